This design comes from an exercise in tuning for small area and a short achievable clock period on the open sky130 flow, not from production work. At most, simulation tests tie the RTL to the original design; equivalence was not proved. Order is by start time. A run may have started before the one above it ended, and the first run may already hold edits. Some runs may be left out. An edit can pass the tests and still lose a function that they never use. Only the layout flow was run in runs 10, 14 and 16 to 20; the RTL was not checked for function there. No driver is modelled on the clock port, so clocking that relies on it looks cheaper here than on a real chip.

--- design/flow/constraint.sdc ---
create_clock -name core_clock -period 13.0 [get_ports {clk}]
set_input_delay 2.6000 -clock core_clock [delete_from_list [all_inputs] [get_ports {clk}]]
set_output_delay 2.6000 -clock core_clock [all_outputs]
set_load 0.01 [all_outputs]
--- design/flow/run.sh ---
#!/bin/bash
# synth_recipe.tcl (not shown) runs the flow's synth.tcl, then flattens the netlist and writes it again
# the make line also repeats each setting of config.mk as NAME=value (left out here)
make -C /OpenROAD-flow-scripts/flow DESIGN_CONFIG=/design/flow/config.mk WORK_HOME=/design/flow/orfs CLKGATE_MAP_FILE= SYNTH_SCRIPT=/design/flow/synth_recipe.tcl finish
--- design/flow/design.v ---
module cic_dec_filter #(
    parameter R     = 32,            
    parameter M     = 1 ,            
    parameter N     = 3 ,            
    parameter BIN   = 12,            
    parameter BOUT  = 24             
) (
    input   wire                clk         ,
    input   wire                rst         ,
    input   wire    [BIN-1:0]   din         ,
    input   wire                din_valid   ,
    output  wire    [BOUT-1:0]  dout        ,
    output  wire                dout_valid  
);
    generate    
        genvar i;
        for ( i=0 ; i<N ; i=i+1 ) begin :LOOP
            reg  [BOUT-1:0]acc;
            wire [BOUT-1:0]sum;
            if ( i == 0 ) begin
                assign sum = acc + {{(BOUT-BIN){din[BIN-1]}},din};
            end else begin
                assign sum = acc + ( LOOP[i-1].sum );
            end
            always@(posedge clk)begin
                if (rst==1'b1)begin
                    acc <= {(BOUT){1'd0}};
                end else if (din_valid == 1'b1) begin
                    acc <= sum;
                end   
            end    
        end
    endgenerate
    wire [BOUT-1:0]acc_out;
    assign acc_out=LOOP[N-1].sum;
    reg [$clog2(R)-1:0]cnt0;
    reg [BOUT-1:0]dec_out;
    wire dval;
    assign dval = (cnt0==(R-1)) && (din_valid == 1'b1);
    always@(posedge clk)begin
        if (rst==1'b1) begin
            cnt0    <=  'd0;
            dec_out <=  'd0;
        end else if(din_valid == 1'b1)begin
            cnt0    <=  dval?'d0        :cnt0 + 1'd1;
            dec_out <=  dval?acc_out   :dec_out;
        end
    end
    generate
        genvar j;
        for ( j=0 ; j<N ; j=j+1 ) begin :LOOP2
            reg  [BOUT-1:0]comb[0:M-1];
            wire [BOUT-1:0]sub;   
            integer k;
            if ( j == 0 ) begin
                if (M==1) begin
                    assign sub = dec_out - comb[0];
                    always@(posedge clk )begin
                        if (rst==1'b1)begin
                            comb[0] <= {(BOUT){1'd0}};
                        end else begin
                            comb[0] <= (dval) ? dec_out : comb[0];
                        end
                    end  
                end else begin
                    assign sub = dec_out - comb[M-1];
                    always@(posedge clk )begin
                        if (rst==1'b1)begin
                            for (k = 0; k<M; k=k+1) begin
                                comb[k] <= {(BOUT){1'd0}};
                            end
                        end else if (dval) begin
                            comb[0] <= dec_out;
                            for (k = 1; k<M; k=k+1) begin
                                comb[k] <= comb[k-1];
                            end
                        end 
                    end  
                end
            end else begin
                if (M==1) begin
                    assign sub = LOOP2[j-1].sub - comb[0];
                    always@(posedge clk )begin
                        if (rst==1'b1)begin
                            comb[0] <= {(BOUT){1'd0}};
                        end else begin
                            comb[0] <= (dval) ? LOOP2[j-1].sub : comb[0];
                        end
                    end  
                end else begin
                    assign sub = LOOP2[j-1].sub - comb[M-1];
                    always@(posedge clk )begin
                        if (rst==1'b1)begin
                            for (k = 0; k<M; k=k+1) begin
                                comb[k] <= {(BOUT){1'd0}};
                            end
                        end else if(dval)begin
                            comb[0] <=  LOOP2[j-1].sub;
                            for (k = 1; k<M; k=k+1) begin
                                comb[k] <= comb[k-1];
                            end
                        end
                    end 
                end
            end
        end
        endgenerate
        assign dout = LOOP2[N-1].sub;
        reg comb_valid;
        always @(posedge clk ) begin
            if (rst==1'b1) begin
                comb_valid <= 1'b0;
            end else begin
                comb_valid <= dval;
            end
        end
        assign dout_valid = comb_valid;
endmodule
module cic_decimator (
    input   wire            clk         ,
    input   wire            rst         ,
    input   wire    [11:0]  din         ,
    input   wire            din_valid   ,
    output  wire    [36:0]  dout        ,
    output  wire            dout_valid
);
    cic_dec_filter #(
        .R    ( 16 ),
        .M    ( 2  ),
        .N    ( 5  ),
        .BIN  ( 12 ),
        .BOUT ( 37 )
    ) u_cic_dec_filter (
        .clk        ( clk        ),
        .rst        ( rst        ),
        .din        ( din        ),
        .din_valid  ( din_valid  ),
        .dout       ( dout       ),
        .dout_valid ( dout_valid )
    );
endmodule
--- design/flow/config.mk ---
export PLATFORM = sky130hd
export DESIGN_NAME = cic_decimator
export DESIGN_NICKNAME = cic_decimator
export VERILOG_FILES = /design/flow/design.v
export SDC_FILE = /design/flow/constraint.sdc
export NUM_CORES = 4
export LEC_CHECK = 0
export CAP_MARGIN = 20
export CORE_MARGIN = 2
export CORE_UTILIZATION = 40
export SLEW_MARGIN = 20
==> reports/metrics.cfg, run 1 <==
[min_path]
worst_hold_path_type = register to register
hold-path-cell-count = 2
worstHoldEndpoint = u_cic_dec_filter.LOOP2[2].comb[0][1]
min_from = u_cic_dec_filter.LOOP2[2].comb[0][1]

[clocking]
cts_num_sinks = 597
clock_tree.root_cell = clkbuf_16
insertion_delay_to_the_later_sink_of_the_worst_skew_pair_ns = 0.61
cts-root-to-sink-buffers = 3
cts_tree = done
cts_inserted_buffers = 68
ctsHoldBuffers = 0
clkTransAtPathRegs_ns = 0.06
h_tree_level_count = 3

[timing]
fin_worst_hold_slack_ns = 0.4522
fmaxAchievable_mhz = 79.75
min_period_over_period_pct = 96.46
transition_time_at_the_pin_with_the_least_slew_margin_ns = 1.077
finalHoldViolCount = 0
slew_headroom_pct = 28.20
clock-skew-final_ns = 0.01962
setup-violations-final = 0
drv_slew = 0
timing.setup.tns_ns = 0
finalCriticalPeriod_ns = 12.54
rsz0062_at_grt = true

[finish]
final_cell_count_no_fill = 5394
area.sequential_um2 = 11950
fillerInstances = 8862
final_net_count = 4549
combined_area_of_the_multi_input_logic_cells_um2 = 23700
fin_util_pct = 45.41
drive_gt1_share_pct = 7.414
antenna-diode-count = 0
area_delta_synth_final_pct = 12.80

[yosys]
synth_warnings = 6
asyncSetResetFlopFracSynth_pct = 0
synthesis.area_per_instance_um2 = 8.933
ys_seq_area_share_pct = 32.44
post_synth_edffs = 0
syn_inst = 4125
synth-seq-cells = 597
postSynthNetCount = 4515
netlist_area_um2 = 36850
synthFlopType = dfxtp_1
synthDistinctLibCells = 95

[placed_design]
gp_congestion = 0.8367
dp.final_hpwl_um = 61770
port_buffers = 52
dp.cells = 5253

[die]
core_region_area_um2 = 91520
fp.dieH_um = 307.5
pin_count = 53
design.die.area_um2 = 94560
placement_rows = 111
floorplan.die.width_um = 307.5
starting_density_of_the_core_pct = 40.26

[routing]
post-route-drc-count = 0
wl_per_cell_um = 15.99
detailed_routing_iteration_count_for_the_pre_antenna_repair_pass = 5
detail_route.vias_per_cell = 5.433
antenna_left = 0
postRouteWirelength_um = 86260
detail_route.iter0.violations = 1585
detailroute.via_count = 29304

[grt]
grt_start_max_net_pins = 230
first_global_vias = 27865
grt_util_met1_pct = 23.73
track_usage_pct = 18.00
grt_antenna_before_repair = 0
global_route_wire_length_before_repair_um = 142100
grt-busiest-layer = met2
grt_remaining_overflow = 0
grt.met2_usage_pct = 30.62
gr-usage-met3_pct = 2.182

[worst_setup_path]
path_class = register to primary output
worst_setup_path_start_kind = register
critical-path-max-stage-delay_ns = 0.56
rr_worst_depth = 46
cp_max_fo = 6
r2r_start = u_cic_dec_filter.LOOP[0].acc[0]
crit_path_top_delay_cell = clkdlybuf4s50_1
worst_setup_path_end_kind = primary output
cp_data_arrival_time_ns = 9.94
rr_endpoint = u_cic_dec_filter.dec_out[36]
critical_path_required_ns = 10.40
ff2ff_setup_slack_ns = 2.98

[status]
status = complete, no violations

[job]
max_cap_viols = 0

==> timing repair <==
item,CTS,global route
pin swaps,9,40
setup endpoints to repair,5,12
buffers inserted,6,16
gates resized for setup,19,90
==> layout by cell type, fill, tap and decap left out, drive strengths merged, types with 11 or more instances in the layout <==
cell type / n
nand3: 55
a31oi: 30
o21bai: 53
mux2i: 148
or3: 18
xnor2: 217
inv: 282
nor3: 40
a211oi: 27
clkdlybuf4s50: 47
nor2b: 36
a21boi: 21
clkbuf: 97
nand4: 31
o211ai: 18
clkinv: 12
buf: 65
o21a: 49
xor2: 110
a22o: 410
a21oi: 304
and3: 37
and2: 15
a21o: 180
nor2: 331
ha: 365
o21ai: 174
nand2: 179
a31o: 11
dfxtp: 597
nand2b: 52
o31ai: 18
or2: 15
==> final cells by class <==
type / count / area share (%)
clock buffer: 95 / 4.708
tap: 1186 / 3.570
sequential: 597 / 28.76
timing repair buffer: 116 / 2.472
clock inverter: 24 / 0.9152
multi-input combinational: 3095 / 57.02
inverter: 281 / 2.556
==> synthesized netlist by cell type, drive strengths merged (7+ instances only) <==
library cell	n	share of area, %
a21oi	304	4.2
a31oi	30	0.51
o211ai	18	0.42
xor2	110	2.6
ha	365	12
o31a	9	0.22
nand2b	52	0.88
buf	17	0.22
a2111oi	8	0.22
or3	18	0.31
a22o	410	9.7
fa	10	0.54
and4	10	0.24
a221oi	7	0.18
dfxtp	597	32
nand4	31	0.53
o21ai	174	2.4
mux2i	148	4.0
and3	37	0.63
nor3	40	0.54
or2	15	0.25
nand2	179	1.8
a211oi	27	0.58
nand3	55	0.75
a221o	8	0.22
clkbuf	134	1.4
nor4	9	0.15
inv	281	2.9
and2	15	0.25
a21boi	21	0.43
a31o	11	0.26
nor2b	36	0.61
nor3b	9	0.18
o21a	49	1.0
a21o	180	3.7
o21bai	53	1.1
o31ai	18	0.38
xnor2	217	5.2
nor2	331	3.4
==> worst max path at each step <==
stage	to	cells after the start	slack [ns]	start
floorplan	dout[36]	50	1.56	u_cic_dec_filter.dec_out[0]
global placement	dout[36]	49	0.08	u_cic_dec_filter.dec_out[0]
detailed placement	dout[36]	49	-0.02	u_cic_dec_filter.dec_out[0]
CTS	dout[35]	43	0.09	u_cic_dec_filter.dec_out[0]
global route	dout[36]	47	-0.19	u_cic_dec_filter.LOOP2[0].comb[1][1]
finish	dout[32]	47	0.46	u_cic_dec_filter.dec_out[0]
==> stage by stage <==
step / instance area, um^2 / worst slack [ns]
floorplan: 36850 / 1.559
global placement: 38600 / 0.08198
detailed placement: 38600 / -0.02395
CTS: 41060 / 0.09186
global route: 41560 / -0.1911
finish: 41560 / 0.4601
==> layer usage <==
layer  wire [um]  up-vias
li1            -    15111
met1       41880    13722
met2       39730      352
met3        2209      119
met4        2440        0
met5           0        -
==> kinds of logic after synthesis <==
kind of cell | after synthesis | share of synthesized area [%]
XOR/XNOR | 330 | 8.034
adder cells (fa/ha/maj) | 375 | 12.94
multiplexers | 149 | 4.051
AND/OR/NAND/NOR | 853 | 10.89
flip-flops | 597 | 32.44
buffers and inverters | 433 | 4.557
AO/OA/AOI/OAI | 1388 | 27.09
==> worst max-delay path, delay by kind of cell, from the launching register on <==
kind / cells / cell delay [ns]
and+or+nand+nor: 9 / 1.62
DFF: 1 / 0.31
xor gates and xnor gates: 5 / 0.83
buffers and inverters: 3 / 0.69
AOI/OAI and AO/OA: 24 / 4.10
adders and majority gates: 6 / 1.76
==> sequential cells by signal, indices dropped and copies added (netlist names) <==
register,count
u_cic_dec_filter.cnt0,4
u_cic_dec_filter.LOOP.acc,185
u_cic_dec_filter.dec_out,37
u_cic_dec_filter.comb_valid,1
u_cic_dec_filter.LOOP2.comb,370
Power of run 1 is not shown: the default activity estimate is doubtful for this run.
==> run 2: changes to the inputs <==
==> design/flow/design.v (replaced) <==
module cic_rca #(
    parameter W = 8
) (
    input  wire [W-1:0] a,
    input  wire [W-1:0] b,
    input  wire         ci,
    output wire [W-1:0] s,
    output wire         co
);
    wire [W:0] c;
    assign c[0] = ci;
    genvar i;
    generate
        for (i = 0; i < W; i = i + 1) begin : B
            assign s[i]   = a[i] ^ b[i] ^ c[i];
            assign c[i+1] = (a[i] & b[i]) | (c[i] & (a[i] ^ b[i]));
        end
    endgenerate
    assign co = c[W];
endmodule
module cic_decimator (
    input   wire            clk         ,
    input   wire            rst         ,
    input   wire    [11:0]  din         ,
    input   wire            din_valid   ,
    output  wire    [36:0]  dout        ,
    output  wire            dout_valid
);
    localparam W  = 37;
    localparam N  = 5;
    localparam K  = 3;                        
    function integer LO(input integer k);
        LO = (k == 0) ? 0 : (k == 1) ? 12 : (k == 2) ? 25 : 37;
    endfunction
    function integer WD(input integer k);
        WD = LO(k + 1) - LO(k);
    endfunction
    wire acc_in = din_valid & ~rst;
    reg  [11:0] xr;
    reg  [3:0]  cnt;
    reg  [N+K:0] vd;                  
    reg  [N+K:0] dd;                  
    reg  [K-1:0] sg;                  
    always @(posedge clk) begin
        if (rst) begin
            xr  <= 12'd0;
            cnt <= 4'd0;
            vd  <= {(N+K+1){1'b0}};
            dd  <= {(N+K+1){1'b0}};
            sg  <= {K{1'b0}};
        end else begin
            xr  <= din_valid ? din : 12'd0;
            if (din_valid) cnt <= cnt + 4'd1;
            vd  <= {vd[N+K-1:0], din_valid};
            dd  <= {dd[N+K-1:0], din_valid & (cnt == 4'd15)};
            sg  <= {sg[K-2:0], xr[11]};
        end
    end
    wire [W-1:0] acc [1:N];
    genvar i, k;
    generate
        for (i = 1; i <= N; i = i + 1) begin : INT
            for (k = 0; k < K; k = k + 1) begin : S
                reg  [WD(k)-1:0] a;
                wire [WD(k)-1:0] b;
                wire [WD(k)-1:0] s;
                wire             ci, co;
                if (i == 1) begin : IN
                    if (k == 0) assign b = xr;
                    else        assign b = {WD(k){sg[k-1]}};
                end else begin : IN
                    assign b = acc[i-1][LO(k) +: WD(k)] & {WD(k){vd[i+k-1]}};
                end
                if (k == 0) begin : C
                    assign ci = 1'b0;
                end else begin : C
                    reg c;
                    always @(posedge clk) c <= rst ? 1'b0 : INT[i].S[k-1].co;
                    assign ci = c;
                end
                cic_rca #(.W(WD(k))) u_add (.a(a), .b(b), .ci(ci), .s(s), .co(co));
                always @(posedge clk) a <= rst ? {WD(k){1'b0}} : s;
                assign acc[i][LO(k) +: WD(k)] = a;
            end
        end
    endgenerate
    reg  [2:0] ph;                    
    reg        pend, run;
    reg  [1:0] grp;                   
    reg  [K-1:1] act_d, byp_d, last_d;
    reg        vout;
    wire cap0  = dd[N];
    wire go    = (cap0 | pend) & (ph == 3'd0);
    wire act0  = go | (run & (ph != 3'd0));
    wire byp0  = go & cap0;
    wire last0 = act0 & (ph == 3'd4);
    wire [K-1:0] act  = {act_d,  act0};
    wire [K-1:0] byp  = {byp_d,  byp0};
    wire [K-1:0] last = {last_d, last0};
    wire         mask = grp[1];
    always @(posedge clk) begin
        if (rst) begin
            ph     <= 3'd0;
            pend   <= 1'b0;
            run    <= 1'b0;
            grp    <= 2'd0;
            act_d  <= {(K-1){1'b0}};
            byp_d  <= {(K-1){1'b0}};
            last_d <= {(K-1){1'b0}};
            vout   <= 1'b0;
        end else begin
            ph     <= (ph == 3'd4) ? 3'd0 : ph + 3'd1;
            pend   <= (cap0 | pend) & ~go;
            run    <= act0 & ~last0;
            act_d  <= act[K-2:0];
            byp_d  <= byp[K-2:0];
            last_d <= last[K-2:0];
            vout   <= last[K-1];
            if (last[K-1] && !grp[1]) grp <= grp + 2'd1;
        end
    end
    generate
        for (k = 0; k < K; k = k + 1) begin : CB
            reg  [WD(k)-1:0] cur;
            reg  [N*WD(k)-1:0] rn;            
            reg  [N*WD(k)-1:0] ro;            
            wire [WD(k)-1:0] d5 = acc[N][LO(k) +: WD(k)];
            wire [WD(k)-1:0] opnd = byp[k] ? d5 : cur;
            wire [WD(k)-1:0] rn0  = rn[WD(k)-1:0];
            wire [WD(k)-1:0] ro0  = ro[WD(k)-1:0];
            wire [WD(k)-1:0] old  = ro0 & {WD(k){mask}};
            wire [WD(k)-1:0] diff;
            wire             ci, co;
            if (k == 0) begin : C
                assign ci = 1'b1;
            end else begin : C
                reg c;
                always @(posedge clk) c <= CB[k-1].co;
                assign ci = c;
            end
            cic_rca #(.W(WD(k))) u_sub (.a(opnd), .b(~old), .ci(ci), .s(diff), .co(co));
            always @(posedge clk) begin
                rn <= {act[k] ? opnd : rn0, rn[N*WD(k)-1:WD(k)]};
                ro <= {act[k] ? rn0  : ro0, ro[N*WD(k)-1:WD(k)]};
                if (act[k])
                    cur <= diff;
                else if (dd[N+k])
                    cur <= d5;
            end
            assign dout[LO(k) +: WD(k)] = cur;
        end
    endgenerate
    assign dout_valid = vout;
endmodule
==> reports/metrics.cfg, run 2 <==
[yosys]
synthMostInstantiatedCell = dfxtp_1
syn_inst = 1740
synth_warnings = 1
netlist_area_um2 = 22820
synthesis.area_per_instance_um2 = 13.12
most_frequent_cells_after_synthesis = dfxtp_1 (614), fa_1 (210), nor2b_1 (182), and2_1 (172), inv_1 (85)
post_synth_edffs = 37
ys_seq_area_share_pct = 58.73
asyncSetResetFlopFracSynth_pct = 0
synth-seq-cells = 651
synthDistinctLibCells = 37
synth_area_leader_cell = dfxtp_1
synthFlopType = dfxtp_1
yosysTopAreaCellShare_pct = 53.86
postSynthNetCount = 1974
ys_top_cells_by_area = dfxtp_1 (54%), fa_1 (18%), nor2b_1 (5.0%), edfxtp_1 (4.9%), and2_1 (4.7%)

[routing]
detailed_routing_iteration_count_for_the_pre_antenna_repair_pass = 4
detail_route.iter0.violations = 439
wl_per_cell_um = 13.21
post-route-drc-count = 0
detailroute.via_count = 11056
detail_route.vias_per_cell = 4.249
postRouteWirelength_um = 34360
antenna_left = 0

[die]
fp.dieH_um = 242.9
floorplan.die.width_um = 242.9
pin_count = 53
design.die.area_um2 = 58980
placement_rows = 87
core_region_area_um2 = 56390
starting_density_of_the_core_pct = 40.47

[worst_setup_path]
worst_setup_path_start_kind = register
critical_path_required_ns = 13.31
cp_data_arrival_time_ns = 7.60
crit_path_top_delay_cell = dfxtp_1
critPathMostFrequentCell = fa_1
worst_setup_path_end_kind = register
critPathTopFamily = adder cells
path_cells = mux2i_1 > fa_1 > fa_1 > fa_1 > fa_1 > fa_1 > fa_1 > fa_1 > fa_1 > fa_1 > inv_1 > fa_1 > inv_1 > fa_1 > fa_1 > inv_1 > fa_1 > nand2_1 > o21ai_0
cp_max_fo = 14
critical-path-max-stage-delay_ns = 0.82
timing.critical_path.buf_inv = 3
path_class = register to register

[grt]
first_global_vias = 11841
grt_start_max_net_pins = 132
grt_antenna_before_repair = 0
global_route_wire_length_before_repair_um = 60210
track_usage_pct = 12.57
grt_remaining_overflow = 0

[finish]
combined_area_of_the_multi_input_logic_cells_um2 = 8797
fillerInstances = 5060
area_delta_synth_final_pct = 15.29
layout_common_cells = dfxtp_1 (611), fa_1 (210), nor2b_1 (182)
antenna-diode-count = 0
area.sequential_um2 = 13410
reg_top3 = CB.rn (185), CB.ro (185), INT.S.a (185)
drive_gt1_share_pct = 8.722
mostFrequentLayoutCell = dfxtp_1
final_net_count = 2028

[clocking]
cts_tree = done
cts_num_sinks = 651
cts_inserted_buffers = 67
h_tree_level_count = 3
cts_repair_resize_count = 0
clock_tree.root_cell = clkbuf_16
ctsHoldBuffers = 0
clkTransAtPathRegs_ns = 0.06
insertion_delay_to_the_later_sink_of_the_worst_skew_pair_ns = 0.59
cts-root-to-sink-buffers = 3
cts_setup_buffers = 0

[timing]
finalCriticalPeriod_ns = 7.291
fin_worst_hold_slack_ns = 0.3115
timing.setup.tns_ns = 0
drv_slew = 0
rsz0062_at_grt = false
transition_time_at_the_pin_with_the_least_slew_margin_ns = 0.9689
clock-skew-final_ns = 0.01783
finalHoldViolCount = 0
fmaxAchievable_mhz = 137.2
slew_headroom_pct = 35.41
setup-violations-final = 0
min_period_over_period_pct = 56.08

[placed_design]
dp.final_hpwl_um = 23340
port_buffers = 52
gp_congestion = 0.7395

[min_path]
worst_hold_path_type = register to register

[job]
max_cap_viols = 0

[status]
status = complete, no violations

==> run 2: changes by cell type in the layout (fill, tap and decap cells not counted), moves of 193 or more <==
cell,before,now
a21oi_1,282,36
xnor2_1,206,13
fa_1,9,210
a22o_1,410,0
inv_1,279,85
nor2_1,326,81
ha_1,353,9
==> run 2: worst paths after layout <==
check,startpoint,to,slack [ns],depth (start not counted)
worst max-delay path,byp_d[1],CB[1].cur[12],5.71,19
worst min register to register,CB[0].ro[14],CB[0].ro[2],0.31,0
worst max register to register,byp_d[1],CB[1].cur[12],5.71,19
worst min-delay path,CB[0].ro[14],CB[0].ro[2],0.31,0
==> run 2: routing by layer <==
layer  global-route usage, %  part of all wire (%)  vias to the layer above
li1                        -                     -                     5545
met1                   17.29                    49                     5277
met2                   19.31                    44                      172
met3                   2.985                   4.2                       62
met4                   4.728                   2.6                        0
met5                       0                     0                        -
==> run 2: cell type report <==
cell class | instances | share of cell area (%)
Inverter | 85 | 1.213
Clock buffer | 94 | 7.261
Timing Repair Buffer | 58 | 2.230
Tap cell | 756 | 3.595
Sequential cell | 651 | 50.95
Clock inverter | 27 | 1.312
Multi-Input combinational cell | 931 | 33.43
==> run 2: cells by family (layout without fill, tap and decap cells) <==
kind of cell | Yosys count | after routing | share of synthesized area (%)
AOI/OAI and AO/OA | 73 | 73 | 2.017
xor gates and xnor gates | 17 | 17 | 0.6524
adders and majority gates | 219 | 219 | 18.91
buffers and inverters | 158 | 264 | 2.725
DFF | 651 | 651 | 58.73
muxes | 80 | 80 | 3.777
and+or+nand+nor | 542 | 542 | 13.19
==> run 2: worst reg2reg max path: cells and delay by family, from the launching register on <==
family / cells / cell delay (ns)
compound gates: 1 / 0.08
fa+ha+maj: 13 / 5.58
buf+inv: 3 / 0.22
flops: 1 / 0.82
mux: 1 / 0.24
simple gates: 1 / 0.07
==> run 2: per-stage QoR <==
step / instance area (um^2) / setup WS [ns] / std cells / util, %
final: 26310 / 5.709 / 2602 / 46.66
after global routing: 26310 / 5.358 / 2602 / 46.66
after CTS: 26280 / 5.662 / 2601 / 46.61
after detailed placement: 24030 / 5.664 / 2480 / 42.61
after global placement: 24030 / 5.744 / 2480 / 42.61
after floorplan: 22820 / 6.242 / 1740 / -
Power of run 2 is not shown: the default activity estimate is doubtful for this run.
==> run 3: changes to the inputs <==
==> design/flow/design.v (replaced) <==
module cic_add #(
    parameter W = 8
) (
    input  wire [W-1:0] a,
    input  wire [W-1:0] b,
    input  wire         ci,
    output wire [W-1:0] s,
    output wire         co
);
    assign {co, s} = a + b + ci;
endmodule
module cic_decimator (
    input   wire            clk         ,
    input   wire            rst         ,
    input   wire    [11:0]  din         ,
    input   wire            din_valid   ,
    output  wire    [36:0]  dout        ,
    output  wire            dout_valid
);
    localparam W  = 37;
    localparam N  = 5;
    localparam K  = 3;                        
    localparam D  = N + K;                    
    function integer LO(input integer k);
        LO = (k * W + K - 1) / K;
    endfunction
    function integer WD(input integer k);
        WD = LO(k + 1) - LO(k);
    endfunction
    reg  [11:0]  xr;
    reg  [3:0]   cnt;
    reg  [D-1:0] vd;                  
    reg  [D-1:0] rd;                  
    reg  [D-1:0] dd;                  
    always @(posedge clk) begin
        xr <= din;
        vd <= {vd[D-2:0], din_valid & ~rst};
        rd <= {rd[D-2:0], rst};
        if (rst) begin
            cnt <= 4'd0;
            dd  <= {D{1'b0}};
        end else begin
            if (din_valid) cnt <= cnt + 4'd1;
            dd  <= {dd[D-2:0], din_valid & (cnt == 4'd15)};
        end
    end
    wire [W-1:0] xs [0:K-1];
    assign xs[0] = {{(W-12){xr[11]}}, xr};
    genvar i, k;
    generate
        for (k = 1; k < K; k = k + 1) begin : XD
            reg [W-1:0] x;
            always @(posedge clk) x <= xs[k-1];
            assign xs[k] = x;
        end
    endgenerate
    wire [W-1:0] acc [0:N];
    assign acc[0] = 0;
    generate
        for (i = 1; i <= N; i = i + 1) begin : INT
            for (k = 0; k < K; k = k + 1) begin : S
                reg  [WD(k)-1:0] a;
                wire [WD(k)-1:0] src = (i == 1) ? xs[k][LO(k) +: WD(k)]
                                                : acc[i-1][LO(k) +: WD(k)];
                wire [WD(k)-1:0] b   = src & {WD(k){vd[i+k-1]}};
                wire [WD(k)-1:0] fb  = a & {WD(k){~rd[i+k-1]}};
                wire [WD(k)-1:0] s;
                wire             ci, co;
                if (k == 0) begin : C
                    assign ci = 1'b0;
                end else begin : C
                    reg c;
                    always @(posedge clk) c <= INT[i].S[k-1].co;
                    assign ci = c;
                end
                cic_add #(.W(WD(k))) u_add (.a(fb), .b(b), .ci(ci), .s(s), .co(co));
                always @(posedge clk) a <= s;
                assign acc[i][LO(k) +: WD(k)] = a;
            end
        end
    endgenerate
    reg  [2:0] ph;                    
    reg        pend, run;
    reg  [1:0] grp;                   
    reg  [K-1:1] act_d, byp_d, last_d;
    reg        vout;
    wire cap0  = dd[N];               
    wire go    = (cap0 | pend) & (ph == 3'd0);
    wire act0  = go | (run & (ph != 3'd0));
    wire byp0  = go & cap0;
    wire last0 = act0 & (ph == 3'd4);
    wire [K-1:0] act  = {act_d,  act0};
    wire [K-1:0] byp  = {byp_d,  byp0};
    wire [K-1:0] last = {last_d, last0};
    wire         mask = grp[1];
    always @(posedge clk) begin
        if (rst) begin
            ph     <= 3'd0;
            pend   <= 1'b0;
            run    <= 1'b0;
            grp    <= 2'd0;
            act_d  <= {(K-1){1'b0}};
            byp_d  <= {(K-1){1'b0}};
            last_d <= {(K-1){1'b0}};
            vout   <= 1'b0;
        end else begin
            ph     <= (ph == 3'd4) ? 3'd0 : ph + 3'd1;
            pend   <= (cap0 | pend) & ~go;
            run    <= act0 & ~last0;
            act_d  <= act[K-2:0];
            byp_d  <= byp[K-2:0];
            last_d <= last[K-2:0];
            vout   <= last[K-1];
            if (last[K-1] && !grp[1]) grp <= grp + 2'd1;
        end
    end
    generate
        for (k = 0; k < K; k = k + 1) begin : CB
            reg  [WD(k)-1:0]   cur;
            reg  [N*WD(k)-1:0] rn;            
            reg  [N*WD(k)-1:0] ro;            
            wire [WD(k)-1:0] rn0  = rn[WD(k)-1:0];
            wire [WD(k)-1:0] ro0  = ro[WD(k)-1:0];
            wire [WD(k)-1:0] d5   = acc[N][LO(k) +: WD(k)];
            wire [WD(k)-1:0] opnd = byp[k] ? d5 : cur;
            wire [WD(k)-1:0] old  = ro0 & {WD(k){mask}};
            wire [WD(k)-1:0] diff;
            wire             ci, co;
            if (k == 0) begin : C
                assign ci = 1'b1;
            end else begin : C
                reg c;
                always @(posedge clk) c <= CB[k-1].co;
                assign ci = c;
            end
            cic_add #(.W(WD(k))) u_sub (.a(opnd), .b(~old), .ci(ci), .s(diff), .co(co));
            always @(posedge clk) begin
                rn <= {act[k] ? opnd : rn0, rn[N*WD(k)-1:WD(k)]};
                ro <= {act[k] ? rn0  : ro0, ro[N*WD(k)-1:WD(k)]};
                if (act[k])
                    cur <= diff;
                else if (dd[N+k])
                    cur <= d5;
            end
            assign dout[LO(k) +: WD(k)] = cur;
        end
    endgenerate
    assign dout_valid = vout;
endmodule
==> reports/metrics.cfg, run 3 <==
[timing]
fmaxAchievable_mhz = 234.1
fin_worst_hold_slack_ns = 0.3078
timing.setup.tns_ns = 0
min_period_over_period_pct = 32.86
drv_slew = 0
rsz0062_at_grt = false
slew_headroom_pct = 28.36
clock-skew-final_ns = 0.02260
finalCriticalPeriod_ns = 4.272
finalHoldViolCount = 0
transition_time_at_the_pin_with_the_least_slew_margin_ns = 1.075
setup-violations-final = 0

[finish]
mostFrequentLayoutCell = dfxtp_1
final_net_count = 2844
reg_top3 = CB.rn (185), CB.ro (185), INT.S.a (185)
drive_gt1_share_pct = 10.38
antenna-diode-count = 0
layout_common_cells = dfxtp_1 (618), nor2b_1 (215), ha_1 (206)
finalInstanceArea_um2 = 31110
area_delta_synth_final_pct = 14.59

[grt]
track_usage_pct = 14.22
gr-usage-met3_pct = 2.610
grt_antenna_before_repair = 1
grt_remaining_overflow = 0
first_global_vias = 17355
grt.met2_usage_pct = 23.79
grt_util_met1_pct = 18.23
grt_start_max_net_pins = 63
global_route_wire_length_before_repair_um = 83470
grt-busiest-layer = met2

[worst_setup_path]
path_class = register to primary output
crit_path_top_delay_cell = clkdlybuf4s50_1
critPathTopFamily = buffers and inverters
cp_max_fo = 5
cp_data_arrival_time_ns = 1.67
timing.critical_path.buf_inv = 1
worst_setup_path_end_kind = primary output
critical_path_required_ns = 10.40
critical-path-max-stage-delay_ns = 0.59
path_cells = clkdlybuf4s50_1
worst_setup_path_start_kind = register

[clocking]
insertion_delay_to_the_later_sink_of_the_worst_skew_pair_ns = 0.61
clkTransAtPathRegs_ns = 0.06
cts_tree = done
cts_inserted_buffers = 73
cts-root-to-sink-buffers = 3
cts_setup_buffers = 0
h_tree_level_count = 3
cts_num_sinks = 658
ctsHoldBuffers = 0
cts_repair_resize_count = 0
clock_tree.root_cell = clkbuf_16

[yosys]
synth-xor-area-share_pct = 5.291
synthesis.area_per_instance_um2 = 10.77
post_synth_edffs = 37
synthFlopType = dfxtp_1
multiplexer_share_of_the_synthesized_area_pct = 5.084
ys_top_cells_by_area = dfxtp_1 (46%), ha_1 (9.5%), nor2b_1 (5.0%), mux2_2 (4.5%), edfxtp_1 (4.1%)
synthMostInstantiatedCell = dfxtp_1
synth_warnings = 1
yosysTopAreaCellShare_pct = 45.79
compound_gate_portion_of_the_synthesized_area_pct = 10.13
netlist_area_um2 = 27150
postSynthNetCount = 2771
most_frequent_cells_after_synthesis = dfxtp_1 (621), nor2b_1 (215), ha_1 (206), and2_1 (159), nand2_1 (125)
ys_seq_area_share_pct = 49.89
synthDistinctLibCells = 69
synth_simple_gate_area_share_pct = 15.78
syn_inst = 2520
largest_family_of_logic_cells_by_synthesized_area = simple AND/OR/NAND/NOR gates
yosys.area_share.adder_pct = 11.78
asyncSetResetFlopFracSynth_pct = 0
synth-seq-cells = 658
synth_area_leader_cell = dfxtp_1

[routing]
postRouteWirelength_um = 49240
detailroute.via_count = 17105
wl_per_cell_um = 13.98
detail_route.iter0.violations = 668
detail_route.vias_per_cell = 4.855
detailed_routing_iteration_count_for_the_pre_antenna_repair_pass = 5
antenna_left = 0
post-route-drc-count = 0

[die]
floorplan.die.width_um = 264.5
pin_count = 53
starting_density_of_the_core_pct = 40.42
core_region_area_um2 = 67160
design.die.area_um2 = 69970
placement_rows = 95
fp.dieH_um = 264.5

[placed_design]
dp.final_hpwl_um = 35380
gp_congestion = 0.8454
postPlaceCellArea_um2 = 28600
port_buffers = 52

[status]
status = complete, no violations

[min_path]
worst_hold_path_type = register to register

[job]
max_cap_viols = 0

## run 3: metal layers
layer	routed length, um	share of wire [%]
met1	23530	48
met2	22610	46
met4	1337	2.7
met5	0	0
met3	1756	3.6
## run 3: metrics by stage
stage	utilization, %	setup WS, ns	instances
after global routing	46.32	8.639	3523
final	46.32	8.728	3523
after global placement	42.58	8.798	3391
after CTS	46.33	8.673	3523
after floorplan	-	9.558	2520
after detailed placement	42.58	8.756	3391
## run 3: final cells by class
cell class / instances / area [um^2]
Clock buffer: 99 / 2161
Clock inverter: 33 / 355.3
Fill cell: 6118 / 36050
Inverter: 83 / 311.5
Multi-Input combinational cell: 1716 / 13060
Sequential cell: 658 / 13550
Tap cell: 873 / 1092
Timing Repair Buffer: 61 / 583.1
## run 3: cells by family (layout without fill, tap and decap cells)
family	after synthesis	count (layout)
AO/OA/AOI/OAI	402	402
AND/OR/NAND/NOR	789	789
XOR/XNOR	164	164
multiplexers	123	123
adder cells (fa/ha/maj)	238	238
flip-flops	658	658
buffers and inverters	146	276
## run 3: path summary, 6_finish.rpt
path                            slack (ns)       endpoint         start  cells after the start
worst min register to register        0.31   CB[1].ro[15]  CB[1].ro[27]                      0
worst max-delay path                  8.73        dout[5]  CB[0].cur[5]                      1
worst max register to register        8.91  CB[0].cur[12]         ph[0]                     13
worst min-delay path                  0.31   CB[1].ro[15]  CB[1].ro[27]                      0
Power of run 3 is not shown: the default activity estimate is doubtful for this run.
==> run 4: changes to the inputs <==
--- a/design/flow/config.mk
+++ b/design/flow/config.mk
@@ -6,4 +6,5 @@
 export NUM_CORES = 4
 export LEC_CHECK = 0
+export ABC_CLOCK_PERIOD_IN_PS = 3000
 export CAP_MARGIN = 20
 export CORE_MARGIN = 2
==> reports/metrics.cfg, run 4 <==
[placed_design]
dp.final_hpwl_um = 35380
port_buffers = 52
gp_congestion = 0.8454

[timing]
slew_headroom_pct = 28.36
setup-violations-final = 0
transition_time_at_the_pin_with_the_least_slew_margin_ns = 1.075
fmaxAchievable_mhz = 234.1
min_period_over_period_pct = 32.86
rsz0062_at_grt = false
finalHoldViolCount = 0
timing.setup.tns_ns = 0
drv_slew = 0
finalCriticalPeriod_ns = 4.272
clock-skew-final_ns = 0.02260

[worst_setup_path]
cp_data_arrival_time_ns = 1.67
crit_path_top_delay_cell = clkdlybuf4s50_1
worst_setup_path_start_kind = register
critPathTopFamily = buffers and inverters
path_cells = clkdlybuf4s50_1
ff2ff_setup_slack_ns = 8.91
critical_path_required_ns = 10.40
path_class = register to primary output
cp_max_fo = 5
worst_setup_path_end_kind = primary output
timing.critical_path.buf_inv = 1
critical-path-max-stage-delay_ns = 0.59

[die]
fp.dieH_um = 264.5
pin_count = 53
placement_rows = 95
floorplan.die.width_um = 264.5
core_region_area_um2 = 67160
design.die.area_um2 = 69970
starting_density_of_the_core_pct = 40.42

[finish]
reg_top3 = CB.rn (185), CB.ro (185), INT.S.a (185)
fin_util_pct = 46.32
mostFrequentLayoutCell = dfxtp_1
layout_common_cells = dfxtp_1 (618), nor2b_1 (215), ha_1 (206)
antenna-diode-count = 0
final_net_count = 2844
drive_gt1_share_pct = 10.38
area_delta_synth_final_pct = 14.59

[yosys]
ys_seq_area_share_pct = 49.89
ys_top_cells_by_area = dfxtp_1 (46%), ha_1 (9.5%), nor2b_1 (5.0%), mux2_2 (4.5%), edfxtp_1 (4.1%)
netlist_area_um2 = 27150
asyncSetResetFlopFracSynth_pct = 0
synth_area_leader_cell = dfxtp_1
syn_inst = 2520
synth-seq-cells = 658
synth_warnings = 1
synthDistinctLibCells = 69
synthesis.area_per_instance_um2 = 10.77
yosysTopAreaCellShare_pct = 45.79
synthFlopType = dfxtp_1
postSynthNetCount = 2771
most_frequent_cells_after_synthesis = dfxtp_1 (621), nor2b_1 (215), ha_1 (206), and2_1 (159), nand2_1 (125)
post_synth_edffs = 37
synthMostInstantiatedCell = dfxtp_1

[grt]
track_usage_pct = 14.22
grt_remaining_overflow = 0
global_route_wire_length_before_repair_um = 83470
first_global_vias = 17355
grt_start_max_net_pins = 63
grt_antenna_before_repair = 1

[routing]
detail_route.iter0.violations = 668
detailroute.via_count = 17105
post-route-drc-count = 0
detail_route.vias_per_cell = 4.855
antenna_left = 0
postRouteWirelength_um = 49240
wl_per_cell_um = 13.98
detailed_routing_iteration_count_for_the_pre_antenna_repair_pass = 5

[clocking]
h_tree_level_count = 3
clock_tree.root_cell = clkbuf_16
clkTransAtPathRegs_ns = 0.06
cts_repair_resize_count = 0
cts_inserted_buffers = 73
cts_num_sinks = 658
ctsHoldBuffers = 0
cts-root-to-sink-buffers = 3
cts_tree = done
cts_setup_buffers = 0
insertion_delay_to_the_later_sink_of_the_worst_skew_pair_ns = 0.61

[job]
max_cap_viols = 0

[min_path]
worst_hold_path_type = register to register

[status]
status = complete, no violations

## run 4: cell counts in the layout (fill, tap and decap cells not counted)
No cell type changed its count.
## run 4: worst paths after layout
kind | start | cells after the start | to
worst max-delay path | CB[0].cur[5] | 1 | dout[5]
worst min register to register | CB[1].ro[27] | 0 | CB[1].ro[15]
worst min-delay path | CB[1].ro[27] | 0 | CB[1].ro[15]
worst max register to register | ph[0] | 13 | CB[0].cur[12]
## run 4: stage by stage
stage	area, um^2	setup WS (ns)	instances	hold slack [ns]
after floorplan	27150	9.558	2520	0.3096
after global placement	28600	8.798	3391	0.3096
after detailed placement	28600	8.756	3391	0.3121
after CTS	31110	8.673	3523	0.3060
after global routing	31110	8.639	3523	0.3173
final	31110	8.728	3523	0.3078
## run 4: kinds of logic after synthesis
kind of cell    synth area share (%)
xor+xnor                       5.291
simple gates                   15.78
flops                          49.89
buf+inv                        2.056
compound gates                 10.13
fa+ha+maj                      11.78
mux                            5.084
## run 4: area by class of cell
class                      instances  area (um^2)
clock buffer                      99         2161
clock inverter                    33        355.3
fill                            6118        36050
inverter                          83        311.5
multi-input combinational       1716        13060
sequential                       658        13550
tap                              873         1092
timing repair buffer              61        583.1
## run 4: per-layer routing
| metal | wire length (um) | vias to the layer above | share of wire [%] | global-route usage [%] |
|---|---|---|---|---|
| met5 | 0 | - | 0 | 0 |
| met4 | 1337 | 0 | 2.7 | 5.482 |
| met3 | 1756 | 74 | 3.6 | 2.610 |
| met2 | 22610 | 250 | 46 | 23.79 |
| met1 | 23530 | 7938 | 48 | 18.23 |
| li1 | - | 8843 | - | - |
Power of run 4 is not shown: the default activity estimate is doubtful for this run.
==> run 5: changes to the inputs <==
--- a/design/flow/config.mk
+++ b/design/flow/config.mk
@@ -6,7 +6,8 @@
 export NUM_CORES = 4
 export LEC_CHECK = 0
-export ABC_CLOCK_PERIOD_IN_PS = 3000
 export CAP_MARGIN = 20
 export CORE_MARGIN = 2
 export CORE_UTILIZATION = 40
+export CTS_BUF_LIST = sky130_fd_sc_hd__clkbuf_4
+export CTS_CLUSTER_SIZE = 20
 export SLEW_MARGIN = 20
==> reports/metrics.cfg, run 5 <==
[grt]
grt_start_max_net_pins = 63
global_route_wire_length_before_repair_um = 85490
grt_antenna_before_repair = 3
first_global_vias = 18386
track_usage_pct = 14.69
grt_remaining_overflow = 0

[timing]
clock-skew-final_ns = 0.06398
fmaxAchievable_mhz = 217.3
slew_headroom_pct = 29.26
timing.setup.tns_ns = 0
setup-violations-final = 0
min_period_over_period_pct = 35.39
drv_slew = 0
rsz0062_at_grt = false
finalHoldViolCount = 0
transition_time_at_the_pin_with_the_least_slew_margin_ns = 1.061
finalCriticalPeriod_ns = 4.601

[routing]
detail_route.iter0.violations = 605
detail_route.vias_per_cell = 4.808
wl_per_cell_um = 13.65
detailroute.via_count = 17702
postRouteWirelength_um = 50270
post-route-drc-count = 0
antenna_left = 0
detailed_routing_iteration_count_for_the_pre_antenna_repair_pass = 5

[finish]
final_net_count = 2943
mostFrequentLayoutCell = dfxtp_1
final_cell_count_no_fill = 3682
layout_common_cells = dfxtp_1 (618), clkbuf_4 (230), nor2b_1 (215)
fillerInstances = 6232
reg_top3 = CB.rn (185), CB.ro (185), INT.S.a (185)
drive_gt1_share_pct = 14.32
area_delta_synth_final_pct = 13.20

[die]
core_region_area_um2 = 67160
placement_rows = 95
pin_count = 53
starting_density_of_the_core_pct = 40.42
design.die.area_um2 = 69970
floorplan.die.width_um = 264.5
fp.dieH_um = 264.5

[yosys]
synthDistinctLibCells = 69
synth_area_leader_cell = dfxtp_1
synthesis.area_per_instance_um2 = 10.77
ys_seq_area_share_pct = 49.89
syn_inst = 2520
synthFlopType = dfxtp_1
postSynthNetCount = 2771
synth-seq-cells = 658
netlist_area_um2 = 27150
ys_top_cells_by_area = dfxtp_1 (46%), ha_1 (9.5%), nor2b_1 (5.0%), mux2_2 (4.5%), edfxtp_1 (4.1%)
synthMostInstantiatedCell = dfxtp_1
yosysTopAreaCellShare_pct = 45.79
synth_warnings = 1
most_frequent_cells_after_synthesis = dfxtp_1 (621), nor2b_1 (215), ha_1 (206), and2_1 (159), nand2_1 (125)
post_synth_edffs = 37
asyncSetResetFlopFracSynth_pct = 0

[status]
status = complete, no violations

[worst_setup_path]
path_cells = clkdlybuf4s50_1
critical-path-max-stage-delay_ns = 0.59
path_class = register to primary output
cp_max_fo = 5
critical_path_required_ns = 10.40
critPathTopFamily = buffers and inverters
cp_data_arrival_time_ns = 2.00
worst_setup_path_end_kind = primary output
worst_setup_path_start_kind = register
timing.critical_path.buf_inv = 1
crit_path_top_delay_cell = clkdlybuf4s50_1

[clocking]
insertion_delay_to_the_later_sink_of_the_worst_skew_pair_ns = 0.98
cts_inserted_buffers = 172
cts_repair_resize_count = 0
ctsHoldBuffers = 0
cts-root-to-sink-buffers = 3
cts_num_sinks = 658
cts_tree = done
clkTransAtPathRegs_ns = 0.07
h_tree_level_count = 4
clock_tree.root_cell = clkbuf_4
cts_setup_buffers = 0

[min_path]
worst_hold_path_type = register to register

[placed_design]
dp.final_hpwl_um = 35380
dp.cells = 3391
port_buffers = 52
gp_congestion = 0.8454

[job]
max_cap_viols = 0

==> run 5: cell counts after synthesis <==
Identical to the previous run, type by type.
==> run 5: cells by family after synthesis <==
logic type	Yosys count	share of synthesized area [%]
adder cells (fa/ha/maj)	238	11.78
flip-flops	658	49.89
XOR/XNOR	164	5.291
AO/OA/AOI/OAI	402	10.13
buffers and inverters	146	2.056
AND/OR/NAND/NOR	789	15.78
multiplexers	123	5.084
==> run 5: final cells by class <==
type                            count  area (um^2)  area share, %
Inverter                           83        311.5          1.014
Clock buffer                      230         1727          5.619
Clock inverter                     59        406.6          1.323
Multi-Input combinational cell   1716        13060          42.49
Timing Repair Buffer               61        583.1          1.897
Tap cell                          873         1092          3.555
Antenna cell                        2        5.005        0.01629
Sequential cell                   658        13550          44.08
==> run 5: path summary, 6_finish.rpt <==
kind	from	end	slack, ns	depth (start not counted)
setup / recovery	CB[0].cur[5]	dout[5]	8.40	1
hold / removal	CB[2].rn[39]	CB[2].rn[27]	0.29	0
setup reg to reg	ph[0]	CB[0].cur[12]	8.88	13
hold reg to reg	CB[2].rn[39]	CB[2].rn[27]	0.29	0
==> run 5: through the flow <==
| stage | hold WS [ns] | setup WS [ns] | utilization [%] | area, um^2 |
|---|---|---|---|---|
| global placement | 0.3096 | 8.798 | 42.58 | 28600 |
| floorplan | 0.3096 | 9.558 | - | 27150 |
| detailed placement | 0.3121 | 8.756 | 42.58 | 28600 |
| finish | 0.2850 | 8.399 | 45.76 | 30730 |
| CTS | 0.2607 | 8.219 | 45.76 | 30730 |
| global route | 0.2717 | 8.217 | 45.76 | 30730 |
==> run 5: per-layer routing <==
| metal | GRT usage [%] | wire, um | vias up |
|---|---|---|---|
| met5 | 0 | 0 | - |
| met3 | 4.143 | 2024 | 100 |
| met4 | 6.496 | 1323 | 0 |
| met2 | 24.35 | 23540 | 293 |
| met1 | 17.76 | 23380 | 8194 |
| li1 | - | - | 9115 |
Power of run 5 is not shown: the default activity estimate is doubtful for this run.
==> run 6: changes to the inputs <==
--- a/design/flow/config.mk
+++ b/design/flow/config.mk
@@ -9,5 +9,5 @@
 export CORE_MARGIN = 2
 export CORE_UTILIZATION = 40
-export CTS_BUF_LIST = sky130_fd_sc_hd__clkbuf_4
-export CTS_CLUSTER_SIZE = 20
+export CTS_BUF_LIST = sky130_fd_sc_hd__clkbuf_8
+export CTS_CLUSTER_SIZE = 30
 export SLEW_MARGIN = 20
==> reports/metrics.cfg, run 6 <==
[worst_setup_path]
path_cells = clkdlybuf4s50_1
crit_path_top_delay_cell = clkdlybuf4s50_1
timing.critical_path.buf_inv = 1
worst_setup_path_end_kind = primary output
cp_data_arrival_time_ns = 1.75
worst_setup_path_start_kind = register
critical-path-max-stage-delay_ns = 0.59
critPathTopFamily = buffers and inverters
cp_max_fo = 5
path_class = register to primary output
critical_path_required_ns = 10.40

[grt]
grt_remaining_overflow = 0
grt_antenna_before_repair = 2
grt_start_max_net_pins = 63
track_usage_pct = 14.36
first_global_vias = 17754
global_route_wire_length_before_repair_um = 84470

[timing]
finalCriticalPeriod_ns = 4.349
setup-violations-final = 0
setup_ws_ns = 8.651
finalHoldViolCount = 0
min_period_over_period_pct = 33.46
timing.setup.tns_ns = 0
fin_worst_hold_slack_ns = 0.2956
fmaxAchievable_mhz = 229.9
clock-skew-final_ns = 0.03839
rsz0062_at_grt = false
transition_time_at_the_pin_with_the_least_slew_margin_ns = 1.069
slew_headroom_pct = 28.71
drv_slew = 0

[finish]
mostFrequentLayoutCell = dfxtp_1
drive_gt1_share_pct = 11.22
reg_top3 = CB.rn (185), CB.ro (185), INT.S.a (185)
combined_area_of_the_multi_input_logic_cells_um2 = 13060
final_net_count = 2878
area_delta_synth_final_pct = 13.28
area.sequential_um2 = 13550
layout_common_cells = dfxtp_1 (618), nor2b_1 (215), ha_1 (206)
fin_util_pct = 45.79
fillerInstances = 6192

[routing]
wl_per_cell_um = 13.88
detailroute.via_count = 17315
detail_route.vias_per_cell = 4.843
detail_route.iter0.violations = 656
post-route-drc-count = 0
detailed_routing_iteration_count_for_the_pre_antenna_repair_pass = 5
antenna_left = 0
postRouteWirelength_um = 49640

[job]
max_cap_viols = 0

[yosys]
syn_inst = 2520
yosysTopAreaCellShare_pct = 45.79
ys_top_cells_by_area = dfxtp_1 (46%), ha_1 (9.5%), nor2b_1 (5.0%), mux2_2 (4.5%), edfxtp_1 (4.1%)
synthesis.area_per_instance_um2 = 10.77
synth_area_leader_cell = dfxtp_1
postSynthNetCount = 2771
synth-seq-cells = 658
most_frequent_cells_after_synthesis = dfxtp_1 (621), nor2b_1 (215), ha_1 (206), and2_1 (159), nand2_1 (125)
asyncSetResetFlopFracSynth_pct = 0
netlist_area_um2 = 27150
synth_warnings = 1
post_synth_edffs = 37
synthFlopType = dfxtp_1
ys_seq_area_share_pct = 49.89
synthMostInstantiatedCell = dfxtp_1
synthDistinctLibCells = 69

[placed_design]
port_buffers = 52
dp.final_hpwl_um = 35380
preCtsSetupSlack_ns = 8.756
gp_congestion = 0.8454

[die]
pin_count = 53
design.die.area_um2 = 69970
fp.dieH_um = 264.5
floorplan.die.width_um = 264.5
placement_rows = 95
core_region_area_um2 = 67160
starting_density_of_the_core_pct = 40.42

[min_path]
worst_hold_path_type = register to register

[clocking]
cts-root-to-sink-buffers = 3
clkTransAtPathRegs_ns = 0.06
cts_inserted_buffers = 107
h_tree_level_count = 3
ctsHoldBuffers = 0
cts_num_sinks = 658
insertion_delay_to_the_later_sink_of_the_worst_skew_pair_ns = 0.71
cts_setup_buffers = 0
clock_tree.root_cell = clkbuf_8
cts_tree = done
cts_repair_resize_count = 0

[status]
status = complete, no violations

[run 6: cells by family after synthesis]
| group | Yosys count | synth area share (%) |
|---|---|---|
| buf+inv | 146 | 2.056 |
| mux | 123 | 5.084 |
| simple gates | 789 | 15.78 |
| xor+xnor | 164 | 5.291 |
| flops | 658 | 49.89 |
| fa+ha+maj | 238 | 11.78 |
| compound gates | 402 | 10.13 |
[run 6: worst paths after layout]
path	start	end	slack [ns]	cells past startpoint
max	CB[0].cur[5]	dout[5]	8.65	1
min	CB[2].rn[49]	CB[2].rn[37]	0.30	0
max reg2reg	ph[0]	CB[0].cur[12]	8.91	13
min reg2reg	CB[2].rn[49]	CB[2].rn[37]	0.30	0
[run 6: stage by stage]
stage / cell area (um^2) / cells
final: 30750 / 3575
after global routing: 30750 / 3575
after CTS: 30750 / 3574
after detailed placement: 28600 / 3391
after global placement: 28600 / 3391
after floorplan: 27150 / 2520
[run 6: cell type report]
type	count	area share [%]
inverter	83	1.013
multi-input combinational	1716	42.46
sequential	658	44.05
clock buffer	123	5.505
antenna	1	0.008137
tap	873	3.552
timing repair buffer	61	1.896
clock inverter	60	1.514
[run 6: per-layer routing]
metal | GRT usage [%] | part of all wire, % | wire length (um) | up-vias
met5 | 0 | 0 | 0 | -
li1 | - | - | - | 8895
met1 | 18.05 | 47 | 23350 | 8062
met4 | 5.037 | 2.6 | 1287 | 0
met3 | 3.158 | 3.7 | 1854 | 93
met2 | 24.27 | 47 | 23150 | 265
Power of run 6 is not shown: the default activity estimate is doubtful for this run.
==> run 7: changes to the inputs <==
--- a/design/flow/config.mk
+++ b/design/flow/config.mk
@@ -8,6 +8,7 @@
 export CAP_MARGIN = 20
 export CORE_MARGIN = 2
-export CORE_UTILIZATION = 40
-export CTS_BUF_LIST = sky130_fd_sc_hd__clkbuf_8
+export CORE_UTILIZATION = 60
+export CTS_BUF_LIST = sky130_fd_sc_hd__clkbuf_16
+export CTS_CLUSTER_DIAMETER = 100
 export CTS_CLUSTER_SIZE = 30
 export SLEW_MARGIN = 20
==> reports/metrics.cfg, run 7 <==
[grt]
gr-usage-met3_pct = 2.274
grt_util_met1_pct = 28.31
grt_remaining_overflow = 0
grt.met2_usage_pct = 34.31
track_usage_pct = 20.37
grt-busiest-layer = met2
global_route_wire_length_before_repair_um = 80130
grt_antenna_before_repair = 0
first_global_vias = 16670
grt_start_max_net_pins = 50

[die]
core_region_area_um2 = 44410
placement_rows = 77
floorplan.die.width_um = 216.7
pin_count = 53
design.die.area_um2 = 46960
fp.dieH_um = 216.7
starting_density_of_the_core_pct = 61.12

[yosys]
asyncSetResetFlopFracSynth_pct = 0
ys_seq_area_share_pct = 49.89
yosysTopAreaCellShare_pct = 45.79
synth_warnings = 1
synthDistinctLibCells = 69
post_synth_edffs = 37
most_frequent_cells_after_synthesis = dfxtp_1 (621), nor2b_1 (215), ha_1 (206), and2_1 (159), nand2_1 (125)
syn_inst = 2520
synthMostInstantiatedCell = dfxtp_1
ys_top_cells_by_area = dfxtp_1 (46%), ha_1 (9.5%), nor2b_1 (5.0%), mux2_2 (4.5%), edfxtp_1 (4.1%)
synth_area_leader_cell = dfxtp_1
synthFlopType = dfxtp_1
synthesis.area_per_instance_um2 = 10.77
postSynthNetCount = 2771
netlist_area_um2 = 27150
synth-seq-cells = 658

[timing]
timing.setup.tns_ns = 0
drv_slew = 0
slew_headroom_pct = 31.98
finalHoldViolCount = 0
fmaxAchievable_mhz = 233.9
clock-skew-final_ns = 0.02126
rsz0062_at_grt = false
transition_time_at_the_pin_with_the_least_slew_margin_ns = 1.020
min_period_over_period_pct = 32.89
setup-violations-final = 0
finalCriticalPeriod_ns = 4.275

[finish]
area_delta_synth_final_pct = 6.558
fillerInstances = 3529
final_net_count = 2796
antenna-diode-count = 0
reg_top3 = CB.rn (185), CB.ro (185), INT.S.a (185)
fin_util_pct = 65.13
layout_common_cells = dfxtp_1 (618), nor2b_1 (215), ha_1 (206)
drive_gt1_share_pct = 6.891
mostFrequentLayoutCell = dfxtp_1
finalInstanceArea_um2 = 28930

[worst_setup_path]
critPathTopFamily = buffers and inverters
critical_path_required_ns = 10.40
r2r_start = byp_d[2]
setup.worst_path.end = dout[5]
rr_worst_depth = 9
path_class = register to primary output
cp_data_arrival_time_ns = 1.68
crit_path_top_delay_cell = clkdlybuf4s50_1
timing.critical_path.buf_inv = 1
critical-path-max-stage-delay_ns = 0.58
path_cells = clkdlybuf4s50_1
cell_depth_of_the_worst_setup_path = 1
worst_setup_path_end_kind = primary output
startpoint = CB[0].cur[5]
rr_endpoint = CB[2].cur[11]
cp_max_fo = 5
ff2ff_setup_slack_ns = 9.15
worst_setup_path_start_kind = register

[routing]
post-route-drc-count = 0
postRouteWirelength_um = 47100
antenna_left = 0
wl_per_cell_um = 14.97
detailroute.via_count = 16701
detailed_routing_iteration_count_for_the_pre_antenna_repair_pass = 7
detail_route.iter0.violations = 781
detail_route.vias_per_cell = 5.309

[clocking]
h_tree_level_count = 1
cts_setup_buffers = 0
cts_repair_resize_count = 0
ctsHoldBuffers = 0
cts_num_sinks = 658
cts_tree = done
cts-root-to-sink-buffers = 3
insertion_delay_to_the_later_sink_of_the_worst_skew_pair_ns = 0.60
cts_inserted_buffers = 25
clkTransAtPathRegs_ns = 0.12
clock_tree.root_cell = clkbuf_16

[job]
max_cap_viols = 0

[placed_design]
gp_congestion = 0.8198
port_buffers = 52
postPlaceCellArea_um2 = 28240
dp.final_hpwl_um = 35040

[min_path]
worst_hold_path_type = register to register
hold-path-cell-count = 0

[status]
status = complete, no violations

==> run 7: how the worst min path moves through the flow <==
stage / startpoint / end / slack, ns
detailed placement: CB[1].rn[50] / CB[1].rn[38] / 0.31
global placement: CB[1].ro[39] / CB[1].ro[27] / 0.31
global route: CB[2].rn[30] / CB[2].rn[18] / 0.33
CTS: CB[2].ro[19] / CB[2].ro[7] / 0.33
finish: CB[2].rn[40] / CB[2].rn[28] / 0.33
floorplan: CB[0].rn[13] / CB[0].rn[0] / 0.31
==> run 7: layout make-up <==
class / instances / area, um^2 / area share [%]
multi-input combinational: 1716 / 13060 / 45.14
sequential: 658 / 13550 / 46.83
clock inverter: 11 / 57.56 / 0.1990
clock buffer: 25 / 625.6 / 2.163
inverter: 83 / 311.5 / 1.077
timing repair buffer: 61 / 588.1 / 2.033
tap: 592 / 740.7 / 2.561
==> run 7: logic make-up (layout without fill, tap and decap cells) <==
group,Yosys count,in the layout,share of synthesized area [%]
xor+xnor,164,164,5.291
simple gates,789,789,15.78
flops,658,658,49.89
mux,123,123,5.084
compound gates,402,402,10.13
buf+inv,146,180,2.056
fa+ha+maj,238,238,11.78
==> run 7: stage by stage <==
stage | setup slack, ns | hold slack, ns | instances
final | 8.725 | 0.3267 | 3146
after detailed placement | 8.843 | 0.3121 | 3110
after global routing | 8.640 | 0.3343 | 3146
after floorplan | 9.558 | 0.3096 | 2520
after global placement | 8.949 | 0.3099 | 3110
after CTS | 8.687 | 0.3276 | 3146
==> run 7: per-layer routing <==
layer,part of all wire (%),vias up
met5,0,-
met1,49,7789
li1,-,8683
met3,2.5,57
met4,2.1,0
met2,46,172
Power of run 7 is not shown: the default activity estimate is doubtful for this run.
==> run 8: changes to the inputs <==
==> design/flow/flow/run.sh (new file) <==
#!/bin/bash
# Standard synthesis and layout; only the port buffers use a faster cell
# than the one buffer_ports picks by default.
set -euo pipefail
bash standard.sh synth > synth.log 2>&1
bash standard.sh "BUFFER_PORTS_ARGS=-buffer_cell sky130_fd_sc_hd__buf_4" finish > layout.log 2>&1
==> design/flow/standard.sh (new file) <==
#!/bin/bash
# synth_recipe.tcl (not shown) runs the flow's synth.tcl, then flattens the netlist and writes it again
# the make line also repeats each setting of config.mk as NAME=value (left out here)
make -C /OpenROAD-flow-scripts/flow DESIGN_CONFIG=/design/flow/config.mk WORK_HOME=/design/flow/orfs CLKGATE_MAP_FILE= SYNTH_SCRIPT=/design/flow/synth_recipe.tcl "${@:-finish}"
removed: design/flow/run.sh
==> reports/metrics.cfg, run 8 <==
[status]
status = complete, no violations

[yosys]
most_frequent_cells_after_synthesis = dfxtp_1 (621), nor2b_1 (215), ha_1 (206), and2_1 (159), nand2_1 (125)
synthMostInstantiatedCell = dfxtp_1
post_synth_edffs = 37
ys_seq_area_share_pct = 49.89
ys_top_cells_by_area = dfxtp_1 (46%), ha_1 (9.5%), nor2b_1 (5.0%), mux2_2 (4.5%), edfxtp_1 (4.1%)
postSynthNetCount = 2771
synthDistinctLibCells = 69
yosysTopAreaCellShare_pct = 45.79
synth-seq-cells = 658
asyncSetResetFlopFracSynth_pct = 0
synth_area_leader_cell = dfxtp_1
synth_warnings = 1
syn_inst = 2520
synthesis.area_per_instance_um2 = 10.77
synthFlopType = dfxtp_1
netlist_area_um2 = 27150

[worst_setup_path]
critical_path_required_ns = 13.35
setup.worst_path.end = CB[0].cur[12]
critPathTopFamily = simple AND/OR/NAND/NOR gates
path_cells = inv_1 > ha_1 > nand3b_1 > mux2i_1 > ha_1 > fa_1 > nor2b_1 > o21ai_0 > nand2b_1 > a221oi_4 > o41ai_4 > a21oi_1 > or3_1
rr_worst_depth = 13
cp_max_fo = 19
cp_data_arrival_time_ns = 4.50
r2r_start = ph[0]
rr_endpoint = CB[0].cur[12]
worst_setup_path_end_kind = register
path_class = register to register
critical-path-max-stage-delay_ns = 0.72
timing.critical_path.buf_inv = 1
cell_depth_of_the_worst_setup_path = 13
crit_path_top_delay_cell = nand3b_1
worst_setup_path_start_kind = register
startpoint = ph[0]
critPathMostFrequentCell = ha_1
ff2ff_setup_slack_ns = 8.85

[timing]
setup_ws_ns = 8.845
clock-skew-final_ns = 0.02364
drv_slew = 0
slew_headroom_pct = 31.86
rsz0062_at_grt = false
transition_time_at_the_pin_with_the_least_slew_margin_ns = 1.022
finalHoldViolCount = 0
fmaxAchievable_mhz = 240.7
min_period_over_period_pct = 31.96
finalCriticalPeriod_ns = 4.155
setup-violations-final = 0
timing.setup.tns_ns = 0

[clocking]
clock_tree.root_cell = clkbuf_16
cts_tree = done
cts-root-to-sink-buffers = 3
insertion_delay_to_the_later_sink_of_the_worst_skew_pair_ns = 0.61
ctsHoldBuffers = 0
cts_num_sinks = 658
clkTransAtPathRegs_ns = 0.12
cts_repair_resize_count = 0
h_tree_level_count = 1
cts_inserted_buffers = 26
cts_setup_buffers = 0

[routing]
detailroute.via_count = 16728
wl_per_cell_um = 15.02
detailed_routing_iteration_count_for_the_pre_antenna_repair_pass = 5
post-route-drc-count = 0
detail_route.vias_per_cell = 5.310
detail_route.iter0.violations = 802
antenna_left = 0
postRouteWirelength_um = 47310

[grt]
grt_start_max_net_pins = 50
gr-usage-met3_pct = 2.204
global_route_wire_length_before_repair_um = 79210
first_global_vias = 16422
grt_util_met1_pct = 28.00
grt_remaining_overflow = 0
grt-busiest-layer = met2
track_usage_pct = 20.13
grt.met2_usage_pct = 34.22
grt_antenna_before_repair = 0

[job]
max_cap_viols = 0

[die]
placement_rows = 77
floorplan.die.width_um = 216.7
fp.dieH_um = 216.7
design.die.area_um2 = 46960
core_region_area_um2 = 44410
starting_density_of_the_core_pct = 61.12
pin_count = 53

[finish]
drive_gt1_share_pct = 9.070
fillerInstances = 3552
area_delta_synth_final_pct = 6.365
final_cell_count_no_fill = 3150
mostFrequentLayoutCell = dfxtp_1
final_net_count = 2796
antenna-diode-count = 0
layout_common_cells = dfxtp_1 (618), nor2b_1 (215), ha_1 (206)
reg_top3 = CB.rn (185), CB.ro (185), INT.S.a (185)

[placed_design]
dp.final_hpwl_um = 35010
port_buffers = 52
dp.cells = 3109
preCtsSetupSlack_ns = 8.881
gp_congestion = 0.8552

[min_path]
worst_hold_path_type = register to register

run 8: cell counts after synthesis:
No cell type changed its count.
run 8: cell type report:
class                   instances  area, um^2  area share [%]
flip-flops and latches        658       13550           46.91
multi-input cells            1716       13060           45.22
well taps                     592       740.7           2.565
clock buffers                  26       650.6           2.253
repair buffers                 60       450.4           1.560
inverters                      83       311.5           1.079
clock inverters                15       117.6          0.4073
run 8: cells by family after synthesis:
family                     count (synthesis)  synth area share, %
buffers and inverters                    146                2.056
muxes                                    123                5.084
and+or+nand+nor                          789                15.78
adders and majority gates                238                11.78
xor gates and xnor gates                 164                5.291
AOI/OAI and AO/OA                        402                10.13
DFF                                      658                49.89
run 8: worst register-to-register path: stages, from the launching register on:
cell and delay (ns):
dfxtp_1 0.33, inv_1 0.06, ha_1 0.26, nand3b_1 0.72
mux2i_1 0.33, ha_1 0.28, fa_1 0.40, nor2b_1 0.12
o21ai_0 0.08, nand2b_1 0.17, a221oi_4 0.10, o41ai_4 0.55
a21oi_1 0.11, or3_1 0.39
run 8: layer usage:
metal | routed length [um] | vias up
met5 | 0 | -
met4 | 804 | 0
met3 | 1161 | 52
met2 | 21870 | 176
met1 | 23480 | 7813
li1 | - | 8687
run 8: how the worst min path moves through the flow:
stage,start,endpoint,slack [ns],depth (start not counted)
2_1_floorplan,CB[0].rn[13],CB[0].rn[0],0.31,0
3_3_place_gp,CB[0].rn[32],CB[0].rn[19],0.31,0
3_5_place_dp,CB[1].rn[17],CB[1].rn[5],0.31,0
4_1_cts,CB[0].ro[36],CB[0].ro[23],0.33,0
5_1_grt,CB[0].ro[36],CB[0].ro[23],0.33,0
6_report,CB[2].ro[31],CB[2].ro[19],0.33,0
run 8: stage by stage:
stage / util, % / hold slack (ns) / cell area (um^2)
2_1_floorplan: - / 0.3096 / 27150
3_3_place_gp: 63.28 / 0.3098 / 28110
3_5_place_dp: 63.28 / 0.3121 / 28110
4_1_cts: 65.01 / 0.3261 / 28880
5_1_grt: 65.01 / 0.3264 / 28880
6_report: 65.01 / 0.3262 / 28880
Power of run 8 is not shown: the default activity estimate is doubtful for this run.
==> run 9: changes to the inputs <==
--- a/design/flow/design.v
+++ b/design/flow/design.v
@@ -30,7 +30,7 @@
     reg  [11:0]  xr;
     reg  [3:0]   cnt;
-    reg  [D-1:0] vd;                  
-    reg  [D-1:0] rd;                  
-    reg  [D-1:0] dd;                  
+    reg  [D-1:0] vd;
+    reg  [D-1:0] rd;
+    reg  [D-1:0] dd;
     always @(posedge clk) begin
         xr <= din;
@@ -82,12 +82,15 @@
     reg  [2:0] ph;                    
     reg        pend, run;
+    reg        go, act0, byp0, last0;
     reg  [1:0] grp;                   
     reg  [K-1:1] act_d, byp_d, last_d;
     reg        vout;
-    wire cap0  = dd[N];               
-    wire go    = (cap0 | pend) & (ph == 3'd0);
-    wire act0  = go | (run & (ph != 3'd0));
-    wire byp0  = go & cap0;
-    wire last0 = act0 & (ph == 3'd4);
+    wire cap0   = dd[N];              
+    wire cap_n  = dd[N-1];            
+    wire [2:0] ph_n = (ph == 3'd4) ? 3'd0 : ph + 3'd1;
+    wire pend_n = (cap0 | pend) & ~go;
+    wire run_n  = act0 & ~last0;
+    wire go_n   = (cap_n | pend_n) & (ph_n == 3'd0);
+    wire act_n  = go_n | (run_n & (ph_n != 3'd0));
     wire [K-1:0] act  = {act_d,  act0};
     wire [K-1:0] byp  = {byp_d,  byp0};
@@ -99,4 +102,8 @@
             pend   <= 1'b0;
             run    <= 1'b0;
+            go     <= 1'b0;
+            act0   <= 1'b0;
+            byp0   <= 1'b0;
+            last0  <= 1'b0;
             grp    <= 2'd0;
             act_d  <= {(K-1){1'b0}};
@@ -105,7 +112,11 @@
             vout   <= 1'b0;
         end else begin
-            ph     <= (ph == 3'd4) ? 3'd0 : ph + 3'd1;
-            pend   <= (cap0 | pend) & ~go;
-            run    <= act0 & ~last0;
+            ph     <= ph_n;
+            pend   <= pend_n;
+            run    <= run_n;
+            go     <= go_n;
+            act0   <= act_n;
+            byp0   <= go_n & cap_n;
+            last0  <= act_n & (ph_n == 3'd4);
             act_d  <= act[K-2:0];
             byp_d  <= byp[K-2:0];
==> design/flow/run.sh (new file) <==
#!/bin/bash
# synth_recipe.tcl (not shown) runs the flow's synth.tcl, then flattens the netlist and writes it again
# the make line also repeats each setting of config.mk as NAME=value (left out here)
make -C /OpenROAD-flow-scripts/flow DESIGN_CONFIG=/design/flow/config.mk WORK_HOME=/design/flow/orfs CLKGATE_MAP_FILE= SYNTH_SCRIPT=/design/flow/synth_recipe.tcl finish
removed: design/flow/flow/run.sh
removed: design/flow/standard.sh
==> reports/metrics.cfg, run 9 <==
[status]
status = complete, no violations

[yosys]
synthMostInstantiatedCell = dfxtp_1
synthesis.area_per_instance_um2 = 10.51
ys_seq_area_share_pct = 49.44
postSynthNetCount = 2870
asyncSetResetFlopFracSynth_pct = 0
synthDistinctLibCells = 66
synth-seq-cells = 661
post_synth_edffs = 37
synthFlopType = dfxtp_1
netlist_area_um2 = 27520
yosysTopAreaCellShare_pct = 45.40
ys_top_cells_by_area = dfxtp_1 (45%), ha_1 (9.4%), nor2b_1 (4.9%), mux2_2 (4.6%), edfxtp_1 (4.0%)
syn_inst = 2618
synth_area_leader_cell = dfxtp_1
most_frequent_cells_after_synthesis = dfxtp_1 (624), nor2b_1 (215), ha_1 (207), and2_1 (164), nor2_1 (159)
synth_warnings = 1

[grt]
grt_antenna_before_repair = 0
global_route_wire_length_before_repair_um = 81680
grt_remaining_overflow = 0
first_global_vias = 16999
grt_start_max_net_pins = 47
track_usage_pct = 20.56

[worst_setup_path]
cp_max_fo = 2
ff2ff_setup_slack_ns = 9.46
critPathTopFamily = buffers and inverters
worst_setup_path_start_kind = register
critical-path-max-stage-delay_ns = 0.57
startpoint = CB[0].cur[9]
path_class = register to primary output
timing.critical_path.buf_inv = 1
critical_path_required_ns = 10.40
r2r_start = byp0
cp_data_arrival_time_ns = 1.57
path_cells = clkdlybuf4s50_1
worst_setup_path_end_kind = primary output
crit_path_top_delay_cell = clkdlybuf4s50_1

[min_path]
min_from = CB[1].rn[23]
worst_hold_path_type = register to register

[routing]
detail_route.vias_per_cell = 5.313
detailroute.via_count = 17266
detailed_routing_iteration_count_for_the_pre_antenna_repair_pass = 5
antenna_left = 0
detail_route.iter0.violations = 874
post-route-drc-count = 0
postRouteWirelength_um = 48090
wl_per_cell_um = 14.80

[die]
placement_rows = 78
design.die.area_um2 = 47590
pin_count = 53
fp.dieH_um = 218.1
core_region_area_um2 = 45280
starting_density_of_the_core_pct = 60.76
floorplan.die.width_um = 218.1

[timing]
clock-skew-final_ns = 0.03190
transition_time_at_the_pin_with_the_least_slew_margin_ns = 1.050
min_period_over_period_pct = 32.06
setup_ws_ns = 8.832
setup-violations-final = 0
rsz0062_at_grt = false
drv_slew = 0
finalHoldViolCount = 0
timing.setup.tns_ns = 0
slew_headroom_pct = 29.98
finalCriticalPeriod_ns = 4.168
fmaxAchievable_mhz = 239.9

[clocking]
cts_tree = done
cts_inserted_buffers = 26
clkTransAtPathRegs_ns = 0.12
clock_tree.root_cell = clkbuf_16
cts_num_sinks = 661
cts_setup_buffers = 0
cts-root-to-sink-buffers = 3
h_tree_level_count = 1
cts_repair_resize_count = 0
ctsHoldBuffers = 0
insertion_delay_to_the_later_sink_of_the_worst_skew_pair_ns = 0.61

[placed_design]
dp.cells = 3210
port_buffers = 52
preCtsSetupSlack_ns = 8.751
dp.final_hpwl_um = 35770
gp_congestion = 0.8377

[finish]
antenna-diode-count = 0
fin_util_pct = 64.75
drive_gt1_share_pct = 6.415
final_cell_count_no_fill = 3250
layout_common_cells = dfxtp_1 (622), nor2b_1 (215), ha_1 (207)
area_delta_synth_final_pct = 6.566
final_net_count = 2890
reg_top3 = CB.rn (185), CB.ro (185), INT.S.a (185)
mostFrequentLayoutCell = dfxtp_1

[job]
max_cap_viols = 0

## run 9: changes by cell type in the layout (fill, tap and decap cells not counted), moves of 17 or more
cell             change
buf_4               -55
clkdlybuf4s50_1     +52
nor2_1              +41
a21oi_1             +34
nor3_1              -31
nand3_1             +20
o21a_1              -20
o21ai_1             +17
xnor2_1             -17
## run 9: final cells by class
| cell class | count | area (um^2) |
|---|---|---|
| Fill cell | 3656 | 15960 |
| Sequential cell | 661 | 13610 |
| Multi-Input combinational cell | 1793 | 13300 |
| Tap cell | 600 | 750.7 |
| Clock buffer | 26 | 650.6 |
| Timing Repair Buffer | 57 | 558.0 |
| Inverter | 99 | 371.6 |
| Clock inverter | 14 | 88.84 |
## run 9: metal layers
metal / up-vias / global-route usage (%) / part of all wire, %
met5: - / 0 / 0
met4: 0 / 3.628 / 1.3
met3: 41 / 2.227 / 2.8
met2: 182 / 34.24 / 45
met1: 8044 / 29.29 / 51
li1: 8999 / - / -
## run 9: kinds of logic after synthesis
| group | count (synthesis) | share of synthesized area [%] |
|---|---|---|
| and+or+nand+nor | 812 | 15.76 |
| buffers and inverters | 164 | 2.237 |
| AOI/OAI and AO/OA | 459 | 10.80 |
| muxes | 126 | 5.111 |
| DFF | 661 | 49.44 |
| adders and majority gates | 237 | 11.60 |
| xor gates and xnor gates | 159 | 5.061 |
## run 9: metrics by stage
step | area (um^2) | hold WS (ns)
6_report | 29320 | 0.3071
5_1_grt | 29320 | 0.3276
4_1_cts | 29320 | 0.3205
3_5_place_dp | 28580 | 0.3121
3_3_place_gp | 28580 | 0.3098
2_1_floorplan | 27520 | 0.3096
## run 9: final timing paths
check | endpoint | cells after the start
worst max-delay path | dout[9] | 1
worst max register to register | CB[0].cur[10] | 10
worst min-delay path | CB[1].rn[11] | 0
worst min register to register | CB[1].rn[11] | 0
Power of run 9 is not shown: the default activity estimate is doubtful for this run.
==> run 10: changes to the inputs <==
--- a/design/flow/design.v
+++ b/design/flow/design.v
@@ -1,4 +1,5 @@
 module cic_add #(
-    parameter W = 8
+    parameter W    = 8,
+    parameter FAST = 1
 ) (
     input  wire [W-1:0] a,
@@ -8,5 +9,31 @@
     output wire         co
 );
-    assign {co, s} = a + b + ci;
+    generate
+        if (FAST) begin : KS
+            assign {co, s} = a + b + ci;
+        end else begin : BK
+            localparam L = 1 << ($clog2(W) - 1);
+            wire [W-1:0] p = a ^ b;
+            reg  [W-1:0] g, q;            
+            integer i, d;
+            always @* begin
+                g = a & b;
+                q = p;
+                g[0] = g[0] | (q[0] & ci);
+                for (d = 1; d < W; d = d * 2)
+                    for (i = 2 * d - 1; i < W; i = i + 2 * d) begin
+                        g[i] = g[i] | (q[i] & g[i-d]);
+                        q[i] = q[i] & q[i-d];
+                    end
+                for (d = L / 2; d >= 1; d = d / 2)
+                    for (i = 3 * d - 1; i < W; i = i + 2 * d) begin
+                        g[i] = g[i] | (q[i] & g[i-d]);
+                        q[i] = q[i] & q[i-d];
+                    end
+            end
+            assign s  = p ^ {g[W-2:0], ci};
+            assign co = g[W-1];
+        end
+    endgenerate
 endmodule
 module cic_decimator (
@@ -74,5 +101,5 @@
                     assign ci = c;
                 end
-                cic_add #(.W(WD(k))) u_add (.a(fb), .b(b), .ci(ci), .s(s), .co(co));
+                cic_add #(.W(WD(k)), .FAST(0)) u_add (.a(fb), .b(b), .ci(ci), .s(s), .co(co));
                 always @(posedge clk) a <= s;
                 assign acc[i][LO(k) +: WD(k)] = a;
@@ -145,5 +172,5 @@
                 assign ci = c;
             end
-            cic_add #(.W(WD(k))) u_sub (.a(opnd), .b(~old), .ci(ci), .s(diff), .co(co));
+            cic_add #(.W(WD(k)), .FAST(1)) u_sub (.a(opnd), .b(~old), .ci(ci), .s(diff), .co(co));
             always @(posedge clk) begin
                 rn <= {act[k] ? opnd : rn0, rn[N*WD(k)-1:WD(k)]};
==> design/flow/flow/run.sh (new file) <==
#!/bin/bash
# Standard synthesis and layout; only the port buffers use a faster cell
# than the one buffer_ports picks by default.
set -euo pipefail
bash standard.sh synth > synth.log 2>&1
bash standard.sh "BUFFER_PORTS_ARGS=-buffer_cell sky130_fd_sc_hd__buf_4" finish > layout.log 2>&1
==> design/flow/standard.sh (new file) <==
#!/bin/bash
# synth_recipe.tcl (not shown) runs the flow's synth.tcl, then flattens the netlist and writes it again
# the make line also repeats each setting of config.mk as NAME=value (left out here)
make -C /OpenROAD-flow-scripts/flow DESIGN_CONFIG=/design/flow/config.mk WORK_HOME=/design/flow/orfs CLKGATE_MAP_FILE= SYNTH_SCRIPT=/design/flow/synth_recipe.tcl "${@:-finish}"
removed: design/flow/run.sh
==> reports/metrics.cfg, run 10 <==
[routing]
postRouteWirelength_um = 42230
antenna_left = 0
detailroute.via_count = 14506
detail_route.vias_per_cell = 5.093
post-route-drc-count = 0
wl_per_cell_um = 14.83
detailed_routing_iteration_count_for_the_pre_antenna_repair_pass = 5
detail_route.iter0.violations = 585

[clocking]
cts_num_sinks = 661
cts_tree = done
cts_setup_buffers = 0
insertion_delay_to_the_later_sink_of_the_worst_skew_pair_ns = 0.62
cts-root-to-sink-buffers = 3
clock_tree.root_cell = clkbuf_16
clkTransAtPathRegs_ns = 0.12
cts_repair_resize_count = 0
ctsHoldBuffers = 0
h_tree_level_count = 1
cts_inserted_buffers = 26

[min_path]
min_from = CB[0].ro[27]
worst_hold_path_type = register to register
worstHoldEndpoint = CB[0].ro[14]
hold-path-cell-count = 0

[die]
core_region_area_um2 = 42980
design.die.area_um2 = 45150
pin_count = 53
placement_rows = 76
floorplan.die.width_um = 212.5
fp.dieH_um = 212.5
starting_density_of_the_core_pct = 60.67

[yosys]
ys_seq_area_share_pct = 52.16
netlist_area_um2 = 26080
synthMostInstantiatedCell = dfxtp_1
synthDistinctLibCells = 66
postSynthNetCount = 2519
syn_inst = 2224
most_frequent_cells_after_synthesis = dfxtp_1 (624), nor2b_1 (194), ha_1 (182), and2_1 (133), mux2_2 (121)
post_synth_edffs = 37
synth-seq-cells = 661
asyncSetResetFlopFracSynth_pct = 0
synth_warnings = 3
ys_top_cells_by_area = dfxtp_1 (48%), ha_1 (8.7%), fa_1 (7.5%), mux2_2 (5.2%), nor2b_1 (4.7%)
yosysTopAreaCellShare_pct = 47.90
synthesis.area_per_instance_um2 = 11.73
synthFlopType = dfxtp_1
synth_area_leader_cell = dfxtp_1

[timing]
transition_time_at_the_pin_with_the_least_slew_margin_ns = 1.037
timing.setup.tns_ns = 0
slew_headroom_pct = 30.89
min_period_over_period_pct = 30.60
clock-skew-final_ns = 0.06000
drv_slew = 0
finalCriticalPeriod_ns = 3.978
finalHoldViolCount = 0
setup_ws_ns = 9.022
setup-violations-final = 0
fmaxAchievable_mhz = 251.4
rsz0062_at_grt = false

[worst_setup_path]
ff2ff_setup_slack_ns = 9.02
r2r_start = vd[2]
cp_max_fo = 28
path_class = register to register
critical-path-max-stage-delay_ns = 0.79
startpoint = vd[2]
path_cells = nand2_2 > xnor2_1 > ha_1 > a21o_1 > fa_1 > maj3_2 > a21o_1 > a21oi_2 > nor2_1 > a31o_2 > ha_1 > nor3_1 > a21oi_1 > nand3_1 > nand2_1
worst_setup_path_end_kind = register
critical_path_required_ns = 13.49
crit_path_top_delay_cell = dfxtp_1
rr_worst_depth = 15
worst_setup_path_start_kind = register
cp_data_arrival_time_ns = 4.47
rr_endpoint = INT[1].S[2].a[11]

[placed_design]
port_buffers = 52
gp_congestion = 0.8334
preCtsSetupSlack_ns = 9.036
dp.final_hpwl_um = 30740

[finish]
antenna-diode-count = 0
final_net_count = 2544
area_delta_synth_final_pct = 6.491
layout_common_cells = dfxtp_1 (622), nor2b_1 (194), ha_1 (182)
mostFrequentLayoutCell = dfxtp_1
reg_top3 = CB.rn (185), CB.ro (185), INT.S.a (185)
drive_gt1_share_pct = 10.83
fin_util_pct = 64.61

[grt]
grt_remaining_overflow = 0
global_route_wire_length_before_repair_um = 72590
grt_antenna_before_repair = 0
track_usage_pct = 19.37
grt_start_max_net_pins = 46
first_global_vias = 14996

[job]
max_cap_viols = 0

[status]
status = complete, no violations

[run 10: worst max-delay path by stage]
stage	slack (ns)	cells past startpoint	endpoint
4_1_cts	9.02	15	INT[1].S[2].a[11]
3_3_place_gp	9.13	15	INT[1].S[2].a[11]
5_1_grt	8.68	15	INT[1].S[2].a[11]
3_5_place_dp	9.04	15	INT[1].S[2].a[11]
2_1_floorplan	9.51	13	INT[2].S[2].a[11]
6_report	9.02	15	INT[1].S[2].a[11]
[run 10: logic make-up (layout without fill, tap and decap cells)]
kind of cell | count (synthesis) | count (layout) | synth area share (%)
AO/OA/AOI/OAI | 279 | 279 | 7.504
XOR/XNOR | 118 | 118 | 3.963
flip-flops | 661 | 661 | 52.16
adder cells (fa/ha/maj) | 283 | 283 | 16.38
multiplexers | 125 | 125 | 5.378
buffers and inverters | 182 | 221 | 2.653
AND/OR/NAND/NOR | 576 | 576 | 11.96
[run 10: worst max-delay path, delay by kind of cell (launching register included)]
family                     cells  cell delay [ns]
AOI/OAI and AO/OA              5             0.85
and+or+nand+nor                5             0.79
xor gates and xnor gates       1             0.26
adders and majority gates      4             1.20
DFF                            1             0.79
[run 10: stage by stage]
| stage | cells | cell area (um^2) | hold slack (ns) |
|---|---|---|---|
| 5_1_grt | 2848 | 27770 | 0.3257 |
| 3_3_place_gp | 2806 | 27020 | 0.3098 |
| 6_report | 2848 | 27770 | 0.3191 |
| 2_1_floorplan | 2224 | 26080 | 0.3096 |
| 3_5_place_dp | 2806 | 27020 | 0.3121 |
| 4_1_cts | 2848 | 27770 | 0.3163 |
[run 10: area by class of cell]
cell class              instances  area (um^2)
fillers                      3426        15210
flip-flops and latches        661        13610
multi-input cells            1381        11780
well taps                     585        732.0
clock buffers                  26        650.6
repair buffers                 61        457.9
inverters                     118        442.9
clock inverters                16        98.84
[run 10: layer usage]
metal / routed length, um / GRT usage (%) / part of all wire [%] / vias to the layer above
met1: 21090 / 26.91 / 50 / 6925
met2: 19210 / 32.68 / 45 / 145
met4: 799 / 4.630 / 1.9 / 0
met5: 0 / 0 / 0 / -
li1: - / - / - / 7387
met3: 1126 / 2.009 / 2.7 / 49
Power of run 10 is not shown: the default activity estimate is doubtful for this run.
==> run 11: changes to the inputs <==
--- a/design/flow/design.v
+++ b/design/flow/design.v
@@ -1,5 +1,4 @@
 module cic_add #(
-    parameter W    = 8,
-    parameter FAST = 1
+    parameter W = 8
 ) (
     input  wire [W-1:0] a,
@@ -9,31 +8,5 @@
     output wire         co
 );
-    generate
-        if (FAST) begin : KS
-            assign {co, s} = a + b + ci;
-        end else begin : BK
-            localparam L = 1 << ($clog2(W) - 1);
-            wire [W-1:0] p = a ^ b;
-            reg  [W-1:0] g, q;            
-            integer i, d;
-            always @* begin
-                g = a & b;
-                q = p;
-                g[0] = g[0] | (q[0] & ci);
-                for (d = 1; d < W; d = d * 2)
-                    for (i = 2 * d - 1; i < W; i = i + 2 * d) begin
-                        g[i] = g[i] | (q[i] & g[i-d]);
-                        q[i] = q[i] & q[i-d];
-                    end
-                for (d = L / 2; d >= 1; d = d / 2)
-                    for (i = 3 * d - 1; i < W; i = i + 2 * d) begin
-                        g[i] = g[i] | (q[i] & g[i-d]);
-                        q[i] = q[i] & q[i-d];
-                    end
-            end
-            assign s  = p ^ {g[W-2:0], ci};
-            assign co = g[W-1];
-        end
-    endgenerate
+    assign {co, s} = a + b + ci;
 endmodule
 module cic_decimator (
@@ -101,5 +74,5 @@
                     assign ci = c;
                 end
-                cic_add #(.W(WD(k)), .FAST(0)) u_add (.a(fb), .b(b), .ci(ci), .s(s), .co(co));
+                cic_add #(.W(WD(k))) u_add (.a(fb), .b(b), .ci(ci), .s(s), .co(co));
                 always @(posedge clk) a <= s;
                 assign acc[i][LO(k) +: WD(k)] = a;
@@ -172,5 +145,5 @@
                 assign ci = c;
             end
-            cic_add #(.W(WD(k)), .FAST(1)) u_sub (.a(opnd), .b(~old), .ci(ci), .s(diff), .co(co));
+            cic_add #(.W(WD(k))) u_sub (.a(opnd), .b(~old), .ci(ci), .s(diff), .co(co));
             always @(posedge clk) begin
                 rn <= {act[k] ? opnd : rn0, rn[N*WD(k)-1:WD(k)]};
==> design/flow/flow/run.sh (replaced) <==
#!/bin/bash
# Standard synthesis and layout; the port buffers use a faster cell than
# the one buffer_ports picks by default, and timing repair aims for a
# slack margin so the design closes well under the clock period.
set -euo pipefail
bash standard.sh synth > synth.log 2>&1
bash standard.sh "BUFFER_PORTS_ARGS=-buffer_cell sky130_fd_sc_hd__buf_4" SETUP_SLACK_MARGIN=9.6 finish > layout.log 2>&1
==> reports/metrics.cfg, run 11 <==
[finish]
antenna-diode-count = 0
area_delta_synth_final_pct = 7.353
final_net_count = 2912
finalInstanceArea_um2 = 29540
drive_gt1_share_pct = 9.476
reg_top3 = CB.rn (185), CB.ro (185), INT.S.a (185)
layout_common_cells = dfxtp_1 (614), nor2b_1 (215), ha_1 (207)
fin_util_pct = 65.23
mostFrequentLayoutCell = dfxtp_1

[clocking]
clock_tree.root_cell = clkbuf_16
cts_inserted_buffers = 26
cts_tree = done
clkTransAtPathRegs_ns = 0.11
h_tree_level_count = 1
ctsHoldBuffers = 0
cts-root-to-sink-buffers = 3
cts_num_sinks = 661
insertion_delay_to_the_later_sink_of_the_worst_skew_pair_ns = 0.61

[timing]
finalHoldViolCount = 0
clock-skew-final_ns = 0.02549
rsz0062_at_grt = true
finalCriticalPeriod_ns = 3.806
timing.setup.tns_ns = 0
min_period_over_period_pct = 29.28
transition_time_at_the_pin_with_the_least_slew_margin_ns = 0.9865
fmaxAchievable_mhz = 262.8
slew_headroom_pct = 34.23
drv_slew = 0
setup-violations-final = 0

[worst_setup_path]
path_class = register to primary output
critical-path-max-stage-delay_ns = 0.45
r2r_start = grp[1]
path_cells = buf_6
cp_max_fo = 2
worst_setup_path_end_kind = primary output
startpoint = CB[2].cur[10]
crit_path_top_delay_cell = edfxtp_1
critical_path_required_ns = 10.40
worst_setup_path_start_kind = register
critPathTopFamily = flip-flops
cp_data_arrival_time_ns = 1.21
timing.critical_path.buf_inv = 1

[min_path]
min_from = CB[2].ro[25]
worst_hold_path_type = register to register

[yosys]
netlist_area_um2 = 27520
asyncSetResetFlopFracSynth_pct = 0
synthDistinctLibCells = 66
ys_top_cells_by_area = dfxtp_1 (45%), ha_1 (9.4%), nor2b_1 (4.9%), mux2_2 (4.6%), edfxtp_1 (4.0%)
synthFlopType = dfxtp_1
post_synth_edffs = 37
synthMostInstantiatedCell = dfxtp_1
most_frequent_cells_after_synthesis = dfxtp_1 (624), nor2b_1 (215), ha_1 (207), and2_1 (164), nor2_1 (159)
yosysTopAreaCellShare_pct = 45.40
synthesis.area_per_instance_um2 = 10.51
synth_warnings = 1
synth_area_leader_cell = dfxtp_1
syn_inst = 2618
synth-seq-cells = 661
ys_seq_area_share_pct = 49.44
postSynthNetCount = 2870

[status]
status = complete, no violations

[die]
placement_rows = 78
core_region_area_um2 = 45280
starting_density_of_the_core_pct = 60.76
design.die.area_um2 = 47590
fp.dieH_um = 218.1
pin_count = 53
floorplan.die.width_um = 218.1

[grt]
grt.met2_usage_pct = 34.97
first_global_vias = 17128
gr-usage-met3_pct = 2.185
grt_antenna_before_repair = 0
track_usage_pct = 20.89
grt_start_max_net_pins = 47
global_route_wire_length_before_repair_um = 83080
grt_remaining_overflow = 0
grt-busiest-layer = met2
grt_util_met1_pct = 29.46

[placed_design]
postPlaceCellArea_um2 = 28450
gp_congestion = 0.8495
port_buffers = 52
dp.final_hpwl_um = 36130

[routing]
detail_route.vias_per_cell = 5.330
detailed_routing_iteration_count_for_the_pre_antenna_repair_pass = 5
detail_route.iter0.violations = 841
postRouteWirelength_um = 49260
post-route-drc-count = 0
detailroute.via_count = 17430
wl_per_cell_um = 15.06
antenna_left = 0

[job]
max_cap_viols = 0

[run 11: cell types whose count changed after synthesis, moves of 33 or more]
cell,before,now
xnor2_1,72,105
fa_1,98,30
a21o_1,85,46
nor2_1,96,159
a21oi_1,65,149
o21ai_0,33,70
[run 11: final cells by class]
cell class                      instances  area (um^2)
Fill cell                            3615        15750
Clock inverter                         12        111.4
Multi-Input combinational cell       1793        13300
Sequential cell                       661        13620
Inverter                               99        371.6
Timing Repair Buffer                   79        732.0
Tap cell                              600        750.7
Clock buffer                           26        650.6
[run 11: what timing repair did]
action,4_1_cts,5_1_grt
gates resized for setup,33,14
endpoints found under the setup margin,40,55
buffers inserted,14,8
cloned,0,0
[run 11: layer usage]
layer  wire length [um]  share of wire, %
met3               1341               2.7
met4                669               1.4
met2              22480                46
met5                  0                 0
met1              24760                50
[run 11: kinds of logic (layout without fill, tap and decap cells)]
logic type,count (synthesis),in the layout,synth area share [%]
muxes,126,126,5.111
AOI/OAI and AO/OA,459,459,10.80
adders and majority gates,237,237,11.60
DFF,661,661,49.44
and+or+nand+nor,812,812,15.76
buffers and inverters,164,216,2.237
xor gates and xnor gates,159,159,5.061
[run 11: path summary, 6_finish.rpt]
check	to	slack, ns	cells after the start
max	dout[35]	9.19	1
min	CB[2].ro[13]	0.33	0
max reg2reg	CB[2].cur[10]	9.77	10
min reg2reg	CB[2].ro[13]	0.33	0
[run 11: stage by stage]
step	hold WS (ns)	worst slack [ns]	std cells
2_1_floorplan	0.3096	9.660	2618
3_3_place_gp	0.3095	9.673	3210
3_5_place_dp	0.3121	9.579	3210
4_1_cts	0.3280	9.153	3262
5_1_grt	0.3344	9.138	3270
6_report	0.3255	9.194	3270
Power of run 11 is not shown: the default activity estimate is doubtful for this run.
==> run 12: changes to the inputs <==
==> design/flow/flow/run.sh (replaced) <==
#!/bin/bash
# Standard synthesis and layout; only the port buffers use a faster cell
# than the one buffer_ports picks by default.
set -euo pipefail
bash standard.sh synth > synth.log 2>&1
bash standard.sh "BUFFER_PORTS_ARGS=-buffer_cell sky130_fd_sc_hd__buf_4" finish > layout.log 2>&1
--- a/design/flow/config.mk
+++ b/design/flow/config.mk
@@ -9,6 +9,6 @@
 export CORE_MARGIN = 2
 export CORE_UTILIZATION = 60
-export CTS_BUF_LIST = sky130_fd_sc_hd__clkbuf_16
-export CTS_CLUSTER_DIAMETER = 100
+export CTS_BUF_LIST = sky130_fd_sc_hd__clkbuf_16 sky130_fd_sc_hd__clkbuf_8
+export CTS_CLUSTER_DIAMETER = 60
 export CTS_CLUSTER_SIZE = 30
 export SLEW_MARGIN = 20
==> reports/metrics.cfg, run 12 <==
[status]
status = complete, no violations

[finish]
layout_common_cells = dfxtp_1 (622), nor2b_1 (215), ha_1 (207)
mostFrequentLayoutCell = dfxtp_1
final_cell_count_no_fill = 3285
drive_gt1_share_pct = 9.832
area_delta_synth_final_pct = 9.027
fin_util_pct = 66.25
antenna-diode-count = 0
final_net_count = 2906
reg_top3 = CB.rn (185), CB.ro (185), INT.S.a (185)

[die]
starting_density_of_the_core_pct = 60.76
design.die.area_um2 = 47590
floorplan.die.width_um = 218.1
fp.dieH_um = 218.1
placement_rows = 78
core_region_area_um2 = 45280
pin_count = 53

[grt]
first_global_vias = 17170
grt_antenna_before_repair = 0
grt_remaining_overflow = 0
track_usage_pct = 21.04
global_route_wire_length_before_repair_um = 82920
grt_start_max_net_pins = 47

[routing]
detail_route.vias_per_cell = 5.310
postRouteWirelength_um = 49070
detailroute.via_count = 17442
detailed_routing_iteration_count_for_the_pre_antenna_repair_pass = 5
detail_route.iter0.violations = 879
post-route-drc-count = 0
antenna_left = 0
wl_per_cell_um = 14.94

[clocking]
h_tree_level_count = 2
clkTransAtPathRegs_ns = 0.11
cts_inserted_buffers = 42
cts-root-to-sink-buffers = 3
ctsHoldBuffers = 0
cts_num_sinks = 661
cts_repair_resize_count = 0
insertion_delay_to_the_later_sink_of_the_worst_skew_pair_ns = 0.60
cts_setup_buffers = 0
cts_tree = done
clock_tree.root_cell = clkbuf_16

[timing]
timing.setup.tns_ns = 0
slew_headroom_pct = 33.05
setup-violations-final = 0
finalHoldViolCount = 0
transition_time_at_the_pin_with_the_least_slew_margin_ns = 1.003
clock-skew-final_ns = 0.02969
rsz0062_at_grt = false
fmaxAchievable_mhz = 260.8
fin_worst_hold_slack_ns = 0.3136
drv_slew = 0
finalCriticalPeriod_ns = 3.835
min_period_over_period_pct = 29.50

[worst_setup_path]
critPathTopFamily = flip-flops
path_class = register to primary output
critical-path-max-stage-delay_ns = 0.45
worst_setup_path_end_kind = primary output
cp_max_fo = 2
critical_path_required_ns = 10.40
crit_path_top_delay_cell = edfxtp_1
worst_setup_path_start_kind = register
cp_data_arrival_time_ns = 1.23
path_cells = buf_4
timing.critical_path.buf_inv = 1

[yosys]
most_frequent_cells_after_synthesis = dfxtp_1 (624), nor2b_1 (215), ha_1 (207), and2_1 (164), nor2_1 (159)
ys_seq_area_share_pct = 49.44
synthDistinctLibCells = 66
syn_inst = 2618
netlist_area_um2 = 27520
synthFlopType = dfxtp_1
synth-seq-cells = 661
synth_area_leader_cell = dfxtp_1
post_synth_edffs = 37
ys_top_cells_by_area = dfxtp_1 (45%), ha_1 (9.4%), nor2b_1 (4.9%), mux2_2 (4.6%), edfxtp_1 (4.0%)
asyncSetResetFlopFracSynth_pct = 0
yosysTopAreaCellShare_pct = 45.40
synth_warnings = 1
synthMostInstantiatedCell = dfxtp_1
postSynthNetCount = 2870
synthesis.area_per_instance_um2 = 10.51

[placed_design]
port_buffers = 52
gp_congestion = 0.8495
dp.cells = 3210
dp.final_hpwl_um = 36130

[job]
max_cap_viols = 0

[min_path]
worst_hold_path_type = register to register

[run 12: cell counts after synthesis]
No cell type changed its count.
[run 12: area by class of cell]
class	instances	area [um^2]
multi-input cells	1793	13300
clock buffers	44	1079
well taps	600	750.7
inverters	99	371.6
fillers	3567	15280
clock inverters	31	465.4
repair buffers	57	427.9
flip-flops and latches	661	13610
[run 12: through the flow]
| stage | cell area [um^2] | worst slack (ns) |
|---|---|---|
| floorplan | 27520 | 9.660 |
| global placement | 28450 | 9.673 |
| detailed placement | 28450 | 9.579 |
| CTS | 30000 | 9.139 |
| global route | 30000 | 9.120 |
| finish | 30000 | 9.165 |
[run 12: cells by family (layout without fill, tap and decap cells)]
| kind of cell | count (synthesis) | in the layout | share of synthesized area [%] |
|---|---|---|---|
| flops | 661 | 661 | 49.44 |
| compound gates | 459 | 459 | 10.80 |
| simple gates | 812 | 812 | 15.76 |
| fa+ha+maj | 237 | 237 | 11.60 |
| buf+inv | 164 | 231 | 2.237 |
| mux | 126 | 126 | 5.111 |
| xor+xnor | 159 | 159 | 5.061 |
[run 12: routing by layer]
layer / vias up / part of all wire [%] / track usage, %
met4: 0 / 2.0 / 5.147
met3: 71 / 2.9 / 3.215
met1: 8102 / 50 / 29.19
met2: 200 / 45 / 34.54
li1: 9069 / - / -
met5: - / 0 / 0
[run 12: worst reg2reg max path, delay by kind of cell (launching register included)]
| family | cells | cell delay (ns) |
|---|---|---|
| mux | 2 | 0.57 |
| fa+ha+maj | 2 | 0.71 |
| compound gates | 4 | 1.02 |
| xor+xnor | 1 | 0.10 |
| flops | 1 | 0.73 |
| buf+inv | 1 | 0.07 |
[run 12: worst paths after layout]
check,start,slack [ns],depth (start not counted),end
max reg2reg,byp0,9.56,10,CB[0].cur[10]
min reg2reg,CB[2].rn[31],0.31,0,CB[2].rn[19]
min,CB[2].rn[31],0.31,0,CB[2].rn[19]
max,CB[1].cur[0],9.17,1,dout[13]
Power of run 12 is not shown: the default activity estimate is doubtful for this run.
==> run 13: changes to the inputs <==
--- a/design/flow/config.mk
+++ b/design/flow/config.mk
@@ -9,6 +9,6 @@
 export CORE_MARGIN = 2
 export CORE_UTILIZATION = 60
-export CTS_BUF_LIST = sky130_fd_sc_hd__clkbuf_16 sky130_fd_sc_hd__clkbuf_8
-export CTS_CLUSTER_DIAMETER = 60
+export CTS_BUF_LIST = sky130_fd_sc_hd__clkbuf_16
+export CTS_CLUSTER_DIAMETER = 100
 export CTS_CLUSTER_SIZE = 30
 export SLEW_MARGIN = 20
==> reports/metrics.cfg, run 13 <==
[clocking]
ctsHoldBuffers = 0
cts_tree = done
cts_repair_resize_count = 0
h_tree_level_count = 1
cts_inserted_buffers = 26
cts_setup_buffers = 0
insertion_delay_to_the_later_sink_of_the_worst_skew_pair_ns = 0.61
cts-root-to-sink-buffers = 3
cts_num_sinks = 661
clock_tree.root_cell = clkbuf_16
clkTransAtPathRegs_ns = 0.12

[grt]
global_route_wire_length_before_repair_um = 82560
first_global_vias = 17022
grt_antenna_before_repair = 0
grt_start_max_net_pins = 47
grt_remaining_overflow = 0
track_usage_pct = 20.75

[timing]
finalHoldViolCount = 0
rsz0062_at_grt = false
setup-violations-final = 0
drv_slew = 0
finalCriticalPeriod_ns = 3.815
clock-skew-final_ns = 0.02603
min_period_over_period_pct = 29.35
fmaxAchievable_mhz = 262.1
slew_headroom_pct = 33.19
timing.setup.tns_ns = 0
transition_time_at_the_pin_with_the_least_slew_margin_ns = 1.002

[worst_setup_path]
path_cells = buf_4
critPathTopFamily = flip-flops
timing.critical_path.buf_inv = 1
critical_path_required_ns = 10.40
startpoint = CB[1].cur[0]
critical-path-max-stage-delay_ns = 0.45
r2r_start = byp0
path_class = register to primary output
crit_path_top_delay_cell = edfxtp_1
worst_setup_path_end_kind = primary output
cp_max_fo = 2
cp_data_arrival_time_ns = 1.22
worst_setup_path_start_kind = register

[routing]
met3WireLength_um = 1448
route.layer.met1.wl_um = 24570
detailroute.via_count = 17388
dr.max_layer_used = met4
detailed_routing_iteration_count_for_the_pre_antenna_repair_pass = 5
wl_per_cell_um = 15.04
detail_route.vias_per_cell = 5.353
detail_route.iter0.violations = 940
postRouteWirelength_um = 48850
antenna_left = 0
post-route-drc-count = 0
met2WireLength_um = 22100

[finish]
final_net_count = 2890
layout_common_cells = dfxtp_1 (622), nor2b_1 (215), ha_1 (207)
antenna-diode-count = 0
mostFrequentLayoutCell = dfxtp_1
drive_gt1_share_pct = 8.346
area_delta_synth_final_pct = 6.184
reg_top3 = CB.rn (185), CB.ro (185), INT.S.a (185)

[yosys]
syn_inst = 2618
synth_area_leader_cell = dfxtp_1
synthDistinctLibCells = 66
postSynthNetCount = 2870
synthesis.area_per_instance_um2 = 10.51
yosysTopAreaCellShare_pct = 45.40
most_frequent_cells_after_synthesis = dfxtp_1 (624), nor2b_1 (215), ha_1 (207), and2_1 (164), nor2_1 (159)
post_synth_edffs = 37
asyncSetResetFlopFracSynth_pct = 0
netlist_area_um2 = 27520
ys_seq_area_share_pct = 49.44
synthMostInstantiatedCell = dfxtp_1
synthFlopType = dfxtp_1
synth_warnings = 1
synth-seq-cells = 661
ys_top_cells_by_area = dfxtp_1 (45%), ha_1 (9.4%), nor2b_1 (4.9%), mux2_2 (4.6%), edfxtp_1 (4.0%)

[status]
status = complete, no violations

[placed_design]
gp_congestion = 0.8495
port_buffers = 52
dp.final_hpwl_um = 36130

[die]
placement_rows = 78
fp.dieH_um = 218.1
design.die.area_um2 = 47590
starting_density_of_the_core_pct = 60.76
floorplan.die.width_um = 218.1
core_region_area_um2 = 45280
pin_count = 53

[job]
max_cap_viols = 0

[min_path]
min_from = CB[2].rn[21]
worst_hold_path_type = register to register

-- run 13: cell families after synthesis --
| group | count (synthesis) | synth area share, % |
|---|---|---|
| AOI/OAI and AO/OA | 459 | 10.80 |
| muxes | 126 | 5.111 |
| buffers and inverters | 164 | 2.237 |
| and+or+nand+nor | 812 | 15.76 |
| xor gates and xnor gates | 159 | 5.061 |
| adders and majority gates | 237 | 11.60 |
| DFF | 661 | 49.44 |
-- run 13: stage by stage --
step | util [%] | worst slack (ns) | hold WS (ns) | area, um^2 | instances
after floorplan | - | 9.660 | 0.3096 | 27520 | 2618
after global placement | 62.83 | 9.673 | 0.3095 | 28450 | 3210
after detailed placement | 62.83 | 9.579 | 0.3121 | 28450 | 3210
after CTS | 64.51 | 9.146 | 0.3280 | 29210 | 3248
after global routing | 64.52 | 9.120 | 0.3353 | 29220 | 3248
final | 64.52 | 9.185 | 0.3242 | 29220 | 3248
-- run 13: path summary, 6_finish.rpt --
check        cells after the start       endpoint  slack (ns)
max                              1       dout[13]        9.18
min                              0    CB[2].rn[9]        0.32
max reg2reg                     10  CB[0].cur[10]        9.57
min reg2reg                      0    CB[2].rn[9]        0.32
-- run 13: routing by layer --
metal | up-vias | GRT usage (%)
li1 | 9010 | -
met1 | 8122 | 29.33
met2 | 206 | 34.55
met3 | 50 | 2.269
met4 | 0 | 4.172
met5 | - | 0
-- run 13: layout make-up --
class | instances | area, um^2
Fill cell | 3652 | 16070
Sequential cell | 661 | 13610
Multi-Input combinational cell | 1793 | 13300
Tap cell | 600 | 750.7
Clock buffer | 26 | 650.6
Timing Repair Buffer | 57 | 427.9
Inverter | 99 | 371.6
Clock inverter | 12 | 111.4
Power of run 13 is not shown: the default activity estimate is doubtful for this run.
==> run 14: changes to the inputs <==
--- a/design/flow/design.v
+++ b/design/flow/design.v
@@ -1,4 +1,5 @@
 module cic_add #(
-    parameter W = 8
+    parameter W    = 8,
+    parameter FAST = 1
 ) (
     input  wire [W-1:0] a,
@@ -8,5 +9,31 @@
     output wire         co
 );
-    assign {co, s} = a + b + ci;
+    generate
+        if (FAST) begin : KS
+            assign {co, s} = a + b + ci;
+        end else begin : BK
+            localparam L = 1 << ($clog2(W) - 1);
+            wire [W-1:0] p = a ^ b;
+            reg  [W-1:0] g, q;            
+            integer i, d;
+            always @* begin
+                g = a & b;
+                q = p;
+                g[0] = g[0] | (q[0] & ci);
+                for (d = 1; d < W; d = d * 2)
+                    for (i = 2 * d - 1; i < W; i = i + 2 * d) begin
+                        g[i] = g[i] | (q[i] & g[i-d]);
+                        q[i] = q[i] & q[i-d];
+                    end
+                for (d = L / 2; d >= 1; d = d / 2)
+                    for (i = 3 * d - 1; i < W; i = i + 2 * d) begin
+                        g[i] = g[i] | (q[i] & g[i-d]);
+                        q[i] = q[i] & q[i-d];
+                    end
+            end
+            assign s  = p ^ {g[W-2:0], ci};
+            assign co = g[W-1];
+        end
+    endgenerate
 endmodule
 module cic_decimator (
@@ -74,5 +101,5 @@
                     assign ci = c;
                 end
-                cic_add #(.W(WD(k))) u_add (.a(fb), .b(b), .ci(ci), .s(s), .co(co));
+                cic_add #(.W(WD(k)), .FAST(0)) u_add (.a(fb), .b(b), .ci(ci), .s(s), .co(co));
                 always @(posedge clk) a <= s;
                 assign acc[i][LO(k) +: WD(k)] = a;
@@ -145,12 +172,11 @@
                 assign ci = c;
             end
-            cic_add #(.W(WD(k))) u_sub (.a(opnd), .b(~old), .ci(ci), .s(diff), .co(co));
+            cic_add #(.W(WD(k)), .FAST(1)) u_sub (.a(opnd), .b(~old), .ci(ci), .s(diff), .co(co));
             always @(posedge clk) begin
                 rn <= {act[k] ? opnd : rn0, rn[N*WD(k)-1:WD(k)]};
                 ro <= {act[k] ? rn0  : ro0, ro[N*WD(k)-1:WD(k)]};
-                if (act[k])
-                    cur <= diff;
-                else if (dd[N+k])
-                    cur <= d5;
+                cur <= ({WD(k){act[k]}} & diff)
+                     | ({WD(k){~act[k] & dd[N+k]}} & d5)
+                     | ({WD(k){~act[k] & ~dd[N+k]}} & cur);
             end
             assign dout[LO(k) +: WD(k)] = cur;
==> design/flow/flow/run.sh (replaced) <==
#!/bin/bash
# Standard synthesis and layout; the port buffers use a faster cell than
# the one buffer_ports picks by default, and timing repair aims for a
# slack margin so the design closes well under the clock period.
set -euo pipefail
bash standard.sh synth > synth.log 2>&1
bash standard.sh "BUFFER_PORTS_ARGS=-buffer_cell sky130_fd_sc_hd__buf_4" SETUP_SLACK_MARGIN=9.6 finish > layout.log 2>&1
==> reports/metrics.cfg, run 14 <==
[status]
status = complete, no violations

[routing]
detail_route.vias_per_cell = 5.074
detailroute.via_count = 15050
post-route-drc-count = 0
detail_route.iter0.violations = 519
detailed_routing_iteration_count_for_the_pre_antenna_repair_pass = 5
wl_per_cell_um = 14.59
postRouteWirelength_um = 43270
antenna_left = 0

[clocking]
cts_inserted_buffers = 26
clock_tree.root_cell = clkbuf_16
h_tree_level_count = 1
cts-root-to-sink-buffers = 3
cts_num_sinks = 661
clkTransAtPathRegs_ns = 0.11
insertion_delay_to_the_later_sink_of_the_worst_skew_pair_ns = 0.61
cts_tree = done

[die]
placement_rows = 76
floorplan.die.width_um = 211.8
core_region_area_um2 = 42890
starting_density_of_the_core_pct = 60.39
pin_count = 53
design.die.area_um2 = 44840
fp.dieH_um = 211.8

[yosys]
post_synth_edffs = 0
synthDistinctLibCells = 53
synth_warnings = 3
syn_inst = 2307
asyncSetResetFlopFracSynth_pct = 0
ys_top_cells_by_area = dfxtp_1 (51%), ha_1 (8.8%), fa_1 (7.6%), nor2b_1 (5.5%), mux2_2 (4.1%)
synthMostInstantiatedCell = dfxtp_1
synthFlopType = dfxtp_1
ys_seq_area_share_pct = 51.09
synthesis.area_per_instance_um2 = 11.23
yosysTopAreaCellShare_pct = 51.09
synth_area_leader_cell = dfxtp_1
netlist_area_um2 = 25900
synth-seq-cells = 661
postSynthNetCount = 2602
most_frequent_cells_after_synthesis = dfxtp_1 (661), nor2b_1 (226), ha_1 (182), and2_1 (135), nand2_1 (114)

[placed_design]
port_buffers = 52
gp_congestion = 0.7973
dp.final_hpwl_um = 31110

[worst_setup_path]
cp_data_arrival_time_ns = 1.08
critPathTopFamily = flip-flops
cp_max_fo = 3
worst_setup_path_start_kind = register
crit_path_top_delay_cell = dfxtp_2
path_class = register to primary output
critical-path-max-stage-delay_ns = 0.37
ff2ff_setup_slack_ns = 9.74
worst_setup_path_end_kind = primary output
path_cells = buf_6
critical_path_required_ns = 10.40
timing.critical_path.buf_inv = 1

[min_path]
worst_hold_path_type = register to register

[finish]
fillerInstances = 3356
antenna-diode-count = 0
mostFrequentLayoutCell = dfxtp_1
reg_top3 = CB.rn (185), CB.ro (185), INT.S.a (185)
final_net_count = 2674
drive_gt1_share_pct = 14.45
layout_common_cells = dfxtp_1 (610), nor2b_1 (225), ha_1 (182)
area_delta_synth_final_pct = 9.715

[timing]
rsz0062_at_grt = true
clock-skew-final_ns = 0.02714
finalCriticalPeriod_ns = 3.683
drv_slew = 0
finalHoldViolCount = 0
min_period_over_period_pct = 28.33
transition_time_at_the_pin_with_the_least_slew_margin_ns = 0.9211
setup-violations-final = 0
fmaxAchievable_mhz = 271.5
timing.setup.tns_ns = 0
fin_worst_hold_slack_ns = 0.3223
slew_headroom_pct = 38.51

[grt]
grt_remaining_overflow = 0
grt_start_max_net_pins = 58
track_usage_pct = 19.63
global_route_wire_length_before_repair_um = 73080
first_global_vias = 15352
grt_antenna_before_repair = 0

[job]
max_cap_viols = 0

[run 14: cell types whose count changed after synthesis, sizes merged, moves of 18 or more]
cell | previous run | this run
a2111oi | 20 | 0
a21oi | 149 | 104
and2 | 164 | 135
dfxtp | 624 | 661
edfxtp | 37 | 0
fa | 30 | 98
ha | 207 | 182
mux2 | 113 | 95
nand3 | 38 | 15
nor2 | 159 | 89
xnor2 | 105 | 64
[run 14: worst paths after layout]
| kind | start | to | cells past startpoint |
|---|---|---|---|
| setup reg to reg | vd[4] | INT[4].S[1].a[11] | 12 |
| hold reg to reg | CB[0].ro[63] | CB[0].ro[50] | 0 |
| hold / removal | CB[0].ro[63] | CB[0].ro[50] | 0 |
| setup / recovery | CB[0].cur[12] | dout[12] | 1 |
[run 14: cells by family (layout without fill, tap and decap cells)]
family                   Yosys count  after routing  synth area share, %
buffers and inverters            176            250                2.560
multiplexers                     123            123                5.213
AND/OR/NAND/NOR                  654            654                13.84
XOR/XNOR                         116            116                3.923
AO/OA/AOI/OAI                    295            295                6.928
adder cells (fa/ha/maj)          282            282                16.44
flip-flops                       661            661                51.09
[run 14: layout make-up]
class | count | area, um^2 | area share (%)
clock buffer | 26 | 650.6 | 2.290
clock inverter | 4 | 50.05 | 0.1761
inverter | 106 | 402.9 | 1.418
multi-input combinational | 1470 | 12180 | 42.85
sequential | 661 | 13310 | 46.85
tap | 585 | 732.0 | 2.576
timing repair buffer | 114 | 1092 | 3.844
[run 14: layer usage]
metal  GRT usage (%)  routed length, um
met5               0                  0
met4           3.497                679
met3           2.329               1025
met2           34.14              20350
met1           26.65              21220
[run 14: timing repair]
item                                    in CTS  in global routing
hold buffers                                 0                  0
setup buffers                               36                 12
resized for setup                          111                 45
pin swaps                                    4                 16
gates cloned                                 0                  2
endpoints found under the setup margin      83                 70
[run 14: per-stage QoR]
stage	cell area (um^2)	instances	setup WS, ns	util (%)
finish	28420	2966	9.317	66.26
global route	28420	2966	9.264	66.26
CTS	28120	2952	9.277	65.56
detailed placement	26860	2886	9.048	62.62
global placement	26860	2886	9.181	62.62
floorplan	25920	2307	9.554	-
Power of run 14 is not shown: the default activity estimate is doubtful for this run.
==> run 15: changes to the inputs <==
--- a/design/flow/design.v
+++ b/design/flow/design.v
@@ -1,5 +1,4 @@
 module cic_add #(
-    parameter W    = 8,
-    parameter FAST = 1
+    parameter W = 8
 ) (
     input  wire [W-1:0] a,
@@ -9,31 +8,5 @@
     output wire         co
 );
-    generate
-        if (FAST) begin : KS
-            assign {co, s} = a + b + ci;
-        end else begin : BK
-            localparam L = 1 << ($clog2(W) - 1);
-            wire [W-1:0] p = a ^ b;
-            reg  [W-1:0] g, q;            
-            integer i, d;
-            always @* begin
-                g = a & b;
-                q = p;
-                g[0] = g[0] | (q[0] & ci);
-                for (d = 1; d < W; d = d * 2)
-                    for (i = 2 * d - 1; i < W; i = i + 2 * d) begin
-                        g[i] = g[i] | (q[i] & g[i-d]);
-                        q[i] = q[i] & q[i-d];
-                    end
-                for (d = L / 2; d >= 1; d = d / 2)
-                    for (i = 3 * d - 1; i < W; i = i + 2 * d) begin
-                        g[i] = g[i] | (q[i] & g[i-d]);
-                        q[i] = q[i] & q[i-d];
-                    end
-            end
-            assign s  = p ^ {g[W-2:0], ci};
-            assign co = g[W-1];
-        end
-    endgenerate
+    assign {co, s} = a + b + ci;
 endmodule
 module cic_decimator (
@@ -101,5 +74,5 @@
                     assign ci = c;
                 end
-                cic_add #(.W(WD(k)), .FAST(0)) u_add (.a(fb), .b(b), .ci(ci), .s(s), .co(co));
+                cic_add #(.W(WD(k))) u_add (.a(fb), .b(b), .ci(ci), .s(s), .co(co));
                 always @(posedge clk) a <= s;
                 assign acc[i][LO(k) +: WD(k)] = a;
@@ -172,5 +145,5 @@
                 assign ci = c;
             end
-            cic_add #(.W(WD(k)), .FAST(1)) u_sub (.a(opnd), .b(~old), .ci(ci), .s(diff), .co(co));
+            cic_add #(.W(WD(k))) u_sub (.a(opnd), .b(~old), .ci(ci), .s(diff), .co(co));
             always @(posedge clk) begin
                 rn <= {act[k] ? opnd : rn0, rn[N*WD(k)-1:WD(k)]};
==> reports/metrics.cfg, run 15 <==
[status]
status = complete, no violations

[routing]
wl_per_cell_um = 15.22
post-route-drc-count = 0
antenna_left = 0
postRouteWirelength_um = 49720
detailed_routing_iteration_count_for_the_pre_antenna_repair_pass = 5
detail_route.vias_per_cell = 5.364
detailroute.via_count = 17524
detail_route.iter0.violations = 809

[min_path]
worst_hold_path_type = register to register

[timing]
min_period_over_period_pct = 28.38
timing.setup.tns_ns = 0
finalHoldViolCount = 0
finalCriticalPeriod_ns = 3.690
transition_time_at_the_pin_with_the_least_slew_margin_ns = 1.070
clock-skew-final_ns = 0.02774
slew_headroom_pct = 28.63
fmaxAchievable_mhz = 271.0
drv_slew = 0
setup-violations-final = 0
rsz0062_at_grt = true

[worst_setup_path]
cp_data_arrival_time_ns = 1.09
critical-path-max-stage-delay_ns = 0.37
crit_path_top_delay_cell = dfxtp_4
path_class = register to primary output
timing.critical_path.buf_inv = 1
path_cells = buf_6
critical_path_required_ns = 10.40
worst_setup_path_end_kind = primary output
worst_setup_path_start_kind = register
critPathTopFamily = flip-flops
cp_max_fo = 3

[yosys]
asyncSetResetFlopFracSynth_pct = 0
synth_warnings = 1
syn_inst = 2604
synthFlopType = dfxtp_1
ys_top_cells_by_area = dfxtp_1 (48%), ha_1 (9.5%), nor2b_1 (5.3%), mux2_2 (4.2%), and2_1 (3.7%)
netlist_area_um2 = 27290
yosysTopAreaCellShare_pct = 48.48
most_frequent_cells_after_synthesis = dfxtp_1 (661), nor2b_1 (230), ha_1 (207), and2_1 (160), a21oi_1 (130)
synth-seq-cells = 661
synthesis.area_per_instance_um2 = 10.48
synth_area_leader_cell = dfxtp_1
postSynthNetCount = 2856
synthMostInstantiatedCell = dfxtp_1
synthDistinctLibCells = 71
ys_seq_area_share_pct = 48.48
post_synth_edffs = 0

[grt]
track_usage_pct = 21.26
global_route_wire_length_before_repair_um = 84250
first_global_vias = 17532
grt_start_max_net_pins = 58
grt_remaining_overflow = 0
grt_antenna_before_repair = 2

[finish]
reg_top3 = CB.rn (185), CB.ro (185), INT.S.a (185)
mostFrequentLayoutCell = dfxtp_1
antenna-diode-count = 0
fillerInstances = 3552
final_net_count = 2916
layout_common_cells = dfxtp_1 (613), nor2b_1 (230), ha_1 (207)
fin_util_pct = 65.18
area_delta_synth_final_pct = 7.898
drive_gt1_share_pct = 10.61

[job]
max_cap_viols = 0

[placed_design]
port_buffers = 52
dp.final_hpwl_um = 35890
gp_congestion = 0.8705

[clocking]
clock_tree.root_cell = clkbuf_16
cts-root-to-sink-buffers = 3
cts_num_sinks = 661
cts_tree = done
ctsHoldBuffers = 0
insertion_delay_to_the_later_sink_of_the_worst_skew_pair_ns = 0.62
cts_inserted_buffers = 26
clkTransAtPathRegs_ns = 0.11
h_tree_level_count = 1

[die]
floorplan.die.width_um = 217.3
fp.dieH_um = 217.3
placement_rows = 78
core_region_area_um2 = 45190
design.die.area_um2 = 47210
starting_density_of_the_core_pct = 60.41
pin_count = 53

-- run 15: logic make-up after synthesis --
family	count (synthesis)	share of synthesized area, %
flip-flops	661	48.48
AND/OR/NAND/NOR	795	16.01
buffers and inverters	157	2.159
adder cells (fa/ha/maj)	237	11.69
multiplexers	140	5.602
AO/OA/AOI/OAI	455	10.96
XOR/XNOR	159	5.102
-- run 15: repair_timing --
item | CTS | global route
endpoints found under the setup margin | 39 | 44
setup buffers | 31 | 3
resized for setup | 78 | 6
-- run 15: cell type report --
class,instances,area (um^2),area share (%)
clock buffer,26,650.6,2.209
multi-input combinational,1786,13470,45.75
clock inverter,5,78.83,0.2677
sequential,661,13300,45.16
inverter,97,364.1,1.236
timing repair buffer,92,833.3,2.829
tap,600,750.7,2.549
-- run 15: worst paths after layout --
kind / startpoint / endpoint / slack [ns] / depth (start not counted)
worst max register to register: rd[3] / INT[2].S[2].a[8] / 9.79 / 11
worst min-delay path: CB[0].rn[34] / CB[0].rn[21] / 0.32 / 0
worst max-delay path: CB[2].cur[11] / dout[36] / 9.31 / 1
worst min register to register: CB[0].rn[34] / CB[0].rn[21] / 0.32 / 0
-- run 15: per-layer routing --
layer  part of all wire, %  vias to the layer above  GRT usage, %
li1                      -                     9015             -
met1                    48                     8253         27.91
met2                    48                      191         37.53
met3                   2.5                       65         2.306
met4                   2.2                        0         5.091
met5                     0                        -             0
-- run 15: metrics by stage --
step	hold WS, ns	worst slack (ns)	instance area [um^2]	instances
after floorplan	0.3096	9.818	27290	2604
after global placement	0.3098	9.471	28260	3202
after detailed placement	0.3121	9.411	28260	3202
after CTS	0.3275	9.267	29420	3264
after global routing	0.3365	9.259	29450	3267
final	0.3232	9.310	29450	3267
Power of run 15 is not shown: the default activity estimate is doubtful for this run.
==> run 16: changes to the inputs <==
--- a/design/flow/design.v
+++ b/design/flow/design.v
@@ -1,4 +1,5 @@
 module cic_add #(
-    parameter W = 8
+    parameter W    = 8,
+    parameter FAST = 1
 ) (
     input  wire [W-1:0] a,
@@ -8,5 +9,31 @@
     output wire         co
 );
-    assign {co, s} = a + b + ci;
+    generate
+        if (FAST) begin : KS
+            assign {co, s} = a + b + ci;
+        end else begin : BK
+            localparam L = 1 << ($clog2(W) - 1);
+            wire [W-1:0] p = a ^ b;
+            reg  [W-1:0] g, q;            
+            integer i, d;
+            always @* begin
+                g = a & b;
+                q = p;
+                g[0] = g[0] | (q[0] & ci);
+                for (d = 1; d < W; d = d * 2)
+                    for (i = 2 * d - 1; i < W; i = i + 2 * d) begin
+                        g[i] = g[i] | (q[i] & g[i-d]);
+                        q[i] = q[i] & q[i-d];
+                    end
+                for (d = L / 2; d >= 1; d = d / 2)
+                    for (i = 3 * d - 1; i < W; i = i + 2 * d) begin
+                        g[i] = g[i] | (q[i] & g[i-d]);
+                        q[i] = q[i] & q[i-d];
+                    end
+            end
+            assign s  = p ^ {g[W-2:0], ci};
+            assign co = g[W-1];
+        end
+    endgenerate
 endmodule
 module cic_decimator (
@@ -74,5 +101,5 @@
                     assign ci = c;
                 end
-                cic_add #(.W(WD(k))) u_add (.a(fb), .b(b), .ci(ci), .s(s), .co(co));
+                cic_add #(.W(WD(k)), .FAST(0)) u_add (.a(fb), .b(b), .ci(ci), .s(s), .co(co));
                 always @(posedge clk) a <= s;
                 assign acc[i][LO(k) +: WD(k)] = a;
@@ -145,5 +172,5 @@
                 assign ci = c;
             end
-            cic_add #(.W(WD(k))) u_sub (.a(opnd), .b(~old), .ci(ci), .s(diff), .co(co));
+            cic_add #(.W(WD(k)), .FAST(0)) u_sub (.a(opnd), .b(~old), .ci(ci), .s(diff), .co(co));
             always @(posedge clk) begin
                 rn <= {act[k] ? opnd : rn0, rn[N*WD(k)-1:WD(k)]};
==> reports/metrics.cfg, run 16 <==
[status]
status = complete, no violations

[clocking]
ctsHoldBuffers = 0
cts_num_sinks = 661
insertion_delay_to_the_later_sink_of_the_worst_skew_pair_ns = 0.60
cts_tree = done
clock_tree.root_cell = clkbuf_16
cts-root-to-sink-buffers = 3
clkTransAtPathRegs_ns = 0.11
h_tree_level_count = 1
cts_inserted_buffers = 26

[placed_design]
port_buffers = 52
gp_congestion = 0.7863
preCtsSetupSlack_ns = 9.218
dp.final_hpwl_um = 29250

[timing]
fmaxAchievable_mhz = 270.2
setup-violations-final = 0
setup_ws_ns = 9.300
min_period_over_period_pct = 28.46
timing.setup.tns_ns = 0
finalHoldViolCount = 0
slew_headroom_pct = 36.02
rsz0062_at_grt = true
transition_time_at_the_pin_with_the_least_slew_margin_ns = 0.9583
drv_slew = 0
finalCriticalPeriod_ns = 3.700
clock-skew-final_ns = 0.01925

[die]
starting_density_of_the_core_pct = 60.85
placement_rows = 75
design.die.area_um2 = 44300
floorplan.die.width_um = 210.5
fp.dieH_um = 210.5
pin_count = 53
core_region_area_um2 = 42040

[worst_setup_path]
critical_path_required_ns = 10.40
timing.critical_path.buf_inv = 1
worst_setup_path_start_kind = register
cp_data_arrival_time_ns = 1.10
path_cells = buf_6
critPathTopFamily = flip-flops
cp_max_fo = 3
path_class = register to primary output
critical-path-max-stage-delay_ns = 0.38
crit_path_top_delay_cell = dfxtp_4
worst_setup_path_end_kind = primary output

[yosys]
postSynthNetCount = 2497
netlist_area_um2 = 25580
synth_warnings = 3
yosysTopAreaCellShare_pct = 51.73
ys_top_cells_by_area = dfxtp_1 (52%), fa_1 (9.9%), ha_1 (8.7%), nor2b_1 (5.1%), and2_1 (3.9%)
post_synth_edffs = 0
ys_seq_area_share_pct = 51.73
synth-seq-cells = 661
synthFlopType = dfxtp_1
most_frequent_cells_after_synthesis = dfxtp_1 (661), nor2b_1 (208), ha_1 (177), and2_1 (159), fa_1 (126)
synthDistinctLibCells = 39
synthesis.area_per_instance_um2 = 11.74
synth_area_leader_cell = dfxtp_1
asyncSetResetFlopFracSynth_pct = 0
syn_inst = 2179
synthMostInstantiatedCell = dfxtp_1

[grt]
grt-busiest-layer = met2
gr-usage-met3_pct = 1.982
first_global_vias = 14420
grt_start_max_net_pins = 62
track_usage_pct = 18.87
global_route_wire_length_before_repair_um = 69570
grt_util_met1_pct = 26.43
grt.met2_usage_pct = 32.07
grt_antenna_before_repair = 0
grt_remaining_overflow = 0

[routing]
detailroute.via_count = 13957
detail_route.vias_per_cell = 5.013
detailed_routing_iteration_count_for_the_pre_antenna_repair_pass = 4
post-route-drc-count = 0
antenna_left = 0
detail_route.iter0.violations = 513
wl_per_cell_um = 14.45
postRouteWirelength_um = 40220

[finish]
drive_gt1_share_pct = 10.20
area_delta_synth_final_pct = 8.266
mostFrequentLayoutCell = dfxtp_1
reg_top3 = CB.rn (185), CB.ro (185), INT.S.a (185)
fin_util_pct = 65.88
layout_common_cells = dfxtp_1 (615), nor2b_1 (208), ha_1 (177)
antenna-diode-count = 0
final_net_count = 2560

[min_path]
worst_hold_path_type = register to register

[job]
max_cap_viols = 0

## run 16: cell count changes after synthesis, sizes merged, moves of 40 or more
cell,previous run,this run
nor2,127,36
o21a,45,4
fa,30,126
o21ai,91,43
xnor2,108,45
a21oi,130,90
## run 16: cell families (layout without fill, tap and decap cells)
kind of cell | Yosys count | after routing | share of synthesized area, %
adders and majority gates | 303 | 303 | 18.52
AOI/OAI and AO/OA | 252 | 252 | 6.104
and+or+nand+nor | 572 | 572 | 12.74
muxes | 108 | 108 | 4.641
buffers and inverters | 183 | 249 | 2.851
xor gates and xnor gates | 100 | 100 | 3.424
DFF | 661 | 661 | 51.73
## run 16: timing repair
item                                    in CTS  in global routing
setup buffers                               33                  2
endpoints found under the setup margin      44                 61
resized for setup                           82                 18
pin swaps                                    1                  2
## run 16: per-stage QoR
step,cell area [um^2],hold slack [ns],instances
after floorplan,25590,0.3096,2179
after global placement,26460,0.3096,2718
after detailed placement,26460,0.3121,2718
after CTS,27620,0.3293,2782
after global routing,27700,0.3343,2784
final,27700,0.3229,2784
## run 16: area by class of cell
type	count	area [um^2]
Clock buffer	26	650.6
Clock inverter	5	56.30
Tap cell	539	674.4
Fill cell	3270	14340
Timing Repair Buffer	99	917.1
Multi-Input combinational cell	1335	11650
Sequential cell	661	13300
Inverter	119	446.7
## run 16: worst paths after layout
kind         cells after the start  slack, ns          from             to
max                              1       9.30  CB[1].cur[1]       dout[14]
min                              0       0.32  CB[0].ro[20]    CB[0].ro[7]
max reg2reg                     14       9.75        grp[1]  CB[2].cur[11]
min reg2reg                      0       0.32  CB[0].ro[20]    CB[0].ro[7]
## run 16: per-layer routing
metal / share of wire, % / vias to the layer above
met2: 46 / 70
met5: 0 / -
met4: 1.9 / 0
met1: 50 / 6667
met3: 1.7 / 48
li1: - / 7172
Power of run 16 is not shown: the default activity estimate is doubtful for this run.
==> run 17: changes to the inputs <==
--- a/design/flow/flow/run.sh
+++ b/design/flow/flow/run.sh
@@ -5,3 +5,3 @@
 set -euo pipefail
 bash standard.sh synth > synth.log 2>&1
-bash standard.sh "BUFFER_PORTS_ARGS=-buffer_cell sky130_fd_sc_hd__buf_4" SETUP_SLACK_MARGIN=9.6 finish > layout.log 2>&1
+bash standard.sh "BUFFER_PORTS_ARGS=-buffer_cell sky130_fd_sc_hd__buf_2" SETUP_SLACK_MARGIN=9.6 finish > layout.log 2>&1
==> reports/metrics.cfg, run 17 <==
[worst_setup_path]
rr_endpoint = CB[2].cur[11]
cp_data_arrival_time_ns = 1.09
path_class = register to primary output
ff2ff_setup_slack_ns = 9.56
critPathTopFamily = flip-flops
r2r_start = byp_d[2]
critical-path-max-stage-delay_ns = 0.38
worst_setup_path_end_kind = primary output
worst_setup_path_start_kind = register
crit_path_top_delay_cell = dfxtp_2
timing.critical_path.buf_inv = 1
path_cells = buf_6
critical_path_required_ns = 10.40
rr_worst_depth = 13
cp_max_fo = 2

[finish]
layout_common_cells = dfxtp_1 (615), nor2b_1 (208), ha_1 (177)
mostFrequentLayoutCell = dfxtp_1
final_net_count = 2564
area.sequential_um2 = 13300
fillerInstances = 3305
reg_top3 = CB.rn (185), CB.ro (185), INT.S.a (185)
area_delta_synth_final_pct = 8.090
combined_area_of_the_multi_input_logic_cells_um2 = 11630
drive_gt1_share_pct = 10.32
antenna-diode-count = 0

[min_path]
worstHoldEndpoint = CB[0].ro[9]
hold-path-cell-count = 0
min_from = CB[0].ro[22]
worst_hold_path_type = register to register

[routing]
post-route-drc-count = 0
detailroute.via_count = 14035
wl_per_cell_um = 14.46
detail_route.iter0.violations = 516
detailed_routing_iteration_count_for_the_pre_antenna_repair_pass = 4
antenna_left = 0
postRouteWirelength_um = 40290
detail_route.vias_per_cell = 5.036

[clocking]
cts_inserted_buffers = 26
cts-root-to-sink-buffers = 3
clock_tree.root_cell = clkbuf_16
ctsHoldBuffers = 0
insertion_delay_to_the_later_sink_of_the_worst_skew_pair_ns = 0.59
h_tree_level_count = 1
clkTransAtPathRegs_ns = 0.11
cts_num_sinks = 661
cts_tree = done

[yosys]
synthMostInstantiatedCell = dfxtp_1
synthDistinctLibCells = 39
synth_warnings = 3
yosysTopAreaCellShare_pct = 51.73
synth_area_leader_cell = dfxtp_1
synth-seq-cells = 661
ys_seq_area_share_pct = 51.73
most_frequent_cells_after_synthesis = dfxtp_1 (661), nor2b_1 (208), ha_1 (177), and2_1 (159), fa_1 (126)
syn_inst = 2179
ys_top_cells_by_area = dfxtp_1 (52%), fa_1 (9.9%), ha_1 (8.7%), nor2b_1 (5.1%), and2_1 (3.9%)
asyncSetResetFlopFracSynth_pct = 0
post_synth_edffs = 0
synthFlopType = dfxtp_1
synthesis.area_per_instance_um2 = 11.74
netlist_area_um2 = 25580
postSynthNetCount = 2497

[die]
pin_count = 53
placement_rows = 75
floorplan.die.width_um = 210.5
fp.dieH_um = 210.5
design.die.area_um2 = 44300
starting_density_of_the_core_pct = 60.85
core_region_area_um2 = 42040

[grt]
global_route_wire_length_before_repair_um = 69660
grt_antenna_before_repair = 1
first_global_vias = 14348
grt_start_max_net_pins = 62
grt_remaining_overflow = 0
track_usage_pct = 18.86

[placed_design]
port_buffers = 52
gp_congestion = 0.7531
dp.final_hpwl_um = 29490

[timing]
clock-skew-final_ns = 0.02625
min_period_over_period_pct = 28.35
rsz0062_at_grt = true
drv_slew = 0
transition_time_at_the_pin_with_the_least_slew_margin_ns = 0.9468
slew_headroom_pct = 36.80
finalHoldViolCount = 0
finalCriticalPeriod_ns = 3.686
fmaxAchievable_mhz = 271.3
setup-violations-final = 0
timing.setup.tns_ns = 0
fin_worst_hold_slack_ns = 0.3281

[status]
status = complete, no violations

[job]
max_cap_viols = 0

[run 17: cell counts after synthesis]
Identical to the previous run, type by type.
[run 17: how the worst max path moves through the flow]
stage / from / endpoint / slack, ns / depth (start not counted)
3_3_place_gp: byp_d[2] / CB[2].cur[11] / 9.22 / 13
5_1_grt: CB[0].cur[10] / dout[10] / 9.27 / 1
6_report: CB[1].cur[1] / dout[14] / 9.31 / 1
3_5_place_dp: byp_d[2] / CB[2].cur[11] / 9.16 / 13
4_1_cts: CB[0].cur[10] / dout[10] / 9.28 / 1
2_1_floorplan: grp[1] / CB[2].cur[11] / 9.65 / 15
[run 17: cells by family after synthesis]
family	Yosys count	share of synthesized area [%]
and+or+nand+nor	572	12.74
buffers and inverters	183	2.851
adders and majority gates	303	18.52
AOI/OAI and AO/OA	252	6.104
DFF	661	51.73
muxes	108	4.641
xor gates and xnor gates	100	3.424
[run 17: per-layer routing]
metal	GRT usage (%)	share of wire [%]
met1	26.55	50
met2	31.51	46
met3	2.712	2.6
met4	3.327	1.7
met5	0	0.032
[run 17: layout make-up]
cell class	count	area share, %
clock buffer	26	2.353
clock inverter	4	0.2036
inverter	119	1.615
multi-input combinational	1335	42.07
sequential	661	48.09
tap	539	2.439
timing repair buffer	103	3.231
[run 17: what timing repair did]
item                                   4_1_cts  5_1_grt
pin swaps                                    0        1
buffers inserted                            34        7
cloned                                       0        0
resized for setup                           84       13
setup endpoints to repair                   49       62
endpoints found under the hold margin        0        0
[run 17: per-stage QoR]
step,utilization [%],cell area [um^2],setup WS (ns),cells
after floorplan,-,25590,9.649,2179
after global placement,62.60,26320,9.221,2716
after detailed placement,62.60,26320,9.158,2716
after CTS,65.57,27570,9.275,2780
after global routing,65.77,27650,9.273,2787
final,65.77,27650,9.314,2787
Power of run 17 is not shown: the default activity estimate is doubtful for this run.
==> run 18: changes to the inputs <==
--- a/design/flow/flow/run.sh
+++ b/design/flow/flow/run.sh
@@ -5,3 +5,3 @@
 set -euo pipefail
 bash standard.sh synth > synth.log 2>&1
-bash standard.sh "BUFFER_PORTS_ARGS=-buffer_cell sky130_fd_sc_hd__buf_2" SETUP_SLACK_MARGIN=9.6 finish > layout.log 2>&1
+bash standard.sh "BUFFER_PORTS_ARGS=-buffer_cell sky130_fd_sc_hd__buf_4" SETUP_SLACK_MARGIN=9.6 finish > layout.log 2>&1
--- a/design/flow/config.mk
+++ b/design/flow/config.mk
@@ -8,5 +8,5 @@
 export CAP_MARGIN = 20
 export CORE_MARGIN = 2
-export CORE_UTILIZATION = 60
+export CORE_UTILIZATION = 70
 export CTS_BUF_LIST = sky130_fd_sc_hd__clkbuf_16
 export CTS_CLUSTER_DIAMETER = 100
==> reports/metrics.cfg, run 18 <==
[status]
status = complete, no violations

[clocking]
clock_tree.root_cell = clkbuf_16
cts_num_sinks = 661
cts_tree = done
cts-root-to-sink-buffers = 3
cts_inserted_buffers = 26
h_tree_level_count = 1
insertion_delay_to_the_later_sink_of_the_worst_skew_pair_ns = 0.59
clkTransAtPathRegs_ns = 0.10

[routing]
wl_per_cell_um = 14.94
post-route-drc-count = 0
detailroute.via_count = 14126
postRouteWirelength_um = 40570
antenna_left = 0
detailed_routing_iteration_count_for_the_pre_antenna_repair_pass = 4
detail_route.iter0.violations = 481
detail_route.vias_per_cell = 5.203

[placed_design]
port_buffers = 52
gp_congestion = 0.7609
dp.final_hpwl_um = 29180

[die]
fp.dieH_um = 195.2
starting_density_of_the_core_pct = 70.55
placement_rows = 70
floorplan.die.width_um = 195.2
core_region_area_um2 = 36260
design.die.area_um2 = 38090
pin_count = 53

[timing]
transition_time_at_the_pin_with_the_least_slew_margin_ns = 0.9925
timing.setup.tns_ns = 0
drv_slew = 0
setup-violations-final = 0
slew_headroom_pct = 33.74
fmaxAchievable_mhz = 271.4
rsz0062_at_grt = true
min_period_over_period_pct = 28.34
clock-skew-final_ns = 0.03746
finalCriticalPeriod_ns = 3.684
finalHoldViolCount = 0

[grt]
first_global_vias = 14635
track_usage_pct = 21.91
grt_start_max_net_pins = 61
grt.met2_usage_pct = 37.94
grt_remaining_overflow = 0
gr-usage-met3_pct = 2.677
grt-busiest-layer = met2
global_route_wire_length_before_repair_um = 69540
grt_antenna_before_repair = 0
grt_util_met1_pct = 30.07

[finish]
final_net_count = 2564
reg_top3 = CB.rn (185), CB.ro (185), INT.S.a (185)
antenna-diode-count = 0
layout_common_cells = dfxtp_1 (615), nor2b_1 (208), ha_1 (177)
area_delta_synth_final_pct = 7.899
drive_gt1_share_pct = 10.19
fillerInstances = 2471
mostFrequentLayoutCell = dfxtp_1

[worst_setup_path]
cp_data_arrival_time_ns = 1.08
critPathTopFamily = flip-flops
timing.critical_path.buf_inv = 1
cp_max_fo = 2
critical-path-max-stage-delay_ns = 0.37
worst_setup_path_end_kind = primary output
crit_path_top_delay_cell = dfxtp_4
worst_setup_path_start_kind = register
path_class = register to primary output
critical_path_required_ns = 10.40
path_cells = buf_6

[yosys]
synthFlopType = dfxtp_1
postSynthNetCount = 2497
post_synth_edffs = 0
most_frequent_cells_after_synthesis = dfxtp_1 (661), nor2b_1 (208), ha_1 (177), and2_1 (159), fa_1 (126)
netlist_area_um2 = 25580
synth_warnings = 3
synth-seq-cells = 661
yosysTopAreaCellShare_pct = 51.73
synthMostInstantiatedCell = dfxtp_1
syn_inst = 2179
ys_seq_area_share_pct = 51.73
synth_area_leader_cell = dfxtp_1
asyncSetResetFlopFracSynth_pct = 0
synthesis.area_per_instance_um2 = 11.74
synthDistinctLibCells = 39
ys_top_cells_by_area = dfxtp_1 (52%), fa_1 (9.9%), ha_1 (8.7%), nor2b_1 (5.1%), and2_1 (3.9%)

[min_path]
worst_hold_path_type = register to register

[job]
max_cap_viols = 0

## run 18: path summary, 6_finish.rpt
kind                 from             to  slack [ns]  cells past startpoint
min reg2reg  CB[2].rn[44]   CB[2].rn[32]        0.33                      0
min          CB[2].rn[44]   CB[2].rn[32]        0.33                      0
max          CB[2].cur[1]       dout[26]        9.32                      1
max reg2reg      byp_d[2]  CB[2].cur[11]        9.59                     13
## run 18: logic make-up (layout without fill, tap and decap cells)
group	Yosys count	in the layout	synth area share, %
AOI/OAI and AO/OA	252	252	6.104
xor gates and xnor gates	100	100	3.424
adders and majority gates	303	303	18.52
buffers and inverters	183	251	2.851
DFF	661	661	51.73
muxes	108	108	4.641
and+or+nand+nor	572	572	12.74
## run 18: final cells by class
class	instances	area [um^2]	area share (%)
well taps	468	585.6	2.121
clock buffers	26	650.6	2.357
inverters	119	450.4	1.632
multi-input cells	1335	11630	42.14
flip-flops and latches	661	13300	48.18
clock inverters	3	50.05	0.1813
repair buffers	103	934.6	3.386
## run 18: routing by layer
metal  routed length [um]  up-vias
li1                     -     7184
met1                19550     6790
met2                19430      110
met3                  964       42
met4                  637        0
met5                    0        -
## run 18: timing repair
item,4_1_cts,5_1_grt
endpoints found under the setup margin,50,53
setup buffers,36,5
resized for setup,81,12
pin swaps,0,1
hold endpoints to repair,0,0
hold buffers,0,0
## run 18: through the flow
| step | cell area, um^2 | utilization (%) | hold slack, ns | setup WS (ns) | std cells |
|---|---|---|---|---|---|
| after global placement | 26360 | 72.70 | 0.3095 | 9.252 | 2645 |
| after detailed placement | 26360 | 72.70 | 0.3121 | 9.214 | 2645 |
| after floorplan | 25590 | - | 0.3096 | 9.649 | 2179 |
| after global routing | 27600 | 76.12 | 0.3327 | 9.277 | 2715 |
| final | 27600 | 76.12 | 0.3277 | 9.316 | 2715 |
| after CTS | 27530 | 75.92 | 0.3279 | 9.291 | 2710 |
Power of run 18 is not shown: the default activity estimate is doubtful for this run.
==> run 19: changes to the inputs <==
--- a/design/flow/design.v
+++ b/design/flow/design.v
@@ -109,7 +109,7 @@
     reg  [2:0] ph;                    
     reg        pend, run;
-    reg        go, act0, byp0, last0;
+    reg        go, act0, last0;
     reg  [1:0] grp;                   
-    reg  [K-1:1] act_d, byp_d, last_d;
+    reg  [K-1:1] act_d, last_d;
     reg        vout;
     wire cap0   = dd[N];              
@@ -121,5 +121,4 @@
     wire act_n  = go_n | (run_n & (ph_n != 3'd0));
     wire [K-1:0] act  = {act_d,  act0};
-    wire [K-1:0] byp  = {byp_d,  byp0};
     wire [K-1:0] last = {last_d, last0};
     wire         mask = grp[1];
@@ -131,9 +130,7 @@
             go     <= 1'b0;
             act0   <= 1'b0;
-            byp0   <= 1'b0;
             last0  <= 1'b0;
             grp    <= 2'd0;
             act_d  <= {(K-1){1'b0}};
-            byp_d  <= {(K-1){1'b0}};
             last_d <= {(K-1){1'b0}};
             vout   <= 1'b0;
@@ -144,8 +141,6 @@
             go     <= go_n;
             act0   <= act_n;
-            byp0   <= go_n & cap_n;
             last0  <= act_n & (ph_n == 3'd4);
             act_d  <= act[K-2:0];
-            byp_d  <= byp[K-2:0];
             last_d <= last[K-2:0];
             vout   <= last[K-1];
@@ -160,6 +155,6 @@
             wire [WD(k)-1:0] rn0  = rn[WD(k)-1:0];
             wire [WD(k)-1:0] ro0  = ro[WD(k)-1:0];
-            wire [WD(k)-1:0] d5   = acc[N][LO(k) +: WD(k)];
-            wire [WD(k)-1:0] opnd = byp[k] ? d5 : cur;
+            wire [WD(k)-1:0] d5   = INT[N].S[k].s;      
+            wire [WD(k)-1:0] opnd = cur;
             wire [WD(k)-1:0] old  = ro0 & {WD(k){mask}};
             wire [WD(k)-1:0] diff;
@@ -177,6 +172,6 @@
                 ro <= {act[k] ? rn0  : ro0, ro[N*WD(k)-1:WD(k)]};
                 cur <= ({WD(k){act[k]}} & diff)
-                     | ({WD(k){~act[k] & dd[N+k]}} & d5)
-                     | ({WD(k){~act[k] & ~dd[N+k]}} & cur);
+                     | ({WD(k){~act[k] & dd[N-1+k]}} & d5)
+                     | ({WD(k){~act[k] & ~dd[N-1+k]}} & cur);
             end
             assign dout[LO(k) +: WD(k)] = cur;
--- a/design/flow/flow/run.sh
+++ b/design/flow/flow/run.sh
@@ -5,3 +5,3 @@
 set -euo pipefail
 bash standard.sh synth > synth.log 2>&1
-bash standard.sh "BUFFER_PORTS_ARGS=-buffer_cell sky130_fd_sc_hd__buf_4" SETUP_SLACK_MARGIN=9.6 finish > layout.log 2>&1
+bash standard.sh "BUFFER_PORTS_ARGS=-buffer_cell sky130_fd_sc_hd__buf_2" SETUP_SLACK_MARGIN=9.6 finish > layout.log 2>&1
--- a/design/flow/config.mk
+++ b/design/flow/config.mk
@@ -8,5 +8,5 @@
 export CAP_MARGIN = 20
 export CORE_MARGIN = 2
-export CORE_UTILIZATION = 70
+export CORE_UTILIZATION = 60
 export CTS_BUF_LIST = sky130_fd_sc_hd__clkbuf_16
 export CTS_CLUSTER_DIAMETER = 100
==> reports/metrics.cfg, run 19 <==
[status]
status = complete, no violations

[worst_setup_path]
critical-path-max-stage-delay_ns = 0.38
r2r_start = vd[4]
cp_max_fo = 2
worst_setup_path_end_kind = primary output
timing.critical_path.buf_inv = 1
path_class = register to primary output
startpoint = CB[1].cur[7]
critPathTopFamily = flip-flops
crit_path_top_delay_cell = dfxtp_4
path_cells = buf_6
critical_path_required_ns = 10.40
cp_data_arrival_time_ns = 1.11
worst_setup_path_start_kind = register

[timing]
fin_worst_hold_slack_ns = 0.3179
finalHoldViolCount = 0
transition_time_at_the_pin_with_the_least_slew_margin_ns = 1.007
timing.setup.tns_ns = 0
fmaxAchievable_mhz = 269.7
slew_headroom_pct = 32.84
setup-violations-final = 0
drv_slew = 0
rsz0062_at_grt = true
min_period_over_period_pct = 28.52
finalCriticalPeriod_ns = 3.707
clock-skew-final_ns = 0.02483

[finish]
drive_gt1_share_pct = 12.87
layout_common_cells = dfxtp_1 (609), nor2b_1 (177), ha_1 (177)
mostFrequentLayoutCell = dfxtp_1
reg_top3 = CB.rn (185), CB.ro (185), INT.S.a (185)
fin_util_pct = 66.34
area_delta_synth_final_pct = 8.739
finalInstanceArea_um2 = 27150
final_net_count = 2470
antenna-diode-count = 0
fillerInstances = 3153

[yosys]
synth_warnings = 3
post_synth_edffs = 0
synth_area_leader_cell = dfxtp_1
synth-seq-cells = 657
ys_seq_area_share_pct = 52.68
postSynthNetCount = 2398
synthesis.area_per_instance_um2 = 12.00
syn_inst = 2080
ys_top_cells_by_area = dfxtp_1 (53%), fa_1 (10%), ha_1 (8.9%), nor2b_1 (4.4%), and2_1 (3.7%)
synthMostInstantiatedCell = dfxtp_1
synthFlopType = dfxtp_1
netlist_area_um2 = 24970
synthDistinctLibCells = 45
most_frequent_cells_after_synthesis = dfxtp_1 (657), ha_1 (177), nor2b_1 (177), and2_1 (147), fa_1 (126)
asyncSetResetFlopFracSynth_pct = 0
yosysTopAreaCellShare_pct = 52.68

[routing]
detail_route.vias_per_cell = 5.034
antenna_left = 0
wl_per_cell_um = 15.05
detailroute.via_count = 13512
postRouteWirelength_um = 40400
post-route-drc-count = 0
detailed_routing_iteration_count_for_the_pre_antenna_repair_pass = 4
detail_route.iter0.violations = 421

[clocking]
cts-root-to-sink-buffers = 3
h_tree_level_count = 1
clkTransAtPathRegs_ns = 0.11
cts_inserted_buffers = 25
cts_tree = done
clock_tree.root_cell = clkbuf_16
ctsHoldBuffers = 0
insertion_delay_to_the_later_sink_of_the_worst_skew_pair_ns = 0.60
cts_num_sinks = 657

[min_path]
min_from = CB[0].ro[34]
worst_hold_path_type = register to register

[grt]
first_global_vias = 14008
grt_remaining_overflow = 0
grt_antenna_before_repair = 0
grt_start_max_net_pins = 54
track_usage_pct = 19.14
global_route_wire_length_before_repair_um = 69080

[placed_design]
postPlaceCellArea_um2 = 25740
port_buffers = 52
dp.final_hpwl_um = 28900
gp_congestion = 0.7956

[die]
fp.dieH_um = 208.0
floorplan.die.width_um = 208.0
design.die.area_um2 = 43260
starting_density_of_the_core_pct = 61.01
pin_count = 53
core_region_area_um2 = 40920
placement_rows = 74

[job]
max_cap_viols = 0

## run 19: changes by cell type in the layout (fill, tap and decap cells not counted), sizes merged, moves of 12 or more
| cell | delta |
|---|---|
| nor2 | -15 |
| nor2b | -31 |
| a211oi | -16 |
| a21oi | -38 |
| nand2 | +16 |
| and2 | -12 |
## run 19: final timing paths
check	to	slack (ns)	depth (start not counted)
worst min register to register	CB[0].ro[21]	0.32	0
worst min-delay path	CB[0].ro[21]	0.32	0
worst max-delay path	dout[20]	9.29	1
worst max register to register	INT[3].S[2].a[11]	9.77	11
## run 19: routing by layer
metal  GRT usage, %  up-vias  share of wire (%)
li1               -     6887                  -
met1          27.11     6498                 50
met2          31.92       84                 46
met3          2.294       43                2.1
met4          3.791        0                1.9
met5              0        -                  0
## run 19: metrics by stage
step	std cells	setup WS (ns)
after global routing	2684	9.248
after global placement	2617	9.372
after detailed placement	2617	9.243
after floorplan	2080	9.640
after CTS	2680	9.240
final	2684	9.293
## run 19: kinds of logic after synthesis
kind of cell	share of synthesized area, %
adder cells (fa/ha/maj)	18.97
AO/OA/AOI/OAI	5.823
AND/OR/NAND/NOR	11.75
flip-flops	52.68
XOR/XNOR	3.508
buffers and inverters	2.631
multiplexers	4.640
## run 19: area by class of cell
class	count	area, um^2	area share (%)
Sequential cell	657	13290	48.94
Multi-Input combinational cell	1250	11210	41.29
Timing Repair Buffer	100	889.6	3.277
Tap cell	532	665.6	2.452
Clock buffer	25	625.6	2.304
Inverter	118	445.4	1.641
Clock inverter	2	25.02	0.09217
## run 19: what timing repair did
action,in CTS,in global routing
endpoints found under the hold margin,0,0
resized for setup,123,31
setup endpoints to repair,62,62
pin swaps,0,2
buffers inserted,36,4
Power of run 19 is not shown: the default activity estimate is doubtful for this run.
==> run 20: changes to the inputs <==
--- a/design/flow/config.mk
+++ b/design/flow/config.mk
@@ -8,5 +8,5 @@
 export CAP_MARGIN = 20
 export CORE_MARGIN = 2
-export CORE_UTILIZATION = 60
+export CORE_UTILIZATION = 70
 export CTS_BUF_LIST = sky130_fd_sc_hd__clkbuf_16
 export CTS_CLUSTER_DIAMETER = 100
==> reports/metrics.cfg, run 20 <==
[timing]
finalCriticalPeriod_ns = 3.698
slew_headroom_pct = 33.47
finalHoldViolCount = 0
fin_worst_hold_slack_ns = 0.3219
timing.setup.tns_ns = 0
transition_time_at_the_pin_with_the_least_slew_margin_ns = 0.9980
drv_slew = 0
setup-violations-final = 0
rsz0062_at_grt = true
min_period_over_period_pct = 28.45
fmaxAchievable_mhz = 270.4
clock-skew-final_ns = 0.01506

[routing]
detailed_routing_iteration_count_for_the_pre_antenna_repair_pass = 4
wl_per_cell_um = 15.39
detailroute.via_count = 13616
postRouteWirelength_um = 40270
antenna_left = 0
post-route-drc-count = 0
detail_route.vias_per_cell = 5.205
detail_route.iter0.violations = 489

[yosys]
synthMostInstantiatedCell = dfxtp_1
synthFlopType = dfxtp_1
yosysTopAreaCellShare_pct = 52.68
synth_area_leader_cell = dfxtp_1
syn_inst = 2080
netlist_area_um2 = 24970
synth-seq-cells = 657
ys_top_cells_by_area = dfxtp_1 (53%), fa_1 (10%), ha_1 (8.9%), nor2b_1 (4.4%), and2_1 (3.7%)
post_synth_edffs = 0
synthDistinctLibCells = 45
postSynthNetCount = 2398
synthesis.area_per_instance_um2 = 12.00
most_frequent_cells_after_synthesis = dfxtp_1 (657), ha_1 (177), nor2b_1 (177), and2_1 (147), fa_1 (126)
synth_warnings = 3
asyncSetResetFlopFracSynth_pct = 0
ys_seq_area_share_pct = 52.68

[finish]
fillerInstances = 2338
area.sequential_um2 = 13290
mostFrequentLayoutCell = dfxtp_1
antenna-diode-count = 0
final_net_count = 2473
area_delta_synth_final_pct = 8.464
reg_top3 = CB.rn (185), CB.ro (185), INT.S.a (185)
layout_common_cells = dfxtp_1 (610), nor2b_1 (177), ha_1 (177)
drive_gt1_share_pct = 13.04
combined_area_of_the_multi_input_logic_cells_um2 = 11220
fin_util_pct = 76.70

[clocking]
cts_inserted_buffers = 25
cts_num_sinks = 657
cts_tree = done
h_tree_level_count = 1
clkTransAtPathRegs_ns = 0.11
insertion_delay_to_the_later_sink_of_the_worst_skew_pair_ns = 0.60
cts-root-to-sink-buffers = 3
clock_tree.root_cell = clkbuf_16

[grt]
grt_antenna_before_repair = 0
global_route_wire_length_before_repair_um = 68100
grt-busiest-layer = met2
grt_start_max_net_pins = 50
track_usage_pct = 22.51
grt_remaining_overflow = 0
gr-usage-met3_pct = 2.346
first_global_vias = 14137
grt_util_met1_pct = 31.71
grt.met2_usage_pct = 38.19

[die]
placement_rows = 69
pin_count = 53
floorplan.die.width_um = 192.9
core_region_area_um2 = 35310
starting_density_of_the_core_pct = 70.71
fp.dieH_um = 192.9
design.die.area_um2 = 37200

[worst_setup_path]
timing.critical_path.buf_inv = 1
critical_path_required_ns = 10.40
cp_max_fo = 2
worst_setup_path_start_kind = register
crit_path_top_delay_cell = dfxtp_4
path_class = register to primary output
path_cells = buf_6
cp_data_arrival_time_ns = 1.10
critPathTopFamily = flip-flops
worst_setup_path_end_kind = primary output
critical-path-max-stage-delay_ns = 0.38

[placed_design]
gp_congestion = 0.8114
port_buffers = 52
dp.final_hpwl_um = 28370

[status]
status = complete, no violations

[job]
max_cap_viols = 0

[min_path]
worst_hold_path_type = register to register

[run 20: area by class of cell]
cell class	count	area share, %
Multi-Input combinational cell	1250	41.43
Inverter	118	1.645
Sequential cell	657	49.06
Tap cell	461	2.130
Clock inverter	2	0.09240
Timing Repair Buffer	103	3.336
Clock buffer	25	2.310
[run 20: cell families (layout without fill, tap and decap cells)]
logic type / count (synthesis) / count (layout) / share of synthesized area, %
muxes: 106 / 106 / 4.640
adders and majority gates: 303 / 303 / 18.97
and+or+nand+nor: 519 / 519 / 11.75
buffers and inverters: 173 / 248 / 2.631
xor gates and xnor gates: 100 / 100 / 3.508
DFF: 657 / 657 / 52.68
AOI/OAI and AO/OA: 222 / 222 / 5.823
[run 20: stage by stage]
step	instance area, um^2	setup WS, ns	instances
after floorplan	24970	9.640	2080
after global placement	25670	9.292	2548
after detailed placement	25670	9.185	2548
after CTS	26960	9.263	2611
after global routing	27080	9.256	2616
final	27080	9.302	2616
[run 20: final timing paths]
check / depth (start not counted) / from / end / slack [ns]
hold / removal: 0 / CB[0].ro[56] / CB[0].ro[43] / 0.32
setup / recovery: 1 / CB[0].cur[2] / dout[2] / 9.30
setup reg to reg: 10 / rd[3] / INT[3].S[1].a[11] / 9.76
hold reg to reg: 0 / CB[0].ro[56] / CB[0].ro[43] / 0.32
[run 20: per-layer routing]
layer,share of wire [%],wire [um]
met5,0,0
met4,1.6,646
met3,2.0,790
met2,47,18940
met1,49,19900
[run 20: what timing repair did]
action | in CTS | in global routing
gates resized for setup | 124 | 27
setup buffers | 36 | 5
setup endpoints to repair | 61 | 57
pin swaps | 0 | 3
endpoints found under the hold margin | 0 | 0
hold buffers | 0 | 0
Power of run 20 is not shown: the default activity estimate is doubtful for this run.
==> run 21: changes to the inputs <==
--- a/design/flow/design.v
+++ b/design/flow/design.v
@@ -1,39 +1,24 @@
-module cic_add #(
+module cic_madd #(
     parameter W    = 8,
-    parameter FAST = 1
+    parameter FILL = 0
 ) (
     input  wire [W-1:0] a,
     input  wire [W-1:0] b,
+    input  wire         v,
     input  wire         ci,
     output wire [W-1:0] s,
     output wire         co
 );
+    wire [W:0] c;
+    assign c[0] = ci;
+    genvar i;
     generate
-        if (FAST) begin : KS
-            assign {co, s} = a + b + ci;
-        end else begin : BK
-            localparam L = 1 << ($clog2(W) - 1);
-            wire [W-1:0] p = a ^ b;
-            reg  [W-1:0] g, q;            
-            integer i, d;
-            always @* begin
-                g = a & b;
-                q = p;
-                g[0] = g[0] | (q[0] & ci);
-                for (d = 1; d < W; d = d * 2)
-                    for (i = 2 * d - 1; i < W; i = i + 2 * d) begin
-                        g[i] = g[i] | (q[i] & g[i-d]);
-                        q[i] = q[i] & q[i-d];
-                    end
-                for (d = L / 2; d >= 1; d = d / 2)
-                    for (i = 3 * d - 1; i < W; i = i + 2 * d) begin
-                        g[i] = g[i] | (q[i] & g[i-d]);
-                        q[i] = q[i] & q[i-d];
-                    end
-            end
-            assign s  = p ^ {g[W-2:0], ci};
-            assign co = g[W-1];
+        for (i = 0; i < W; i = i + 1) begin : B
+            wire p = v ? (a[i] ^ b[i]) : (a[i] ^ FILL[0]);
+            assign c[i+1] = p ? c[i] : a[i];
+            assign s[i]   = p ^ c[i];
         end
     endgenerate
+    assign co = c[W];
 endmodule
 module cic_decimator (
@@ -90,5 +75,4 @@
                 wire [WD(k)-1:0] src = (i == 1) ? xs[k][LO(k) +: WD(k)]
                                                 : acc[i-1][LO(k) +: WD(k)];
-                wire [WD(k)-1:0] b   = src & {WD(k){vd[i+k-1]}};
                 wire [WD(k)-1:0] fb  = a & {WD(k){~rd[i+k-1]}};
                 wire [WD(k)-1:0] s;
@@ -101,5 +85,5 @@
                     assign ci = c;
                 end
-                cic_add #(.W(WD(k)), .FAST(0)) u_add (.a(fb), .b(b), .ci(ci), .s(s), .co(co));
+                cic_madd #(.W(WD(k)), .FILL(0)) u_add (.a(fb), .b(src), .v(vd[i+k-1]), .ci(ci), .s(s), .co(co));
                 always @(posedge clk) a <= s;
                 assign acc[i][LO(k) +: WD(k)] = a;
@@ -157,5 +141,4 @@
             wire [WD(k)-1:0] d5   = INT[N].S[k].s;      
             wire [WD(k)-1:0] opnd = cur;
-            wire [WD(k)-1:0] old  = ro0 & {WD(k){mask}};
             wire [WD(k)-1:0] diff;
             wire             ci, co;
@@ -167,5 +150,5 @@
                 assign ci = c;
             end
-            cic_add #(.W(WD(k)), .FAST(0)) u_sub (.a(opnd), .b(~old), .ci(ci), .s(diff), .co(co));
+            cic_madd #(.W(WD(k)), .FILL(1)) u_sub (.a(opnd), .b(~ro0), .v(mask), .ci(ci), .s(diff), .co(co));
             always @(posedge clk) begin
                 rn <= {act[k] ? opnd : rn0, rn[N*WD(k)-1:WD(k)]};
--- a/design/flow/config.mk
+++ b/design/flow/config.mk
@@ -6,7 +6,8 @@
 export NUM_CORES = 4
 export LEC_CHECK = 0
+export ABC_AREA = 1
 export CAP_MARGIN = 20
 export CORE_MARGIN = 2
-export CORE_UTILIZATION = 70
+export CORE_UTILIZATION = 60
 export CTS_BUF_LIST = sky130_fd_sc_hd__clkbuf_16
 export CTS_CLUSTER_DIAMETER = 100
==> reports/metrics.cfg, run 21 <==
[die]
pin_count = 53
design.die.area_um2 = 40520
core_region_area_um2 = 38560
starting_density_of_the_core_pct = 60.57
placement_rows = 72
fp.dieH_um = 201.3
floorplan.die.width_um = 201.3

[placed_design]
dp.final_hpwl_um = 26270
postPlaceCellArea_um2 = 23970
port_buffers = 52
gp_congestion = 0.7446

[worst_setup_path]
worst_setup_path_start_kind = register
r2r_start = rd[5]
ff2ff_setup_slack_ns = 9.87
critical_path_required_ns = 10.40
crit_path_top_delay_cell = dfxtp_4
critical-path-max-stage-delay_ns = 0.37
worst_setup_path_end_kind = primary output
rr_worst_depth = 26
cp_data_arrival_time_ns = 1.08
timing.critical_path.buf_inv = 1
cp_max_fo = 4
rr_endpoint = CB[1].cur[11]
path_cells = buf_6
path_class = register to primary output
critPathTopFamily = flip-flops

[grt]
grt_antenna_before_repair = 0
grt_start_max_net_pins = 62
track_usage_pct = 19.40
first_global_vias = 14733
global_route_wire_length_before_repair_um = 67010
grt_remaining_overflow = 0

[yosys]
largest_family_of_logic_cells_by_synthesized_area = simple AND/OR/NAND/NOR gates
netlist_area_um2 = 23350
post_synth_edffs = 0
multiplexer_share_of_the_synthesized_area_pct = 0.04822
synth_area_leader_cell = dfxtp_1
yosysTopAreaCellShare_pct = 56.32
asyncSetResetFlopFracSynth_pct = 0
synth-seq-cells = 657
compound_gate_portion_of_the_synthesized_area_pct = 4.586
syn_inst = 2616
synthFlopType = dfxtp_1
ys_top_cells_by_area = dfxtp_1 (56%), nand2_1 (16%), xor2_1 (8.0%), xnor2_1 (5.7%), o21ai_0 (1.6%)
synthDistinctLibCells = 43
synth_simple_gate_area_share_pct = 21.09
synth-xor-area-share_pct = 14.07
synthMostInstantiatedCell = nand2_1
ys_seq_area_share_pct = 56.32
yosys.area_share.adder_pct = 0.7982
postSynthNetCount = 2645
synth_warnings = 1
synthesis.area_per_instance_um2 = 8.928
most_frequent_cells_after_synthesis = nand2_1 (997), dfxtp_1 (657), xor2_1 (214), xnor2_1 (152), inv_1 (90)

[finish]
final_net_count = 2710
finalInstanceArea_um2 = 25380
layout_common_cells = nand2_1 (997), dfxtp_1 (611), xor2_1 (213)
reg_top3 = CB.rn (185), CB.ro (185), INT.S.a (185)
mostFrequentLayoutCell = nand2_1
antenna-diode-count = 0
drive_gt1_share_pct = 10.37
area_delta_synth_final_pct = 8.668

[clocking]
cts_num_sinks = 657
h_tree_level_count = 1
clkTransAtPathRegs_ns = 0.10
cts-root-to-sink-buffers = 3
cts_inserted_buffers = 25
insertion_delay_to_the_later_sink_of_the_worst_skew_pair_ns = 0.60
cts_tree = done
clock_tree.root_cell = clkbuf_16

[status]
status = complete, no violations

[timing]
rsz0062_at_grt = true
transition_time_at_the_pin_with_the_least_slew_margin_ns = 1.069
drv_slew = 0
fmaxAchievable_mhz = 271.9
clock-skew-final_ns = 0.01231
timing.setup.tns_ns = 0
finalHoldViolCount = 0
slew_headroom_pct = 28.44
min_period_over_period_pct = 28.29
setup-violations-final = 0
finalCriticalPeriod_ns = 3.677

[job]
max_cap_viols = 0

[routing]
detailroute.via_count = 15235
postRouteWirelength_um = 38400
antenna_left = 0
detail_route.vias_per_cell = 4.761
post-route-drc-count = 0
detailed_routing_iteration_count_for_the_pre_antenna_repair_pass = 4
wl_per_cell_um = 12.00
detail_route.iter0.violations = 502

[min_path]
hold-path-cell-count = 0
worst_hold_path_type = register to register
min_from = CB[0].ro[42]
worstHoldEndpoint = CB[0].ro[29]

[run 21: worst max path at each step]
stage | endpoint | from | cells after the start | slack [ns]
floorplan | cnt[3] | din_valid | 5 | 9.95
global placement | cnt[1] | rst | 4 | 9.60
detailed placement | CB[1].cur[11] | rd[5] | 25 | 9.49
CTS | dout[16] | CB[1].cur[3] | 1 | 9.28
global route | dout[16] | CB[1].cur[3] | 1 | 9.28
finish | dout[2] | CB[0].cur[2] | 1 | 9.32
[run 21: layout make-up]
| class | instances | area (um^2) |
|---|---|---|
| Clock inverter | 3 | 16.27 |
| Multi-Input combinational cell | 1794 | 9497 |
| Fill cell | 3226 | 13180 |
| Clock buffer | 25 | 625.6 |
| Sequential cell | 657 | 13270 |
| Tap cell | 518 | 648.1 |
| Timing Repair Buffer | 106 | 943.4 |
| Inverter | 95 | 374.1 |
| Timing Repair inverter | 2 | 10.01 |
[run 21: metrics by stage]
step	cells	hold WS (ns)	setup slack, ns	util, %
after floorplan	2616	0.3096	9.946	-
after global placement	3124	0.3099	9.598	62.14
after detailed placement	3125	0.3121	9.494	62.16
after CTS	3187	0.3298	9.276	65.34
after global routing	3200	0.3347	9.280	65.82
final	3200	0.3324	9.323	65.82
[run 21: cell families after synthesis]
family | count (synthesis)
adder cells (fa/ha/maj) | 15
AND/OR/NAND/NOR | 1222
XOR/XNOR | 371
flip-flops | 657
multiplexers | 1
buffers and inverters | 165
AO/OA/AOI/OAI | 185
[run 21: repair_timing]
| item | CTS | global route |
|---|---|---|
| buffers inserted | 33 | 12 |
| hold buffers | 0 | 0 |
| endpoints found under the setup margin | 41 | 58 |
| gates resized for setup | 107 | 31 |
| gates cloned | 1 | 1 |
[run 21: per-layer routing]
metal	global-route usage, %	wire (um)	vias to the layer above
li1	-	-	8184
met1	25.61	18620	6876
met2	34.31	18060	128
met3	2.316	973	47
met4	4.175	750	0
met5	0	0	-
Power of run 21 is not shown: the default activity estimate is doubtful for this run.
==> run 22: changes to the inputs <==
--- a/design/flow/flow/run.sh
+++ b/design/flow/flow/run.sh
@@ -5,3 +5,3 @@
 set -euo pipefail
 bash standard.sh synth > synth.log 2>&1
-bash standard.sh "BUFFER_PORTS_ARGS=-buffer_cell sky130_fd_sc_hd__buf_2" SETUP_SLACK_MARGIN=9.6 finish > layout.log 2>&1
+bash standard.sh "BUFFER_PORTS_ARGS=-buffer_cell sky130_fd_sc_hd__buf_2" SETUP_SLACK_MARGIN=9.0 finish > layout.log 2>&1
==> reports/metrics.cfg, run 22 <==
[status]
status = complete, no violations

[die]
fp.dieH_um = 201.3
floorplan.die.width_um = 201.3
design.die.area_um2 = 40520
core_region_area_um2 = 38560
starting_density_of_the_core_pct = 60.57
pin_count = 53
placement_rows = 72

[timing]
finalCriticalPeriod_ns = 3.840
drv_slew = 0
transition_time_at_the_pin_with_the_least_slew_margin_ns = 1.036
min_period_over_period_pct = 29.53
finalHoldViolCount = 0
setup-violations-final = 0
slew_headroom_pct = 30.65
clock-skew-final_ns = 0.01197
fmaxAchievable_mhz = 260.4
rsz0062_at_grt = false
timing.setup.tns_ns = 0

[worst_setup_path]
worst_setup_path_end_kind = primary output
rr_endpoint = CB[1].cur[11]
critical-path-max-stage-delay_ns = 0.45
critPathTopFamily = flip-flops
path_class = register to primary output
ff2ff_setup_slack_ns = 9.48
rr_worst_depth = 25
path_cells = buf_2
r2r_start = rd[5]
cp_data_arrival_time_ns = 1.24
crit_path_top_delay_cell = dfxtp_1
cp_max_fo = 5
worst_setup_path_start_kind = register
timing.critical_path.buf_inv = 1
critical_path_required_ns = 10.40

[yosys]
synthFlopType = dfxtp_1
syn_inst = 2616
synth-seq-cells = 657
synthMostInstantiatedCell = nand2_1
post_synth_edffs = 0
postSynthNetCount = 2645
yosysTopAreaCellShare_pct = 56.32
synth_area_leader_cell = dfxtp_1
ys_seq_area_share_pct = 56.32
synth_warnings = 1
synthesis.area_per_instance_um2 = 8.928
ys_top_cells_by_area = dfxtp_1 (56%), nand2_1 (16%), xor2_1 (8.0%), xnor2_1 (5.7%), o21ai_0 (1.6%)
asyncSetResetFlopFracSynth_pct = 0
netlist_area_um2 = 23350
most_frequent_cells_after_synthesis = nand2_1 (997), dfxtp_1 (657), xor2_1 (214), xnor2_1 (152), inv_1 (90)
synthDistinctLibCells = 43

[clocking]
h_tree_level_count = 1
cts_inserted_buffers = 25
cts-root-to-sink-buffers = 3
cts_setup_buffers = 0
cts_repair_resize_count = 0
ctsHoldBuffers = 0
cts_num_sinks = 657
insertion_delay_to_the_later_sink_of_the_worst_skew_pair_ns = 0.59
clock_tree.root_cell = clkbuf_16
clkTransAtPathRegs_ns = 0.10
cts_tree = done

[job]
max_cap_viols = 0

[min_path]
worstHoldEndpoint = CB[0].ro[29]
min_from = CB[0].ro[42]
hold-path-cell-count = 0
worst_hold_path_type = register to register

[placed_design]
dp.final_hpwl_um = 26270
gp_congestion = 0.7446
port_buffers = 52

[finish]
area_delta_synth_final_pct = 5.379
mostFrequentLayoutCell = nand2_1
drive_gt1_share_pct = 6.983
layout_common_cells = nand2_1 (997), dfxtp_1 (654), xor2_1 (214)
reg_top3 = CB.rn (185), CB.ro (185), INT.S.a (185)
final_net_count = 2663
antenna-diode-count = 0
fillerInstances = 3305

[grt]
track_usage_pct = 19.06
grt_remaining_overflow = 0
global_route_wire_length_before_repair_um = 65940
grt_start_max_net_pins = 62
grt_antenna_before_repair = 0
first_global_vias = 14470

[routing]
detail_route.iter0.violations = 584
detailroute.via_count = 14942
detail_route.vias_per_cell = 4.739
post-route-drc-count = 0
detailed_routing_iteration_count_for_the_pre_antenna_repair_pass = 4
antenna_left = 0
postRouteWirelength_um = 37440
wl_per_cell_um = 11.88

-- run 22: cell count changes in the layout (fill, tap and decap cells not counted), moves of 2 or more --
| cell | before | now |
|---|---|---|
| dfxtp_1 | 611 | 654 |
| buf_4 | 49 | 9 |
| buf_6 | 40 | 0 |
| buf_2 | 14 | 52 |
| dfxtp_4 | 22 | 0 |
| dfxtp_2 | 24 | 3 |
| buf_12 | 2 | 0 |
| clkinvlp_2 | 2 | 0 |
| clkinvlp_4 | 2 | 0 |
| inv_1 | 89 | 91 |
| inv_2 | 2 | 4 |
| inv_6 | 3 | 1 |
-- run 22: layout make-up --
| class | instances | area [um^2] | share of cell area, % |
|---|---|---|---|
| repair buffers | 61 | 327.8 | 1.332 |
| flip-flops and latches | 657 | 13160 | 53.46 |
| inverters | 95 | 356.6 | 1.449 |
| clock inverters | 3 | 16.27 | 0.06609 |
| clock buffers | 25 | 625.6 | 2.542 |
| multi-input cells | 1794 | 9480 | 38.52 |
| well taps | 518 | 648.1 | 2.633 |
-- run 22: worst max-delay path by stage --
stage / start / to / slack (ns) / depth (start not counted)
floorplan: din_valid / cnt[3] / 9.95 / 5
global placement: rst / cnt[1] / 9.60 / 4
detailed placement: rd[5] / CB[1].cur[11] / 9.49 / 25
CTS: CB[1].cur[0] / dout[13] / 9.12 / 1
global route: rd[5] / CB[1].cur[11] / 9.10 / 25
finish: CB[1].cur[0] / dout[13] / 9.16 / 1
-- run 22: cell families after synthesis --
kind of cell	after synthesis	synth area share [%]
AO/OA/AOI/OAI	185	4.586
XOR/XNOR	371	14.07
adder cells (fa/ha/maj)	15	0.7982
buffers and inverters	165	3.091
flip-flops	657	56.32
multiplexers	1	0.04821
AND/OR/NAND/NOR	1222	21.09
-- run 22: per-stage QoR --
| step | utilization, % | area, um^2 | cells | setup WS, ns | hold WS [ns] |
|---|---|---|---|---|---|
| after floorplan | - | 23350 | 2616 | 9.946 | 0.3096 |
| after CTS | 63.83 | 24610 | 3153 | 9.123 | 0.3298 |
| final | 63.83 | 24610 | 3153 | 9.160 | 0.3298 |
| after detailed placement | 62.16 | 23970 | 3125 | 9.494 | 0.3121 |
| after global routing | 63.83 | 24610 | 3153 | 9.103 | 0.3340 |
| after global placement | 62.14 | 23960 | 3124 | 9.598 | 0.3099 |
-- run 22: per-layer routing --
| layer | share of wire [%] | vias up | GRT usage, % |
|---|---|---|---|
| met4 | 1.8 | 0 | 3.965 |
| met1 | 49 | 6721 | 25.42 |
| met2 | 46 | 97 | 33.42 |
| met3 | 2.4 | 42 | 2.316 |
| li1 | - | 8082 | - |
| met5 | 0 | - | 0 |
Power of run 22 is not shown: the default activity estimate is doubtful for this run.
==> run 23: changes to the inputs <==
==> design/flow/run.sh (new file) <==
#!/bin/bash
# synth_recipe.tcl (not shown) runs the flow's synth.tcl, then flattens the netlist and writes it again
# the make line also repeats each setting of config.mk as NAME=value (left out here)
make -C /OpenROAD-flow-scripts/flow DESIGN_CONFIG=/design/flow/config.mk WORK_HOME=/design/flow/orfs CLKGATE_MAP_FILE= SYNTH_SCRIPT=/design/flow/synth_recipe.tcl finish
removed: design/flow/flow/run.sh
removed: design/flow/standard.sh
==> reports/metrics.cfg, run 23 <==
[clocking]
clkTransAtPathRegs_ns = 0.11
clock_tree.root_cell = clkbuf_16
cts_num_sinks = 657
cts_setup_buffers = 0
insertion_delay_to_the_later_sink_of_the_worst_skew_pair_ns = 0.58
h_tree_level_count = 1
cts_inserted_buffers = 25
cts_tree = done
cts_repair_resize_count = 0
cts-root-to-sink-buffers = 3
ctsHoldBuffers = 0

[timing]
finalCriticalPeriod_ns = 4.233
clock-skew-final_ns = 0.01671
setup-violations-final = 0
finalHoldViolCount = 0
slew_headroom_pct = 32.08
fmaxAchievable_mhz = 236.2
drv_slew = 0
min_period_over_period_pct = 32.56
transition_time_at_the_pin_with_the_least_slew_margin_ns = 1.019
timing.setup.tns_ns = 0
rsz0062_at_grt = false

[worst_setup_path]
worst_setup_path_start_kind = register
crit_path_top_delay_cell = clkdlybuf4s50_1
critical_path_required_ns = 10.40
worst_setup_path_end_kind = primary output
path_class = register to primary output
timing.critical_path.buf_inv = 1
path_cells = clkdlybuf4s50_1
startpoint = CB[1].cur[0]
r2r_start = vd[1]
critical-path-max-stage-delay_ns = 0.62
critPathTopFamily = buffers and inverters
cp_data_arrival_time_ns = 1.63
cp_max_fo = 5

[die]
core_region_area_um2 = 38560
placement_rows = 72
pin_count = 53
floorplan.die.width_um = 201.3
fp.dieH_um = 201.3
design.die.area_um2 = 40520
starting_density_of_the_core_pct = 60.57

[yosys]
ys_seq_area_share_pct = 56.32
yosysTopAreaCellShare_pct = 56.32
netlist_area_um2 = 23350
synth_warnings = 1
synth_area_leader_cell = dfxtp_1
post_synth_edffs = 0
asyncSetResetFlopFracSynth_pct = 0
syn_inst = 2616
ys_top_cells_by_area = dfxtp_1 (56%), nand2_1 (16%), xor2_1 (8.0%), xnor2_1 (5.7%), o21ai_0 (1.6%)
synthMostInstantiatedCell = nand2_1
synthFlopType = dfxtp_1
synth-seq-cells = 657
synthesis.area_per_instance_um2 = 8.928
postSynthNetCount = 2645
most_frequent_cells_after_synthesis = nand2_1 (997), dfxtp_1 (657), xor2_1 (214), xnor2_1 (152), inv_1 (90)
synthDistinctLibCells = 43

[job]
max_cap_viols = 0

[routing]
postRouteWirelength_um = 37540
detailroute.via_count = 15090
antenna_left = 0
detailed_routing_iteration_count_for_the_pre_antenna_repair_pass = 5
post-route-drc-count = 0
wl_per_cell_um = 11.91
detail_route.vias_per_cell = 4.787
detail_route.iter0.violations = 540

[finish]
mostFrequentLayoutCell = nand2_1
antenna-diode-count = 0
drive_gt1_share_pct = 5.125
layout_common_cells = nand2_1 (997), dfxtp_1 (655), xor2_1 (214)
area_delta_synth_final_pct = 6.509
reg_top3 = CB.rn (185), CB.ro (185), INT.S.a (185)
final_net_count = 2663
combined_area_of_the_multi_input_logic_cells_um2 = 9488
area.sequential_um2 = 13160
fillerInstances = 3319

[grt]
grt_antenna_before_repair = 0
grt_start_max_net_pins = 62
global_route_wire_length_before_repair_um = 66020
track_usage_pct = 19.08
grt_remaining_overflow = 0
first_global_vias = 14601

[status]
status = complete, no violations

[min_path]
min_from = CB[0].rn[37]
worst_hold_path_type = register to register

[placed_design]
port_buffers = 52
gp_congestion = 0.7715
dp.final_hpwl_um = 26400

-- run 23: changes by cell type in the layout (fill, tap and decap cells not counted) --
cell | previous run | this run
inv_1 | 91 | 90
clkdlybuf4s50_1 | 0 | 52
buf_2 | 52 | 0
clkinv_1 | 2 | 1
nor2_2 | 0 | 3
dfxtp_1 | 654 | 655
dfxtp_2 | 3 | 2
nor2_1 | 88 | 85
clkinv_2 | 0 | 1
-- run 23: logic make-up after synthesis --
group / Yosys count / share of synthesized area (%)
simple gates: 1222 / 21.09
xor+xnor: 371 / 14.07
compound gates: 185 / 4.586
flops: 657 / 56.32
buf+inv: 165 / 3.091
mux: 1 / 0.04821
fa+ha+maj: 15 / 0.7982
-- run 23: layout make-up --
type	instances	area share, %
sequential	657	52.88
multi-input combinational	1794	38.14
tap	518	2.606
clock buffer	25	2.515
timing repair buffer	61	2.364
inverter	95	1.434
clock inverter	2	0.05533
-- run 23: through the flow --
step	util (%)	worst slack [ns]	area (um^2)	hold WS [ns]	std cells
3_5_place_dp	62.84	8.705	24230	0.3121	3125
6_report	64.52	8.767	24880	0.3283	3152
3_3_place_gp	62.84	8.887	24230	0.3098	3125
5_1_grt	64.52	8.683	24880	0.3393	3152
4_1_cts	64.50	8.726	24870	0.3307	3152
2_1_floorplan	-	9.946	23350	0.3096	2616
-- run 23: final timing paths --
check	slack, ns	cells past startpoint	to
worst max-delay path	8.77	1	dout[13]
worst min-delay path	0.33	0	CB[0].rn[24]
worst max register to register	9.50	23	INT[1].S[2].C.c
worst min register to register	0.33	0	CB[0].rn[24]
-- run 23: layer usage --
layer / track usage, % / share of wire (%) / vias to the layer above / routed length (um)
met5: 0 / 0 / - / 0
met3: 2.187 / 2.5 / 46 / 932
met4: 3.860 / 1.9 / 0 / 700
met2: 34.11 / 47 / 127 / 17480
li1: - / - / 8076 / -
met1: 25.01 / 49 / 6841 / 18440
Power of run 23 is not shown: the default activity estimate is doubtful for this run.
==> run 24: changes to the inputs <==
==> design/flow/flow/run.sh (new file) <==
#!/bin/bash
# Standard synthesis and layout; the port buffers use a faster cell than
# the one buffer_ports picks by default, timing repair aims for a slack
# margin so the design closes well under the clock period, and the clock
# tree puts fewer buffer levels between the clock port and the registers.
set -euo pipefail
bash standard.sh synth > synth.log 2>&1
bash standard.sh "BUFFER_PORTS_ARGS=-buffer_cell sky130_fd_sc_hd__buf_2" SETUP_SLACK_MARGIN=9.3 \
  "CTS_ARGS=-sink_clustering_enable -repair_clock_nets -sink_clustering_size 30 -sink_clustering_max_diameter 100 -buf_list sky130_fd_sc_hd__clkbuf_16 -distance_between_buffers 1000 -branching_point_buffers_distance 1000" \
  finish > layout.log 2>&1
==> design/flow/standard.sh (new file) <==
#!/bin/bash
# synth_recipe.tcl (not shown) runs the flow's synth.tcl, then flattens the netlist and writes it again
# the make line also repeats each setting of config.mk as NAME=value (left out here)
make -C /OpenROAD-flow-scripts/flow DESIGN_CONFIG=/design/flow/config.mk WORK_HOME=/design/flow/orfs CLKGATE_MAP_FILE= SYNTH_SCRIPT=/design/flow/synth_recipe.tcl "${@:-finish}"
removed: design/flow/run.sh
==> reports/metrics.cfg, run 24 <==
[worst_setup_path]
critPathTopFamily = flip-flops
worst_setup_path_end_kind = primary output
critical-path-max-stage-delay_ns = 0.37
cp_max_fo = 4
worst_setup_path_start_kind = register
cp_data_arrival_time_ns = 1.07
path_class = register to primary output
timing.critical_path.buf_inv = 1
critical_path_required_ns = 10.40
crit_path_top_delay_cell = dfxtp_4
path_cells = buf_6

[finish]
final_net_count = 2702
mostFrequentLayoutCell = nand2_1
fillerInstances = 3245
area.sequential_um2 = 13250
drive_gt1_share_pct = 9.835
area_delta_synth_final_pct = 7.902
reg_top3 = CB.rn (185), CB.ro (185), INT.S.a (185)
layout_common_cells = nand2_1 (997), dfxtp_1 (615), xor2_1 (214)
antenna-diode-count = 0
final_cell_count_no_fill = 3192
combined_area_of_the_multi_input_logic_cells_um2 = 9480

[placed_design]
gp_congestion = 0.7446
dp.final_hpwl_um = 26270
dp.cells = 3125
port_buffers = 52

[routing]
detail_route.iter0.violations = 553
post-route-drc-count = 0
wl_per_cell_um = 11.95
detail_route.vias_per_cell = 4.741
detailroute.via_count = 15134
postRouteWirelength_um = 38160
antenna_left = 0
detailed_routing_iteration_count_for_the_pre_antenna_repair_pass = 4

[yosys]
ys_seq_area_share_pct = 56.32
asyncSetResetFlopFracSynth_pct = 0
synthDistinctLibCells = 43
post_synth_edffs = 0
ys_top_cells_by_area = dfxtp_1 (56%), nand2_1 (16%), xor2_1 (8.0%), xnor2_1 (5.7%), o21ai_0 (1.6%)
synth_area_leader_cell = dfxtp_1
postSynthNetCount = 2645
most_frequent_cells_after_synthesis = nand2_1 (997), dfxtp_1 (657), xor2_1 (214), xnor2_1 (152), inv_1 (90)
synthMostInstantiatedCell = nand2_1
yosysTopAreaCellShare_pct = 56.32
netlist_area_um2 = 23350
synth_warnings = 1
synthFlopType = dfxtp_1
synth-seq-cells = 657
syn_inst = 2616
synthesis.area_per_instance_um2 = 8.928

[timing]
timing.setup.tns_ns = 0
min_period_over_period_pct = 28.27
setup-violations-final = 0
rsz0062_at_grt = true
slew_headroom_pct = 31.56
fmaxAchievable_mhz = 272.1
transition_time_at_the_pin_with_the_least_slew_margin_ns = 1.023
finalHoldViolCount = 0
clock-skew-final_ns = 0.009961
drv_slew = 0
finalCriticalPeriod_ns = 3.675

[die]
starting_density_of_the_core_pct = 60.57
fp.dieH_um = 201.3
core_region_area_um2 = 38560
floorplan.die.width_um = 201.3
design.die.area_um2 = 40520
pin_count = 53
placement_rows = 72

[min_path]
worst_hold_path_type = register to register

[clocking]
h_tree_level_count = 1
ctsHoldBuffers = 0
clkTransAtPathRegs_ns = 0.11
insertion_delay_to_the_later_sink_of_the_worst_skew_pair_ns = 0.59
cts_tree = done
cts_inserted_buffers = 25
cts_num_sinks = 657
cts-root-to-sink-buffers = 3
clock_tree.root_cell = clkbuf_16

[grt]
first_global_vias = 14689
grt_antenna_before_repair = 0
global_route_wire_length_before_repair_um = 66870
grt_remaining_overflow = 0
track_usage_pct = 19.35
grt_start_max_net_pins = 62

[job]
max_cap_viols = 0

[status]
status = complete, no violations

-- run 24: per-layer routing --
| layer | track usage, % | routed length (um) | up-vias |
|---|---|---|---|
| met5 | 0 | 0 | - |
| met2 | 34.08 | 17880 | 118 |
| li1 | - | - | 8165 |
| met3 | 2.316 | 981 | 45 |
| met1 | 25.67 | 18580 | 6806 |
| met4 | 4.123 | 714 | 0 |
-- run 24: layout make-up --
cell class / instances / share of cell area, %
timing repair inverter: 1 / 0.01986
clock buffer: 25 / 2.483
multi-input combinational: 1794 / 37.62
timing repair buffer: 99 / 3.222
sequential: 657 / 52.59
clock inverter: 3 / 0.06455
tap: 518 / 2.572
inverter: 95 / 1.430
-- run 24: through the flow --
step	area, um^2	util [%]	hold slack [ns]	setup WS, ns
4_1_cts	25080	65.04	0.3298	9.269
6_report	25200	65.36	0.3314	9.325
2_1_floorplan	23350	-	0.3096	9.946
5_1_grt	25200	65.36	0.3347	9.280
3_5_place_dp	23970	62.16	0.3121	9.494
3_3_place_gp	23960	62.14	0.3099	9.598
-- run 24: final timing paths --
path / startpoint / to / slack, ns / depth (start not counted)
max: CB[0].cur[2] / dout[2] / 9.33 / 1
min: CB[0].ro[16] / CB[0].ro[3] / 0.33 / 0
min reg2reg: CB[0].ro[16] / CB[0].ro[3] / 0.33 / 0
max reg2reg: rd[5] / CB[1].cur[11] / 9.67 / 26
-- run 24: cell families after synthesis --
family / share of synthesized area [%]
buf+inv: 3.091
xor+xnor: 14.07
mux: 0.04821
simple gates: 21.09
compound gates: 4.586
fa+ha+maj: 0.7982
flops: 56.32
-- run 24: worst reg2reg max path, delay by kind of cell, from the launching register on --
family	cells	cell delay, ns
AOI/OAI and AO/OA	4	0.59
adders and majority gates	1	0.31
buffers and inverters	1	0.27
DFF	1	0.43
and+or+nand+nor	20	1.62
-- run 24: what timing repair did --
item / CTS / global route
setup endpoints to repair: 37 / 35
hold endpoints to repair: 0 / 0
gates resized for setup: 83 / 21
buffers inserted: 33 / 5
cloned: 0 / 1
Power of run 24 is not shown: the default activity estimate is doubtful for this run.
==> run 25: changes to the inputs <==
==> design/flow/flow/run.sh (replaced) <==
#!/bin/bash
# Standard synthesis and layout; the port buffers use a faster cell than
# the one buffer_ports picks by default, and timing repair aims for a
# slack margin so the design closes well under the clock period.
set -euo pipefail
bash standard.sh synth > synth.log 2>&1
bash standard.sh "BUFFER_PORTS_ARGS=-buffer_cell sky130_fd_sc_hd__buf_2" SETUP_SLACK_MARGIN=9.3 finish > layout.log 2>&1
==> reports/metrics.cfg, run 25 <==
[yosys]
postSynthNetCount = 2645
compound_gate_portion_of_the_synthesized_area_pct = 4.586
synthDistinctLibCells = 43
synthFlopType = dfxtp_1
largest_family_of_logic_cells_by_synthesized_area = simple AND/OR/NAND/NOR gates
netlist_area_um2 = 23350
synth-xor-area-share_pct = 14.07
most_frequent_cells_after_synthesis = nand2_1 (997), dfxtp_1 (657), xor2_1 (214), xnor2_1 (152), inv_1 (90)
asyncSetResetFlopFracSynth_pct = 0
synth_area_leader_cell = dfxtp_1
yosysTopAreaCellShare_pct = 56.32
ys_seq_area_share_pct = 56.32
yosys.area_share.adder_pct = 0.7982
post_synth_edffs = 0
synth_simple_gate_area_share_pct = 21.09
multiplexer_share_of_the_synthesized_area_pct = 0.04822
synth_warnings = 1
ys_top_cells_by_area = dfxtp_1 (56%), nand2_1 (16%), xor2_1 (8.0%), xnor2_1 (5.7%), o21ai_0 (1.6%)
synthMostInstantiatedCell = nand2_1
synthesis.area_per_instance_um2 = 8.928
synth-seq-cells = 657
syn_inst = 2616

[timing]
finalHoldViolCount = 0
slew_headroom_pct = 31.56
rsz0062_at_grt = true
transition_time_at_the_pin_with_the_least_slew_margin_ns = 1.023
timing.setup.tns_ns = 0
drv_slew = 0
clock-skew-final_ns = 0.009961
setup-violations-final = 0
min_period_over_period_pct = 28.27
finalCriticalPeriod_ns = 3.675
fmaxAchievable_mhz = 272.1

[routing]
detail_route.vias_per_cell = 4.741
antenna_left = 0
detailroute.via_count = 15134
detailed_routing_iteration_count_for_the_pre_antenna_repair_pass = 4
post-route-drc-count = 0
postRouteWirelength_um = 38160
detail_route.iter0.violations = 553
wl_per_cell_um = 11.95

[clocking]
cts_inserted_buffers = 25
insertion_delay_to_the_later_sink_of_the_worst_skew_pair_ns = 0.59
cts_num_sinks = 657
clkTransAtPathRegs_ns = 0.11
cts_tree = done
h_tree_level_count = 1
clock_tree.root_cell = clkbuf_16
cts-root-to-sink-buffers = 3

[worst_setup_path]
critical_path_required_ns = 10.40
critPathTopFamily = flip-flops
path_class = register to primary output
cp_max_fo = 4
rr_endpoint = CB[1].cur[11]
crit_path_top_delay_cell = dfxtp_4
worst_setup_path_start_kind = register
r2r_start = rd[5]
rr_worst_depth = 26
cp_data_arrival_time_ns = 1.07
critical-path-max-stage-delay_ns = 0.37
ff2ff_setup_slack_ns = 9.67
worst_setup_path_end_kind = primary output
timing.critical_path.buf_inv = 1
path_cells = buf_6

[min_path]
min_from = CB[0].ro[16]
worst_hold_path_type = register to register
worstHoldEndpoint = CB[0].ro[3]
hold-path-cell-count = 0

[grt]
track_usage_pct = 19.35
grt_antenna_before_repair = 0
global_route_wire_length_before_repair_um = 66870
grt_start_max_net_pins = 62
grt_remaining_overflow = 0
first_global_vias = 14689

[die]
placement_rows = 72
fp.dieH_um = 201.3
floorplan.die.width_um = 201.3
core_region_area_um2 = 38560
starting_density_of_the_core_pct = 60.57
design.die.area_um2 = 40520
pin_count = 53

[placed_design]
postPlaceCellArea_um2 = 23970
port_buffers = 52
dp.final_hpwl_um = 26270
dp.cells = 3125
gp_congestion = 0.7446

[finish]
layout_common_cells = nand2_1 (997), dfxtp_1 (615), xor2_1 (214)
reg_top3 = CB.rn (185), CB.ro (185), INT.S.a (185)
area_delta_synth_final_pct = 7.902
mostFrequentLayoutCell = nand2_1
antenna-diode-count = 0
final_net_count = 2702
fin_util_pct = 65.36
drive_gt1_share_pct = 9.835
fillerInstances = 3245
finalInstanceArea_um2 = 25200
final_cell_count_no_fill = 3192

[job]
max_cap_viols = 0

[status]
status = complete, no violations

[run 25: cell counts in the layout (fill, tap and decap cells not counted)]
Identical to the previous run, type by type.
[run 25: per-layer routing]
metal	GRT usage (%)	vias up	part of all wire, %
li1	-	8165	-
met2	34.08	118	47
met3	2.316	45	2.6
met4	4.123	0	1.9
met5	0	-	0
met1	25.67	6806	49
[run 25: worst max-delay path by stage]
| stage | from | endpoint | depth (start not counted) |
|---|---|---|---|
| after floorplan | din_valid | cnt[3] | 5 |
| after global placement | rst | cnt[1] | 4 |
| after detailed placement | rd[5] | CB[1].cur[11] | 25 |
| after CTS | CB[1].cur[0] | dout[13] | 1 |
| after global routing | CB[1].cur[3] | dout[16] | 1 |
| final | CB[0].cur[2] | dout[2] | 1 |
[run 25: final cells by class]
| cell class | instances | area [um^2] | area share (%) |
|---|---|---|---|
| Tap cell | 518 | 648.1 | 2.572 |
| Sequential cell | 657 | 13250 | 52.59 |
| Timing Repair inverter | 1 | 5.005 | 0.01986 |
| Clock buffer | 25 | 625.6 | 2.483 |
| Clock inverter | 3 | 16.27 | 0.06455 |
| Inverter | 95 | 360.3 | 1.430 |
| Timing Repair Buffer | 99 | 812.0 | 3.222 |
| Multi-Input combinational cell | 1794 | 9480 | 37.62 |
[run 25: cell families (layout without fill, tap and decap cells)]
kind of cell	count (synthesis)	after routing
multiplexers	1	1
AND/OR/NAND/NOR	1222	1222
flip-flops	657	657
AO/OA/AOI/OAI	185	185
XOR/XNOR	371	371
buffers and inverters	165	223
adder cells (fa/ha/maj)	15	15
[run 25: what timing repair did]
item,CTS,global route
hold buffers,0,0
setup endpoints to repair,37,35
gates cloned,0,1
setup buffers,33,5
gates resized for setup,83,21
[run 25: metrics by stage]
step           hold WS, ns  setup slack, ns
6_report            0.3314            9.325
5_1_grt             0.3347            9.280
4_1_cts             0.3298            9.269
3_5_place_dp        0.3121            9.494
3_3_place_gp        0.3099            9.598
2_1_floorplan       0.3096            9.946
Power of run 25 is not shown: the default activity estimate is doubtful for this run.
==> run 26: changes to the inputs <==
--- a/design/flow/config.mk
+++ b/design/flow/config.mk
@@ -11,5 +11,5 @@
 export CORE_UTILIZATION = 60
 export CTS_BUF_LIST = sky130_fd_sc_hd__clkbuf_16
-export CTS_CLUSTER_DIAMETER = 100
-export CTS_CLUSTER_SIZE = 30
+export CTS_CLUSTER_DIAMETER = 60
+export CTS_CLUSTER_SIZE = 45
 export SLEW_MARGIN = 20
==> reports/metrics.cfg, run 26 <==
[routing]
detail_route.vias_per_cell = 4.726
detail_route.iter0.violations = 569
wl_per_cell_um = 12.05
post-route-drc-count = 0
detailed_routing_iteration_count_for_the_pre_antenna_repair_pass = 4
antenna_left = 0
postRouteWirelength_um = 38940
detailroute.via_count = 15273

[yosys]
postSynthNetCount = 2645
netlist_area_um2 = 23350
ys_top_cells_by_area = dfxtp_1 (56%), nand2_1 (16%), xor2_1 (8.0%), xnor2_1 (5.7%), o21ai_0 (1.6%)
most_frequent_cells_after_synthesis = nand2_1 (997), dfxtp_1 (657), xor2_1 (214), xnor2_1 (152), inv_1 (90)
ys_seq_area_share_pct = 56.32
synth-seq-cells = 657
synthesis.area_per_instance_um2 = 8.928
synthDistinctLibCells = 43
asyncSetResetFlopFracSynth_pct = 0
synth_area_leader_cell = dfxtp_1
synth_warnings = 1
syn_inst = 2616
synthMostInstantiatedCell = nand2_1
synthFlopType = dfxtp_1
yosysTopAreaCellShare_pct = 56.32
post_synth_edffs = 0

[die]
starting_density_of_the_core_pct = 60.57
pin_count = 53
design.die.area_um2 = 40520
placement_rows = 72
fp.dieH_um = 201.3
core_region_area_um2 = 38560
floorplan.die.width_um = 201.3

[grt]
gr-usage-met3_pct = 2.899
global_route_wire_length_before_repair_um = 67930
grt-busiest-layer = met2
grt_util_met1_pct = 26.06
track_usage_pct = 19.90
grt_start_max_net_pins = 62
grt_antenna_before_repair = 0
first_global_vias = 14820
grt.met2_usage_pct = 34.39
grt_remaining_overflow = 0

[worst_setup_path]
path_class = register to primary output
cp_max_fo = 3
critPathTopFamily = flip-flops
critical-path-max-stage-delay_ns = 0.37
cp_data_arrival_time_ns = 1.07
ff2ff_setup_slack_ns = 9.68
critical_path_required_ns = 10.40
crit_path_top_delay_cell = dfxtp_4
timing.critical_path.buf_inv = 1
worst_setup_path_end_kind = primary output
worst_setup_path_start_kind = register
path_cells = buf_6

[placed_design]
preCtsSetupSlack_ns = 9.494
gp_congestion = 0.7446
port_buffers = 52
dp.final_hpwl_um = 26270

[timing]
finalHoldViolCount = 0
drv_slew = 0
slew_headroom_pct = 30.91
fmaxAchievable_mhz = 272.6
rsz0062_at_grt = true
setup-violations-final = 0
transition_time_at_the_pin_with_the_least_slew_margin_ns = 1.033
clock-skew-final_ns = 0.02914
fin_worst_hold_slack_ns = 0.3102
setup_ws_ns = 9.332
timing.setup.tns_ns = 0
finalCriticalPeriod_ns = 3.668
min_period_over_period_pct = 28.21

[status]
status = complete, no violations

[finish]
final_net_count = 2713
area_delta_synth_final_pct = 10.78
layout_common_cells = nand2_1 (997), dfxtp_1 (616), xor2_1 (214)
reg_top3 = CB.rn (185), CB.ro (185), INT.S.a (185)
mostFrequentLayoutCell = nand2_1
fin_util_pct = 67.10
fillerInstances = 3178
drive_gt1_share_pct = 11.13
antenna-diode-count = 0

[clocking]
cts_num_sinks = 657
clock_tree.root_cell = clkbuf_16
insertion_delay_to_the_later_sink_of_the_worst_skew_pair_ns = 0.58
h_tree_level_count = 2
clkTransAtPathRegs_ns = 0.10
cts_tree = done
ctsHoldBuffers = 0
cts_inserted_buffers = 38
cts-root-to-sink-buffers = 3

[min_path]
worst_hold_path_type = register to register

[job]
max_cap_viols = 0

run 26: cell counts after synthesis:
No cell type changed its count.
run 26: worst paths after layout:
path,startpoint,to,cells past startpoint
max reg2reg,rd[5],CB[1].cur[11],26
max,CB[1].cur[3],dout[16],1
min reg2reg,CB[1].rn[24],CB[1].rn[12],0
min,CB[1].rn[24],CB[1].rn[12],0
run 26: repair_timing:
item | 4_1_cts | 5_1_grt
gates resized for setup | 81 | 18
setup buffers | 33 | 3
endpoints found under the hold margin | 0 | 0
gates cloned | 0 | 1
endpoints found under the setup margin | 37 | 26
run 26: layout make-up:
| class | instances | area (um^2) | share of cell area (%) |
|---|---|---|---|
| clock buffer | 41 | 1026 | 3.966 |
| clock inverter | 29 | 335.3 | 1.296 |
| inverter | 95 | 365.4 | 1.412 |
| multi-input combinational | 1794 | 9480 | 36.64 |
| sequential | 657 | 13250 | 51.21 |
| tap | 518 | 648.1 | 2.505 |
| timing repair buffer | 97 | 763.2 | 2.950 |
| timing repair inverter | 1 | 5.005 | 0.01934 |
run 26: cell families (layout without fill, tap and decap cells):
group	count (synthesis)	count (layout)	synth area share (%)
xor+xnor	371	371	14.07
fa+ha+maj	15	15	0.7982
flops	657	657	56.32
compound gates	185	185	4.586
mux	1	1	0.04821
buf+inv	165	263	3.091
simple gates	1222	1222	21.09
run 26: per-layer routing:
layer	up-vias	wire length (um)
met5	-	0
met4	0	669
met3	44	1163
met2	140	18320
met1	6874	18790
li1	8215	-
run 26: metrics by stage:
step,area (um^2),cells
4_1_cts,25790,3228
3_3_place_gp,23960,3124
5_1_grt,25870,3232
3_5_place_dp,23970,3125
6_report,25870,3232
2_1_floorplan,23350,2616
Power of run 26 is not shown: the default activity estimate is doubtful for this run.
==> run 27: changes to the inputs <==
--- a/design/flow/config.mk
+++ b/design/flow/config.mk
@@ -11,5 +11,6 @@
 export CORE_UTILIZATION = 60
 export CTS_BUF_LIST = sky130_fd_sc_hd__clkbuf_16
-export CTS_CLUSTER_DIAMETER = 60
-export CTS_CLUSTER_SIZE = 45
+export CTS_CLUSTER_DIAMETER = 100
+export CTS_CLUSTER_SIZE = 30
+export PLACE_DENSITY = 0.75
 export SLEW_MARGIN = 20
==> reports/metrics.cfg, run 27 <==
[yosys]
synthFlopType = dfxtp_1
synthDistinctLibCells = 43
postSynthNetCount = 2645
synth-seq-cells = 657
asyncSetResetFlopFracSynth_pct = 0
ys_seq_area_share_pct = 56.32
synthesis.area_per_instance_um2 = 8.928
synth_area_leader_cell = dfxtp_1
ys_top_cells_by_area = dfxtp_1 (56%), nand2_1 (16%), xor2_1 (8.0%), xnor2_1 (5.7%), o21ai_0 (1.6%)
netlist_area_um2 = 23350
synth_warnings = 1
syn_inst = 2616
most_frequent_cells_after_synthesis = nand2_1 (997), dfxtp_1 (657), xor2_1 (214), xnor2_1 (152), inv_1 (90)
yosysTopAreaCellShare_pct = 56.32
synthMostInstantiatedCell = nand2_1
post_synth_edffs = 0

[timing]
timing.setup.tns_ns = 0
setup_ws_ns = 9.307
drv_slew = 0
min_period_over_period_pct = 28.41
setup-violations-final = 0
finalCriticalPeriod_ns = 3.693
transition_time_at_the_pin_with_the_least_slew_margin_ns = 1.063
rsz0062_at_grt = true
clock-skew-final_ns = 0.01942
fmaxAchievable_mhz = 270.8
finalHoldViolCount = 0
slew_headroom_pct = 28.87

[grt]
track_usage_pct = 19.41
first_global_vias = 15108
grt_remaining_overflow = 0
global_route_wire_length_before_repair_um = 67480
grt_antenna_before_repair = 0
grt_start_max_net_pins = 62

[finish]
mostFrequentLayoutCell = nand2_1
reg_top3 = CB.rn (185), CB.ro (185), INT.S.a (185)
antenna-diode-count = 0
drive_gt1_share_pct = 9.644
fin_util_pct = 64.97
final_net_count = 2695
fillerInstances = 3222
layout_common_cells = nand2_1 (997), dfxtp_1 (615), xor2_1 (214)
area_delta_synth_final_pct = 7.264
final_cell_count_no_fill = 3183

[worst_setup_path]
worst_setup_path_start_kind = register
timing.critical_path.buf_inv = 1
critPathTopFamily = flip-flops
critical-path-max-stage-delay_ns = 0.41
path_class = register to primary output
ff2ff_setup_slack_ns = 9.67
path_cells = buf_6
worst_setup_path_end_kind = primary output
rr_endpoint = CB[1].cur[11]
rr_worst_depth = 26
crit_path_top_delay_cell = dfxtp_4
cp_data_arrival_time_ns = 1.09
cp_max_fo = 5
r2r_start = rd[5]
critical_path_required_ns = 10.40

[clocking]
cts_tree = done
clock_tree.root_cell = clkbuf_16
insertion_delay_to_the_later_sink_of_the_worst_skew_pair_ns = 0.58
cts-root-to-sink-buffers = 3
ctsHoldBuffers = 0
clkTransAtPathRegs_ns = 0.11
h_tree_level_count = 1
cts_num_sinks = 657
cts_inserted_buffers = 25

[die]
placement_rows = 72
floorplan.die.width_um = 201.3
design.die.area_um2 = 40520
fp.dieH_um = 201.3
core_region_area_um2 = 38560
starting_density_of_the_core_pct = 60.57
pin_count = 53

[min_path]
worstHoldEndpoint = CB[2].ro[11]
hold-path-cell-count = 0
worst_hold_path_type = register to register
min_from = CB[2].ro[23]

[routing]
postRouteWirelength_um = 38940
post-route-drc-count = 0
detail_route.vias_per_cell = 4.859
antenna_left = 0
detail_route.iter0.violations = 602
wl_per_cell_um = 12.23
detailroute.via_count = 15466
detailed_routing_iteration_count_for_the_pre_antenna_repair_pass = 5

[placed_design]
dp.final_hpwl_um = 27020
dp.cells = 3123
preCtsSetupSlack_ns = 9.374
gp_congestion = 0.7505
port_buffers = 52

[job]
max_cap_viols = 0

[status]
status = complete, no violations

run 27: cells by family (layout without fill, tap and decap cells):
logic type,after synthesis,count (layout),share of synthesized area [%]
xor gates and xnor gates,371,371,14.07
muxes,1,1,0.04821
AOI/OAI and AO/OA,185,185,4.586
adders and majority gates,15,15,0.7982
DFF,657,657,56.32
buffers and inverters,165,214,3.091
and+or+nand+nor,1222,1222,21.09
run 27: worst max path at each step:
stage,cells past startpoint,start,endpoint
6_report,1,CB[1].cur[2],dout[15]
5_1_grt,1,CB[1].cur[2],dout[15]
4_1_cts,1,CB[1].cur[2],dout[15]
3_5_place_dp,23,vd[2],INT[1].S[2].a[11]
3_3_place_gp,23,vd[2],INT[1].S[2].a[11]
2_1_floorplan,5,din_valid,cnt[3]
run 27: final cells by class:
cell class	count	area (um^2)	share of cell area, %
timing repair buffer	92	651.9	2.602
multi-input combinational	1794	9483	37.85
tap	518	648.1	2.587
sequential	657	13270	52.97
clock inverter	1	5.005	0.01998
timing repair inverter	1	5.005	0.01998
inverter	95	362.8	1.448
clock buffer	25	625.6	2.497
run 27: routing by layer:
metal | vias up | track usage (%) | wire, um
met5 | - | 0 | 0
met4 | 0 | 5.016 | 784
met3 | 47 | 1.830 | 767
met2 | 124 | 34.92 | 18830
met1 | 7149 | 25.08 | 18560
li1 | 8146 | - | -
run 27: worst reg2reg max path, cell delays in order (launching register included):
cell	delay, ns
dfxtp_1	0.43
clkinvlp_4	0.28
nand2_1	0.21
nor2_1	0.06
o21ai_1	0.20
nand2_1	0.08
nand2_1	0.10
nand2_1	0.06
nand2_1	0.09
nand2_1	0.07
nand2_2	0.07
nand2_1	0.06
nand2_1	0.10
nand2_1	0.07
nand2_2	0.08
nand2_1	0.05
nand2_1	0.10
nand2_1	0.07
nand2_2	0.07
nand2_1	0.06
nand2_2	0.08
nand2_2	0.05
nand2_1	0.08
a21oi_1	0.07
ha_1	0.31
a22o_1	0.19
o21bai_1	0.14
run 27: through the flow:
| stage | area [um^2] | hold slack (ns) |
|---|---|---|
| finish | 25050 | 0.3297 |
| global route | 25050 | 0.3346 |
| CTS | 24910 | 0.3205 |
| detailed placement | 23950 | 0.3121 |
| global placement | 23950 | 0.3095 |
| floorplan | 23350 | 0.3096 |
run 27: what timing repair did:
item | 4_1_cts | 5_1_grt
gates resized for setup | 65 | 23
gates cloned | 0 | 1
endpoints found under the setup margin | 37 | 27
buffers inserted | 27 | 6
Power of run 27 is not shown: the default activity estimate is doubtful for this run.
==> run 28: changes to the inputs <==
--- a/design/flow/config.mk
+++ b/design/flow/config.mk
@@ -9,8 +9,7 @@
 export CAP_MARGIN = 20
 export CORE_MARGIN = 2
-export CORE_UTILIZATION = 60
+export CORE_UTILIZATION = 70
 export CTS_BUF_LIST = sky130_fd_sc_hd__clkbuf_16
 export CTS_CLUSTER_DIAMETER = 100
 export CTS_CLUSTER_SIZE = 30
-export PLACE_DENSITY = 0.75
 export SLEW_MARGIN = 20
==> reports/metrics.cfg, run 28 <==
[finish]
reg_top3 = CB.rn (185), CB.ro (185), INT.S.a (185)
mostFrequentLayoutCell = nand2_1
finalInstanceArea_um2 = 24990
area.sequential_um2 = 13250
combined_area_of_the_multi_input_logic_cells_um2 = 9488
fillerInstances = 2341
layout_common_cells = nand2_1 (997), dfxtp_1 (615), xor2_1 (214)
final_net_count = 2705
antenna-diode-count = 0
area_delta_synth_final_pct = 6.997
drive_gt1_share_pct = 10.05

[grt]
grt_start_max_net_pins = 62
grt_remaining_overflow = 0
global_route_wire_length_before_repair_um = 67960
grt_antenna_before_repair = 0
track_usage_pct = 22.59
first_global_vias = 15261

[yosys]
ys_top_cells_by_area = dfxtp_1 (56%), nand2_1 (16%), xor2_1 (8.0%), xnor2_1 (5.7%), o21ai_0 (1.6%)
syn_inst = 2616
synthMostInstantiatedCell = nand2_1
ys_seq_area_share_pct = 56.32
asyncSetResetFlopFracSynth_pct = 0
netlist_area_um2 = 23350
postSynthNetCount = 2645
synth_area_leader_cell = dfxtp_1
post_synth_edffs = 0
synth_warnings = 1
synthFlopType = dfxtp_1
synth-seq-cells = 657
most_frequent_cells_after_synthesis = nand2_1 (997), dfxtp_1 (657), xor2_1 (214), xnor2_1 (152), inv_1 (90)
yosysTopAreaCellShare_pct = 56.32
synthDistinctLibCells = 43
synthesis.area_per_instance_um2 = 8.928

[worst_setup_path]
r2r_start = rd[4]
critical-path-max-stage-delay_ns = 0.36
rr_worst_depth = 25
startpoint = CB[1].cur[8]
cp_data_arrival_time_ns = 1.07
rr_endpoint = CB[0].cur[12]
timing.critical_path.buf_inv = 1
cp_max_fo = 2
path_cells = buf_2
ff2ff_setup_slack_ns = 9.69
worst_setup_path_end_kind = primary output
crit_path_top_delay_cell = dfxtp_4
path_class = register to primary output
setup.worst_path.end = dout[21]
critical_path_required_ns = 10.40
worst_setup_path_start_kind = register
cell_depth_of_the_worst_setup_path = 1
critPathTopFamily = flip-flops

[die]
placement_rows = 66
design.die.area_um2 = 34840
fp.dieH_um = 186.7
starting_density_of_the_core_pct = 71.42
core_region_area_um2 = 32700
pin_count = 53
floorplan.die.width_um = 186.7

[clocking]
cts_tree = done
h_tree_level_count = 1
clock_tree.root_cell = clkbuf_16
cts_num_sinks = 657
insertion_delay_to_the_later_sink_of_the_worst_skew_pair_ns = 0.58
cts-root-to-sink-buffers = 3
ctsHoldBuffers = 0
clkTransAtPathRegs_ns = 0.10
cts_inserted_buffers = 25

[routing]
detailroute.via_count = 15423
wl_per_cell_um = 12.50
postRouteWirelength_um = 38970
detail_route.vias_per_cell = 4.946
post-route-drc-count = 0
antenna_left = 0
detail_route.iter0.violations = 693
detailed_routing_iteration_count_for_the_pre_antenna_repair_pass = 5

[timing]
finalCriticalPeriod_ns = 3.670
drv_slew = 0
setup-violations-final = 0
rsz0062_at_grt = true
transition_time_at_the_pin_with_the_least_slew_margin_ns = 1.017
clock-skew-final_ns = 0.01748
finalHoldViolCount = 0
fmaxAchievable_mhz = 272.5
slew_headroom_pct = 32.21
timing.setup.tns_ns = 0
min_period_over_period_pct = 28.23

[placed_design]
dp.final_hpwl_um = 26870
gp_congestion = 0.7851
postPlaceCellArea_um2 = 23850
port_buffers = 52

[min_path]
worst_hold_path_type = register to register
hold-path-cell-count = 0

[job]
max_cap_viols = 0

[status]
status = complete, no violations

[run 28: cell counts after synthesis]
No cell type changed its count.
[run 28: worst min-delay path by stage]
stage | endpoint | start | slack (ns)
after floorplan | CB[0].rn[0] | CB[0].rn[13] | 0.31
after global placement | CB[0].ro[11] | CB[0].ro[24] | 0.31
after detailed placement | CB[0].rn[11] | CB[0].rn[24] | 0.31
after CTS | CB[2].rn[11] | CB[2].rn[23] | 0.33
after global routing | CB[2].rn[11] | CB[2].rn[23] | 0.34
final | CB[2].rn[11] | CB[2].rn[23] | 0.33
[run 28: timing repair]
action                     CTS  global route
setup endpoints to repair   37            23
cloned                       0             2
resized for setup           56            15
hold endpoints to repair     0             0
setup buffers               34             9
[run 28: logic make-up (layout without fill, tap and decap cells)]
kind of cell	after synthesis	count (layout)	synth area share, %
buffers and inverters	165	225	3.091
adders and majority gates	15	15	0.7982
xor gates and xnor gates	371	371	14.07
muxes	1	1	0.04821
DFF	657	657	56.32
and+or+nand+nor	1222	1222	21.09
AOI/OAI and AO/OA	185	185	4.586
[run 28: routing by layer]
metal  vias up  GRT usage [%]  routed length [um]  share of wire, %
li1       8161              -                   -                 -
met1      7092          29.09               18210                47
met2       127          41.28               19250                49
met3        43          2.219                 827               2.1
met4         0          4.579                 675               1.7
met5         -              0                   0                 0
[run 28: final cells by class]
cell class | instances | share of cell area (%)
sequential | 657 | 53.02
clock inverter | 2 | 0.05508
timing repair inverter | 2 | 0.04006
multi-input combinational | 1794 | 37.97
clock buffer | 25 | 2.504
inverter | 95 | 1.457
timing repair buffer | 101 | 2.739
tap | 442 | 2.213
[run 28: metrics by stage]
step / hold WS (ns) / instances / utilization [%] / setup slack (ns)
floorplan: 0.3096 / 2616 / - / 9.946
global placement: 0.3095 / 3046 / 72.93 / 9.564
detailed placement: 0.3121 / 3046 / 72.93 / 9.360
CTS: 0.3295 / 3107 / 75.96 / 9.255
global route: 0.3365 / 3118 / 76.42 / 9.299
finish: 0.3289 / 3118 / 76.42 / 9.330
Power of run 28 is not shown: the default activity estimate is doubtful for this run.
==> run 29: changes to the inputs <==
--- a/design/flow/config.mk
+++ b/design/flow/config.mk
@@ -11,5 +11,5 @@
 export CORE_UTILIZATION = 70
 export CTS_BUF_LIST = sky130_fd_sc_hd__clkbuf_16
-export CTS_CLUSTER_DIAMETER = 100
-export CTS_CLUSTER_SIZE = 30
+export CTS_CLUSTER_DIAMETER = 50
+export CTS_CLUSTER_SIZE = 60
 export SLEW_MARGIN = 20
==> reports/metrics.cfg, run 29 <==
[status]
status = complete, no violations

[clocking]
cts_tree = done
cts-root-to-sink-buffers = 3
h_tree_level_count = 2
cts_num_sinks = 657
cts_inserted_buffers = 44
insertion_delay_to_the_later_sink_of_the_worst_skew_pair_ns = 0.58
clkTransAtPathRegs_ns = 0.09
clock_tree.root_cell = clkbuf_16

[yosys]
synthMostInstantiatedCell = nand2_1
synthFlopType = dfxtp_1
most_frequent_cells_after_synthesis = nand2_1 (997), dfxtp_1 (657), xor2_1 (214), xnor2_1 (152), inv_1 (90)
synth-seq-cells = 657
asyncSetResetFlopFracSynth_pct = 0
synthDistinctLibCells = 43
netlist_area_um2 = 23350
post_synth_edffs = 0
yosysTopAreaCellShare_pct = 56.32
ys_top_cells_by_area = dfxtp_1 (56%), nand2_1 (16%), xor2_1 (8.0%), xnor2_1 (5.7%), o21ai_0 (1.6%)
ys_seq_area_share_pct = 56.32
synth_warnings = 1
postSynthNetCount = 2645
synth_area_leader_cell = dfxtp_1
syn_inst = 2616
synthesis.area_per_instance_um2 = 8.928

[worst_setup_path]
cp_data_arrival_time_ns = 1.07
crit_path_top_delay_cell = dfxtp_4
cp_max_fo = 4
cell_depth_of_the_worst_setup_path = 1
critPathTopFamily = flip-flops
critical_path_required_ns = 10.40
startpoint = CB[0].cur[12]
path_class = register to primary output
rr_worst_depth = 25
worst_setup_path_start_kind = register
path_cells = buf_4
critical-path-max-stage-delay_ns = 0.36
r2r_start = rd[4]
worst_setup_path_end_kind = primary output
timing.critical_path.buf_inv = 1

[routing]
post-route-drc-count = 0
detail_route.iter0.violations = 665
detailroute.via_count = 15840
wl_per_cell_um = 12.98
detailed_routing_iteration_count_for_the_pre_antenna_repair_pass = 5
postRouteWirelength_um = 41160
antenna_left = 0
detail_route.vias_per_cell = 4.994

[finish]
fillerInstances = 2132
drive_gt1_share_pct = 11.65
antenna-diode-count = 0
area_delta_synth_final_pct = 11.55
layout_common_cells = nand2_1 (997), dfxtp_1 (616), xor2_1 (214)
final_net_count = 2726
reg_top3 = CB.rn (185), CB.ro (185), INT.S.a (185)
mostFrequentLayoutCell = nand2_1
fin_util_pct = 79.67

[grt]
grt_remaining_overflow = 0
track_usage_pct = 23.81
global_route_wire_length_before_repair_um = 70680
first_global_vias = 15656
grt_start_max_net_pins = 62
grt_antenna_before_repair = 0

[timing]
finalCriticalPeriod_ns = 3.669
transition_time_at_the_pin_with_the_least_slew_margin_ns = 1.041
finalHoldViolCount = 0
timing.setup.tns_ns = 0
clock-skew-final_ns = 0.03020
min_period_over_period_pct = 28.23
slew_headroom_pct = 30.62
rsz0062_at_grt = false
setup-violations-final = 0
drv_slew = 0
fmaxAchievable_mhz = 272.5
fin_worst_hold_slack_ns = 0.3044

[die]
pin_count = 53
core_region_area_um2 = 32700
design.die.area_um2 = 34840
fp.dieH_um = 186.7
placement_rows = 66
floorplan.die.width_um = 186.7
starting_density_of_the_core_pct = 71.42

[placed_design]
port_buffers = 52
dp.final_hpwl_um = 26870
gp_congestion = 0.7851

[job]
max_cap_viols = 0

[min_path]
hold-path-cell-count = 0
worst_hold_path_type = register to register
min_from = CB[1].ro[24]

[run 29: routing by layer]
layer | GRT usage (%) | vias to the layer above | wire length [um]
li1 | - | 8253 | -
met1 | 29.86 | 7329 | 18430
met2 | 42.64 | 185 | 20480
met3 | 3.385 | 73 | 1229
met4 | 6.990 | 0 | 1021
met5 | 0 | - | 0
[run 29: kinds of logic after synthesis]
logic type               after synthesis  synth area share, %
flip-flops                           657                56.32
multiplexers                           1              0.04821
XOR/XNOR                             371                14.07
AND/OR/NAND/NOR                     1222                21.09
AO/OA/AOI/OAI                        185                4.586
adder cells (fa/ha/maj)               15               0.7982
buffers and inverters                165                3.091
[run 29: final cells by class]
cell class              instances  area [um^2]  area share, %
clock buffers                  45         1126          4.322
clock inverters                34        573.1          2.200
inverters                      95        366.6          1.407
multi-input cells            1794         9485          36.41
flip-flops and latches        657        13250          50.87
well taps                     442        553.0          2.123
repair buffers                103        684.4          2.627
repair inverters                2        10.01        0.03842
[run 29: per-stage QoR]
| stage | instance area, um^2 | instances | setup slack (ns) |
|---|---|---|---|
| 2_1_floorplan | 23350 | 2616 | 9.946 |
| 3_3_place_gp | 23850 | 3046 | 9.564 |
| 3_5_place_dp | 23850 | 3046 | 9.360 |
| 4_1_cts | 25870 | 3155 | 9.260 |
| 5_1_grt | 26050 | 3172 | 9.300 |
| 6_report | 26050 | 3172 | 9.331 |
[run 29: final timing paths]
| kind | to | slack (ns) |
|---|---|---|
| setup / recovery | dout[12] | 9.33 |
| hold / removal | CB[1].ro[12] | 0.30 |
| setup reg to reg | CB[0].cur[12] | 9.71 |
| hold reg to reg | CB[1].ro[12] | 0.30 |
[run 29: timing repair]
item | 4_1_cts | 5_1_grt
hold endpoints to repair | 0 | 0
endpoints found under the setup margin | 37 | 13
resized for setup | 56 | 14
buffers inserted | 30 | 13
gates cloned | 0 | 2
hold buffers | 0 | 0
Power of run 29 is not shown: the default activity estimate is doubtful for this run.
==> run 30: changes to the inputs <==
--- a/design/flow/flow/run.sh
+++ b/design/flow/flow/run.sh
@@ -5,3 +5,3 @@
 set -euo pipefail
 bash standard.sh synth > synth.log 2>&1
-bash standard.sh "BUFFER_PORTS_ARGS=-buffer_cell sky130_fd_sc_hd__buf_2" SETUP_SLACK_MARGIN=9.3 finish > layout.log 2>&1
+bash standard.sh "BUFFER_PORTS_ARGS=-buffer_cell sky130_fd_sc_hd__buf_2" finish > layout.log 2>&1
--- a/design/flow/config.mk
+++ b/design/flow/config.mk
@@ -11,5 +11,5 @@
 export CORE_UTILIZATION = 70
 export CTS_BUF_LIST = sky130_fd_sc_hd__clkbuf_16
-export CTS_CLUSTER_DIAMETER = 50
-export CTS_CLUSTER_SIZE = 60
+export CTS_CLUSTER_DIAMETER = 100
+export CTS_CLUSTER_SIZE = 30
 export SLEW_MARGIN = 20
==> reports/metrics.cfg, run 30 <==
[status]
status = complete, no violations

[timing]
min_period_over_period_pct = 29.35
slew_headroom_pct = 29.99
finalHoldViolCount = 0
timing.setup.tns_ns = 0
drv_slew = 0
clock-skew-final_ns = 0.01699
fmaxAchievable_mhz = 262.1
finalCriticalPeriod_ns = 3.816
setup-violations-final = 0
rsz0062_at_grt = false
transition_time_at_the_pin_with_the_least_slew_margin_ns = 1.049

[clocking]
cts_tree = done
clkTransAtPathRegs_ns = 0.11
cts_setup_buffers = 0
clock_tree.root_cell = clkbuf_16
ctsHoldBuffers = 0
insertion_delay_to_the_later_sink_of_the_worst_skew_pair_ns = 0.58
cts_inserted_buffers = 25
cts_repair_resize_count = 0
cts_num_sinks = 657
h_tree_level_count = 1
cts-root-to-sink-buffers = 3

[worst_setup_path]
cp_data_arrival_time_ns = 1.22
critical-path-max-stage-delay_ns = 0.47
critical_path_required_ns = 10.40
cp_max_fo = 5
ff2ff_setup_slack_ns = 9.32
worst_setup_path_start_kind = register
critPathTopFamily = flip-flops
crit_path_top_delay_cell = dfxtp_1
worst_setup_path_end_kind = primary output
path_cells = buf_2
timing.critical_path.buf_inv = 1
path_class = register to primary output

[routing]
antenna_left = 0
detail_route.vias_per_cell = 4.952
post-route-drc-count = 0
detailed_routing_iteration_count_for_the_pre_antenna_repair_pass = 4
detail_route.iter0.violations = 606
detailroute.via_count = 15218
wl_per_cell_um = 12.38
postRouteWirelength_um = 38030

[yosys]
synth-seq-cells = 657
asyncSetResetFlopFracSynth_pct = 0
synthMostInstantiatedCell = nand2_1
post_synth_edffs = 0
syn_inst = 2616
synthesis.area_per_instance_um2 = 8.928
netlist_area_um2 = 23350
most_frequent_cells_after_synthesis = nand2_1 (997), dfxtp_1 (657), xor2_1 (214), xnor2_1 (152), inv_1 (90)
synth_area_leader_cell = dfxtp_1
synthFlopType = dfxtp_1
ys_top_cells_by_area = dfxtp_1 (56%), nand2_1 (16%), xor2_1 (8.0%), xnor2_1 (5.7%), o21ai_0 (1.6%)
postSynthNetCount = 2645
synthDistinctLibCells = 43
ys_seq_area_share_pct = 56.32
yosysTopAreaCellShare_pct = 56.32
synth_warnings = 1

[finish]
antenna-diode-count = 0
fillerInstances = 2415
mostFrequentLayoutCell = nand2_1
finalInstanceArea_um2 = 24490
layout_common_cells = nand2_1 (997), dfxtp_1 (655), xor2_1 (214)
reg_top3 = CB.rn (185), CB.ro (185), INT.S.a (185)
area_delta_synth_final_pct = 4.870
drive_gt1_share_pct = 6.918
final_net_count = 2660

[grt]
grt.met2_usage_pct = 40.13
grt_start_max_net_pins = 62
grt_antenna_before_repair = 0
grt-busiest-layer = met2
grt_remaining_overflow = 0
grt_util_met1_pct = 28.97
gr-usage-met3_pct = 2.163
first_global_vias = 14952
track_usage_pct = 22.18
global_route_wire_length_before_repair_um = 66850

[die]
core_region_area_um2 = 32700
placement_rows = 66
pin_count = 53
starting_density_of_the_core_pct = 71.42
design.die.area_um2 = 34840
floorplan.die.width_um = 186.7
fp.dieH_um = 186.7

[job]
max_cap_viols = 0

[min_path]
worst_hold_path_type = register to register

[placed_design]
port_buffers = 52
gp_congestion = 0.7851
postPlaceCellArea_um2 = 23850
dp.final_hpwl_um = 26870

run 30: logic make-up after synthesis:
logic type / after synthesis / share of synthesized area [%]
simple gates: 1222 / 21.09
fa+ha+maj: 15 / 0.7982
mux: 1 / 0.04821
compound gates: 185 / 4.586
xor+xnor: 371 / 14.07
flops: 657 / 56.32
buf+inv: 165 / 3.091
run 30: stage by stage:
step                      instances  utilization (%)  hold WS [ns]  setup slack, ns
after floorplan                2616                -        0.3096            9.946
after global placement         3046            72.93        0.3095            9.564
after detailed placement       3046            72.93        0.3121            9.360
after CTS                      3073            74.89        0.3295            9.174
after global routing           3073            74.90        0.3367            8.876
final                          3073            74.90        0.3303            9.184
run 30: layout make-up:
| cell class | count | area, um^2 | area share, % |
|---|---|---|---|
| Timing Repair Buffer | 58 | 305.3 | 1.246 |
| Clock inverter | 2 | 13.76 | 0.05619 |
| Multi-Input combinational cell | 1794 | 9483 | 38.72 |
| Inverter | 95 | 356.6 | 1.456 |
| Sequential cell | 657 | 13160 | 53.71 |
| Clock buffer | 25 | 625.6 | 2.554 |
| Tap cell | 442 | 553.0 | 2.258 |
run 30: per-layer routing:
| metal | vias up | part of all wire, % |
|---|---|---|
| met5 | - | 0 |
| met4 | 0 | 1.8 |
| met3 | 43 | 2.4 |
| met2 | 139 | 48 |
| met1 | 6965 | 47 |
| li1 | 8071 | - |
run 30: worst paths after layout:
check	endpoint	from	depth (start not counted)
setup / recovery	dout[3]	CB[0].cur[3]	1
hold / removal	CB[0].ro[1]	CB[0].ro[14]	0
setup reg to reg	INT[1].S[2].a[11]	vd[2]	23
hold reg to reg	CB[0].ro[1]	CB[0].ro[14]	0
Power of run 30 is not shown: the default activity estimate is doubtful for this run.
==> run 31: changes to the inputs <==
--- a/design/flow/flow/run.sh
+++ b/design/flow/flow/run.sh
@@ -5,3 +5,3 @@
 set -euo pipefail
 bash standard.sh synth > synth.log 2>&1
-bash standard.sh "BUFFER_PORTS_ARGS=-buffer_cell sky130_fd_sc_hd__buf_2" finish > layout.log 2>&1
+bash standard.sh "BUFFER_PORTS_ARGS=-buffer_cell sky130_fd_sc_hd__buf_2" SETUP_SLACK_MARGIN=9.45 finish > layout.log 2>&1
==> reports/metrics.cfg, run 31 <==
[clocking]
insertion_delay_to_the_later_sink_of_the_worst_skew_pair_ns = 0.58
h_tree_level_count = 1
clkTransAtPathRegs_ns = 0.11
cts_num_sinks = 657
ctsHoldBuffers = 0
clock_tree.root_cell = clkbuf_16
cts-root-to-sink-buffers = 3
cts_inserted_buffers = 25
cts_tree = done

[yosys]
synth_warnings = 1
netlist_area_um2 = 23350
ys_seq_area_share_pct = 56.32
asyncSetResetFlopFracSynth_pct = 0
post_synth_edffs = 0
ys_top_cells_by_area = dfxtp_1 (56%), nand2_1 (16%), xor2_1 (8.0%), xnor2_1 (5.7%), o21ai_0 (1.6%)
syn_inst = 2616
synthFlopType = dfxtp_1
postSynthNetCount = 2645
synthDistinctLibCells = 43
synthesis.area_per_instance_um2 = 8.928
synth_area_leader_cell = dfxtp_1
synthMostInstantiatedCell = nand2_1
most_frequent_cells_after_synthesis = nand2_1 (997), dfxtp_1 (657), xor2_1 (214), xnor2_1 (152), inv_1 (90)
yosysTopAreaCellShare_pct = 56.32
synth-seq-cells = 657

[timing]
transition_time_at_the_pin_with_the_least_slew_margin_ns = 1.038
timing.setup.tns_ns = 0
setup-violations-final = 0
finalCriticalPeriod_ns = 3.660
drv_slew = 0
rsz0062_at_grt = true
fmaxAchievable_mhz = 273.2
finalHoldViolCount = 0
min_period_over_period_pct = 28.15
clock-skew-final_ns = 0.01576
slew_headroom_pct = 30.81

[min_path]
hold-path-cell-count = 0
worst_hold_path_type = register to register
min_from = CB[1].ro[24]

[worst_setup_path]
path_cells = buf_6
rr_worst_depth = 25
cp_data_arrival_time_ns = 1.06
path_class = register to primary output
critPathTopFamily = flip-flops
cp_max_fo = 2
timing.critical_path.buf_inv = 1
critical-path-max-stage-delay_ns = 0.37
cell_depth_of_the_worst_setup_path = 1
worst_setup_path_start_kind = register
startpoint = CB[1].cur[8]
worst_setup_path_end_kind = primary output
r2r_start = rd[1]
crit_path_top_delay_cell = dfxtp_4
critical_path_required_ns = 10.40

[routing]
detailed_routing_iteration_count_for_the_pre_antenna_repair_pass = 5
post-route-drc-count = 0
wl_per_cell_um = 12.76
postRouteWirelength_um = 39850
detailroute.via_count = 15532
detail_route.iter0.violations = 698
antenna_left = 0
detail_route.vias_per_cell = 4.973

[finish]
drive_gt1_share_pct = 10.26
layout_common_cells = nand2_1 (997), dfxtp_1 (614), xor2_1 (214)
mostFrequentLayoutCell = nand2_1
final_net_count = 2710
reg_top3 = CB.rn (185), CB.ro (185), INT.S.a (185)
antenna-diode-count = 0
area_delta_synth_final_pct = 8.015

[die]
placement_rows = 66
starting_density_of_the_core_pct = 71.42
core_region_area_um2 = 32700
fp.dieH_um = 186.7
floorplan.die.width_um = 186.7
design.die.area_um2 = 34840
pin_count = 53

[grt]
global_route_wire_length_before_repair_um = 68920
grt_antenna_before_repair = 0
grt_remaining_overflow = 0
first_global_vias = 15359
grt_start_max_net_pins = 62
track_usage_pct = 22.95

[placed_design]
dp.final_hpwl_um = 26870
gp_congestion = 0.7851
port_buffers = 52

[status]
status = complete, no violations

[job]
max_cap_viols = 0

-- run 31: path summary, 6_finish.rpt --
check,endpoint,slack (ns)
min reg2reg,CB[1].ro[12],0.33
max,dout[21],9.34
max reg2reg,INT[1].S[2].C.c,9.81
min,CB[1].ro[12],0.33
-- run 31: kinds of logic after synthesis --
logic type,Yosys count,synth area share [%]
xor+xnor,371,14.07
mux,1,0.04821
fa+ha+maj,15,0.7982
simple gates,1222,21.09
buf+inv,165,3.091
flops,657,56.32
compound gates,185,4.586
-- run 31: routing by layer --
metal  global-route usage, %  routed length (um)
met4                   4.487                 792
met3                   2.182                 883
met5                       0                   0
met2                   42.29               19760
met1                   29.37               18420
-- run 31: layout make-up --
| cell class | instances | area, um^2 |
|---|---|---|
| multi-input cells | 1794 | 9493 |
| well taps | 442 | 553.0 |
| repair inverters | 2 | 10.01 |
| clock inverters | 2 | 13.76 |
| flip-flops and latches | 657 | 13250 |
| inverters | 95 | 369.1 |
| fillers | 2292 | 7475 |
| clock buffers | 25 | 625.6 |
| repair buffers | 106 | 908.4 |
-- run 31: per-stage QoR --
stage	instance area, um^2	util [%]	hold slack, ns	setup WS, ns	instances
floorplan	23350	-	0.3096	9.946	2616
global placement	23850	72.93	0.3095	9.564	3046
detailed placement	23850	72.93	0.3121	9.360	3046
finish	25230	77.14	0.3284	9.340	3123
CTS	25090	76.71	0.3295	9.309	3110
global route	25230	77.14	0.3365	9.299	3123
-- run 31: what timing repair did --
item	4_1_cts	5_1_grt
endpoints found under the setup margin	39	51
pin swaps	0	0
buffers inserted	37	11
resized for setup	96	16
gates cloned	0	2
Power of run 31 is not shown: the default activity estimate is doubtful for this run.

==> re-timing with driven ports <==
No port has a modelled driver above. Below, the same layouts with a new extraction and two added sets of constraints. Step 1 (the two cells are an assumption about what drives the block):
set clk [get_ports {clk}]
set_driving_cell -lib_cell sky130_fd_sc_hd__clkbuf_16 $clk
set_driving_cell -lib_cell sky130_fd_sc_hd__buf_2 [delete_from_list [all_inputs] $clk]
Step 2 adds t to the input delays and takes it off the output delays; t is the mean of the earliest and latest rising clock arrival at the registers after step 1. Input paths then give back, and output paths get back, about the clock's delay inside the block. Slacks: ideal ports / drivers / drivers and shift; pairs: ideal ports / drivers.
run | shift t [ns] | slack for setup (ns) | hold WS [ns] | worst slew at a driven data input, ns | pins driven straight from the clock port
run 1 | 0.664 | 0.460 / 0.396 / 0.239 | 0.452 / 0.452 / 0.452 | 0.07 | 1
run 2 | 0.637 | 5.709 / 5.709 / 5.709 | 0.312 / 0.312 / 0.312 | 0.04 | 1
run 3 | 0.661 | 8.728 / 8.670 / 8.911 | 0.308 / 0.308 / 0.308 | 0.09 | 1
run 4 | 0.661 | 8.728 / 8.670 / 8.911 | 0.308 / 0.308 / 0.308 | 0.09 | 1
run 5 | 1.007 | 8.399 / 8.340 / 8.877 | 0.285 / 0.285 / 0.285 | 0.09 | 1
run 6 | 0.748 | 8.651 / 8.592 / 8.907 | 0.296 / 0.296 / 0.296 | 0.09 | 1
run 7 | 0.645 | 8.725 / 8.669 / 8.857 | 0.327 / 0.327 / 0.327 | 0.04 | 1
run 8 | 0.647 | 8.845 / 8.845 / 8.845 | 0.326 / 0.326 / 0.326 | 0.09 | 1
run 9 | 0.655 | 8.832 / 8.770 / 8.758 | 0.307 / 0.307 / 0.307 | 0.04 | 1
run 10 | 0.643 | 9.022 / 9.022 / 9.022 | 0.319 / 0.319 / 0.319 | 0.09 | 1
run 11 | 0.656 | 9.194 / 9.136 / 9.694 | 0.325 / 0.325 / 0.325 | 0.05 | 1
run 12 | 0.647 | 9.165 / 9.107 / 9.557 | 0.314 / 0.314 / 0.314 | 0.04 | 1
run 13 | 0.655 | 9.185 / 9.127 / 9.566 | 0.324 / 0.324 / 0.324 | 0.05 | 1
run 14 | 0.651 | 9.317 / 9.258 / 9.526 | 0.322 / 0.322 / 0.322 | 0.11 | 1
run 15 | 0.659 | 9.310 / 9.256 / 9.529 | 0.323 / 0.323 / 0.323 | 0.05 | 1
run 16 | 0.645 | 9.300 / 9.244 / 9.608 | 0.323 / 0.323 / 0.323 | 0.04 | 1
run 17 | 0.638 | 9.314 / 9.258 / 9.478 | 0.328 / 0.328 / 0.328 | 0.10 | 1
run 18 | 0.625 | 9.316 / 9.263 / 9.586 | 0.328 / 0.328 / 0.328 | 0.06 | 1
run 19 | 0.652 | 9.293 / 9.233 / 9.593 | 0.318 / 0.318 / 0.318 | 0.04 | 1
run 20 | 0.639 | 9.302 / 9.251 / 9.574 | 0.322 / 0.322 / 0.322 | 0.04 | 1
run 21 | 0.642 | 9.323 / 9.267 / 9.573 | 0.332 / 0.332 / 0.332 | 0.03 | 1
run 22 | 0.639 | 9.160 / 9.104 / 9.477 | 0.330 / 0.330 / 0.330 | 0.03 | 1
run 23 | 0.631 | 8.767 / 8.711 / 8.733 | 0.328 / 0.328 / 0.328 | 0.03 | 1
run 24 | 0.639 | 9.325 / 9.269 / 9.574 | 0.331 / 0.331 / 0.331 | 0.03 | 1
run 25 | 0.639 | 9.325 / 9.269 / 9.574 | 0.331 / 0.331 / 0.331 | 0.03 | 1
run 26 | 0.623 | 9.332 / 9.278 / 9.573 | 0.310 / 0.310 / 0.310 | 0.03 | 1
run 27 | 0.630 | 9.307 / 9.247 / 9.561 | 0.330 / 0.330 / 0.330 | 0.03 | 1
run 28 | 0.623 | 9.330 / 9.279 / 9.546 | 0.329 / 0.329 / 0.329 | 0.03 | 1
run 29 | 0.613 | 9.331 / 9.276 / 9.556 | 0.304 / 0.304 / 0.304 | 0.03 | 1
run 30 | 0.621 | 9.184 / 9.134 / 9.323 | 0.330 / 0.330 / 0.330 | 0.03 | 1
run 31 | 0.623 | 9.340 / 9.289 / 9.543 | 0.328 / 0.328 / 0.328 | 0.03 | 1
After both steps every run listed still meets setup and hold. For run 1, which loses most, drivers alone change the setup slack by -0.064 ns; drivers and shift together by -0.221 ns.
